Source: an optimization exercise on an open RTL-to-GDS flow (aim: small area, a short achievable clock period and few clock cycles). Production flows keep margins and buffers that such runs may drop.
RTL that was checked went through simulation tests only; none was proved equivalent to the original.
Order is by start time. A run may have started before the one above it ended, and the first run may already hold edits.
The series may have gaps, and a smaller design here may also do less where the tests do not look.
No functional check of the RTL was part of run 1.

===== flow/design.v =====
module fix_mul(
	output reg overflow, 
	output reg [16-1:0] z, 
	input [16-1:0] a, b 
);
reg sign;
reg [16-1:0] abs_a, abs_b;
reg [2*16-1:0] abs_r_result;
always@(*) begin
	sign = a[16-1] ^ b[16-1];
	abs_a = a[16-1] ? ~a + 1 : a;
	abs_b = b[16-1] ? ~b + 1 : b;
	abs_r_result = abs_a[16-1:0] * abs_b[16-1:0];
	z = sign ? ~abs_r_result[16-1+10:10] + 1 : abs_r_result[16-1+10:10];
	if(abs_r_result[2*16-2:16-1+10] > 0) overflow = 1'b1;
	else overflow = 1'b0;
end
endmodule
module fix_div(
	output reg overflow, 
	output reg [16-1:0] z, 
	input [16-1:0] a, b 
);
reg sign;
reg [2*16-1:0] abs_a;
reg [16-1:0] abs_b;
reg [2*16-1:0] abs_r_result;
always@(*) begin
	sign = a[16-1] ^ b[16-1];
	abs_a[16-1:0] = 0;
	abs_a[16-1+10:10] = a[16-1] ? ~a + 1 : a;
	abs_a[2*16-1:16+10] = 0;
	abs_b = b[16-1] ? ~b + 1 : b;
	abs_r_result = abs_a[2*16-1:0] / {{16{1'b0}},abs_b[16-1:0]};
	z = sign ? ~abs_r_result[16-1:0] + 1 : abs_r_result[16-1:0];
	if(abs_r_result[2*16-2:16] > 0 || abs_b == 0) overflow = 1'b1;
	else overflow = 1'b0;
end
endmodule
module fix_add(
	output reg overflow, 
	output reg [16-1:0] z, 
	input [16-1:0] a, b 
);
reg [16:0] ext_a, ext_b, r_result;
always@(*) begin
	ext_a = {a[16-1],a};
	ext_b = {b[16-1],b};
	r_result = ext_a + ext_b;
	z = r_result[16-1:0];
	if(r_result[16] != r_result[16-1]) overflow = 1'b1;
	else overflow = 1'b0;
end
endmodule
module fix_mac(	 
	output overflow, 
	output [16-1:0] z, 
	input [16-1:0] a, b, c 
);
wire u_fix_mul_overflow;
wire [16-1:0] u_fix_mul_z;
fix_mul u_fix_mul(
	.overflow(u_fix_mul_overflow), 
	.z(u_fix_mul_z), 
	.a(a), .b(b) 
);
wire u_fix_add_overflow;
wire [16-1:0] u_fix_add_z;
fix_add u_fix_add(
	.overflow(u_fix_add_overflow), 
	.z(u_fix_add_z), 
	.a(u_fix_mul_z), .b(c) 
);
assign z = u_fix_add_z;
assign overflow = u_fix_mul_overflow | u_fix_add_overflow;
endmodule
module fix_sdc(	 
	output overflow, 
	output [16-1:0] z, 
	input [16-1:0] a, b, c 
);
wire [16-1:0] minus_b = ~b + 1;
wire u_fix_sub_overflow;
wire [16-1:0] u_fix_sub_z;
fix_add u_fix_sub(
	.overflow(u_fix_sub_overflow), 
	.z(u_fix_sub_z), 
	.a(a), .b(minus_b) 
);
wire u_fix_div_overflow;
wire [16-1:0] u_fix_div_z;
fix_div u_fix_div(
	.overflow(u_fix_div_overflow), 
	.z(u_fix_div_z), 
	.a(u_fix_sub_z), .b(c) 
);
assign z = u_fix_div_z;
assign overflow = u_fix_sub_overflow | u_fix_div_overflow;
endmodule
module fixu(
	output reg ack, 
	output reg overflow, 
	output reg [16-1:0] z, 
	input [16-1:0] a, b, c, 
	input fn, 
	input req, 
	input enable, 
	input rstn, clk 
);
reg [16-1:0] u_fix_mac_a, u_fix_mac_b, u_fix_mac_c;
wire [16-1:0] u_fix_mac_z;
wire u_fix_mac_overflow;
fix_mac u_fix_mac(
	.a(u_fix_mac_a), .b(u_fix_mac_b), .c(u_fix_mac_c), 
	.z(u_fix_mac_z), .overflow(u_fix_mac_overflow) 
);
reg [16-1:0] u_fix_sdc_a, u_fix_sdc_b, u_fix_sdc_c;
wire [16-1:0] u_fix_sdc_z;
wire u_fix_sdc_overflow;
fix_sdc u_fix_sdc(
	.a(u_fix_sdc_a), .b(u_fix_sdc_b), .c(u_fix_sdc_c), 
	.z(u_fix_sdc_z), .overflow(u_fix_sdc_overflow)
);
reg [1:0] req_d;
always@(negedge rstn or posedge clk) begin
	if(!rstn) req_d <= 2'b00;
	else if(enable) begin
		req_d[1] <= req_d[0];
		req_d[0] <= req;
	end
end
wire req_x = ^req_d;
reg [4:0] cnt;
always@(negedge rstn or posedge clk) begin
	if(!rstn) begin
		cnt <= 5'd0;
		ack <= 1'b0;
		z <= 0;
		overflow <= 1'b0;
	end
	else if(enable) begin
		if(cnt == 5'd0) begin
			if(req_x) begin
				case(fn)
					1'd0: begin
						cnt <= 5'd2;
						u_fix_mac_a <= a;
						u_fix_mac_b <= b;
						u_fix_mac_c <= c;
					end
					1'd1: begin
						cnt <= 5'd10;
						u_fix_sdc_a <= a;
						u_fix_sdc_b <= b;
						u_fix_sdc_c <= c;
					end
					default: begin
						u_fix_mac_a <= u_fix_mac_a;
						u_fix_mac_b <= u_fix_mac_b;
						u_fix_mac_c <= u_fix_mac_c;
						u_fix_sdc_a <= u_fix_sdc_a;
						u_fix_sdc_b <= u_fix_sdc_b;
						u_fix_sdc_c <= u_fix_sdc_c;
					end
				endcase
			end
		end
		else begin
			cnt <= cnt - 5'd1;
			if(cnt == 5'd1) begin
				ack <= ~ack;
				case(fn)
					1'd0: begin
						z <= u_fix_mac_z;
						overflow <= u_fix_mac_overflow;
					end
					1'd1: begin
						z <= u_fix_sdc_z;
						overflow <= u_fix_sdc_overflow;
					end
					default: begin
						z <= z;
						overflow <= overflow;
					end
				endcase
			end
		end
	end
end
endmodule
module fix_hpf_table(
	input sel_hpf_0p008, sel_hpf_0p002, sel_hpf_0p00025, 
	output [15:0] hpf_b1, hpf_b2, 
	output [15:0] hpf_a1, hpf_a2
);
assign hpf_b1 = sel_hpf_0p008 ? 16'd732		: sel_hpf_0p002 ? 16'd931	: sel_hpf_0p00025 ? 16'd1011	: 16'd1024;
assign hpf_b2 = sel_hpf_0p008 ? -16'd732	: sel_hpf_0p002 ? -16'd931	: sel_hpf_0p00025 ? -16'd1011	: 16'd1024;
assign hpf_a1 = sel_hpf_0p008 ? -16'd1024	: sel_hpf_0p002 ? -16'd1024	: sel_hpf_0p00025 ? -16'd1024	: 16'd1024;
assign hpf_a2 = sel_hpf_0p008 ? 16'd441		: sel_hpf_0p002 ? 16'd838	: sel_hpf_0p00025 ? 16'd998		: 16'd1024;
endmodule
module fix_lpf_table(
	input sel_lpf_0p1875, sel_lpf_0p325, sel_lpf_0p75, 
	output [15:0] lpf_b1, lpf_b2, lpf_b3, lpf_b4, lpf_b5, lpf_b6, 
	output [15:0] lpf_a1, lpf_a2, lpf_a3, lpf_a4, lpf_a5, lpf_a6
);
assign lpf_b1 = sel_lpf_0p1875 ? 16'd30		: sel_lpf_0p325 ? 16'd54	: sel_lpf_0p75 ? 16'd321	: 16'd1024;
assign lpf_b2 = sel_lpf_0p1875 ? -16'd55	: sel_lpf_0p325 ? -16'd3	: sel_lpf_0p75 ? 16'd1362	: 16'd1024;
assign lpf_b3 = sel_lpf_0p1875 ? 16'd33		: sel_lpf_0p325 ? 16'd56	: sel_lpf_0p75 ? 16'd2518	: 16'd1024;
assign lpf_b4 = sel_lpf_0p1875 ? 16'd33		: sel_lpf_0p325 ? 16'd56	: sel_lpf_0p75 ? 16'd2518	: 16'd1024;
assign lpf_b5 = sel_lpf_0p1875 ? -16'd55	: sel_lpf_0p325 ? -16'd3	: sel_lpf_0p75 ? 16'd1362	: 16'd1024;
assign lpf_b6 = sel_lpf_0p1875 ? 16'd30		: sel_lpf_0p325 ? 16'd54	: sel_lpf_0p75 ? 16'd321	: 16'd1024;
assign lpf_a1 = sel_lpf_0p1875 ? 16'd1024	: sel_lpf_0p325 ? 16'd1024	: sel_lpf_0p75 ? 16'd1024	: 16'd1024;
assign lpf_a2 = sel_lpf_0p1875 ? -16'd3507	: sel_lpf_0p325 ? -16'd2266	: sel_lpf_0p75 ? 16'd2270	: 16'd1024;
assign lpf_a3 = sel_lpf_0p1875 ? 16'd5000	: sel_lpf_0p325 ? 16'd2479	: sel_lpf_0p75 ? 16'd2647	: 16'd1024;
assign lpf_a4 = sel_lpf_0p1875 ? -16'd3656	: sel_lpf_0p325 ? -16'd1413	: sel_lpf_0p75 ? 16'd1729	: 16'd1024;
assign lpf_a5 = sel_lpf_0p1875 ? 16'd1366	: sel_lpf_0p325 ? 16'd444	: sel_lpf_0p75 ? 16'd631	: 16'd1024;
assign lpf_a6 = sel_lpf_0p1875 ? -16'd206	: sel_lpf_0p325 ? -16'd53	: sel_lpf_0p75 ? 16'd100	: 16'd1024;
endmodule
module fix_audio_ns(
	output reg ack, 
	output reg overflow, 
	output reg [16-1:0] tx_data, 
	input [16-1:0] rx_data, 
	input [16+16+16+4-1:0] conf, 
	input req, 
	input enable, 
	input rstn, clk 
);
reg [5:0] cst;
localparam
	st_error = (53^(53>>1)),
	st_done = (52^(52>>1)),
	st_vol = (51^(51>>1)), st_load_vol = (50^(50>>1)),
	st_vol_idle = (49^(49>>1)),
	st_kal_update_eec = (48^(48>>1)), st_kal_update_load_eec = (47^(47>>1)),
	st_kal_update_es = (46^(46>>1)), st_kal_update_load_es = (45^(45>>1)),
	st_kal_update_k = (44^(44>>1)),
	st_kal_update_k_load = (43^(43>>1)), st_kal_update_k_1 = (42^(42>>1)),
	st_kal_idle = (40^(40>>1)),
	st_lpf_y0 = (38^(38>>1)), st_lpf_a1 = (37^(37>>1)), 
	st_lpf_a6 = (36^(36>>1)), st_lpf_load_a6 = (35^(35>>1)), 
	st_lpf_a5 = (34^(34>>1)), st_lpf_load_a5 = (33^(33>>1)), 
	st_lpf_a4 = (32^(32>>1)), st_lpf_load_a4 = (31^(31>>1)), 
	st_lpf_a3 = (30^(30>>1)), st_lpf_load_a3 = (29^(29>>1)), 
	st_lpf_a2 = (28^(28>>1)), st_lpf_load_a2 = (27^(27>>1)), 
	st_lpf_b6 = (26^(26>>1)), st_lpf_load_b6 = (25^(25>>1)), 
	st_lpf_b5 = (24^(24>>1)), st_lpf_load_b5 = (23^(23>>1)), 
	st_lpf_b4 = (22^(22>>1)), st_lpf_load_b4 = (21^(21>>1)), 
	st_lpf_b3 = (20^(20>>1)), st_lpf_load_b3 = (19^(19>>1)), 
	st_lpf_b2 = (18^(18>>1)), st_lpf_load_b2 = (17^(17>>1)), 
	st_lpf_b1 = (16^(16>>1)), st_lpf_load_b1 = (15^(15>>1)), 
	st_lpf_shift = (14^(14>>1)),
	st_hpf_y0 = (13^(13>>1)),
	st_hpf_a1 = (12^(12>>1)), st_hpf_load_a1 = (11^(11>>1)), 
	st_hpf_a2 = (10^(10>>1)), st_hpf_load_a2 = (09^(09>>1)), 
	st_hpf_b2 = (08^(08>>1)), st_hpf_load_b2 = (07^(07>>1)), 
	st_hpf_b1 = (06^(06>>1)), st_hpf_load_b1 = (05^(05>>1)), 
	st_hpf_shift = (04^(04>>1)),
	st_in_vol = (03^(03>>1)), st_load_in_vol = (02^(02>>1)),
	st_in_vol_idle = (01^(01>>1)),
	st_idle = (00^(00>>1));
wire [1:0] sel_hpf = conf[1:0];
wire sel_hpf_0p008 = sel_hpf == 2'b11;
wire sel_hpf_0p002 = sel_hpf == 2'b10;
wire sel_hpf_0p00025 = sel_hpf == 2'b01;
wire disable_hpf = sel_hpf == 2'b00;
wire [15:0] hpf_b1, hpf_b2, hpf_a1, hpf_a2;
fix_hpf_table u_fix_hpf_table(
	sel_hpf_0p008, sel_hpf_0p002, sel_hpf_0p00025, 
	hpf_b1, hpf_b2, 
	hpf_a1, hpf_a2
);
wire [1:0] sel_lpf = conf[3:2];
wire sel_lpf_0p75 = sel_lpf == 2'b01;
wire sel_lpf_0p325 = sel_lpf == 2'b10;
wire sel_lpf_0p1875 = sel_lpf == 2'b11;
wire disable_lpf = sel_lpf == 2'b00;
wire [15:0] lpf_b1, lpf_b2, lpf_b3, lpf_b4, lpf_b5, lpf_b6;
wire [15:0] lpf_a1, lpf_a2, lpf_a3, lpf_a4, lpf_a5, lpf_a6;
fix_lpf_table u_fix_lpf_table(
	sel_lpf_0p1875, sel_lpf_0p325, sel_lpf_0p75, 
	lpf_b1, lpf_b2, lpf_b3, lpf_b4, lpf_b5, lpf_b6, 
	lpf_a1, lpf_a2, lpf_a3, lpf_a4, lpf_a5, lpf_a6
);
wire [16-1:0] kal_pnc = conf[16+4-1:4];
wire disable_kal = kal_pnc == {16{1'b0}};
wire [16-1:0] kal_mnc = 16'd1024;
wire [16-1:0] vol = conf[16+16+4-1:16+4];
wire disable_vol = vol == 16'd1024;
wire [16-1:0] in_vol = conf[16+16+16+4-1:16+16+4];
wire disable_in_vol = in_vol == 16'd1024;
wire u_fixu_ack;
wire u_fixu_overflow;
wire [16-1:0] u_fixu_z;
reg [16-1:0] u_fixu_a, u_fixu_b, u_fixu_c;
reg u_fixu_fn;
reg u_fixu_req;
fixu u_fixu(
	.ack(u_fixu_ack), 
	.overflow(u_fixu_overflow), 
	.z(u_fixu_z), 
	.a(u_fixu_a), .b(u_fixu_b), .c(u_fixu_c), 
	.fn(u_fixu_fn), 
	.req(u_fixu_req), 
	.enable(enable), 
	.rstn(rstn), .clk(clk) 
);
reg [1:0] req_d, u_fixu_ack_d;
always@(negedge rstn or posedge clk) begin
	if(!rstn) begin
		req_d <= 2'b00;
		u_fixu_ack_d <= 2'b00;
	end
	else if(enable) begin
		req_d[1] <= req_d[0];
		req_d[0] <= req;
		u_fixu_ack_d[1] <= u_fixu_ack_d[0];
		u_fixu_ack_d[0] <= u_fixu_ack;
	end
end
wire req_x = ^req_d;
wire u_fixu_ack_x = ^u_fixu_ack_d;
reg [16-1:0] data;
reg [16-1:0] hpf_x0, hpf_x1;
reg [16-1:0] hpf_y0, hpf_y1;
reg [16-1:0] lpf_x0, lpf_x1, lpf_x2, lpf_x3, lpf_x4, lpf_x5;
reg [16-1:0] lpf_y0, lpf_y1, lpf_y2, lpf_y3, lpf_y4, lpf_y5;
reg [15:0] kal_k, kal_es, kal_eec;
wire [15:0] kal_es_nst = kal_es;
wire [15:0] kal_eec_nst = kal_eec + kal_pnc;
always@(negedge rstn or posedge clk) begin
	if(!rstn) begin
		cst <= st_idle;
		data <= 0;
		u_fixu_fn <= 1'b0;
		u_fixu_req <= 1'b0;
		u_fixu_a <= 0;
		u_fixu_b <= 0;
		u_fixu_c <= 0;
		hpf_x0 <= 0; hpf_x1 <= 0;
		hpf_y0 <= 0; hpf_y1 <= 0;
		lpf_x0 <= 0; lpf_x1 <= 0; lpf_x2 <= 0; lpf_x3 <= 0; lpf_x4 <= 0; lpf_x5 <= 0;
		lpf_y0 <= 0; lpf_y1 <= 0; lpf_y2 <= 0; lpf_y3 <= 0; lpf_y4 <= 0; lpf_y5 <= 0;
		kal_k <= 0; kal_es <= 0; kal_eec <= 0;
		overflow <= 1'b0;
		ack <= 1'b0;
	end
	else if(enable) begin
		case(cst)
			st_idle: 
				if(req_x) begin
					cst <= st_in_vol_idle;
					data <= rx_data;
					overflow <= 1'b0;
				end
			st_in_vol_idle: begin
				if(disable_in_vol) cst <= st_hpf_shift;
				else cst <= st_load_in_vol;
			end
			st_load_in_vol: begin
				cst <= st_in_vol;
				u_fixu_fn <= 1'b0;
				u_fixu_req <= ~u_fixu_req;
				u_fixu_a <= data;
				u_fixu_b <= in_vol;
				u_fixu_c <= 0;
			end
			st_in_vol:
				if(u_fixu_ack_x) begin
					if(u_fixu_overflow) cst <= st_error;
					else begin
						cst <= st_hpf_shift;
						data <= u_fixu_z;
					end
				end
			st_hpf_shift: begin
				if(disable_hpf) cst <= st_lpf_shift;
				else cst <= st_hpf_load_b1;
				hpf_x0 <= data; hpf_x1 <= hpf_x0;
				hpf_y1 <= hpf_y0;
			end
			st_hpf_load_b1: begin
				cst <= st_hpf_b1;
				u_fixu_fn <= 1'b0;
				u_fixu_req <= ~u_fixu_req;
				u_fixu_a <= hpf_b1;
				u_fixu_b <= hpf_x0;
				u_fixu_c <= 0;
			end
			st_hpf_b1: 
				if(u_fixu_ack_x) begin
					if(u_fixu_overflow) cst <= st_error;
					else cst <= st_hpf_load_b2;
				end
			st_hpf_load_b2: begin
				cst <= st_hpf_b2;
				u_fixu_fn <= 1'b0;
				u_fixu_req <= ~u_fixu_req;
				u_fixu_a <= hpf_b2;
				u_fixu_b <= hpf_x1;
				u_fixu_c <= u_fixu_z;
			end
			st_hpf_b2: 
				if(u_fixu_ack_x) begin
					if(u_fixu_overflow) cst <= st_error;
					else begin
						cst <= st_hpf_load_a2;
						data <= u_fixu_z;
					end
				end
			st_hpf_load_a2: begin
				cst <= st_hpf_a2;
				u_fixu_fn <= 1'b0;
				u_fixu_req <= ~u_fixu_req;
				u_fixu_a <= hpf_a2;
				u_fixu_b <= hpf_y1;
				u_fixu_c <= 0;
			end
			st_hpf_a2: 
				if(u_fixu_ack_x) begin
					if(u_fixu_overflow) cst <= st_error;
					else cst <= st_hpf_load_a1;
				end
			st_hpf_load_a1: begin
				cst <= st_hpf_y0;
				u_fixu_fn <= 1'b1;
				u_fixu_req <= ~u_fixu_req;
				u_fixu_a <= data;
				u_fixu_b <= u_fixu_z;
				u_fixu_c <= hpf_a1;
			end
			st_hpf_y0: 
				if(u_fixu_ack_x) begin
					if(u_fixu_overflow) cst <= st_error;
					else begin
						cst <= st_lpf_shift;
						hpf_y0 <= u_fixu_z;
						data <= u_fixu_z;
					end
				end
			st_lpf_shift: begin
				if(disable_lpf) cst <= st_kal_idle;
				else cst <= st_lpf_load_b1;
				lpf_x0 <= data;
				lpf_x1 <= lpf_x0; lpf_x2 <= lpf_x1; lpf_x3 <= lpf_x2; lpf_x4 <= lpf_x3; lpf_x5 <= lpf_x4;
				lpf_y1 <= lpf_y0; lpf_y2 <= lpf_y1; lpf_y3 <= lpf_y2; lpf_y4 <= lpf_y3; lpf_y5 <= lpf_y4;
			end
			st_lpf_load_b1: begin
				cst <= st_lpf_b1;
				u_fixu_fn <= 1'b0;
				u_fixu_req <= ~u_fixu_req;
				u_fixu_a <= lpf_b1;
				u_fixu_b <= lpf_x0;
				u_fixu_c <= 0;
			end
			st_lpf_b1: 
				if(u_fixu_ack_x) begin
					if(u_fixu_overflow) cst <= st_error;
					else cst <= st_lpf_load_b2;
				end
			st_lpf_load_b2: begin
				cst <= st_lpf_b2;
				u_fixu_fn <= 1'b0;
				u_fixu_req <= ~u_fixu_req;
				u_fixu_a <= lpf_b2;
				u_fixu_b <= lpf_x1;
				u_fixu_c <= u_fixu_z;
			end
			st_lpf_b2: 
				if(u_fixu_ack_x) begin
					if(u_fixu_overflow) cst <= st_error;
					else cst <= st_lpf_load_b3;
				end
			st_lpf_load_b3: begin
				cst <= st_lpf_b3;
				u_fixu_fn <= 1'b0;
				u_fixu_req <= ~u_fixu_req;
				u_fixu_a <= lpf_b3;
				u_fixu_b <= lpf_x2;
				u_fixu_c <= u_fixu_z;
			end
			st_lpf_b3: 
				if(u_fixu_ack_x) begin
					if(u_fixu_overflow) cst <= st_error;
					else cst <= st_lpf_load_b4;
				end
			st_lpf_load_b4: begin
				cst <= st_lpf_b4;
				u_fixu_fn <= 1'b0;
				u_fixu_req <= ~u_fixu_req;
				u_fixu_a <= lpf_b4;
				u_fixu_b <= lpf_x3;
				u_fixu_c <= u_fixu_z;
			end
			st_lpf_b4: 
				if(u_fixu_ack_x) begin
					if(u_fixu_overflow) cst <= st_error;
					else cst <= st_lpf_load_b5;
				end
			st_lpf_load_b5: begin
				cst <= st_lpf_b5;
				u_fixu_fn <= 1'b0;
				u_fixu_req <= ~u_fixu_req;
				u_fixu_a <= lpf_b5;
				u_fixu_b <= lpf_x4;
				u_fixu_c <= u_fixu_z;
			end
			st_lpf_b5: 
				if(u_fixu_ack_x) begin
					if(u_fixu_overflow) cst <= st_error;
					else cst <= st_lpf_load_b6;
				end
			st_lpf_load_b6: begin
				cst <= st_lpf_b6;
				u_fixu_fn <= 1'b0;
				u_fixu_req <= ~u_fixu_req;
				u_fixu_a <= lpf_b6;
				u_fixu_b <= lpf_x5;
				u_fixu_c <= u_fixu_z;
			end
			st_lpf_b6: 
				if(u_fixu_ack_x) begin
					if(u_fixu_overflow) cst <= st_error;
					else begin
						cst <= st_lpf_load_a2;
						data <= u_fixu_z;
					end
				end
			st_lpf_load_a2: begin
				cst <= st_lpf_a2;
				u_fixu_fn <= 1'b0;
				u_fixu_req <= ~u_fixu_req;
				u_fixu_a <= lpf_a2;
				u_fixu_b <= lpf_y1;
				u_fixu_c <= 0;
			end
			st_lpf_a2: 
				if(u_fixu_ack_x) begin
					if(u_fixu_overflow) cst <= st_error;
					else cst <= st_lpf_load_a3;
				end
			st_lpf_load_a3: begin
				cst <= st_lpf_a3;
				u_fixu_fn <= 1'b0;
				u_fixu_req <= ~u_fixu_req;
				u_fixu_a <= lpf_a3;
				u_fixu_b <= lpf_y2;
				u_fixu_c <= u_fixu_z;
			end
			st_lpf_a3: 
				if(u_fixu_ack_x) begin
					if(u_fixu_overflow) cst <= st_error;
					else cst <= st_lpf_load_a4;
				end
			st_lpf_load_a4: begin
				cst <= st_lpf_a4;
				u_fixu_fn <= 1'b0;
				u_fixu_req <= ~u_fixu_req;
				u_fixu_a <= lpf_a4;
				u_fixu_b <= lpf_y3;
				u_fixu_c <= u_fixu_z;
			end
			st_lpf_a4: 
				if(u_fixu_ack_x) begin
					if(u_fixu_overflow) cst <= st_error;
					else cst <= st_lpf_load_a5;
				end
			st_lpf_load_a5: begin
				cst <= st_lpf_a5;
				u_fixu_fn <= 1'b0;
				u_fixu_req <= ~u_fixu_req;
				u_fixu_a <= lpf_a5;
				u_fixu_b <= lpf_y4;
				u_fixu_c <= u_fixu_z;
			end
			st_lpf_a5: 
				if(u_fixu_ack_x) begin
					if(u_fixu_overflow) cst <= st_error;
					else cst <= st_lpf_load_a6;
				end
			st_lpf_load_a6: begin
				cst <= st_lpf_a6;
				u_fixu_fn <= 1'b0;
				u_fixu_req <= ~u_fixu_req;
				u_fixu_a <= lpf_a6;
				u_fixu_b <= lpf_y5;
				u_fixu_c <= u_fixu_z;
			end
			st_lpf_a6: 
				if(u_fixu_ack_x) begin
					if(u_fixu_overflow) cst <= st_error;
					else cst <= st_lpf_a1;
				end
			st_lpf_a1: begin
				cst <= st_lpf_y0;
				u_fixu_fn <= 1'b1;
				u_fixu_req <= ~u_fixu_req;
				u_fixu_a <= data;
				u_fixu_b <= u_fixu_z;
				u_fixu_c <= lpf_a1;
			end
			st_lpf_y0: 
				if(u_fixu_ack_x) begin
					if(u_fixu_overflow) cst <= st_error;
					else begin
						cst <= st_kal_idle;
						lpf_y0 <= u_fixu_z;
						data <= u_fixu_z;
					end
				end
			st_kal_idle: begin
				if(disable_kal) cst <= st_vol_idle;
				else cst <= st_kal_update_k_1;
			end
			st_kal_update_k_1: begin
				cst <= st_kal_update_k_load;
				kal_k <= kal_eec_nst + kal_mnc;
			end
			st_kal_update_k_load: begin
				cst <= st_kal_update_k;
				u_fixu_fn <= 1'b1;
				u_fixu_req <= ~u_fixu_req;
				u_fixu_a <= kal_eec_nst;
				u_fixu_b <= 0;
				u_fixu_c <= kal_k;
			end
			st_kal_update_k: 
				if(u_fixu_ack_x) begin
					if(u_fixu_overflow) cst <= st_error;
					else begin
						cst <= st_kal_update_load_es;
						kal_k <= u_fixu_z;
					end
				end
			st_kal_update_load_es: begin
				cst <= st_kal_update_es;
				u_fixu_fn <= 1'b0;
				u_fixu_req <= ~u_fixu_req;
				u_fixu_a <= kal_k;
				u_fixu_b <= data + (~kal_es_nst + 1);
				u_fixu_c <= kal_es_nst;
			end
			st_kal_update_es: 
				if(u_fixu_ack_x) begin
					if(u_fixu_overflow) cst <= st_error;
					else begin
						cst <= st_kal_update_load_eec;
						kal_es <= u_fixu_z;
					end
				end
			st_kal_update_load_eec: begin
				cst <= st_kal_update_eec;
				u_fixu_fn <= 1'b0;
				u_fixu_req <= ~u_fixu_req;
				u_fixu_a <= ~kal_k + 1;
				u_fixu_b <= kal_eec_nst;
				u_fixu_c <= kal_eec_nst;
			end
			st_kal_update_eec: 
				if(u_fixu_ack_x) begin
					if(u_fixu_overflow) cst <= st_error;
					else begin
						cst <= st_vol_idle;
						kal_eec <= u_fixu_z;
						data <= kal_es;
					end
				end
			st_vol_idle: begin
				if(disable_vol) cst <= st_done;
				else cst <= st_load_vol;
			end
			st_load_vol: begin
				cst <= st_vol;
				u_fixu_fn <= 1'b0;
				u_fixu_req <= ~u_fixu_req;
				u_fixu_a <= data;
				u_fixu_b <= vol;
				u_fixu_c <= 0;
			end
			st_vol:
				if(u_fixu_ack_x) begin
					if(u_fixu_overflow) cst <= st_error;
					else begin
						cst <= st_done;
						data <= u_fixu_z;
					end
				end
			st_error: begin
				cst <= st_done;
				overflow <= 1'b1;
			end
			st_done: begin
				cst <= st_idle;
				tx_data <= data;
				ack <= ~ack;
			end
			default: cst <= st_idle;
		endcase
	end
end
endmodule

===== flow/run.sh =====
#!/bin/bash
# synth_recipe.tcl (not shown) runs the flow's synth.tcl, then flattens the netlist and writes it again
# the make line also repeats each setting of config.mk as NAME=value (left out here)
make -C /OpenROAD-flow-scripts/flow DESIGN_CONFIG=/design/flow/config.mk WORK_HOME=/design/flow/orfs CLKGATE_MAP_FILE= SYNTH_SCRIPT=/design/flow/synth_recipe.tcl finish

===== flow/config.mk =====
export PLATFORM = sky130hd
export DESIGN_NAME = fix_audio_ns
export DESIGN_NICKNAME = fix_audio_ns
export VERILOG_FILES = /design/flow/design.v
export SDC_FILE = /design/flow/constraint.sdc
export NUM_CORES = 4
export LEC_CHECK = 0
export CAP_MARGIN = 20
export CORE_MARGIN = 2
export CORE_UTILIZATION = 40
export SLEW_MARGIN = 20

===== flow/constraint.sdc =====
create_clock -name core_clock -period 90.0 [get_ports {clk}]
set_input_delay 18.0000 -clock core_clock [delete_from_list [all_inputs] [get_ports {clk}]]
set_output_delay 18.0000 -clock core_clock [all_outputs]
set_load 0.01 [all_outputs]

==> summary.txt, run 1 <==
ROUTE
--------------------------------------------------------------------------------
DRT met1 WL                                                         101,000 microns
Per-cell routed wire length                                         23.2 microns
Via density per instance                                                    6.10
Drt initial violations                                                     4,876
Drt drc                                                                        0
Vias                                                                      58,807
Routed met2 length                                                  101,000 microns
Uppermost metal layer occupied by signal nets                               met4
Detailed route wirelength on metal3                                 14,000 microns
Detailed-router iteration count before antenna repair                         10
Total Wirelength                                                    223,000 microns
Routed Antenna Nets                                                            0

CRITICAL PATH
--------------------------------------------------------------------------------
Critical Path Source Type                                                   flop
Worst path max stage delay                                               0.61 ns
Worst r2r path cells                                                         438
Worst Path Max Fanout                                                         33
Endpoint arrival time on the critical path                              85.05 ns
Cell at the slowest stage of the critical path                      sky130_fd_sc_hd__or4_4
Critical R2R Launch                                                 u_fixu.u_fix_sdc_c[9]
Worst flop-to-flop path endpoint                                    u_fixu.z[12]
Data required time at the worst endpoint                                90.55 ns
CP dominant cell by count                                           sky130_fd_sc_hd__a21o_1
Flop2flop setup slack                                                    5.50 ns
Worst Path Class, Setup                                             flop to flop
Kind of end point of the critical path                                      flop

FLOORPLAN
--------------------------------------------------------------------------------
Placeable Area                                                       0.154 sq mm
Initial core utilization                                                   0.402
X dimension of the die                                               397 microns
Vert. Die Dim                                                        397 microns
Placement Rows                                                               144
Top-level I/O count                                                           90
Area enclosed by the die boundary                                    0.158 sq mm

SYNTHESIS
--------------------------------------------------------------------------------
Dominant synthesized flop cell                                      sky130_fd_sc_hd__dfrtp_1
Number of synthesized register bits                                          519
Synthesis Warnings                                                             5
Number of flops mapped to enable cells by yosys                              112
Area share of the leading cell type in the synthesized netlist             0.165
Post-synthesis sequential area ratio                                       0.219
Combined area of all synthesized cells                              0.0618 sq mm
Synth area leaders                                                  sky130_fd_sc_hd__dfrtp_1 16%, sky130_fd_sc_hd__ha_1 11%, sky130_fd_sc_hd__mux2_2 6.7%
Post-Synthesis Cells                                                       7,380
Number of library cell types mapped by synthesis                             129
Library cell with the largest summed area after synthesis           sky130_fd_sc_hd__dfrtp_1
Share of async-settable or async-resettable flops after synthesis          0.784
Syn Area/Cell                                                         8.37 sq um

TIMING
--------------------------------------------------------------------------------
Final total negative setup slack                                            0 ns
Clock Skew                                                             0.0459 ns
Maximum achievable frequency                                          0.0118 GHz
Max Transition Viols Final                                                     0
# setup viols final                                                            0
Slew headroom                                                              0.141
Minimum clock period                                                    84.50 ns
Transition time at the pin with the least slew margin                    1.28 ns
Setup slack of the critical path after layout                            5.50 ns
Worst hold margin                                                       0.472 ns
Final cycle utilization of the critical path                               0.939
Final Hold Violating Endpoints                                                 0

HOLD PATH
--------------------------------------------------------------------------------
Instance count along the most critical hold path                               1
Hold Crit Start                                                       u_fixu_req
Worst hold path endpoint                                              u_fixu_req
Tightest Hold Check Type                                            flop to flop

CLOCK NETWORK
--------------------------------------------------------------------------------
Root buffer cell                                                    sky130_fd_sc_hd__clkbuf_16
Maximum count of clock buffers along a single path                             3
Number of buffers created by CTS                                              52
Clock Sinks                                                                  519
Skew-Pair Late Insertion Delay                                           0.65 ns
TritonCTS clock tree                                                       built
Clock Pin Slew Worst Setup and Hold Paths                                0.07 ns
Total number of H-tree levels                                                  2

PLACED DESIGN
--------------------------------------------------------------------------------
Gpl congestion                                                             0.953
Number of port buffers                                                        89
DP Area                                                             0.0663 sq mm
Hpwl dp                                                             170,000 microns
Pre-CTS setup slack                                                     -3.09 ns

GLOBAL ROUTE
--------------------------------------------------------------------------------
Via count of the first global-routing pass                                56,582
Largest net degree at the start of global routing                            184
Total global routing overflow                                                  0
Overall routing resource usage                                             0.274
Initial antenna violation count                                                1
First-pass GRT wire length                                          340,000 microns

CELLS AND AREA
--------------------------------------------------------------------------------
Layout net count                                                           8,391
Area growth syn-to-layout                                                  12.5%
# diodes                                                                       0
Count of filler cells inserted in the layout                              15,092
Fraction of layout instances using a drive strength above 1                0.144
Final standard cell area without fillers                            0.0695 sq mm

STATUS
--------------------------------------------------------------------------------
Status                                                  timing/DRC/antenna clean

RUN
--------------------------------------------------------------------------------
Max cap viols                                                                  0

==> layout by cell type, fill, tap and decap left out, types with 54 or more instances in the layout <==
cell type                         count
sky130_fd_sc_hd__and2_1              75
sky130_fd_sc_hd__a22oi_1             73
sky130_fd_sc_hd__a21o_1             177
sky130_fd_sc_hd__a31oi_1             83
sky130_fd_sc_hd__nand2b_1           118
sky130_fd_sc_hd__xor2_1             131
sky130_fd_sc_hd__nand3_1            134
sky130_fd_sc_hd__mux2i_1             54
sky130_fd_sc_hd__fa_1               197
sky130_fd_sc_hd__o31ai_1             94
sky130_fd_sc_hd__nor4_1              56
sky130_fd_sc_hd__nor2_1             653
sky130_fd_sc_hd__buf_4              323
sky130_fd_sc_hd__a21oi_1            467
sky130_fd_sc_hd__inv_1              443
sky130_fd_sc_hd__nor3_1             183
sky130_fd_sc_hd__xnor2_1            266
sky130_fd_sc_hd__or3_1               62
sky130_fd_sc_hd__clkdlybuf4s50_1     88
sky130_fd_sc_hd__ha_1               557
sky130_fd_sc_hd__nor2b_1             59
sky130_fd_sc_hd__edfxtp_1           112
sky130_fd_sc_hd__o21ai_0            332
sky130_fd_sc_hd__dfrtp_1            407
sky130_fd_sc_hd__nand4_1             83
sky130_fd_sc_hd__mux2_2             368
sky130_fd_sc_hd__a221oi_1            62
sky130_fd_sc_hd__nand2_1            647
sky130_fd_sc_hd__o21a_1             134
sky130_fd_sc_hd__o211ai_1            58
==> metal layers <==
layer / GRT usage / vias up
met4: 0.0815 / 0
met2: 0.442 / 2158
met5: 0 / -
li1: - / 27459
met1: 0.385 / 28798
met3: 0.0279 / 392
==> cells in the mapped netlist, types with 83 or more instances <==
master,instances
sky130_fd_sc_hd__nand4_1,83
sky130_fd_sc_hd__nand3_1,138
sky130_fd_sc_hd__nand2b_1,119
sky130_fd_sc_hd__clkbuf_1,231
sky130_fd_sc_hd__o31ai_1,97
sky130_fd_sc_hd__xnor2_1,272
sky130_fd_sc_hd__o21a_1,135
sky130_fd_sc_hd__mux2_2,368
sky130_fd_sc_hd__a31oi_1,83
sky130_fd_sc_hd__ha_1,563
sky130_fd_sc_hd__inv_1,443
sky130_fd_sc_hd__nor3_1,198
sky130_fd_sc_hd__a21oi_1,499
sky130_fd_sc_hd__nand2_1,655
sky130_fd_sc_hd__nor2_1,669
sky130_fd_sc_hd__a21o_1,178
sky130_fd_sc_hd__xor2_1,135
sky130_fd_sc_hd__fa_1,197
sky130_fd_sc_hd__o21ai_0,359
sky130_fd_sc_hd__dfrtp_1,407
sky130_fd_sc_hd__edfxtp_1,112
==> cell type report <==
class                           instances  area (sq um)  area share
Clock inverter                         17           201     0.00290
Timing Repair Buffer                  422          3490      0.0502
Tap cell                             2044          2560      0.0368
Clock buffer                           74          1470      0.0212
Sequential cell                       519         13500       0.195
Multi-Input combinational cell       6112         46500       0.669
Inverter                              452          1700      0.0244
==> cells by family (layout without fill, tap and decap cells) <==
group | after synthesis | in the layout | share of synthesized area
simple gates | 2375 | 2380 | 0.186
flops | 519 | 519 | 0.219
fa+ha+maj | 760 | 760 | 0.178
compound gates | 2128 | 2128 | 0.234
xor+xnor | 408 | 408 | 0.0580
buf+inv | 758 | 965 | 0.0471
other cells | 1 | 5 | 0.0000607
mux | 431 | 431 | 0.0776
==> timing repair <==
action                                  4_1_cts  5_1_grt
pin swaps                                     2       55
endpoints found under the setup margin       16       16
hold buffers                                  0        0
setup buffers                                 2       73
resized for setup                            28      194
gates cloned                                  1        5
==> per-stage QoR <==
stage               utilization  cells
detailed placement        0.431   9468
CTS                       0.443   9562
finish                    0.452   9640
global placement          0.431   9467
floorplan                     -   7384
global route              0.452   9640
==> worst max-delay path by stage <==
stage                           from            to  depth (start not counted)
2_1_floorplan  u_fixu.u_fix_sdc_c[0]  u_fixu.z[12]                        470
3_3_place_gp   u_fixu.u_fix_sdc_c[9]  u_fixu.z[10]                        429
3_5_place_dp   u_fixu.u_fix_sdc_c[9]  u_fixu.z[10]                        432
4_1_cts        u_fixu.u_fix_sdc_c[9]  u_fixu.z[12]                        436
5_1_grt        u_fixu.u_fix_sdc_c[0]  u_fixu.z[12]                        447
6_report       u_fixu.u_fix_sdc_c[9]  u_fixu.z[12]                        438
==> critical path, delay by kind of cell, from the launching register on <==
| kind | cells | cell delay [ns] |
|---|---|---|
| fa+ha+maj | 32 | 9.63 |
| simple gates | 136 | 25.77 |
| buf+inv | 28 | 4.72 |
| flops | 1 | 0.43 |
| compound gates | 233 | 41.39 |
| xor+xnor | 2 | 0.37 |
| mux | 7 | 1.97 |
Power of run 1 is left out: the tool's default activity adds up to more than one toggle a clock period on the data nets, which glitch-free logic cannot reach.
==> run 2, diff against run 1 <==
==> flow/design.v (replaced) <==
module fix_audio_ns(
	output reg ack,
	output reg overflow,
	output reg [15:0] tx_data,
	input [15:0] rx_data,
	input [51:0] conf,
	input req,
	input enable,
	input rstn, clk
);
reg req_r;
reg [15:0] rx_r;
reg [51:0] cf;
always @(negedge rstn or posedge clk)
	if (!rstn) req_r <= 1'b0;
	else req_r <= req;
always @(posedge clk) begin
	rx_r <= rx_data;
	cf <= conf;
end
wire [1:0] sel_hpf = cf[1:0];
wire [1:0] sel_lpf = cf[3:2];
wire [15:0] pnc = cf[19:4];
wire [15:0] vol = cf[35:20];
wire [15:0] in_vol = cf[51:36];
wire hpf_en = |sel_hpf;
wire lpf_en = |sel_lpf;
wire kal_en = |pnc;
wire vol_en = vol != 16'd1024;
wire iv_en = in_vol != 16'd1024;
localparam [4:0]
	S_IDLE = 5'd0,
	S_H1 = 5'd2, S_H2 = 5'd3, S_H3 = 5'd4,
	S_L1 = 5'd5, S_L2 = 5'd6, S_L3 = 5'd7, S_L4 = 5'd8, S_L5 = 5'd9, S_L6 = 5'd10,
	S_L7 = 5'd11, S_L8 = 5'd12, S_L9 = 5'd13, S_L10 = 5'd14, S_L11 = 5'd15,
	S_K2 = 5'd16, S_K1 = 5'd17, S_VOL = 5'd18;
reg [4:0] st;
wire go = (st == S_IDLE) & (req_r ^ ack);    
wire s_inv = go;
reg [15:0] data, acc;
reg [15:0] hx, hy;                  
reg [15:0] x1, x2, x3, x4, x5;      
reg [15:0] y1, y2, y3, y4, y5;      
reg [15:0] es, eec;                 
reg [2:0] cnt;                      
reg ovf;
reg hpend, lpend;
reg [15:0] dr, dq;                  
reg [2:0] dph;
reg [15:0] coef;
always @(*) begin
	coef = 16'd0;
	case (st)
	S_H1: case (sel_hpf) 2'b11: coef = 16'd732; 2'b10: coef = 16'd931; default: coef = 16'd1011; endcase
	S_H2: case (sel_hpf) 2'b11: coef = -16'd732; 2'b10: coef = -16'd931; default: coef = -16'd1011; endcase
	S_H3: case (sel_hpf) 2'b11: coef = 16'd441; 2'b10: coef = 16'd838; default: coef = 16'd998; endcase
	S_L1, S_L6: case (sel_lpf) 2'b11: coef = 16'd30; 2'b10: coef = 16'd54; default: coef = 16'd321; endcase
	S_L2, S_L5: case (sel_lpf) 2'b11: coef = -16'd55; 2'b10: coef = -16'd3; default: coef = 16'd1362; endcase
	S_L3, S_L4: case (sel_lpf) 2'b11: coef = 16'd33; 2'b10: coef = 16'd56; default: coef = 16'd2518; endcase
	S_L7: case (sel_lpf) 2'b11: coef = -16'd3507; 2'b10: coef = -16'd2266; default: coef = 16'd2270; endcase
	S_L8: case (sel_lpf) 2'b11: coef = 16'd5000; 2'b10: coef = 16'd2479; default: coef = 16'd2647; endcase
	S_L9: case (sel_lpf) 2'b11: coef = -16'd3656; 2'b10: coef = -16'd1413; default: coef = 16'd1729; endcase
	S_L10: case (sel_lpf) 2'b11: coef = 16'd1366; 2'b10: coef = 16'd444; default: coef = 16'd631; endcase
	S_L11: case (sel_lpf) 2'b11: coef = -16'd206; 2'b10: coef = -16'd53; default: coef = 16'd100; endcase
	default: coef = 16'd0;
	endcase
end
wire [15:0] eec_nst = eec + pnc;
wire [15:0] kk = eec_nst + 16'd1024;
wire [15:0] ae = eec_nst[15] ? ~eec_nst + 16'd1 : eec_nst;
wire [15:0] ad = kk[15] ? ~kk + 16'd1 : kk;
wire sgn_k = eec_nst[15] ^ kk[15];
wire dovf = (ad == 16'd0) | ({6'd0, ae} >= {ad, 6'd0});
function [31:0] div4(input [15:0] r_in, input [15:0] n_in, input [15:0] d);
	reg [15:0] r, n;
	reg [16:0] r17, t;
	integer i;
	begin
		r = r_in; n = n_in;
		for (i = 0; i < 4; i = i + 1) begin
			r17 = {r, n[15]};
			t = r17 - {1'b0, d};
			n = {n[14:0], ~t[16]};
			r = t[16] ? r17[15:0] : t[15:0];
		end
		div4 = {r, n};
	end
endfunction
wire [31:0] dstep = s_inv ? div4({6'd0, ae[15:6]}, {ae[5:0], 10'd0}, ad) : div4(dr, dq, ad);
wire [15:0] kq = dstep[15:0];
wire kready = dph == 3'd4;
reg [15:0] opa, opb, opc;
reg nega;
always @(*) begin
	opa = coef; opb = data; opc = 16'd0; nega = 1'b0;
	if (s_inv) begin opa = rx_r; opb = in_vol; end
	else case (st)
	S_H1: opb = data;
	S_H2: begin opb = (cnt != 3'd0) ? hx : 16'd0; opc = acc; end
	S_H3: opb = hy;
	S_L1: opb = data;
	S_L2: begin opb = (cnt >= 3'd1) ? x1 : 16'd0; opc = acc; end
	S_L3: begin opb = (cnt >= 3'd2) ? x2 : 16'd0; opc = acc; end
	S_L4: begin opb = (cnt >= 3'd3) ? x3 : 16'd0; opc = acc; end
	S_L5: begin opb = (cnt >= 3'd4) ? x4 : 16'd0; opc = acc; end
	S_L6: begin opb = (cnt >= 3'd5) ? x5 : 16'd0; opc = acc; end
	S_L7: opb = y1;
	S_L8: begin opb = (cnt >= 3'd1) ? y2 : 16'd0; opc = acc; end
	S_L9: begin opb = (cnt >= 3'd2) ? y3 : 16'd0; opc = acc; end
	S_L10: begin opb = (cnt >= 3'd3) ? y4 : 16'd0; opc = acc; end
	S_L11: begin opb = (cnt >= 3'd4) ? y5 : 16'd0; opc = acc; end
	S_K2: begin opa = dq; nega = 1'b1; opb = eec_nst; opc = eec_nst; end
	S_K1: begin opa = dq; opb = data - es; opc = es; end
	S_VOL: begin opa = vol; opb = data; end
	default: ;
	endcase
end
wire [15:0] ma = opa[15] ? ~opa + 16'd1 : opa;
wire [15:0] mb = opb[15] ? ~opb + 16'd1 : opb;
wire [31:0] prod = ma * mb;
wire msgn = opa[15] ^ opb[15] ^ (nega & (opa != 16'h8000));
wire movf = |prod[30:25];
wire [16:0] msum = {opc[15], opc} + ({1'b0, prod[25:10]} ^ {17{msgn}}) + {16'd0, msgn};
wire [15:0] z = msum[15:0];
wire mac_ovf = movf | (msum[16] ^ msum[15]);
wire [16:0] dsub = {data[15], data} - {z[15], z};
wire sovf = dsub[16] ^ dsub[15];
wire [15:0] yo = (st == S_H3) ? ~dsub[15:0] + 16'd1 : dsub[15:0];
wire [4:0] after_l = kal_en ? S_K2 : S_VOL;
wire [4:0] after_h = lpf_en ? S_L1 : after_l;
wire [4:0] after_i = hpf_en ? S_H1 : after_h;
always @(negedge rstn or posedge clk) begin
	if (!rstn) begin
		st <= S_IDLE;
		ack <= 1'b0;
		overflow <= 1'b0;
		ovf <= 1'b0;
		cnt <= 3'd0;
		hpend <= 1'b0;
		lpend <= 1'b0;
		dph <= 3'd0;
		hy <= 16'd0;
		y1 <= 16'd0;
		es <= 16'd0;
		eec <= 16'd0;
	end
	else if (enable) begin
		hpend <= s_inv;
		lpend <= s_inv & ~hpf_en | (st == S_H3);
		if (s_inv) dph <= 3'd1;
		else if (dph != 3'd4) dph <= dph + 3'd1;
		if (s_inv) begin
			st <= after_i;
			ovf <= iv_en & mac_ovf | kal_en & dovf;
		end
		else case (st)
		S_IDLE: ;
		S_H3: begin st <= after_h; ovf <= ovf | mac_ovf | sovf; hy <= yo; end
		S_L11: begin st <= after_l; ovf <= ovf | mac_ovf | sovf; y1 <= yo; end
		S_K2: if (kready) begin st <= S_K1; ovf <= ovf | mac_ovf; eec <= z; end
		S_K1: begin st <= S_VOL; ovf <= ovf | mac_ovf; es <= z; end
		S_VOL: begin
			st <= S_IDLE;
			ack <= ~ack;
			overflow <= ovf | vol_en & mac_ovf;
			if (cnt != 3'd5) cnt <= cnt + 3'd1;
		end
		default: begin st <= st + 5'd1; ovf <= ovf | mac_ovf; end
		endcase
	end
end
always @(posedge clk) begin
	if (enable) begin
		if (dph != 3'd4 || s_inv) begin
			dr <= dstep[31:16];
			dq <= (dph == 3'd3 && !s_inv) ? (sgn_k ? ~kq + 16'd1 : kq) : kq;
		end
		if (s_inv) data <= iv_en ? z : rx_r;
		case (st)
		S_H1, S_L1, S_L2, S_L3, S_L4, S_L5, S_L7, S_L8, S_L9, S_L10: acc <= z;
		S_H2, S_L6, S_K1: data <= z;
		S_H3, S_L11: data <= yo;
		S_VOL: tx_data <= vol_en ? z : data;
		default: ;
		endcase
		if ((st == S_H2) | hpend & ~hpf_en) hx <= data;
		if ((st == S_L6) | lpend & ~lpf_en) begin
			x1 <= data; x2 <= x1; x3 <= x2; x4 <= x3; x5 <= x4;
		end
		if ((st == S_L11) | lpend & ~lpf_en) begin
			y2 <= y1; y3 <= y2; y4 <= y3; y5 <= y4;
		end
	end
end
endmodule
==> summary.txt, run 2 <==
CRITICAL PATH
------------------------------------------------------------------------------------
Endpoint arrival time on the critical path                                  20.55 ns
Critical Path Source Type                                               primary input
Worst Path Max Fanout                                                             65
Data required time at the worst endpoint                                    90.20 ns
Kind of end point of the critical path                                          flop
Worst Path Class, Setup                                                 primary input to flop

GLOBAL ROUTE
------------------------------------------------------------------------------------
Overall routing resource usage                                                 0.260
Initial antenna violation count                                                    6
Total global routing overflow                                                      0
Via count of the first global-routing pass                                    31,193
Largest net degree at the start of global routing                                 66
First-pass GRT wire length                                              190,000 microns

ROUTE
------------------------------------------------------------------------------------
Detailed-router iteration count before antenna repair                              8
Total Wirelength                                                        125,000 microns
Routed Antenna Nets                                                                0
Via density per instance                                                        5.83
Per-cell routed wire length                                             22.9 microns
Drt drc                                                                            0
Vias                                                                          31,853
Drt initial violations                                                         3,284

CLOCK NETWORK
------------------------------------------------------------------------------------
Maximum count of clock buffers along a single path                                 3
Clock Pin Slew Worst Setup and Hold Paths                                    0.06 ns
Setup Fix Bufs, Post-CTS                                                           0
TritonCTS clock tree                                                           built
Skew-Pair Late Insertion Delay                                               0.60 ns
Post-cts gate resize count                                                         0
Root buffer cell                                                        sky130_fd_sc_hd__clkbuf_16
Number of buffers inserted for hold repair after clock tree synthesis              0
Total number of H-tree levels                                                      2
Number of buffers created by CTS                                                  43
Clock Sinks                                                                      389

SYNTHESIS
------------------------------------------------------------------------------------
Area share of the leading cell type in the synthesized netlist                 0.193
Post-Synthesis Cells                                                           4,106
Syn Area/Cell                                                             9.11 sq um
Dominant synthesized flop cell                                          sky130_fd_sc_hd__edfxtp_1
Most frequent cells after synthesis                                     408 x sky130_fd_sc_hd__nand2_1, 405 x sky130_fd_sc_hd__inv_1, 312 x sky130_fd_sc_hd__ha_1
Post-synthesis sequential area ratio                                           0.283
Number of synthesized register bits                                              389
Number of library cell types mapped by synthesis                                 107
Top-count cell post-synth                                               sky130_fd_sc_hd__nand2_1
Synthesis Warnings                                                                 1
Number of flops mapped to enable cells by yosys                                  240
Share of async-settable or async-resettable flops after synthesis              0.208
Combined area of all synthesized cells                                  0.0374 sq mm
Synth area leaders                                                      sky130_fd_sc_hd__edfxtp_1 19%, sky130_fd_sc_hd__fa_1 11%, sky130_fd_sc_hd__ha_1 10%
Library cell with the largest summed area after synthesis               sky130_fd_sc_hd__edfxtp_1

FLOORPLAN
------------------------------------------------------------------------------------
Area enclosed by the die boundary                                       0.0960 sq mm
Initial core utilization                                                       0.402
Placement Rows                                                                   112
Top-level I/O count                                                               90
Vert. Die Dim                                                            310 microns
Placeable Area                                                          0.0930 sq mm
X dimension of the die                                                   310 microns

TIMING
------------------------------------------------------------------------------------
Minimum clock period                                                        20.34 ns
Slew headroom                                                                  0.229
# setup viols final                                                                0
Transition time at the pin with the least slew margin                        1.15 ns
Final cycle utilization of the critical path                                   0.226
Unrepaired setup endpoints after global routing                                false
Final total negative setup slack                                                0 ns
Final Hold Violating Endpoints                                                     0
Max Transition Viols Final                                                         0
Maximum achievable frequency                                              0.0492 GHz
Clock Skew                                                                 0.0219 ns

STATUS
------------------------------------------------------------------------------------
Status                                                      timing/DRC/antenna clean

PLACED DESIGN
------------------------------------------------------------------------------------
Gpl congestion                                                                 0.987
Cell count after placement                                                     5,382
Hpwl dp                                                                 96,500 microns
Number of port buffers                                                            89

CELLS AND AREA
------------------------------------------------------------------------------------
Most common cell after layout, fill and taps aside                      sky130_fd_sc_hd__nand2_1
Number of standard cells in the final layout excluding fillers                 5,462
Area growth syn-to-layout                                                      11.1%
Fraction of layout instances using a drive strength above 1                   0.0739
Count of filler cells inserted in the layout                                   9,112
Most flop-heavy register                                                          cf
Layout net count                                                               4,761
Leading cell types in the layout, fill and taps excluded                407 x sky130_fd_sc_hd__nand2_1, 405 x sky130_fd_sc_hd__inv_1, 312 x sky130_fd_sc_hd__ha_1
Flip-flop count of the largest register, all copies and words added               52

HOLD PATH
------------------------------------------------------------------------------------
Tightest Hold Check Type                                                flop to flop

RUN
------------------------------------------------------------------------------------
Max cap viols                                                                      0

## run 2: changes by cell type after synthesis, moves of 107 or more
| cell | delta |
|---|---|
| sky130_fd_sc_hd__nor2_1 | -410 |
| sky130_fd_sc_hd__dfrtp_1 | -326 |
| sky130_fd_sc_hd__mux2_2 | -314 |
| sky130_fd_sc_hd__a21oi_1 | -291 |
| sky130_fd_sc_hd__ha_1 | -251 |
| sky130_fd_sc_hd__nand2_1 | -247 |
| sky130_fd_sc_hd__o21ai_0 | -144 |
| sky130_fd_sc_hd__edfxtp_1 | +128 |
| sky130_fd_sc_hd__a21o_1 | -124 |
| sky130_fd_sc_hd__nor3_1 | -120 |
| sky130_fd_sc_hd__o21a_1 | -107 |
## run 2: per-stage QoR
stage,setup slack (ns),hold WS [ns],util,cell area [sq um]
floorplan,67.69,0.417,-,37400
global placement,69.25,0.430,0.431,40100
detailed placement,69.14,0.433,0.431,40100
CTS,69.77,0.443,0.446,41500
global route,68.21,0.453,0.446,41500
finish,69.66,0.448,0.447,41500
## run 2: layout make-up
class | count | area, sq um | area share
clock buffer | 58 | 1220 | 0.0293
tap | 1254 | 1570 | 0.0378
clock inverter | 21 | 236 | 0.00569
multi-input combinational | 3140 | 24700 | 0.595
inverter | 405 | 1520 | 0.0366
sequential | 389 | 10600 | 0.255
antenna | 1 | 2.50 | 0.0000602
timing repair buffer | 194 | 1680 | 0.0404
## run 2: worst paths after layout
| check | from | end | slack (ns) | cells past startpoint |
|---|---|---|---|---|
| min in group asynchronous | rstn | y1[8] | 17.30 | 1 |
| worst max-delay path | enable | x2[11] | 69.66 | 4 |
| worst min-delay path | y2[11] | y3[11] | 0.45 | 0 |
| worst min register to register | y2[11] | y3[11] | 0.45 | 0 |
| worst max register to register | eec[9] | dq[14] | 70.06 | 75 |
| max in group asynchronous | rstn | eec[5] | 71.49 | 2 |
## run 2: cell families (layout without fill, tap and decap cells)
logic type / count (synthesis) / in the layout / share of synthesized area
simple gates: 1268 / 1268 / 0.169
other cells: 1 / 3 / 0.000100
fa+ha+maj: 517 / 517 / 0.214
buf+inv: 578 / 678 / 0.0600
mux: 136 / 136 / 0.0401
flops: 389 / 389 / 0.283
xor+xnor: 262 / 262 / 0.0623
compound gates: 955 / 955 / 0.171
## run 2: worst max-delay path: stages
cell and delay, ns:
sky130_fd_sc_hd__clkdlybuf4s50_1 0.81, sky130_fd_sc_hd__inv_1 0.36, sky130_fd_sc_hd__nor2_4 0.51, sky130_fd_sc_hd__buf_4 0.78
## run 2: layer usage
metal	wire, microns	track usage	up-vias
met5	32	0	-
met4	4950	0.0910	6
met3	10800	0.0433	247
met2	56200	0.417	1296
met1	53400	0.354	15566
li1	-	-	14738
Testbench counts for the RTL of run 2, summed over its fixed seeds: cycles 67,520.
Power of run 2 is left out for the same reason.
==> run 3, diff against run 2 <==
==> flow/design.v (replaced) <==
module fix_audio_ns(
	output reg ack,
	output reg overflow,
	output reg [15:0] tx_data,
	input [15:0] rx_data,
	input [51:0] conf,
	input req,
	input enable,
	input rstn, clk
);
reg req_r;
reg [15:0] rx_r;
reg [51:0] cf;
always @(negedge rstn or posedge clk)
	if (!rstn) req_r <= 1'b0;
	else req_r <= req;
always @(posedge clk) begin
	rx_r <= rx_data;
	cf <= conf;
end
wire [1:0] sel_hpf = cf[1:0];
wire [1:0] sel_lpf = cf[3:2];
wire [15:0] pnc = cf[19:4];
wire [15:0] vol = cf[35:20];
wire [15:0] in_vol = cf[51:36];
wire hen = |sel_hpf;
wire len = |sel_lpf;
wire ken = |pnc;
wire vol_en = vol != 16'd1024;
wire iv_en = in_vol != 16'd1024;
function [15:0] hcoef(input [1:0] i, input [1:0] s);
	case (i)
	2'd0: hcoef = s == 2'b11 ? 16'd732 : s == 2'b10 ? 16'd931 : 16'd1011;
	2'd1: hcoef = s == 2'b11 ? -16'd732 : s == 2'b10 ? -16'd931 : -16'd1011;
	default: hcoef = s == 2'b11 ? 16'd441 : s == 2'b10 ? 16'd838 : 16'd998;
	endcase
endfunction
function [15:0] lcoef(input [3:0] i, input [1:0] s);
	case (i)
	4'd0, 4'd5: lcoef = s == 2'b11 ? 16'd30 : s == 2'b10 ? 16'd54 : 16'd321;
	4'd1, 4'd4: lcoef = s == 2'b11 ? -16'd55 : s == 2'b10 ? -16'd3 : 16'd1362;
	4'd2, 4'd3: lcoef = s == 2'b11 ? 16'd33 : s == 2'b10 ? 16'd56 : 16'd2518;
	4'd6: lcoef = s == 2'b11 ? -16'd3507 : s == 2'b10 ? -16'd2266 : 16'd2270;
	4'd7: lcoef = s == 2'b11 ? 16'd5000 : s == 2'b10 ? 16'd2479 : 16'd2647;
	4'd8: lcoef = s == 2'b11 ? -16'd3656 : s == 2'b10 ? -16'd1413 : 16'd1729;
	4'd9: lcoef = s == 2'b11 ? 16'd1366 : s == 2'b10 ? 16'd444 : 16'd631;
	default: lcoef = s == 2'b11 ? -16'd206 : s == 2'b10 ? -16'd53 : 16'd100;
	endcase
endfunction
function [17:0] smul(input [15:0] a, input [15:0] b, input nega);
	reg [15:0] ma, mb;
	reg [31:0] p;
	begin
		ma = a[15] ? ~a + 16'd1 : a;
		mb = b[15] ? ~b + 16'd1 : b;
		p = ma * mb;
		smul = {|p[30:25], a[15] ^ b[15] ^ (nega & (a != 16'h8000)), p[25:10]};
	end
endfunction
function [16:0] sacc(input [15:0] c, input [17:0] m);
	reg [16:0] s;
	begin
		s = {c[15], c} + ({1'b0, m[15:0]} ^ {17{m[16]}}) + {16'd0, m[16]};
		sacc = {m[17] | (s[16] ^ s[15]), s[15:0]};
	end
endfunction
localparam [3:0]
	P_IDLE = 4'd0, P_H = 4'd1, P_LA1 = 4'd2, P_LA2 = 4'd3, P_LA3 = 4'd4,
	P_L1 = 4'd5, P_L2 = 4'd6, P_L3 = 4'd7, P_K = 4'd8, P_VOL = 4'd9;
reg [3:0] st;
wire go = (st == P_IDLE) & (req_r ^ ack);
reg [15:0] data, lacc, ha, la;
reg [15:0] hx, hy;                  
reg [15:0] x1, x2, x3, x4, x5;      
reg [15:0] y1, y2, y3, y4, y5;      
reg [15:0] es, eec;                 
reg [2:0] cnt;                      
reg ovf, k2done;
reg hpend, lpend;
reg [15:0] dr, dq;                  
reg [2:0] dph;
wire [15:0] hxv = cnt != 3'd0 ? hx : 16'd0;
wire [15:0] x1v = cnt >= 3'd1 ? x1 : 16'd0;
wire [15:0] x2v = cnt >= 3'd2 ? x2 : 16'd0;
wire [15:0] x3v = cnt >= 3'd3 ? x3 : 16'd0;
wire [15:0] x4v = cnt >= 3'd4 ? x4 : 16'd0;
wire [15:0] x5v = cnt >= 3'd5 ? x5 : 16'd0;
wire [15:0] y2v = cnt >= 3'd1 ? y2 : 16'd0;
wire [15:0] y3v = cnt >= 3'd2 ? y3 : 16'd0;
wire [15:0] y4v = cnt >= 3'd3 ? y4 : 16'd0;
wire [15:0] y5v = cnt >= 3'd4 ? y5 : 16'd0;
wire [15:0] eec_nst = eec + pnc;
wire [15:0] kk = eec_nst + 16'd1024;
wire [15:0] ae = eec_nst[15] ? ~eec_nst + 16'd1 : eec_nst;
wire [15:0] ad = kk[15] ? ~kk + 16'd1 : kk;
wire sgn_k = eec_nst[15] ^ kk[15];
wire dovf = (ad == 16'd0) | ({6'd0, ae} >= {ad, 6'd0});
function [31:0] div4(input [15:0] r_in, input [15:0] n_in, input [15:0] d);
	reg [15:0] r, n;
	reg [16:0] r17, t;
	integer i;
	begin
		r = r_in; n = n_in;
		for (i = 0; i < 4; i = i + 1) begin
			r17 = {r, n[15]};
			t = r17 - {1'b0, d};
			n = {n[14:0], ~t[16]};
			r = t[16] ? r17[15:0] : t[15:0];
		end
		div4 = {r, n};
	end
endfunction
wire [31:0] dstep = go ? div4({6'd0, ae[15:6]}, {ae[5:0], 10'd0}, ad) : div4(dr, dq, ad);
wire [15:0] kq = dstep[15:0];
wire kready = dph == 3'd4;
reg [15:0] a1, b1, c1, a2, b2, c2s;
reg n2, pair, u1, u2;
always @(*) begin
	a1 = 16'd0; b1 = data; c1 = 16'd0;
	a2 = 16'd0; b2 = 16'd0; c2s = 16'd0; n2 = 1'b0;
	pair = 1'b0; u1 = 1'b0; u2 = 1'b0;
	if (go) begin
		a1 = in_vol; b1 = rx_r; u1 = iv_en;
		a2 = hen ? hcoef(2'd2, sel_hpf) : lcoef(4'd6, sel_lpf);
		b2 = hen ? hy : y1;
		u2 = hen | len;
	end
	else case (st)
	P_H: begin
		a1 = hcoef(2'd0, sel_hpf); b1 = data;
		a2 = hcoef(2'd1, sel_hpf); b2 = hxv;
		pair = 1'b1; u1 = 1'b1; u2 = 1'b1;
	end
	P_LA1: begin
		a1 = hen ? lcoef(4'd6, sel_lpf) : lcoef(4'd7, sel_lpf);
		b1 = hen ? y1 : y2v;
		c1 = hen ? 16'd0 : la;
		a2 = hen ? lcoef(4'd7, sel_lpf) : lcoef(4'd8, sel_lpf);
		b2 = hen ? y2v : y3v;
		pair = 1'b1; u1 = 1'b1; u2 = 1'b1;
	end
	P_LA2: begin
		a1 = hen ? lcoef(4'd8, sel_lpf) : lcoef(4'd9, sel_lpf);
		b1 = hen ? y3v : y4v;
		c1 = la;
		a2 = hen ? lcoef(4'd9, sel_lpf) : lcoef(4'd10, sel_lpf);
		b2 = hen ? y4v : y5v;
		pair = 1'b1; u1 = 1'b1; u2 = 1'b1;
	end
	P_LA3: begin
		a1 = lcoef(4'd10, sel_lpf); b1 = y5v; c1 = la; u1 = 1'b1;
		a2 = dq; n2 = 1'b1; b2 = eec_nst; c2s = eec_nst; u2 = ken & kready;
	end
	P_L1: begin
		a1 = lcoef(4'd0, sel_lpf); b1 = data;
		a2 = lcoef(4'd1, sel_lpf); b2 = x1v;
		pair = 1'b1; u1 = 1'b1; u2 = 1'b1;
	end
	P_L2: begin
		a1 = lcoef(4'd2, sel_lpf); b1 = x2v; c1 = lacc;
		a2 = lcoef(4'd3, sel_lpf); b2 = x3v;
		pair = 1'b1; u1 = 1'b1; u2 = 1'b1;
	end
	P_L3: begin
		a1 = lcoef(4'd4, sel_lpf); b1 = x4v; c1 = lacc;
		a2 = lcoef(4'd5, sel_lpf); b2 = x5v;
		pair = 1'b1; u1 = 1'b1; u2 = 1'b1;
	end
	P_K: begin
		a1 = dq; b1 = data - es; c1 = es; u1 = kready;
		a2 = dq; n2 = 1'b1; b2 = eec_nst; c2s = eec_nst; u2 = kready & ~k2done;
	end
	P_VOL: begin
		a1 = vol; b1 = data; u1 = vol_en;
	end
	default: ;
	endcase
end
wire [17:0] m1 = smul(a1, b1, 1'b0);
wire [17:0] m2 = smul(a2, b2, n2);
wire [16:0] s1 = sacc(c1, m1);
wire [16:0] s2 = sacc(pair ? s1[15:0] : c2s, m2);
wire ovf1 = u1 & s1[16];
wire ovf2 = u2 & s2[16];
wire [15:0] sa = (st == P_H) ? ha : la;
wire [16:0] dsub = {s2[15], s2[15:0]} - {sa[15], sa};
wire sovf = dsub[16] ^ dsub[15];
wire [15:0] yo = (st == P_H) ? ~dsub[15:0] + 16'd1 : dsub[15:0];
wire [3:0] after_l = ken ? P_K : P_VOL;
wire [3:0] after_h = len ? P_LA1 : after_l;
wire [3:0] after_i = hen ? P_H : after_h;
always @(negedge rstn or posedge clk) begin
	if (!rstn) begin
		st <= P_IDLE;
		ack <= 1'b0;
		overflow <= 1'b0;
		ovf <= 1'b0;
		k2done <= 1'b0;
		cnt <= 3'd0;
		hpend <= 1'b0;
		lpend <= 1'b0;
		dph <= 3'd0;
		hy <= 16'd0;
		y1 <= 16'd0;
		es <= 16'd0;
		eec <= 16'd0;
	end
	else if (enable) begin
		hpend <= go;
		lpend <= go & ~hen | (st == P_H);
		if (go) dph <= 3'd1;
		else if (dph != 3'd4) dph <= dph + 3'd1;
		if (go) begin
			st <= after_i;
			ovf <= ovf1 | ovf2 | ken & dovf;
			k2done <= 1'b0;
		end
		else case (st)
		P_IDLE: ;
		P_H: begin st <= after_h; ovf <= ovf | ovf1 | ovf2 | sovf; hy <= yo; end
		P_LA2: begin st <= hen ? P_LA3 : P_L1; ovf <= ovf | ovf1 | ovf2; end
		P_LA3: begin
			st <= P_L1; ovf <= ovf | ovf1 | ovf2;
			if (u2) begin k2done <= 1'b1; eec <= s2[15:0]; end
		end
		P_L3: begin st <= after_l; ovf <= ovf | ovf1 | ovf2 | sovf; y1 <= yo; end
		P_K: if (kready) begin
			st <= P_VOL; ovf <= ovf | ovf1 | ovf2;
			es <= s1[15:0];
			if (u2) eec <= s2[15:0];
		end
		P_VOL: begin
			st <= P_IDLE;
			ack <= ~ack;
			overflow <= ovf | ovf1;
			if (cnt != 3'd5) cnt <= cnt + 3'd1;
		end
		default: begin st <= st + 4'd1; ovf <= ovf | ovf1 | ovf2; end
		endcase
	end
end
always @(posedge clk) begin
	if (enable) begin
		if (dph != 3'd4 || go) begin
			dr <= dstep[31:16];
			dq <= (dph == 3'd3 && !go) ? (sgn_k ? ~kq + 16'd1 : kq) : kq;
		end
		if (go) begin
			data <= iv_en ? s1[15:0] : rx_r;
			if (hen) ha <= s2[15:0];
			else la <= s2[15:0];
		end
		case (st)
		P_LA1, P_LA2: la <= s2[15:0];
		P_LA3: la <= s1[15:0];
		P_L1, P_L2: lacc <= s2[15:0];
		P_H, P_L3: data <= yo;
		P_K: if (kready) data <= s1[15:0];
		P_VOL: tx_data <= vol_en ? s1[15:0] : data;
		default: ;
		endcase
		if ((st == P_H) | hpend & ~hen) hx <= data;
		if ((st == P_L3) | lpend & ~len) begin
			x1 <= data; x2 <= x1; x3 <= x2; x4 <= x3; x5 <= x4;
			y2 <= y1; y3 <= y2; y4 <= y3; y5 <= y4;
		end
	end
end
endmodule
==> summary.txt, run 3 <==
SYNTHESIS
------------------------------------------------------------------------------------
Synth area leaders                                                      sky130_fd_sc_hd__edfxtp_1 17%, sky130_fd_sc_hd__fa_1 16%, sky130_fd_sc_hd__ha_1 11%
Number of flops mapped to enable cells by yosys                                  272
Post-Synthesis Cells                                                           5,543
Number of synthesized register bits                                              421
Top-count cell post-synth                                               sky130_fd_sc_hd__nand2_1
Combinational family with the most area after synthesis                  adder cells
Syn Area/Cell                                                             8.91 sq um
Combined area of all synthesized cells                                  0.0494 sq mm
Fraction of the mapped netlist area in compound gates                          0.165
Synth Area in XOR/XNOR                                                        0.0648
Dominant synthesized flop cell                                          sky130_fd_sc_hd__edfxtp_1
Number of library cell types mapped by synthesis                                 121
Most frequent cells after synthesis                                     647 x sky130_fd_sc_hd__nand2_1, 624 x sky130_fd_sc_hd__inv_1, 430 x sky130_fd_sc_hd__ha_1
Library cell with the largest summed area after synthesis               sky130_fd_sc_hd__edfxtp_1
Area share of the leading cell type in the synthesized netlist                 0.165
Post-synthesis sequential area ratio                                           0.234
Synthesis Warnings                                                                 1
Portion of netlist area occupied by mux cells                                 0.0339
Adder-cell area share of the yosys netlist                                     0.270
Share of async-settable or async-resettable flops after synthesis              0.192
Simple-gate area share of the yosys netlist                                    0.164

TIMING
------------------------------------------------------------------------------------
Maximum achievable frequency                                              0.0481 GHz
Final total negative setup slack                                                0 ns
Minimum clock period                                                        20.80 ns
Final Hold Violating Endpoints                                                     0
Transition time at the pin with the least slew margin                        1.20 ns
Slew headroom                                                                  0.186
Final cycle utilization of the critical path                                   0.231
Clock Skew                                                                 0.0957 ns
Setup slack of the critical path after layout                               69.20 ns
# setup viols final                                                                0
Unrepaired setup endpoints after global routing                                false
Max Transition Viols Final                                                         0

CELLS AND AREA
------------------------------------------------------------------------------------
Most common cell after layout, fill and taps aside                      sky130_fd_sc_hd__nand2_1
Total area of sequential cells                                          0.0116 sq mm
Number of standard cells in the final layout excluding fillers                 7,275
Fraction of layout instances using a drive strength above 1                   0.0806
Area growth syn-to-layout                                                      10.5%
Most flop-heavy register                                                          cf
Flip-flop count of the largest register, all copies and words added               52
Leading cell types in the layout, fill and taps excluded                646 x sky130_fd_sc_hd__nand2_1, 623 x sky130_fd_sc_hd__inv_1, 430 x sky130_fd_sc_hd__ha_1
Layout net count                                                               6,504
Multi-input logic area                                                  0.0347 sq mm
Count of filler cells inserted in the layout                                  11,875

CRITICAL PATH
------------------------------------------------------------------------------------
Cell at the slowest stage of the critical path                          sky130_fd_sc_hd__buf_4
Kind of end point of the critical path                                          flop
Endpoint arrival time on the critical path                                  21.04 ns
CP dominant cell by count                                               sky130_fd_sc_hd__buf_4
First element of the critical path                                            enable
Critical Path Source Type                                               primary input
Worst path max stage delay                                                   0.91 ns
Cell family with the largest share of critical-path delay               buffers and inverters
Data required time at the worst endpoint                                    90.24 ns
CP cell instances                                                       clkdlybuf4s50_1 -> buf_4 -> inv_1 -> a21oi_4 -> buf_4 -> buf_4
Worst Path Max Fanout                                                             77
Worst Path Class, Setup                                                 primary input to flop
Critical R2R Launch                                                           eec[0]
Worst path bufs/invs                                                               5

GLOBAL ROUTE
------------------------------------------------------------------------------------
First-pass GRT wire length                                              255,000 microns
Overall routing resource usage                                                 0.264
Largest net degree at the start of global routing                                 78
Via count of the first global-routing pass                                    41,043
Total global routing overflow                                                      0
Initial antenna violation count                                                    5

ROUTE
------------------------------------------------------------------------------------
Drt drc                                                                            0
Routed Antenna Nets                                                                0
Via density per instance                                                        5.80
Total Wirelength                                                        169,000 microns
Per-cell routed wire length                                             23.2 microns
Vias                                                                          42,176
Drt initial violations                                                         4,279
Detailed-router iteration count before antenna repair                              6

CLOCK NETWORK
------------------------------------------------------------------------------------
Skew-Pair Late Insertion Delay                                               0.70 ns
Number of buffers created by CTS                                                  51
Clock Sinks                                                                      421
Maximum count of clock buffers along a single path                                 3
Number of buffers inserted for hold repair after clock tree synthesis              0
Post-cts gate resize count                                                         0
Setup Fix Bufs, Post-CTS                                                           0
Root buffer cell                                                        sky130_fd_sc_hd__clkbuf_16
Total number of H-tree levels                                                      2
TritonCTS clock tree                                                           built
Clock Pin Slew Worst Setup and Hold Paths                                    0.06 ns

FLOORPLAN
------------------------------------------------------------------------------------
Placeable Area                                                           0.122 sq mm
Initial core utilization                                                       0.404
Placement Rows                                                                   128
Vert. Die Dim                                                            355 microns
Top-level I/O count                                                               90
Area enclosed by the die boundary                                        0.126 sq mm
X dimension of the die                                                   355 microns

RUN
------------------------------------------------------------------------------------
Max cap viols                                                                      0

PLACED DESIGN
------------------------------------------------------------------------------------
Gpl congestion                                                                 0.933
Cell count after placement                                                     7,177
Number of port buffers                                                            89
Hpwl dp                                                                 130,000 microns
Pre-CTS setup slack                                                         68.62 ns

HOLD PATH
------------------------------------------------------------------------------------
Tightest Hold Check Type                                                flop to flop
Hold Crit Start                                                                x4[5]

STATUS
------------------------------------------------------------------------------------
Status                                                      timing/DRC/antenna clean

==> run 3: area by class of cell <==
type | count | share of cell area
multi-input combinational | 4252 | 0.636
sequential | 421 | 0.212
inverter | 625 | 0.0430
timing repair buffer | 254 | 0.0390
tap | 1625 | 0.0373
clock buffer | 67 | 0.0269
clock inverter | 29 | 0.00649
antenna | 2 | 0.0000917
==> run 3: layer usage <==
| metal | vias up | GRT usage | share of wire |
|---|---|---|---|
| met4 | 8 | 0.0997 | 0.041 |
| met1 | 20785 | 0.356 | 0.41 |
| met5 | - | 0 | 0.00030 |
| met3 | 283 | 0.0571 | 0.096 |
| met2 | 1806 | 0.417 | 0.45 |
| li1 | 19294 | - | - |
==> run 3: metrics by stage <==
step,cell area (sq um),hold WS (ns),utilization
after floorplan,49400,0.417,-
after global placement,52700,0.424,0.431
after detailed placement,52700,0.427,0.431
after CTS,54500,0.432,0.446
after global routing,54600,0.449,0.447
final,54600,0.451,0.447
==> run 3: path summary, 6_finish.rpt <==
kind,to,slack [ns],depth (start not counted)
max,y4[1],69.20,6
min,x5[5],0.45,0
max reg2reg,dq[14],71.17,77
min reg2reg,x5[5],0.45,0
max in group asynchronous,ack,71.58,2
min in group asynchronous,eec[5],17.19,1
==> run 3: logic make-up (layout without fill, tap and decap cells) <==
| group | after synthesis | after routing |
|---|---|---|
| fa+ha+maj | 829 | 829 |
| other cells | 1 | 4 |
| flops | 421 | 421 |
| mux | 157 | 157 |
| compound gates | 1202 | 1202 |
| xor+xnor | 359 | 359 |
| buf+inv | 871 | 975 |
| simple gates | 1703 | 1703 |
Testbench counts for the RTL of run 3, summed over its fixed seeds: cycles 41,920.
Power of run 3 is left out for the same reason.
==> run 4, diff against run 3 <==
--- a/flow/design.v
+++ b/flow/design.v
@@ -1,3 +1,24 @@
+module umul16 (input [15:0] a, input [15:0] b, output [31:0] p);
+  localparam N = 16, M = 16;
+  wire [N*M-1:0] s, c;
+  genvar i, j;
+  generate for (i = 0; i < M; i = i + 1) begin : row
+    for (j = 0; j < N; j = j + 1) begin : col
+      wire x = a[j] & b[i];
+      if (i == 0) begin : r0
+        assign s[j] = x; assign c[j] = 1'b0;
+      end else begin : rn
+        wire y, z;
+        if (j == N-1) begin : top assign y = 1'b0; end else begin : nt assign y = s[(i-1)*N+j+1]; end
+        assign z = c[(i-1)*N+j];
+        assign s[i*N+j] = x ^ y ^ z;
+        assign c[i*N+j] = (x & y) | (x & z) | (y & z);
+      end
+    end
+    assign p[i] = s[i*N];
+  end endgenerate
+  assign p[31:16] = {1'b0, s[M*N-1:(M-1)*N+1]} + c[M*N-1:(M-1)*N];
+endmodule
 module fix_audio_ns(
 	output reg ack,
 	output reg overflow,
@@ -47,15 +68,11 @@
 	default: lcoef = s == 2'b11 ? -16'd206 : s == 2'b10 ? -16'd53 : 16'd100;
 	endcase
 endfunction
-function [17:0] smul(input [15:0] a, input [15:0] b, input nega);
-	reg [15:0] ma, mb;
-	reg [31:0] p;
-	begin
-		ma = a[15] ? ~a + 16'd1 : a;
-		mb = b[15] ? ~b + 16'd1 : b;
-		p = ma * mb;
-		smul = {|p[30:25], a[15] ^ b[15] ^ (nega & (a != 16'h8000)), p[25:10]};
-	end
+function [15:0] mag(input [15:0] a);
+	mag = a[15] ? ~a + 16'd1 : a;
+endfunction
+function [17:0] smul(input [31:0] p, input [15:0] a, input [15:0] b, input nega);
+	smul = {|p[30:25], a[15] ^ b[15] ^ (nega & (a != 16'h8000)), p[25:10]};
 endfunction
 function [16:0] sacc(input [15:0] c, input [17:0] m);
 	reg [16:0] s;
@@ -176,8 +193,11 @@
 	default: ;
 	endcase
 end
-wire [17:0] m1 = smul(a1, b1, 1'b0);
-wire [17:0] m2 = smul(a2, b2, n2);
+wire [31:0] p1, p2;
+umul16 u_mul1(.a(mag(a1)), .b(mag(b1)), .p(p1));
+umul16 u_mul2(.a(mag(a2)), .b(mag(b2)), .p(p2));
+wire [17:0] m1 = smul(p1, a1, b1, 1'b0);
+wire [17:0] m2 = smul(p2, a2, b2, n2);
 wire [16:0] s1 = sacc(c1, m1);
 wire [16:0] s2 = sacc(pair ? s1[15:0] : c2s, m2);
 wire ovf1 = u1 & s1[16];
==> summary.txt, run 4 <==
STATUS
------------------------------------------------------------------------------------
Status                                                      timing/DRC/antenna clean

CLOCK NETWORK
------------------------------------------------------------------------------------
Skew-Pair Late Insertion Delay                                               0.63 ns
Number of buffers inserted for hold repair after clock tree synthesis              0
Setup Fix Bufs, Post-CTS                                                           0
Clock Pin Slew Worst Setup and Hold Paths                                    0.06 ns
Number of buffers created by CTS                                                  48
Post-cts gate resize count                                                         0
Root buffer cell                                                        sky130_fd_sc_hd__clkbuf_16
Clock Sinks                                                                      421
Maximum count of clock buffers along a single path                                 3
TritonCTS clock tree                                                           built
Total number of H-tree levels                                                      2

TIMING
------------------------------------------------------------------------------------
Final total negative setup slack                                                0 ns
Maximum achievable frequency                                              0.0480 GHz
Minimum clock period                                                        20.85 ns
Final cycle utilization of the critical path                                   0.232
# setup viols final                                                                0
Clock Skew                                                                 0.0337 ns
Unrepaired setup endpoints after global routing                                false
Final Hold Violating Endpoints                                                     0
Transition time at the pin with the least slew margin                        1.21 ns
Max Transition Viols Final                                                         0
Worst hold margin                                                           0.453 ns
Slew headroom                                                                  0.169

GLOBAL ROUTE
------------------------------------------------------------------------------------
Total global routing overflow                                                      0
Overall routing resource usage                                                 0.256
Largest net degree at the start of global routing                                 77
Via count of the first global-routing pass                                    38,394
Initial antenna violation count                                                    4
First-pass GRT wire length                                              234,000 microns

CRITICAL PATH
------------------------------------------------------------------------------------
CP cell instances                                                       clkdlybuf4s50_1 -> buf_4 -> inv_1 -> a21oi_4 -> buf_4 -> buf_4
Worst path bufs/invs                                                               5
Critical Path Source Type                                               primary input
Data required time at the worst endpoint                                    90.24 ns
Kind of end point of the critical path                                          flop
Cell family with the largest share of critical-path delay               buffers and inverters
Worst path max stage delay                                                   0.87 ns
CP dominant cell by count                                               sky130_fd_sc_hd__buf_4
Worst Path Max Fanout                                                             76
Worst Path Class, Setup                                                 primary input to flop
Endpoint arrival time on the critical path                                  21.08 ns
Cell at the slowest stage of the critical path                          sky130_fd_sc_hd__buf_4

CELLS AND AREA
------------------------------------------------------------------------------------
Final standard cell area without fillers                                0.0512 sq mm
Count of filler cells inserted in the layout                                  11,094
Layout net count                                                               5,957
Most common cell after layout, fill and taps aside                      sky130_fd_sc_hd__nor2_1
Flip-flop count of the largest register, all copies and words added               52
Leading cell types in the layout, fill and taps excluded                729 x sky130_fd_sc_hd__nor2_1, 419 x sky130_fd_sc_hd__fa_1, 369 x sky130_fd_sc_hd__nand2_1
Area growth syn-to-layout                                                      10.3%
Fraction of layout instances using a drive strength above 1                   0.0811
Most flop-heavy register                                                          cf

HOLD PATH
------------------------------------------------------------------------------------
Tightest Hold Check Type                                                flop to flop

ROUTE
------------------------------------------------------------------------------------
Drt drc                                                                            0
Per-cell routed wire length                                             22.8 microns
Detailed-router iteration count before antenna repair                              8
Routed Antenna Nets                                                                0
Total Wirelength                                                        154,000 microns
Via density per instance                                                        5.91
Drt initial violations                                                         3,830
Vias                                                                          39,798

SYNTHESIS
------------------------------------------------------------------------------------
Dominant synthesized flop cell                                          sky130_fd_sc_hd__edfxtp_1
Post-synthesis sequential area ratio                                           0.249
Portion of netlist area occupied by mux cells                                 0.0313
Fraction of the mapped netlist area in compound gates                          0.177
Most frequent cells after synthesis                                     729 x sky130_fd_sc_hd__nor2_1, 419 x sky130_fd_sc_hd__fa_1, 370 x sky130_fd_sc_hd__nand2_1
Synthesis Warnings                                                                 1
Combined area of all synthesized cells                                  0.0464 sq mm
Number of library cell types mapped by synthesis                                 110
Number of flops mapped to enable cells by yosys                                  272
Area share of the leading cell type in the synthesized netlist                 0.181
Share of async-settable or async-resettable flops after synthesis              0.192
Combinational family with the most area after synthesis                  adder cells
Synth area leaders                                                      sky130_fd_sc_hd__fa_1 18%, sky130_fd_sc_hd__edfxtp_1 18%, sky130_fd_sc_hd__ha_1 7.8%
Top-count cell post-synth                                               sky130_fd_sc_hd__nor2_1
Synth Area in XOR/XNOR                                                        0.0613
Syn Area/Cell                                                             9.06 sq um
Number of synthesized register bits                                              421
Simple-gate area share of the yosys netlist                                    0.174
Post-Synthesis Cells                                                           5,122
Library cell with the largest summed area after synthesis               sky130_fd_sc_hd__fa_1
Adder-cell area share of the yosys netlist                                     0.261

FLOORPLAN
------------------------------------------------------------------------------------
X dimension of the die                                                   345 microns
Placeable Area                                                           0.115 sq mm
Vert. Die Dim                                                            345 microns
Placement Rows                                                                   124
Area enclosed by the die boundary                                        0.119 sq mm
Initial core utilization                                                       0.405
Top-level I/O count                                                               90

PLACED DESIGN
------------------------------------------------------------------------------------
Gpl congestion                                                                  1.01
Hpwl dp                                                                 120,000 microns
Number of port buffers                                                            89
DP Area                                                                 0.0495 sq mm

RUN
------------------------------------------------------------------------------------
Max cap viols                                                                      0

[run 4: kinds of logic after synthesis]
kind of cell	Yosys count
other cells	1
flops	421
buf+inv	558
compound gates	1239
xor+xnor	318
mux	134
fa+ha+maj	716
simple gates	1735
[run 4: worst paths after layout]
kind	cells past startpoint	slack [ns]	from	end
max	6	69.15	enable	x1[15]
min	0	0.45	x3[12]	x4[12]
max reg2reg	63	69.29	st[0]	data[15]
min reg2reg	0	0.45	x3[12]	x4[12]
max in group asynchronous	2	71.51	rstn	y1[8]
min in group asynchronous	1	17.24	rstn	dph[2]
[run 4: worst register-to-register path: cells and delay by family (launching register included)]
kind	cells	cell delay [ns]
compound gates	19	5.70
xor+xnor	5	1.34
fa+ha+maj	22	9.33
buf+inv	8	1.19
flops	1	0.43
simple gates	9	2.41
[run 4: stage by stage]
stage | setup slack (ns) | instances | util
after floorplan | 64.02 | 5123 | -
after global placement | 68.64 | 6639 | 0.432
after detailed placement | 68.58 | 6639 | 0.432
after CTS | 69.25 | 6729 | 0.446
after global routing | 68.36 | 6729 | 0.446
final | 69.15 | 6732 | 0.446
[run 4: metal layers]
layer,vias up,GRT usage,part of all wire
met4,2,0.0998,0.044
met1,19757,0.358,0.44
met3,289,0.0411,0.080
met5,-,0,0.000085
li1,18222,-,-
met2,1528,0.398,0.44
[run 4: layout make-up]
class,count,area (sq um),area share
timing repair buffer,262,2190,0.0427
inverter,300,1130,0.0220
antenna,3,7.51,0.000147
clock inverter,21,249,0.00486
clock buffer,69,1370,0.0267
sequential,421,11600,0.226
tap,1512,1890,0.0370
multi-input combinational,4144,32800,0.641
Testbench counts for the RTL of run 4, summed over its fixed seeds: cycles 41,920.
Power of run 4 is left out for the same reason.
==> run 5, diff against run 4 <==
--- a/flow/config.mk
+++ b/flow/config.mk
@@ -5,7 +5,7 @@
 export SDC_FILE = /design/flow/constraint.sdc
 export NUM_CORES = 4
 export LEC_CHECK = 0
-export CAP_MARGIN = 20
+export CAP_MARGIN = 40
 export CORE_MARGIN = 2
 export CORE_UTILIZATION = 40
-export SLEW_MARGIN = 20
+export SLEW_MARGIN = 60
==> summary.txt, run 5 <==
STATUS
------------------------------------------------------------------------------------
Status                                                      timing/DRC/antenna clean

TIMING
------------------------------------------------------------------------------------
Maximum achievable frequency                                              0.0494 GHz
Worst hold margin                                                           0.447 ns
Final cycle utilization of the critical path                                   0.225
Unrepaired setup endpoints after global routing                                false
Minimum clock period                                                        20.25 ns
Max Transition Viols Final                                                         0
# setup viols final                                                                0
Clock Skew                                                                 0.0432 ns
Setup slack of the critical path after layout                               69.75 ns
Final total negative setup slack                                                0 ns
Transition time at the pin with the least slew margin                       0.644 ns
Slew headroom                                                                  0.571
Final Hold Violating Endpoints                                                     0

HOLD PATH
------------------------------------------------------------------------------------
Tightest Hold Check Type                                                flop to flop
Instance count along the most critical hold path                                   0
Hold Crit Start                                                               x1[12]
Worst hold path endpoint                                                      x2[12]

CRITICAL PATH
------------------------------------------------------------------------------------
Worst r2r path cells                                                              65
Worst flop-to-flop path endpoint                                            data[15]
Critical R2R Launch                                                            cf[0]
Critical Path Source Type                                               primary input
Worst Path Max Fanout                                                             69
Worst Path Class, Setup                                                 primary input to flop
Flop2flop setup slack                                                       70.49 ns
Kind of end point of the critical path                                          flop
Endpoint arrival time on the critical path                                  20.55 ns
Data required time at the worst endpoint                                    90.30 ns

FLOORPLAN
------------------------------------------------------------------------------------
Area enclosed by the die boundary                                        0.119 sq mm
Top-level I/O count                                                               90
Placement Rows                                                                   124
Vert. Die Dim                                                            345 microns
X dimension of the die                                                   345 microns
Placeable Area                                                           0.115 sq mm
Initial core utilization                                                       0.405

ROUTE
------------------------------------------------------------------------------------
Routed Antenna Nets                                                                0
Via density per instance                                                        5.89
Per-cell routed wire length                                             22.9 microns
Drt drc                                                                            0
Total Wirelength                                                        154,000 microns
Detailed-router iteration count before antenna repair                              8
Vias                                                                          39,749
Drt initial violations                                                         3,845

CLOCK NETWORK
------------------------------------------------------------------------------------
Number of buffers created by CTS                                                  49
Root buffer cell                                                        sky130_fd_sc_hd__clkbuf_16
Clock Sinks                                                                      421
Total number of H-tree levels                                                      2
Number of buffers inserted for hold repair after clock tree synthesis              0
Skew-Pair Late Insertion Delay                                               0.65 ns
Clock Pin Slew Worst Setup and Hold Paths                                    0.07 ns
Maximum count of clock buffers along a single path                                 3
Setup Fix Bufs, Post-CTS                                                           0
Post-cts gate resize count                                                         0
TritonCTS clock tree                                                           built

SYNTHESIS
------------------------------------------------------------------------------------
Syn Area/Cell                                                             9.06 sq um
Top-count cell post-synth                                               sky130_fd_sc_hd__nor2_1
Number of synthesized register bits                                              421
Synth area leaders                                                      sky130_fd_sc_hd__fa_1 18%, sky130_fd_sc_hd__edfxtp_1 18%, sky130_fd_sc_hd__ha_1 7.8%
Synthesis Warnings                                                                 1
Library cell with the largest summed area after synthesis               sky130_fd_sc_hd__fa_1
Combined area of all synthesized cells                                  0.0464 sq mm
Share of async-settable or async-resettable flops after synthesis              0.192
Dominant synthesized flop cell                                          sky130_fd_sc_hd__edfxtp_1
Post-synthesis sequential area ratio                                           0.249
Area share of the leading cell type in the synthesized netlist                 0.181
Post-Synthesis Cells                                                           5,122
Number of library cell types mapped by synthesis                                 110
Number of flops mapped to enable cells by yosys                                  272
Most frequent cells after synthesis                                     729 x sky130_fd_sc_hd__nor2_1, 419 x sky130_fd_sc_hd__fa_1, 370 x sky130_fd_sc_hd__nand2_1

PLACED DESIGN
------------------------------------------------------------------------------------
Hpwl dp                                                                 121,000 microns
Gpl congestion                                                                  1.01
Pre-CTS setup slack                                                         69.18 ns
Cell count after placement                                                     6,651
Number of port buffers                                                            89

GLOBAL ROUTE
------------------------------------------------------------------------------------
Initial antenna violation count                                                    2
Via count of the first global-routing pass                                    38,527
Total global routing overflow                                                      0
Overall routing resource usage                                                 0.258
Largest net degree at the start of global routing                                 77
First-pass GRT wire length                                              234,000 microns

CELLS AND AREA
------------------------------------------------------------------------------------
Most common cell after layout, fill and taps aside                      sky130_fd_sc_hd__nor2_1
Area growth syn-to-layout                                                      12.2%
Most flop-heavy register                                                          cf
Layout net count                                                               5,977
Leading cell types in the layout, fill and taps excluded                725 x sky130_fd_sc_hd__nor2_1, 419 x sky130_fd_sc_hd__fa_1, 368 x sky130_fd_sc_hd__nand2_1
Count of filler cells inserted in the layout                                  11,135
Number of standard cells in the final layout excluding fillers                 6,752
Fraction of layout instances using a drive strength above 1                    0.100
Flip-flop count of the largest register, all copies and words added               52

RUN
------------------------------------------------------------------------------------
Max cap viols                                                                      0

==> run 5: cells by family (layout without fill, tap and decap cells) <==
family	count (synthesis)	after routing	synth area share
other	1	4	0.0000808
XOR/XNOR	318	318	0.0613
AND/OR/NAND/NOR	1735	1735	0.174
adder cells (fa/ha/maj)	716	716	0.261
buffers and inverters	558	673	0.0463
AO/OA/AOI/OAI	1239	1239	0.177
flip-flops	421	421	0.249
multiplexers	134	134	0.0313
==> run 5: stage by stage <==
stage | util | cell area, sq um
global route | 0.454 | 52000
detailed placement | 0.437 | 50100
floorplan | - | 46400
CTS | 0.452 | 51800
global placement | 0.432 | 49500
finish | 0.454 | 52000
==> run 5: critical path, cell delays in order <==
cell	delay, ns
sky130_fd_sc_hd__clkdlybuf4s50_1	0.46
sky130_fd_sc_hd__buf_4	0.43
sky130_fd_sc_hd__inv_1	0.28
sky130_fd_sc_hd__a21oi_4	0.21
sky130_fd_sc_hd__buf_8	0.43
sky130_fd_sc_hd__buf_8	0.29
sky130_fd_sc_hd__buf_16	0.30
==> run 5: worst max path at each step <==
| stage | start | end | depth (start not counted) | slack (ns) |
|---|---|---|---|---|
| 2_1_floorplan | enable | x1[0] | 3 | 64.02 |
| 3_3_place_gp | enable | x3[15] | 6 | 68.64 |
| 3_5_place_dp | enable | x1[15] | 6 | 69.18 |
| 4_1_cts | enable | x1[15] | 6 | 69.84 |
| 5_1_grt | enable | x1[15] | 7 | 69.65 |
| 6_report | enable | x1[15] | 7 | 69.75 |
==> run 5: layout make-up <==
class                           instances  area, sq um  share of cell area
Multi-Input combinational cell       4144        33300               0.641
Antenna cell                            2         5.00           0.0000962
Clock buffer                           69         1490              0.0286
Tap cell                             1512         1890              0.0364
Timing Repair Buffer                  281         2420              0.0465
Inverter                              300         1130              0.0216
Sequential cell                       421        11600               0.222
Clock inverter                         23          205             0.00394
==> run 5: per-layer routing <==
metal | global-route usage | part of all wire
met4 | 0.111 | 0.049
met3 | 0.0464 | 0.082
met1 | 0.357 | 0.43
met2 | 0.396 | 0.44
met5 | 0 | 0.000084
Power of run 5 is left out for the same reason.
==> run 6, diff against run 5 <==
==> flow/design.v (replaced) <==
module umul16 (input [15:0] a, input [15:0] b, output [31:0] p);
  localparam N = 16, M = 16;
  wire [N*M-1:0] s, c;
  genvar i, j;
  generate for (i = 0; i < M; i = i + 1) begin : row
    for (j = 0; j < N; j = j + 1) begin : col
      wire x = a[j] & b[i];
      if (i == 0) begin : r0
        assign s[j] = x; assign c[j] = 1'b0;
      end else begin : rn
        wire y, z;
        if (j == N-1) begin : top assign y = 1'b0; end else begin : nt assign y = s[(i-1)*N+j+1]; end
        assign z = c[(i-1)*N+j];
        assign s[i*N+j] = x ^ y ^ z;
        assign c[i*N+j] = (x & y) | (x & z) | (y & z);
      end
    end
    assign p[i] = s[i*N];
  end endgenerate
  assign p[31:16] = {1'b0, s[M*N-1:(M-1)*N+1]} + c[M*N-1:(M-1)*N];
endmodule
module fix_audio_ns(
	output reg ack,
	output reg overflow,
	output reg [15:0] tx_data,
	input [15:0] rx_data,
	input [51:0] conf,
	input req,
	input enable,
	input rstn, clk
);
reg [15:0] rx_r;
reg [51:0] cf;
always @(posedge clk) begin
	rx_r <= rx_data;
	cf <= conf;
end
wire [1:0] sel_hpf = cf[1:0];
wire [1:0] sel_lpf = cf[3:2];
wire [15:0] pnc = cf[19:4];
wire [15:0] vol = cf[35:20];
wire [15:0] in_vol = cf[51:36];
wire hen = |sel_hpf;
wire len = |sel_lpf;
wire ken = |pnc;
wire vol_en = vol != 16'd1024;
wire iv_en = in_vol != 16'd1024;
function [15:0] hcoef(input [1:0] i, input [1:0] s);
	case (i)
	2'd0: hcoef = s == 2'b11 ? 16'd732 : s == 2'b10 ? 16'd931 : 16'd1011;
	2'd1: hcoef = s == 2'b11 ? -16'd732 : s == 2'b10 ? -16'd931 : -16'd1011;
	default: hcoef = s == 2'b11 ? 16'd441 : s == 2'b10 ? 16'd838 : 16'd998;
	endcase
endfunction
function [15:0] lbcoef(input [2:0] i, input [1:0] s);
	case (i)
	3'd0, 3'd5: lbcoef = s == 2'b11 ? 16'd30 : s == 2'b10 ? 16'd54 : 16'd321;
	3'd1, 3'd4: lbcoef = s == 2'b11 ? -16'd55 : s == 2'b10 ? -16'd3 : 16'd1362;
	default: lbcoef = s == 2'b11 ? 16'd33 : s == 2'b10 ? 16'd56 : 16'd2518;
	endcase
endfunction
function [15:0] lacoef(input [2:0] i, input [1:0] s);
	case (i)
	3'd0: lacoef = s == 2'b11 ? -16'd3507 : s == 2'b10 ? -16'd2266 : 16'd2270;
	3'd1: lacoef = s == 2'b11 ? 16'd5000 : s == 2'b10 ? 16'd2479 : 16'd2647;
	3'd2: lacoef = s == 2'b11 ? -16'd3656 : s == 2'b10 ? -16'd1413 : 16'd1729;
	3'd3: lacoef = s == 2'b11 ? 16'd1366 : s == 2'b10 ? 16'd444 : 16'd631;
	default: lacoef = s == 2'b11 ? -16'd206 : s == 2'b10 ? -16'd53 : 16'd100;
	endcase
endfunction
function [15:0] mag(input [15:0] a);
	mag = a[15] ? ~a + 16'd1 : a;
endfunction
function [17:0] smul(input [31:0] p, input [15:0] a, input [15:0] b, input nega);
	smul = {|p[30:25], a[15] ^ b[15] ^ (nega & (a != 16'h8000)), p[25:10]};
endfunction
function [16:0] sacc(input [15:0] c, input [17:0] m);
	reg [16:0] s;
	begin
		s = {c[15], c} + ({1'b0, m[15:0]} ^ {17{m[16]}}) + {16'd0, m[16]};
		sacc = {m[17] | (s[16] ^ s[15]), s[15:0]};
	end
endfunction
localparam [2:0]
	P_IDLE = 3'd0, P_H = 3'd1, P_X = 3'd2, P_L1 = 3'd3, P_L2 = 3'd4, P_L3 = 3'd5,
	P_K = 3'd6, P_VOL = 3'd7;
reg [2:0] st;
reg go;                             
reg tg;                             
reg [15:0] data, lacc;
reg [15:0] hx, hy;                  
reg [15:0] x1, x2, x3, x4, x5;      
reg [15:0] y1, y2, y3, y4, y5;      
reg [15:0] es, eec;                 
reg [2:0] nsh;                      
reg ovf;
reg hpend, lpend;
reg [15:0] ha, la;
reg ha_v, ha_o, la_o;
reg [1:0] ha_sel, la_sel;
reg [2:0] ps;                       
reg [15:0] dused, dr, dq;
reg [2:0] dph;
wire [15:0] hxv = nsh != 3'd0 ? hx : 16'd0;
wire [15:0] x1v = nsh >= 3'd1 ? x1 : 16'd0;
wire [15:0] x2v = nsh >= 3'd2 ? x2 : 16'd0;
wire [15:0] x3v = nsh >= 3'd3 ? x3 : 16'd0;
wire [15:0] x4v = nsh >= 3'd4 ? x4 : 16'd0;
wire [15:0] x5v = nsh >= 3'd5 ? x5 : 16'd0;
wire [15:0] y2v = nsh >= 3'd1 ? y2 : 16'd0;
wire [15:0] y3v = nsh >= 3'd2 ? y3 : 16'd0;
wire [15:0] y4v = nsh >= 3'd3 ? y4 : 16'd0;
wire [15:0] y5v = nsh >= 3'd4 ? y5 : 16'd0;
function [15:0] ysel(input [2:0] i, input [15:0] v1, v2, v3, v4, v5);
	case (i)
	3'd0: ysel = v1;
	3'd1: ysel = v2;
	3'd2: ysel = v3;
	3'd3: ysel = v4;
	default: ysel = v5;
	endcase
endfunction
wire [15:0] eec_nst = eec + pnc;
wire [15:0] kk = dused + 16'd1024;
wire [15:0] ae = mag(dused);
wire [15:0] ad = mag(kk);
wire sgn_k = dused[15] ^ kk[15];
wire dovf = (ad == 16'd0) | ({6'd0, ae} >= {ad, 6'd0});
function [31:0] div4(input [15:0] r_in, input [15:0] n_in, input [15:0] d);
	reg [15:0] r, n;
	reg [16:0] r17, t;
	integer i;
	begin
		r = r_in; n = n_in;
		for (i = 0; i < 4; i = i + 1) begin
			r17 = {r, n[15]};
			t = r17 - {1'b0, d};
			n = {n[14:0], ~t[16]};
			r = t[16] ? r17[15:0] : t[15:0];
		end
		div4 = {r, n};
	end
endfunction
wire [31:0] dstep = dph == 3'd0 ? div4({6'd0, ae[15:6]}, {ae[5:0], 10'd0}, ad) : div4(dr, dq, ad);
wire [15:0] kq = dstep[15:0];
wire kready = (dph == 3'd4) & (dused == eec_nst);
wire idle_free = (st == P_IDLE) & ~go;
wire m1free = idle_free | (st == P_X);
wire m2free = m1free | go | (st == P_VOL);
wire ha_ok = ha_v & (ha_sel == sel_hpf);
wire [2:0] ps_e = la_sel == sel_lpf ? ps : 3'd0;
wire do_ha = m2free & hen & ~ha_ok;
wire do_la1 = m1free & len & (ps_e != 3'd5);
wire [2:0] i2 = do_la1 ? ps_e + 3'd1 : ps_e;
wire do_la2 = m2free & ~do_ha & len & (i2 != 3'd5);
wire k_go = (st == P_K) & kready;
reg [15:0] a1, b1, c1, a2, b2, c2s;
reg pair, u1;
always @(*) begin
	a1 = 16'd0; b1 = data; c1 = 16'd0; u1 = 1'b0;
	a2 = 16'd0; b2 = 16'd0; c2s = 16'd0;
	pair = 1'b0;
	case (st)
	P_H: begin
		a1 = hcoef(2'd0, sel_hpf); b1 = data;
		a2 = hcoef(2'd1, sel_hpf); b2 = hxv;
		pair = 1'b1; u1 = 1'b1;
	end
	P_L1: begin
		a1 = lbcoef(3'd0, sel_lpf); b1 = data;
		a2 = lbcoef(3'd1, sel_lpf); b2 = x1v;
		pair = 1'b1; u1 = 1'b1;
	end
	P_L2: begin
		a1 = lbcoef(3'd2, sel_lpf); b1 = x2v; c1 = lacc;
		a2 = lbcoef(3'd3, sel_lpf); b2 = x3v;
		pair = 1'b1; u1 = 1'b1;
	end
	P_L3: begin
		a1 = lbcoef(3'd4, sel_lpf); b1 = x4v; c1 = lacc;
		a2 = lbcoef(3'd5, sel_lpf); b2 = x5v;
		pair = 1'b1; u1 = 1'b1;
	end
	P_K: begin
		a1 = dq; b1 = data - es; c1 = es; u1 = kready;
		a2 = dq; b2 = eec_nst; c2s = eec_nst;
	end
	P_VOL: begin
		a1 = vol; b1 = data; u1 = vol_en;
	end
	default: ;
	endcase
	if (go) begin
		a1 = in_vol; b1 = rx_r; u1 = iv_en;
	end
	if (do_la1) begin
		a1 = lacoef(ps_e, sel_lpf); b1 = ysel(ps_e, y1, y2v, y3v, y4v, y5v);
		c1 = ps_e == 3'd0 ? 16'd0 : la;
	end
	if (do_ha) begin
		a2 = hcoef(2'd2, sel_hpf); b2 = hy; c2s = 16'd0;
	end
	if (do_la2) begin
		a2 = lacoef(i2, sel_lpf); b2 = ysel(i2, y1, y2v, y3v, y4v, y5v);
		pair = do_la1;
		c2s = ps_e == 3'd0 ? 16'd0 : la;
	end
end
wire [31:0] p1, p2;
umul16 u_mul1(.a(mag(a1)), .b(mag(b1)), .p(p1));
umul16 u_mul2(.a(mag(a2)), .b(mag(b2)), .p(p2));
wire [17:0] m1 = smul(p1, a1, b1, 1'b0);
wire [17:0] m2 = smul(p2, a2, b2, st == P_K);
wire [16:0] s1 = sacc(c1, m1);
wire [16:0] s2 = sacc(pair ? s1[15:0] : c2s, m2);
wire ovf1 = u1 & s1[16];
wire ovf12 = ovf1 | s2[16];
wire [15:0] sa = (st == P_H) ? ha : la;
wire [16:0] dsub = {s2[15], s2[15:0]} - {sa[15], sa};
wire sovf = dsub[16] ^ dsub[15];
wire [15:0] yo = (st == P_H) ? ~dsub[15:0] + 16'd1 : dsub[15:0];
wire shift_now = (st == P_L3) | lpend & ~len;
wire ha_ok_n = (ha_ok | do_ha) & (st != P_H);
wire [2:0] ps_n = ps_e + {2'd0, do_la1} + {2'd0, do_la2};
wire [2:0] after_l = ken ? P_K : P_VOL;
wire [2:0] after_h = len ? (ps_n == 3'd5 ? P_L1 : P_X) : after_l;
wire [2:0] after_i = hen ? (ha_ok_n ? P_H : P_X) : after_h;
reg [2:0] st_n;
reg ack_n;
always @(*) begin
	st_n = st; ack_n = ack;
	if (enable) begin
		if (go) st_n = after_i;
		else case (st)
		P_H: st_n = after_h;
		P_X: if (tg ? ps_n == 3'd5 : ha_ok_n) st_n = tg ? P_L1 : P_H;
		P_L1: st_n = P_L2;
		P_L2: st_n = P_L3;
		P_L3: st_n = after_l;
		P_K: if (kready) st_n = P_VOL;
		P_VOL: begin st_n = P_IDLE; ack_n = ~ack; end
		default: ;
		endcase
	end
end
always @(negedge rstn or posedge clk) begin
	if (!rstn) begin
		st <= P_IDLE;
		go <= 1'b0;
		ack <= 1'b0;
		overflow <= 1'b0;
		tg <= 1'b0;
		ovf <= 1'b0;
		nsh <= 3'd0;
		hpend <= 1'b0;
		lpend <= 1'b0;
		ha_v <= 1'b0;
		ps <= 3'd0;
		dph <= 3'd5;
		hy <= 16'd0;
		y1 <= 16'd0;
		es <= 16'd0;
		eec <= 16'd0;
	end
	else begin
		st <= st_n;
		ack <= ack_n;
		go <= (st_n == P_IDLE) & (req ^ ack_n);
		if (enable) begin
			hpend <= go;
			lpend <= go & ~hen | (st == P_H);
			if (go) begin
				tg <= ~hen;
				ovf <= ovf1;
			end
			case (st)
			P_H: begin
				tg <= 1'b1;
				ovf <= ovf | ovf12 | sovf | ha_o;
				hy <= yo;
			end
			P_L1, P_L2: ovf <= ovf | ovf12;
			P_L3: begin ovf <= ovf | ovf12 | sovf | la_o; y1 <= yo; end
			P_K: if (kready) begin
				ovf <= ovf | ovf12 | dovf;
				es <= s1[15:0];
				eec <= s2[15:0];
			end
			P_VOL: begin
				overflow <= ovf | ovf1;
			end
			default: ;
			endcase
			if (shift_now & nsh != 3'd5) nsh <= nsh + 3'd1;
			ha_v <= ha_ok_n;
			ps <= shift_now ? 3'd0 : ps_n;
			if (k_go | dph == 3'd5 | dused != eec_nst) dph <= 3'd0;
			else if (dph != 3'd4) dph <= dph + 3'd1;
		end
	end
end
always @(posedge clk) begin
	if (enable) begin
		if (k_go) dused <= s2[15:0] + pnc;
		else if (dph == 3'd5 | dused != eec_nst) dused <= eec_nst;
		else if (dph != 3'd4) begin
			dr <= dstep[31:16];
			dq <= dph == 3'd3 ? (sgn_k ? ~kq + 16'd1 : kq) : kq;
		end
		if (do_ha) begin
			ha <= s2[15:0]; ha_o <= s2[16]; ha_sel <= sel_hpf;
		end
		if (do_la1 | do_la2) begin
			la <= do_la2 ? s2[15:0] : s1[15:0];
			la_o <= (ps_e != 3'd0 & la_o) | do_la1 & s1[16] | do_la2 & s2[16];
			la_sel <= sel_lpf;
		end
		if (go) data <= iv_en ? s1[15:0] : rx_r;
		case (st)
		P_L1, P_L2: lacc <= s2[15:0];
		P_H, P_L3: data <= yo;
		P_K: if (kready) data <= s1[15:0];
		P_VOL: tx_data <= vol_en ? s1[15:0] : data;
		default: ;
		endcase
		if ((st == P_H) | hpend & ~hen) hx <= data;
		if (shift_now) begin
			x1 <= data; x2 <= x1; x3 <= x2; x4 <= x3; x5 <= x4;
			y2 <= y1; y3 <= y2; y4 <= y3; y5 <= y4;
		end
	end
end
endmodule
--- a/flow/config.mk
+++ b/flow/config.mk
@@ -5,7 +5,7 @@
 export SDC_FILE = /design/flow/constraint.sdc
 export NUM_CORES = 4
 export LEC_CHECK = 0
-export CAP_MARGIN = 40
+export CAP_MARGIN = 20
 export CORE_MARGIN = 2
 export CORE_UTILIZATION = 40
-export SLEW_MARGIN = 60
+export SLEW_MARGIN = 20
==> summary.txt, run 6 <==
ROUTE
------------------------------------------------------------------------------------
Drt initial violations                                                         4,288
Total Wirelength                                                        159,000 microns
Per-cell routed wire length                                             23.2 microns
Detailed-router iteration count before antenna repair                              9
Via density per instance                                                        5.87
Routed Antenna Nets                                                                0
Drt drc                                                                            0
Vias                                                                          40,123

TIMING
------------------------------------------------------------------------------------
Transition time at the pin with the least slew margin                        1.08 ns
Clock Skew                                                                 0.0501 ns
Final cycle utilization of the critical path                                   0.223
Maximum achievable frequency                                              0.0499 GHz
# setup viols final                                                                0
Max Transition Viols Final                                                         0
Minimum clock period                                                        20.03 ns
Final total negative setup slack                                                0 ns
Final Hold Violating Endpoints                                                     0
Unrepaired setup endpoints after global routing                                false
Slew headroom                                                                  0.275

CELLS AND AREA
------------------------------------------------------------------------------------
Layout net count                                                               6,051
Most common cell after layout, fill and taps aside                      sky130_fd_sc_hd__nor2_1
Leading cell types in the layout, fill and taps excluded                652 x sky130_fd_sc_hd__nor2_1, 425 x sky130_fd_sc_hd__nand2_1, 421 x sky130_fd_sc_hd__fa_1
Area growth syn-to-layout                                                      10.5%
Fraction of layout instances using a drive strength above 1                   0.0802
Most flop-heavy register                                                          cf
Flip-flop count of the largest register, all copies and words added               52

CRITICAL PATH
------------------------------------------------------------------------------------
Cell at the slowest stage of the critical path                          sky130_fd_sc_hd__buf_4
Worst path max stage delay                                                   0.78 ns
Worst path bufs/invs                                                               4
CP cell instances                                                       buf_2 -> buf_4 -> nand2_1 -> inv_6 -> buf_4
Cell family with the largest share of critical-path delay               buffers and inverters
Endpoint arrival time on the critical path                                  20.29 ns
Worst Path Max Fanout                                                             81
Worst Path Class, Setup                                                 primary input to flop
Kind of end point of the critical path                                          flop
Critical Path Source Type                                               primary input
CP dominant cell by count                                               sky130_fd_sc_hd__buf_4
Data required time at the worst endpoint                                    90.26 ns

FLOORPLAN
------------------------------------------------------------------------------------
X dimension of the die                                                   350 microns
Top-level I/O count                                                               90
Placeable Area                                                           0.118 sq mm
Vert. Die Dim                                                            350 microns
Placement Rows                                                                   126
Area enclosed by the die boundary                                        0.122 sq mm
Initial core utilization                                                       0.404

SYNTHESIS
------------------------------------------------------------------------------------
Syn Area/Cell                                                             9.17 sq um
Number of library cell types mapped by synthesis                                 115
Synthesis Warnings                                                                 1
Top-count cell post-synth                                               sky130_fd_sc_hd__nor2_1
Post-Synthesis Cells                                                           5,209
Number of synthesized register bits                                              446
Post-synthesis sequential area ratio                                           0.257
Area share of the leading cell type in the synthesized netlist                 0.185
Share of async-settable or async-resettable flops after synthesis              0.188
Number of flops mapped to enable cells by yosys                                  294
Most frequent cells after synthesis                                     655 x sky130_fd_sc_hd__nor2_1, 425 x sky130_fd_sc_hd__nand2_1, 421 x sky130_fd_sc_hd__fa_1
Combined area of all synthesized cells                                  0.0477 sq mm
Synth area leaders                                                      sky130_fd_sc_hd__edfxtp_1 18%, sky130_fd_sc_hd__fa_1 18%, sky130_fd_sc_hd__ha_1 7.9%
Library cell with the largest summed area after synthesis               sky130_fd_sc_hd__edfxtp_1
Dominant synthesized flop cell                                          sky130_fd_sc_hd__edfxtp_1

PLACED DESIGN
------------------------------------------------------------------------------------
Hpwl dp                                                                 125,000 microns
Gpl congestion                                                                  1.01
Number of port buffers                                                            89

CLOCK NETWORK
------------------------------------------------------------------------------------
Maximum count of clock buffers along a single path                                 3
Root buffer cell                                                        sky130_fd_sc_hd__clkbuf_16
Skew-Pair Late Insertion Delay                                               0.67 ns
Clock Pin Slew Worst Setup and Hold Paths                                    0.06 ns
Post-cts gate resize count                                                         0
Clock Sinks                                                                      446
Total number of H-tree levels                                                      2
Number of buffers created by CTS                                                  53
TritonCTS clock tree                                                           built
Number of buffers inserted for hold repair after clock tree synthesis              0
Setup Fix Bufs, Post-CTS                                                           0

GLOBAL ROUTE
------------------------------------------------------------------------------------
Largest net degree at the start of global routing                                 82
Total global routing overflow                                                      0
Overall routing resource usage                                                 0.256
Via count of the first global-routing pass                                    38,346
First-pass GRT wire length                                              239,000 microns
Initial antenna violation count                                                    4

HOLD PATH
------------------------------------------------------------------------------------
Tightest Hold Check Type                                                flop to flop

RUN
------------------------------------------------------------------------------------
Max cap viols                                                                      0

STATUS
------------------------------------------------------------------------------------
Status                                                      timing/DRC/antenna clean

==> run 6: cell families (layout without fill, tap and decap cells) <==
kind of cell	count (synthesis)	count (layout)	synth area share
AND/OR/NAND/NOR	1623	1623	0.156
adder cells (fa/ha/maj)	738	738	0.259
XOR/XNOR	360	360	0.0680
AO/OA/AOI/OAI	1303	1303	0.179
buffers and inverters	593	683	0.0481
other	1	4	0.0000785
flip-flops	446	446	0.257
multiplexers	145	145	0.0326
==> run 6: final cells by class <==
type                       count  area [sq um]
fill                       11562         65500
multi-input combinational   4171         33300
sequential                   446         12300
timing repair buffer         253          2130
tap                         1536          1920
clock buffer                  69          1450
inverter                     331          1250
clock inverter                30           390
antenna                        2          5.00
==> run 6: final timing paths <==
check	start	to	slack [ns]	cells past startpoint
max in group asynchronous	rstn	st[0]	71.42	2
min reg2reg	x4[15]	x5[15]	0.43	0
max reg2reg	cf[2]	ovf	70.09	61
min in group asynchronous	rstn	es[4]	17.27	1
min	x4[15]	x5[15]	0.43	0
max	enable	y3[4]	69.97	5
==> run 6: through the flow <==
| stage | setup slack, ns | utilization | cells | instance area, sq um | hold WS (ns) |
|---|---|---|---|---|---|
| 3_5_place_dp | 69.41 | 0.430 | 6736 | 50900 | 0.435 |
| 5_1_grt | 68.92 | 0.446 | 6836 | 52800 | 0.419 |
| 3_3_place_gp | 69.43 | 0.430 | 6736 | 50900 | 0.431 |
| 2_1_floorplan | 68.12 | - | 5210 | 47800 | 0.403 |
| 6_report | 69.97 | 0.446 | 6838 | 52800 | 0.428 |
| 4_1_cts | 70.07 | 0.446 | 6835 | 52700 | 0.411 |
==> run 6: per-layer routing <==
| metal | vias to the layer above | part of all wire | routed length, microns | track usage |
|---|---|---|---|---|
| met5 | - | 0.00015 | 23 | 0 |
| met4 | 4 | 0.043 | 6880 | 0.101 |
| met3 | 321 | 0.089 | 14200 | 0.0534 |
| met1 | 19683 | 0.42 | 66400 | 0.342 |
| met2 | 1652 | 0.45 | 71000 | 0.408 |
| li1 | 18463 | - | - | - |
Testbench counts for the RTL of run 6, summed over its fixed seeds: cycles 34,560.
Power of run 6 is left out for the same reason.
==> run 7, diff against run 6 <==
--- a/flow/config.mk
+++ b/flow/config.mk
@@ -5,7 +5,7 @@
 export SDC_FILE = /design/flow/constraint.sdc
 export NUM_CORES = 4
 export LEC_CHECK = 0
-export CAP_MARGIN = 20
+export CAP_MARGIN = 40
 export CORE_MARGIN = 2
 export CORE_UTILIZATION = 40
-export SLEW_MARGIN = 20
+export SLEW_MARGIN = 60
==> summary.txt, run 7 <==
TIMING
------------------------------------------------------------------------------------
Final Hold Violating Endpoints                                                     0
Clock Skew                                                                 0.0308 ns
Maximum achievable frequency                                              0.0506 GHz
Slew headroom                                                                  0.529
Final total negative setup slack                                                0 ns
Transition time at the pin with the least slew margin                       0.704 ns
Worst hold margin                                                           0.440 ns
Final cycle utilization of the critical path                                   0.220
Minimum clock period                                                        19.76 ns
Max Transition Viols Final                                                         0
# setup viols final                                                                0
Unrepaired setup endpoints after global routing                                false

CELLS AND AREA
------------------------------------------------------------------------------------
Layout net count                                                               6,078
Area growth syn-to-layout                                                      12.5%
Leading cell types in the layout, fill and taps excluded                650 x sky130_fd_sc_hd__nor2_1, 421 x sky130_fd_sc_hd__nand2_1, 420 x sky130_fd_sc_hd__fa_1
Most common cell after layout, fill and taps aside                      sky130_fd_sc_hd__nor2_1
Count of filler cells inserted in the layout                                  11,465
Flip-flop count of the largest register, all copies and words added               52
Fraction of layout instances using a drive strength above 1                    0.102
Most flop-heavy register                                                          cf

SYNTHESIS
------------------------------------------------------------------------------------
Top-count cell post-synth                                               sky130_fd_sc_hd__nor2_1
Dominant synthesized flop cell                                          sky130_fd_sc_hd__edfxtp_1
Area share of the leading cell type in the synthesized netlist                 0.185
Number of synthesized register bits                                              446
Number of library cell types mapped by synthesis                                 115
Synth area leaders                                                      sky130_fd_sc_hd__edfxtp_1 18%, sky130_fd_sc_hd__fa_1 18%, sky130_fd_sc_hd__ha_1 7.9%
Share of async-settable or async-resettable flops after synthesis              0.188
Library cell with the largest summed area after synthesis               sky130_fd_sc_hd__edfxtp_1
Syn Area/Cell                                                             9.17 sq um
Post-Synthesis Cells                                                           5,209
Combined area of all synthesized cells                                  0.0477 sq mm
Number of flops mapped to enable cells by yosys                                  294
Post-synthesis sequential area ratio                                           0.257
Synthesis Warnings                                                                 1
Most frequent cells after synthesis                                     655 x sky130_fd_sc_hd__nor2_1, 425 x sky130_fd_sc_hd__nand2_1, 421 x sky130_fd_sc_hd__fa_1

ROUTE
------------------------------------------------------------------------------------
Total Wirelength                                                        159,000 microns
Per-cell routed wire length                                             23.2 microns
Routed Antenna Nets                                                                0
Detailed-router iteration count before antenna repair                              7
Drt initial violations                                                         4,280
Drt drc                                                                            0
Vias                                                                          40,452
Via density per instance                                                        5.89

FLOORPLAN
------------------------------------------------------------------------------------
Initial core utilization                                                       0.404
Placement Rows                                                                   126
Area enclosed by the die boundary                                        0.122 sq mm
Placeable Area                                                           0.118 sq mm
Vert. Die Dim                                                            350 microns
Top-level I/O count                                                               90
X dimension of the die                                                   350 microns

CRITICAL PATH
------------------------------------------------------------------------------------
Cell family with the largest share of critical-path delay               buffers and inverters
Worst path max stage delay                                                   0.60 ns
Cell at the slowest stage of the critical path                          sky130_fd_sc_hd__clkdlybuf4s50_1
Data required time at the worst endpoint                                    72.00 ns
Kind of end point of the critical path                                  primary output
Endpoint arrival time on the critical path                                   1.76 ns
CP cell instances                                                       clkdlybuf4s50_1
Worst Path Max Fanout                                                              1
Worst path bufs/invs                                                               1
Worst Path Class, Setup                                                 flop to primary output
Critical Path Source Type                                                       flop

CLOCK NETWORK
------------------------------------------------------------------------------------
Maximum count of clock buffers along a single path                                 3
Post-cts gate resize count                                                         0
TritonCTS clock tree                                                           built
Root buffer cell                                                        sky130_fd_sc_hd__clkbuf_16
Total number of H-tree levels                                                      2
Skew-Pair Late Insertion Delay                                               0.67 ns
Setup Fix Bufs, Post-CTS                                                           0
Number of buffers created by CTS                                                  56
Clock Sinks                                                                      446
Clock Pin Slew Worst Setup and Hold Paths                                    0.06 ns
Number of buffers inserted for hold repair after clock tree synthesis              0

GLOBAL ROUTE
------------------------------------------------------------------------------------
Largest net degree at the start of global routing                                 82
Initial antenna violation count                                                    4
Total global routing overflow                                                      0
Via count of the first global-routing pass                                    38,785
Overall routing resource usage                                                 0.259
First-pass GRT wire length                                              241,000 microns

PLACED DESIGN
------------------------------------------------------------------------------------
Number of port buffers                                                            89
Gpl congestion                                                                  1.01
Hpwl dp                                                                 125,000 microns

HOLD PATH
------------------------------------------------------------------------------------
Tightest Hold Check Type                                                flop to flop

RUN
------------------------------------------------------------------------------------
Max cap viols                                                                      0

STATUS
------------------------------------------------------------------------------------
Status                                                      timing/DRC/antenna clean

run 7: cell counts after synthesis:
No cell type changed its count.
run 7: cells by family after synthesis:
| group | after synthesis | share of synthesized area |
|---|---|---|
| simple gates | 1623 | 0.156 |
| flops | 446 | 0.257 |
| mux | 145 | 0.0326 |
| other cells | 1 | 0.0000785 |
| buf+inv | 593 | 0.0481 |
| compound gates | 1303 | 0.179 |
| fa+ha+maj | 738 | 0.259 |
| xor+xnor | 360 | 0.0680 |
run 7: final timing paths:
check	slack, ns	cells after the start	start	endpoint
min reg2reg	0.44	0	x2[8]	x3[8]
min	0.44	0	x2[8]	x3[8]
min in group asynchronous	17.26	1	rstn	eec[6]
max reg2reg	70.98	61	cf[3]	ovf
max in group asynchronous	71.82	3	rstn	dph[0]
max	70.24	1	tx_data[14]	tx_data[14]
run 7: layout make-up:
type / instances / area, sq um / share of cell area
inverters: 331 / 1260 / 0.0235
clock buffers: 74 / 1590 / 0.0297
well taps: 1536 / 1920 / 0.0358
clock inverters: 32 / 342 / 0.00636
flip-flops and latches: 446 / 12300 / 0.229
repair buffers: 277 / 2340 / 0.0436
diodes: 1 / 2.50 / 0.0000466
multi-input cells: 4171 / 33900 / 0.632
run 7: through the flow:
step / cells / area (sq um) / util / setup WS, ns
after CTS: 6859 / 53500 / 0.453 / 70.25
after global routing: 6867 / 53700 / 0.454 / 69.88
after floorplan: 5210 / 47800 / - / 68.12
after detailed placement: 6753 / 51600 / 0.436 / 69.70
final: 6868 / 53700 / 0.454 / 70.24
after global placement: 6736 / 50900 / 0.430 / 69.43
run 7: metal layers:
| layer | wire length, microns | up-vias | GRT usage |
|---|---|---|---|
| li1 | - | 18526 | - |
| met1 | 66100 | 19859 | 0.346 |
| met2 | 71100 | 1752 | 0.408 |
| met3 | 14400 | 315 | 0.0533 |
| met4 | 7400 | 0 | 0.107 |
| met5 | 0 | - | 0 |
Power of run 7 is left out for the same reason.
==> run 8, diff against run 7 <==
--- a/flow/design.v
+++ b/flow/design.v
@@ -29,12 +29,9 @@
 	input enable,
 	input rstn, clk
 );
-reg [15:0] rx_r;
 reg [51:0] cf;
-always @(posedge clk) begin
-	rx_r <= rx_data;
+always @(posedge clk)
 	cf <= conf;
-end
 wire [1:0] sel_hpf = cf[1:0];
 wire [1:0] sel_lpf = cf[3:2];
 wire [15:0] pnc = cf[19:4];
@@ -87,7 +84,7 @@
 reg [2:0] st;
 reg go;                             
 reg tg;                             
-reg [15:0] data, lacc;
+reg [15:0] data;
 reg [15:0] hx, hy;                  
 reg [15:0] x1, x2, x3, x4, x5;      
 reg [15:0] y1, y2, y3, y4, y5;      
@@ -149,7 +146,7 @@
 wire m2free = m1free | go | (st == P_VOL);
 wire ha_ok = ha_v & (ha_sel == sel_hpf);
 wire [2:0] ps_e = la_sel == sel_lpf ? ps : 3'd0;
-wire do_ha = m2free & hen & ~ha_ok;
+wire do_ha = m2free & hen & ~ha_ok & ~((st == P_X) & tg);
 wire do_la1 = m1free & len & (ps_e != 3'd5);
 wire [2:0] i2 = do_la1 ? ps_e + 3'd1 : ps_e;
 wire do_la2 = m2free & ~do_ha & len & (i2 != 3'd5);
@@ -172,12 +169,12 @@
 		pair = 1'b1; u1 = 1'b1;
 	end
 	P_L2: begin
-		a1 = lbcoef(3'd2, sel_lpf); b1 = x2v; c1 = lacc;
+		a1 = lbcoef(3'd2, sel_lpf); b1 = x2v; c1 = ha;
 		a2 = lbcoef(3'd3, sel_lpf); b2 = x3v;
 		pair = 1'b1; u1 = 1'b1;
 	end
 	P_L3: begin
-		a1 = lbcoef(3'd4, sel_lpf); b1 = x4v; c1 = lacc;
+		a1 = lbcoef(3'd4, sel_lpf); b1 = x4v; c1 = ha;
 		a2 = lbcoef(3'd5, sel_lpf); b2 = x5v;
 		pair = 1'b1; u1 = 1'b1;
 	end
@@ -191,7 +188,7 @@
 	default: ;
 	endcase
 	if (go) begin
-		a1 = in_vol; b1 = rx_r; u1 = iv_en;
+		a1 = in_vol; b1 = data; u1 = iv_en;
 	end
 	if (do_la1) begin
 		a1 = lacoef(ps_e, sel_lpf); b1 = ysel(ps_e, y1, y2v, y3v, y4v, y5v);
@@ -300,6 +297,7 @@
 	end
 end
 always @(posedge clk) begin
+	if ((st == P_IDLE) & ~(go & enable)) data <= rx_data;
 	if (enable) begin
 		if (k_go) dused <= s2[15:0] + pnc;
 		else if (dph == 3'd5 | dused != eec_nst) dused <= eec_nst;
@@ -315,9 +313,9 @@
 			la_o <= (ps_e != 3'd0 & la_o) | do_la1 & s1[16] | do_la2 & s2[16];
 			la_sel <= sel_lpf;
 		end
-		if (go) data <= iv_en ? s1[15:0] : rx_r;
+		if (go & iv_en) data <= s1[15:0];
 		case (st)
-		P_L1, P_L2: lacc <= s2[15:0];
+		P_L1, P_L2: ha <= s2[15:0];
 		P_H, P_L3: data <= yo;
 		P_K: if (kready) data <= s1[15:0];
 		P_VOL: tx_data <= vol_en ? s1[15:0] : data;
--- a/flow/config.mk
+++ b/flow/config.mk
@@ -5,7 +5,7 @@
 export SDC_FILE = /design/flow/constraint.sdc
 export NUM_CORES = 4
 export LEC_CHECK = 0
-export CAP_MARGIN = 40
+export CAP_MARGIN = 20
 export CORE_MARGIN = 2
 export CORE_UTILIZATION = 40
-export SLEW_MARGIN = 60
+export SLEW_MARGIN = 20
==> summary.txt, run 8 <==
ROUTE
------------------------------------------------------------------------------------
Vias                                                                          40,459
Total Wirelength                                                        158,000 microns
Uppermost metal layer occupied by signal nets                                   met5
DRT met1 WL                                                             64,600 microns
Routed Antenna Nets                                                                0
Per-cell routed wire length                                             22.9 microns
Drt drc                                                                            0
Via density per instance                                                        5.89
Detailed route wirelength on metal3                                     13,900 microns
Detailed-router iteration count before antenna repair                             10
Drt initial violations                                                         4,209
Routed met2 length                                                      70,500 microns

TIMING
------------------------------------------------------------------------------------
Minimum clock period                                                        20.09 ns
Unrepaired setup endpoints after global routing                                false
Clock Skew                                                                 0.0508 ns
Max Transition Viols Final                                                         0
Final Hold Violating Endpoints                                                     0
Maximum achievable frequency                                              0.0498 GHz
Slew headroom                                                                  0.161
Final total negative setup slack                                                0 ns
Transition time at the pin with the least slew margin                        1.25 ns
Final cycle utilization of the critical path                                   0.223
Setup slack of the critical path after layout                               69.91 ns
# setup viols final                                                                0

SYNTHESIS
------------------------------------------------------------------------------------
Combined area of all synthesized cells                                  0.0467 sq mm
Post-Synthesis Cells                                                           5,251
Area share of the leading cell type in the synthesized netlist                 0.180
Synthesis Warnings                                                                 1
Most frequent cells after synthesis                                     725 x sky130_fd_sc_hd__nor2_1, 436 x sky130_fd_sc_hd__nand2_1, 421 x sky130_fd_sc_hd__fa_1
Number of synthesized register bits                                              414
Post-synthesis sequential area ratio                                           0.243
Synth area leaders                                                      sky130_fd_sc_hd__fa_1 18%, sky130_fd_sc_hd__edfxtp_1 17%, sky130_fd_sc_hd__ha_1 8.1%
Number of library cell types mapped by synthesis                                 115
Top-count cell post-synth                                               sky130_fd_sc_hd__nor2_1
Library cell with the largest summed area after synthesis               sky130_fd_sc_hd__fa_1
Dominant synthesized flop cell                                          sky130_fd_sc_hd__edfxtp_1
Number of flops mapped to enable cells by yosys                                  262
Share of async-settable or async-resettable flops after synthesis              0.203
Syn Area/Cell                                                             8.90 sq um

CLOCK NETWORK
------------------------------------------------------------------------------------
Total number of H-tree levels                                                      2
TritonCTS clock tree                                                           built
Post-cts gate resize count                                                         0
Setup Fix Bufs, Post-CTS                                                           0
Clock Sinks                                                                      414
Number of buffers created by CTS                                                  50
Skew-Pair Late Insertion Delay                                               0.67 ns
Maximum count of clock buffers along a single path                                 3
Root buffer cell                                                        sky130_fd_sc_hd__clkbuf_16
Number of buffers inserted for hold repair after clock tree synthesis              0
Clock Pin Slew Worst Setup and Hold Paths                                    0.07 ns

GLOBAL ROUTE
------------------------------------------------------------------------------------
Largest net degree at the start of global routing                                 88
First-pass GRT wire length                                              241,000 microns
Total global routing overflow                                                      0
Via count of the first global-routing pass                                    39,438
Overall routing resource usage                                                 0.260
Initial antenna violation count                                                    6

CRITICAL PATH
------------------------------------------------------------------------------------
Data required time at the worst endpoint                                    90.26 ns
Worst path max stage delay                                                   0.94 ns
CP dominant cell by count                                               sky130_fd_sc_hd__buf_4
Cell at the slowest stage of the critical path                          sky130_fd_sc_hd__buf_4
Cell family with the largest share of critical-path delay               buffers and inverters
CP cell instances                                                       buf_2 -> buf_4 -> nand2_1 -> inv_6 -> buf_4
Worst Path Class, Setup                                                 primary input to flop
Worst path bufs/invs                                                               4
Endpoint arrival time on the critical path                                  20.35 ns
Worst Path Max Fanout                                                             87
Critical Path Source Type                                               primary input
Kind of end point of the critical path                                          flop

FLOORPLAN
------------------------------------------------------------------------------------
X dimension of the die                                                   346 microns
Initial core utilization                                                       0.403
Vert. Die Dim                                                            346 microns
Placement Rows                                                                   125
Area enclosed by the die boundary                                        0.120 sq mm
Placeable Area                                                           0.116 sq mm
Top-level I/O count                                                               90

PLACED DESIGN
------------------------------------------------------------------------------------
Number of port buffers                                                            89
Hpwl dp                                                                 123,000 microns
Pre-CTS setup slack                                                         69.34 ns
Gpl congestion                                                                 0.974

CELLS AND AREA
------------------------------------------------------------------------------------
Layout net count                                                               6,097
Area growth syn-to-layout                                                      10.5%
Most flop-heavy register                                                          cf
Flip-flop count of the largest register, all copies and words added               52
Fraction of layout instances using a drive strength above 1                   0.0790
Most common cell after layout, fill and taps aside                      sky130_fd_sc_hd__nor2_1
Leading cell types in the layout, fill and taps excluded                722 x sky130_fd_sc_hd__nor2_1, 436 x sky130_fd_sc_hd__nand2_1, 421 x sky130_fd_sc_hd__fa_1

STATUS
------------------------------------------------------------------------------------
Status                                                      timing/DRC/antenna clean

RUN
------------------------------------------------------------------------------------
Max cap viols                                                                      0

HOLD PATH
------------------------------------------------------------------------------------
Tightest Hold Check Type                                                flop to flop

==> run 8: worst reg2reg max path: cells and delay by family (launching register included) <==
kind,cells,cell delay (ns)
buffers and inverters,6,1.28
adder cells (fa/ha/maj),21,9.69
flip-flops,1,0.31
AO/OA/AOI/OAI,11,2.15
XOR/XNOR,5,1.78
AND/OR/NAND/NOR,17,4.07
==> run 8: final cells by class <==
cell class / instances / area [sq um]
fillers: 11385 / 64400
multi-input cells: 4210 / 33200
flip-flops and latches: 414 / 11300
repair buffers: 259 / 2160
well taps: 1524 / 1910
clock buffers: 72 / 1470
inverters: 367 / 1380
clock inverters: 22 / 221
diodes: 3 / 7.51
==> run 8: per-stage QoR <==
step / instances / instance area, sq um / hold WS [ns] / util
5_1_grt: 6868 / 51600 / 0.457 / 0.445
6_report: 6871 / 51700 / 0.449 / 0.445
2_1_floorplan: 5252 / 46700 / 0.422 / -
3_5_place_dp: 6773 / 49900 / 0.435 / 0.430
4_1_cts: 6867 / 51600 / 0.446 / 0.445
3_3_place_gp: 6773 / 49900 / 0.429 / 0.430
==> run 8: path summary, 6_finish.rpt <==
check,from,end,slack (ns),cells after the start
worst max-delay path,enable,x5[5],69.91,5
worst max register to register,cf[3],data[15],70.53,60
min in group asynchronous,rstn,dph[1],17.25,1
worst min-delay path,x2[3],x3[3],0.45,0
worst min register to register,x2[3],x3[3],0.45,0
max in group asynchronous,rstn,es[8],71.44,2
==> run 8: cell families (layout without fill, tap and decap cells) <==
kind of cell,count (synthesis),after routing,synth area share
other,1,5,0.0000803
buffers and inverters,628,720,0.0516
adders and majority gates,741,741,0.265
and+or+nand+nor,1652,1652,0.158
xor gates and xnor gates,357,357,0.0676
AOI/OAI and AO/OA,1322,1322,0.184
muxes,136,136,0.0309
DFF,414,414,0.243
==> run 8: metal layers <==
metal | up-vias | GRT usage
li1 | 18502 | -
met1 | 19942 | 0.342
met2 | 1661 | 0.413
met3 | 348 | 0.0508
met4 | 6 | 0.121
met5 | - | 0
Testbench counts for the RTL of run 8, summed over its fixed seeds: cycles 34,560.
Power of run 8 is left out for the same reason.
==> run 9, diff against run 8 <==
--- a/flow/config.mk
+++ b/flow/config.mk
@@ -5,7 +5,7 @@
 export SDC_FILE = /design/flow/constraint.sdc
 export NUM_CORES = 4
 export LEC_CHECK = 0
-export CAP_MARGIN = 20
+export CAP_MARGIN = 40
 export CORE_MARGIN = 2
 export CORE_UTILIZATION = 40
-export SLEW_MARGIN = 20
+export SLEW_MARGIN = 60
==> summary.txt, run 9 <==
RUN
------------------------------------------------------------------------------------
Max cap viols                                                                      0

ROUTE
------------------------------------------------------------------------------------
Drt drc                                                                            0
Detailed-router iteration count before antenna repair                             11
Drt initial violations                                                         4,435
Vias                                                                          40,641
Routed Antenna Nets                                                                0
Per-cell routed wire length                                             23.0 microns
Total Wirelength                                                        158,000 microns
Via density per instance                                                        5.90

FLOORPLAN
------------------------------------------------------------------------------------
Placement Rows                                                                   125
Top-level I/O count                                                               90
X dimension of the die                                                   346 microns
Placeable Area                                                           0.116 sq mm
Vert. Die Dim                                                            346 microns
Initial core utilization                                                       0.403
Area enclosed by the die boundary                                        0.120 sq mm

SYNTHESIS
------------------------------------------------------------------------------------
Synthesis Warnings                                                                 1
Area share of the leading cell type in the synthesized netlist                 0.180
Combined area of all synthesized cells                                  0.0467 sq mm
Post-Synthesis Cells                                                           5,251
Adder-cell area share of the yosys netlist                                     0.265
Number of flops mapped to enable cells by yosys                                  262
Simple-gate area share of the yosys netlist                                    0.158
Library cell with the largest summed area after synthesis               sky130_fd_sc_hd__fa_1
Portion of netlist area occupied by mux cells                                 0.0309
Synth Area in XOR/XNOR                                                        0.0676
Number of synthesized register bits                                              414
Share of async-settable or async-resettable flops after synthesis              0.203
Post-synthesis sequential area ratio                                           0.243
Fraction of the mapped netlist area in compound gates                          0.184
Syn Area/Cell                                                             8.90 sq um
Combinational family with the most area after synthesis                  adder cells
Synth area leaders                                                      sky130_fd_sc_hd__fa_1 18%, sky130_fd_sc_hd__edfxtp_1 17%, sky130_fd_sc_hd__ha_1 8.1%
Dominant synthesized flop cell                                          sky130_fd_sc_hd__edfxtp_1
Number of library cell types mapped by synthesis                                 115
Most frequent cells after synthesis                                     725 x sky130_fd_sc_hd__nor2_1, 436 x sky130_fd_sc_hd__nand2_1, 421 x sky130_fd_sc_hd__fa_1
Top-count cell post-synth                                               sky130_fd_sc_hd__nor2_1

CRITICAL PATH
------------------------------------------------------------------------------------
Worst Path Class, Setup                                                 flop to primary output
Cell at the slowest stage of the critical path                          sky130_fd_sc_hd__clkdlybuf4s50_1
Data required time at the worst endpoint                                    72.00 ns
Critical Path Source Type                                                       flop
Endpoint arrival time on the critical path                                   1.80 ns
CP cell instances                                                       clkdlybuf4s50_1
Kind of end point of the critical path                                  primary output
Worst path bufs/invs                                                               1
Worst Path Max Fanout                                                              1
Worst path max stage delay                                                   0.63 ns
Cell family with the largest share of critical-path delay               buffers and inverters

CLOCK NETWORK
------------------------------------------------------------------------------------
Number of buffers created by CTS                                                  50
Clock Sinks                                                                      414
Maximum count of clock buffers along a single path                                 3
Root buffer cell                                                        sky130_fd_sc_hd__clkbuf_16
Setup Fix Bufs, Post-CTS                                                           0
Skew-Pair Late Insertion Delay                                               0.64 ns
Total number of H-tree levels                                                      2
Post-cts gate resize count                                                         0
Clock Pin Slew Worst Setup and Hold Paths                                    0.06 ns
TritonCTS clock tree                                                           built
Number of buffers inserted for hold repair after clock tree synthesis              0

GLOBAL ROUTE
------------------------------------------------------------------------------------
Via count of the first global-routing pass                                    39,560
Largest net degree at the start of global routing                                 63
Initial antenna violation count                                                    5
Total global routing overflow                                                      0
First-pass GRT wire length                                              242,000 microns
Overall routing resource usage                                                 0.261

TIMING
------------------------------------------------------------------------------------
Slew headroom                                                                  0.584
Transition time at the pin with the least slew margin                       0.620 ns
Final total negative setup slack                                                0 ns
Clock Skew                                                                 0.0356 ns
Final cycle utilization of the critical path                                   0.220
Setup slack of the critical path after layout                               70.20 ns
# setup viols final                                                                0
Unrepaired setup endpoints after global routing                                false
Final Hold Violating Endpoints                                                     0
Minimum clock period                                                        19.80 ns
Max Transition Viols Final                                                         0
Maximum achievable frequency                                              0.0505 GHz

CELLS AND AREA
------------------------------------------------------------------------------------
Most flop-heavy register                                                          cf
Multi-input logic area                                                  0.0337 sq mm
Layout net count                                                               6,116
Area growth syn-to-layout                                                      12.2%
Leading cell types in the layout, fill and taps excluded                714 x sky130_fd_sc_hd__nor2_1, 432 x sky130_fd_sc_hd__nand2_1, 420 x sky130_fd_sc_hd__fa_1
Flip-flop count of the largest register, all copies and words added               52
Total area of sequential cells                                          0.0113 sq mm
Fraction of layout instances using a drive strength above 1                   0.0974
Most common cell after layout, fill and taps aside                      sky130_fd_sc_hd__nor2_1
Count of filler cells inserted in the layout                                  11,363

PLACED DESIGN
------------------------------------------------------------------------------------
Hpwl dp                                                                 124,000 microns
Pre-CTS setup slack                                                         69.67 ns
Number of port buffers                                                            89
Gpl congestion                                                                 0.974

STATUS
------------------------------------------------------------------------------------
Status                                                      timing/DRC/antenna clean

HOLD PATH
------------------------------------------------------------------------------------
Tightest Hold Check Type                                                flop to flop

[run 9: cell counts after synthesis]
Identical to the previous run, type by type.
[run 9: worst paths after layout]
kind	from	slack, ns	cells after the start	end
worst min register to register	x3[13]	0.44	0	x4[13]
worst max register to register	cf[3]	71.25	62	data[15]
worst min-delay path	x3[13]	0.44	0	x4[13]
max in group asynchronous	rstn	71.84	3	hy[7]
worst max-delay path	tx_data[1]	70.20	1	tx_data[1]
min in group asynchronous	rstn	17.28	1	dph[1]
[run 9: logic make-up (layout without fill, tap and decap cells)]
kind of cell,after synthesis,after routing
simple gates,1652,1652
compound gates,1322,1322
fa+ha+maj,741,741
buf+inv,628,736
flops,414,414
xor+xnor,357,357
mux,136,136
other cells,1,3
[run 9: final cells by class]
cell class                 count  area share
antenna                        1   0.0000477
clock buffer                  61      0.0258
clock inverter                30     0.00673
inverter                     367      0.0264
multi-input combinational   4210       0.644
sequential                   414       0.216
tap                         1524      0.0364
timing repair buffer         278      0.0448
[run 9: metrics by stage]
step	hold slack (ns)	utilization	instances	instance area, sq um
6_report	0.437	0.452	6885	52400
5_1_grt	0.460	0.452	6884	52400
4_1_cts	0.433	0.450	6881	52200
3_5_place_dp	0.435	0.435	6790	50500
3_3_place_gp	0.429	0.430	6773	49900
2_1_floorplan	0.422	-	5252	46700
[run 9: routing by layer]
| metal | track usage | routed length, microns | share of wire |
|---|---|---|---|
| met1 | 0.350 | 65500 | 0.41 |
| met2 | 0.418 | 71200 | 0.45 |
| met3 | 0.0439 | 13700 | 0.087 |
| met4 | 0.109 | 7830 | 0.049 |
| met5 | 0 | 24 | 0.00015 |
Power of run 9 is left out for the same reason.
==> run 10, diff against run 9 <==
--- a/flow/config.mk
+++ b/flow/config.mk
@@ -7,5 +7,5 @@
 export LEC_CHECK = 0
 export CAP_MARGIN = 40
 export CORE_MARGIN = 2
-export CORE_UTILIZATION = 40
+export CORE_UTILIZATION = 65
 export SLEW_MARGIN = 60
==> summary.txt, run 10 <==
TIMING
------------------------------------------------------------------------------------
Final total negative setup slack                                                0 ns
Final cycle utilization of the critical path                                   0.219
Unrepaired setup endpoints after global routing                                false
Transition time at the pin with the least slew margin                       0.670 ns
Minimum clock period                                                        19.74 ns
Max Transition Viols Final                                                         0
Clock Skew                                                                 0.0575 ns
# setup viols final                                                                0
Slew headroom                                                                  0.549
Final Hold Violating Endpoints                                                     0
Maximum achievable frequency                                              0.0507 GHz
Worst hold margin                                                           0.444 ns

CELLS AND AREA
------------------------------------------------------------------------------------
Area growth syn-to-layout                                                      10.4%
Most flop-heavy register                                                          cf
Fraction of layout instances using a drive strength above 1                   0.0946
Count of filler cells inserted in the layout                                   5,568
Flip-flop count of the largest register, all copies and words added               52
Layout net count                                                               6,117
Leading cell types in the layout, fill and taps excluded                715 x sky130_fd_sc_hd__nor2_1, 432 x sky130_fd_sc_hd__nand2_1, 421 x sky130_fd_sc_hd__fa_1
Final design utilization                                                       0.723
Number of standard cells in the final layout excluding fillers                 6,314
Most common cell after layout, fill and taps aside                      sky130_fd_sc_hd__nor2_1

SYNTHESIS
------------------------------------------------------------------------------------
Number of synthesized register bits                                              414
Simple-gate area share of the yosys netlist                                    0.158
Synthesis Warnings                                                                 1
Number of library cell types mapped by synthesis                                 115
Fraction of the mapped netlist area in compound gates                          0.184
Area share of the leading cell type in the synthesized netlist                 0.180
Combinational family with the most area after synthesis                  adder cells
Post-Synthesis Cells                                                           5,251
Post-synthesis sequential area ratio                                           0.243
Syn Area/Cell                                                             8.90 sq um
Dominant synthesized flop cell                                          sky130_fd_sc_hd__edfxtp_1
Synth Area in XOR/XNOR                                                        0.0676
Top-count cell post-synth                                               sky130_fd_sc_hd__nor2_1
Portion of netlist area occupied by mux cells                                 0.0309
Library cell with the largest summed area after synthesis               sky130_fd_sc_hd__fa_1
Most frequent cells after synthesis                                     725 x sky130_fd_sc_hd__nor2_1, 436 x sky130_fd_sc_hd__nand2_1, 421 x sky130_fd_sc_hd__fa_1
Adder-cell area share of the yosys netlist                                     0.265
Number of flops mapped to enable cells by yosys                                  262
Synth area leaders                                                      sky130_fd_sc_hd__fa_1 18%, sky130_fd_sc_hd__edfxtp_1 17%, sky130_fd_sc_hd__ha_1 8.1%
Share of async-settable or async-resettable flops after synthesis              0.203
Combined area of all synthesized cells                                  0.0467 sq mm

CRITICAL PATH
------------------------------------------------------------------------------------
Worst r2r path cells                                                              59
Flop2flop setup slack                                                       71.23 ns
Critical Path Source Type                                               primary input
Endpoint arrival time on the critical path                                  20.01 ns
Cell family with the largest share of critical-path delay               buffers and inverters
Data required time at the worst endpoint                                    90.27 ns
Worst path max stage delay                                                   0.46 ns
Kind of end point of the critical path                                          flop
Cell at the slowest stage of the critical path                          sky130_fd_sc_hd__buf_4
CP cell instances                                                       buf_2 -> buf_4 -> nand2_1 -> inv_8 -> buf_8 -> buf_16
Worst flop-to-flop path endpoint                                            data[15]
Worst Path Max Fanout                                                             71
Critical R2R Launch                                                            st[1]
Worst Path Class, Setup                                                 primary input to flop
Worst path bufs/invs                                                               5

STATUS
------------------------------------------------------------------------------------
Status                                                      timing/DRC/antenna clean

CLOCK NETWORK
------------------------------------------------------------------------------------
Skew-Pair Late Insertion Delay                                               0.65 ns
TritonCTS clock tree                                                           built
Root buffer cell                                                        sky130_fd_sc_hd__clkbuf_16
Setup Fix Bufs, Post-CTS                                                           0
Clock Sinks                                                                      414
Post-cts gate resize count                                                         0
Clock Pin Slew Worst Setup and Hold Paths                                    0.06 ns
Total number of H-tree levels                                                      2
Number of buffers created by CTS                                                  49
Maximum count of clock buffers along a single path                                 3
Number of buffers inserted for hold repair after clock tree synthesis              0

GLOBAL ROUTE
------------------------------------------------------------------------------------
Via count of the first global-routing pass                                    40,225
Overall routing resource usage                                                 0.427
First-pass GRT wire length                                              240,000 microns
Largest net degree at the start of global routing                                 75
Initial antenna violation count                                                    5
Total global routing overflow                                                      0

PLACED DESIGN
------------------------------------------------------------------------------------
Gpl congestion                                                                  1.02
Number of port buffers                                                            89
Hpwl dp                                                                 121,000 microns
Cell count after placement                                                     6,214

ROUTE
------------------------------------------------------------------------------------
Uppermost metal layer occupied by signal nets                                   met5
Routed met2 length                                                      69,400 microns
Total Wirelength                                                        157,000 microns
Routed Antenna Nets                                                                0
Detailed-router iteration count before antenna repair                             11
Via density per instance                                                        6.64
Detailed route wirelength on metal3                                     18,600 microns
Drt drc                                                                            0
Vias                                                                          41,942
DRT met1 WL                                                             57,600 microns
Per-cell routed wire length                                             24.9 microns
Drt initial violations                                                         5,572

FLOORPLAN
------------------------------------------------------------------------------------
X dimension of the die                                                   272 microns
Initial core utilization                                                       0.655
Area enclosed by the die boundary                                       0.0740 sq mm
Top-level I/O count                                                               90
Placement Rows                                                                    98
Vert. Die Dim                                                            272 microns
Placeable Area                                                          0.0714 sq mm

HOLD PATH
------------------------------------------------------------------------------------
Worst hold path endpoint                                                       x3[6]
Hold Crit Start                                                                x2[6]
Instance count along the most critical hold path                                   0
Tightest Hold Check Type                                                flop to flop

RUN
------------------------------------------------------------------------------------
Max cap viols                                                                      0

-- run 10: cell counts after synthesis --
Identical to the previous run, type by type.
-- run 10: cell type report --
class,instances,area (sq um),area share
multi-input cells,4210,33600,0.652
flip-flops and latches,414,11300,0.220
repair buffers,280,2340,0.0454
inverters,367,1390,0.0269
clock buffers,55,1260,0.0244
well taps,950,1190,0.0230
clock inverters,35,429,0.00832
diodes,3,7.51,0.000145
-- run 10: stage by stage --
step,area (sq um),setup slack (ns)
floorplan,46700,68.08
global placement,49200,69.40
detailed placement,49700,69.75
CTS,51400,70.34
global route,51600,70.13
finish,51600,70.26
-- run 10: kinds of logic (layout without fill, tap and decap cells) --
kind of cell             count (synthesis)  count (layout)
XOR/XNOR                               357             357
AND/OR/NAND/NOR                       1652            1652
AO/OA/AOI/OAI                         1322            1322
other                                    1               5
multiplexers                           136             136
buffers and inverters                  628             737
adder cells (fa/ha/maj)                741             741
flip-flops                             414             414
-- run 10: worst reg2reg max path, delay by kind of cell, from the launching register on --
family	cells	cell delay, ns
and+or+nand+nor	10	2.30
adders and majority gates	21	9.01
xor gates and xnor gates	4	1.05
DFF	1	0.78
AOI/OAI and AO/OA	16	3.49
buffers and inverters	8	2.00
-- run 10: routing by layer --
layer | vias to the layer above | GRT usage
met2 | 2593 | 0.655
met4 | 4 | 0.263
met1 | 20242 | 0.557
met5 | - | 0
li1 | 18541 | -
met3 | 562 | 0.0928
-- run 10: worst max-delay path by stage --
| stage | start | to | slack, ns | cells after the start |
|---|---|---|---|---|
| after floorplan | enable | x1[0] | 68.08 | 4 |
| after global placement | enable | x3[10] | 69.40 | 5 |
| after detailed placement | enable | x5[8] | 69.75 | 5 |
| after CTS | tx_data[15] | tx_data[15] | 70.34 | 1 |
| after global routing | enable | data[4] | 70.13 | 11 |
| final | enable | x5[8] | 70.26 | 6 |
Power of run 10 is left out for the same reason.
==> run 11, diff against run 10 <==
--- a/flow/design.v
+++ b/flow/design.v
@@ -97,7 +97,8 @@
 reg [1:0] ha_sel, la_sel;
 reg [2:0] ps;                       
 reg [15:0] dused, dr, dq;
-reg [2:0] dph;
+reg [2:0] dph;                      
+reg dlong;                          
 wire [15:0] hxv = nsh != 3'd0 ? hx : 16'd0;
 wire [15:0] x1v = nsh >= 3'd1 ? x1 : 16'd0;
 wire [15:0] x2v = nsh >= 3'd2 ? x2 : 16'd0;
@@ -138,8 +139,12 @@
 		div4 = {r, n};
 	end
 endfunction
-wire [31:0] dstep = dph == 3'd0 ? div4({6'd0, ae[15:6]}, {ae[5:0], 10'd0}, ad) : div4(dr, dq, ad);
+wire [15:0] dr0 = dph != 3'd0 ? dr : dlong ? {6'd0, ae[15:6]} : {2'd0, ae[15:2]};
+wire [15:0] dq0 = dph != 3'd0 ? dq : dlong ? {ae[5:0], 10'd0} : {ae[1:0], 14'd0};
+wire [31:0] dstep = div4(dr0, dq0, ad);
 wire [15:0] kq = dstep[15:0];
+wire dshort_bad = ~dlong & ({2'd0, ae[15:2]} >= ad);
+wire dlast = dlong ? dph == 3'd3 : dph == 3'd2;
 wire kready = (dph == 3'd4) & (dused == eec_nst);
 wire idle_free = (st == P_IDLE) & ~go;
 wire m1free = idle_free | (st == P_X);
@@ -254,6 +259,7 @@
 		ha_v <= 1'b0;
 		ps <= 3'd0;
 		dph <= 3'd5;
+		dlong <= 1'b0;
 		hy <= 16'd0;
 		y1 <= 16'd0;
 		es <= 16'd0;
@@ -291,7 +297,11 @@
 			if (shift_now & nsh != 3'd5) nsh <= nsh + 3'd1;
 			ha_v <= ha_ok_n;
 			ps <= shift_now ? 3'd0 : ps_n;
-			if (k_go | dph == 3'd5 | dused != eec_nst) dph <= 3'd0;
+			if (k_go | dph == 3'd5 | dused != eec_nst) begin
+				dph <= 3'd0; dlong <= 1'b0;
+			end
+			else if (dph == 3'd0 & dshort_bad) dlong <= 1'b1;
+			else if (dlast) dph <= 3'd4;
 			else if (dph != 3'd4) dph <= dph + 3'd1;
 		end
 	end
@@ -301,9 +311,9 @@
 	if (enable) begin
 		if (k_go) dused <= s2[15:0] + pnc;
 		else if (dph == 3'd5 | dused != eec_nst) dused <= eec_nst;
-		else if (dph != 3'd4) begin
+		else if (dph != 3'd4 & ~(dph == 3'd0 & dshort_bad)) begin
 			dr <= dstep[31:16];
-			dq <= dph == 3'd3 ? (sgn_k ? ~kq + 16'd1 : kq) : kq;
+			dq <= dlast ? (sgn_k ? ~kq + 16'd1 : kq) : kq;
 		end
 		if (do_ha) begin
 			ha <= s2[15:0]; ha_o <= s2[16]; ha_sel <= sel_hpf;
==> flow/config.mk (replaced) <==
export PLATFORM = sky130hd
export DESIGN_NAME = fix_audio_ns
export DESIGN_NICKNAME = fix_audio_ns
export VERILOG_FILES = /design/flow/design.v
export SDC_FILE = /design/flow/constraint.sdc
export NUM_CORES = 4
export LEC_CHECK = 0
export CAP_MARGIN = 20
export CORE_MARGIN = 2
export CORE_UTILIZATION = 40
export SLEW_MARGIN = 20
==> summary.txt, run 11 <==
CELLS AND AREA
------------------------------------------------------------------------------------
Area growth syn-to-layout                                                      10.9%
Most common cell after layout, fill and taps aside                      sky130_fd_sc_hd__nor2_1
Layout net count                                                               5,721
Fraction of layout instances using a drive strength above 1                   0.0771
# diodes                                                                           0
Total area of sequential cells                                          0.0114 sq mm
Leading cell types in the layout, fill and taps excluded                645 x sky130_fd_sc_hd__nor2_1, 417 x sky130_fd_sc_hd__fa_1, 348 x sky130_fd_sc_hd__nand2_1
Final design utilization                                                       0.448
Count of filler cells inserted in the layout                                  10,859
Multi-input logic area                                                  0.0314 sq mm
Flip-flop count of the largest register, all copies and words added               52
Most flop-heavy register                                                          cf

TIMING
------------------------------------------------------------------------------------
Slew headroom                                                                  0.183
Transition time at the pin with the least slew margin                        1.22 ns
Final cycle utilization of the critical path                                   0.227
Clock Skew                                                                 0.0451 ns
Final total negative setup slack                                                0 ns
Minimum clock period                                                        20.41 ns
Final Hold Violating Endpoints                                                     0
Unrepaired setup endpoints after global routing                                false
Maximum achievable frequency                                              0.0490 GHz
# setup viols final                                                                0
Max Transition Viols Final                                                         0

FLOORPLAN
------------------------------------------------------------------------------------
Initial core utilization                                                       0.404
Top-level I/O count                                                               90
Placeable Area                                                           0.111 sq mm
Placement Rows                                                                   122
X dimension of the die                                                   339 microns
Vert. Die Dim                                                            339 microns
Area enclosed by the die boundary                                        0.115 sq mm

HOLD PATH
------------------------------------------------------------------------------------
Instance count along the most critical hold path                                   0
Tightest Hold Check Type                                                flop to flop

CRITICAL PATH
------------------------------------------------------------------------------------
Worst path max stage delay                                                   0.85 ns
Worst Path Class, Setup                                                 primary input to flop
CP cell instances                                                       clkdlybuf4s50_1 -> buf_4 -> nand2b_1 -> inv_6 -> buf_4
Critical Path Source Type                                               primary input
CP dominant cell by count                                               sky130_fd_sc_hd__buf_4
Data required time at the worst endpoint                                    90.27 ns
Endpoint arrival time on the critical path                                  20.68 ns
Worst r2r path cells                                                              58
Kind of end point of the critical path                                          flop
Cell at the slowest stage of the critical path                          sky130_fd_sc_hd__buf_4
Worst Path Max Fanout                                                             77

ROUTE
------------------------------------------------------------------------------------
Per-cell routed wire length                                             24.1 microns
Routed Antenna Nets                                                                0
Detailed-router iteration count before antenna repair                              9
Vias                                                                          38,976
Drt drc                                                                            0
Via density per instance                                                        5.99
Total Wirelength                                                        157,000 microns
Drt initial violations                                                         4,471

CLOCK NETWORK
------------------------------------------------------------------------------------
Number of buffers created by CTS                                                  51
Root buffer cell                                                        sky130_fd_sc_hd__clkbuf_16
Post-cts gate resize count                                                         0
Total number of H-tree levels                                                      2
TritonCTS clock tree                                                           built
Setup Fix Bufs, Post-CTS                                                           0
Clock Pin Slew Worst Setup and Hold Paths                                    0.06 ns
Skew-Pair Late Insertion Delay                                               0.66 ns
Maximum count of clock buffers along a single path                                 3
Number of buffers inserted for hold repair after clock tree synthesis              0
Clock Sinks                                                                      415

PLACED DESIGN
------------------------------------------------------------------------------------
Number of port buffers                                                            89
Gpl congestion                                                                  1.01
Hpwl dp                                                                 123,000 microns

SYNTHESIS
------------------------------------------------------------------------------------
Area share of the leading cell type in the synthesized netlist                 0.186
Synthesis Warnings                                                                 1
Share of async-settable or async-resettable flops after synthesis              0.205
Combined area of all synthesized cells                                  0.0449 sq mm
Synth area leaders                                                      sky130_fd_sc_hd__fa_1 19%, sky130_fd_sc_hd__edfxtp_1 18%, sky130_fd_sc_hd__ha_1 7.1%
Top-count cell post-synth                                               sky130_fd_sc_hd__nor2_1
Dominant synthesized flop cell                                          sky130_fd_sc_hd__edfxtp_1
Number of synthesized register bits                                              415
Library cell with the largest summed area after synthesis               sky130_fd_sc_hd__fa_1
Most frequent cells after synthesis                                     645 x sky130_fd_sc_hd__nor2_1, 417 x sky130_fd_sc_hd__fa_1, 348 x sky130_fd_sc_hd__nand2_1
Number of flops mapped to enable cells by yosys                                  262
Post-synthesis sequential area ratio                                           0.253
Post-Synthesis Cells                                                           4,931
Number of library cell types mapped by synthesis                                 102
Syn Area/Cell                                                             9.10 sq um

RUN
------------------------------------------------------------------------------------
Max cap viols                                                                      0

GLOBAL ROUTE
------------------------------------------------------------------------------------
Via count of the first global-routing pass                                    37,668
Overall routing resource usage                                                 0.270
First-pass GRT wire length                                              239,000 microns
Initial antenna violation count                                                    4
Largest net degree at the start of global routing                                 78
Total global routing overflow                                                      0

STATUS
------------------------------------------------------------------------------------
Status                                                      timing/DRC/antenna clean

## run 11: area by class of cell
| class | instances | share of cell area |
|---|---|---|
| multi-input combinational | 3921 | 0.631 |
| sequential | 415 | 0.228 |
| timing repair buffer | 248 | 0.0418 |
| tap | 1488 | 0.0374 |
| clock buffer | 67 | 0.0288 |
| inverter | 340 | 0.0258 |
| clock inverter | 29 | 0.00629 |
## run 11: cells by family after synthesis
logic type / synth area share
buf+inv: 0.0502
mux: 0.0279
simple gates: 0.162
compound gates: 0.185
fa+ha+maj: 0.260
xor+xnor: 0.0614
flops: 0.253
## run 11: per-stage QoR
stage | hold WS (ns) | setup slack [ns] | std cells | area [sq um]
finish | 0.448 | 69.59 | 6508 | 49700
CTS | 0.450 | 69.67 | 6507 | 49700
floorplan | 0.406 | 68.33 | 4931 | 44900
global placement | 0.430 | 69.06 | 6411 | 47900
detailed placement | 0.435 | 68.98 | 6411 | 48000
global route | 0.455 | 68.87 | 6508 | 49700
## run 11: worst max-delay path: cells and delay by family
kind	cells	cell delay (ns)
buffers and inverters	4	2.29
and+or+nand+nor	1	0.28
## run 11: worst paths after layout
kind	endpoint	slack, ns	start
max	x3[9]	69.59	enable
min	x5[11]	0.45	x4[11]
max reg2reg	ovf	69.83	cf[3]
min reg2reg	x5[11]	0.45	x4[11]
max in group asynchronous	st[0]	71.44	rstn
min in group asynchronous	eec[14]	17.39	rstn
## run 11: routing by layer
| layer | vias up | GRT usage | share of wire |
|---|---|---|---|
| met1 | 19414 | 0.371 | 0.42 |
| met4 | 0 | 0.107 | 0.045 |
| met3 | 280 | 0.0409 | 0.084 |
| li1 | 17591 | - | - |
| met2 | 1691 | 0.426 | 0.45 |
| met5 | - | 0 | 0 |
Testbench counts for the RTL of run 11, summed over its fixed seeds: cycles 33,600.
Power of run 11 is left out for the same reason.
==> run 12, diff against run 11 <==
--- a/flow/config.mk
+++ b/flow/config.mk
@@ -5,7 +5,7 @@
 export SDC_FILE = /design/flow/constraint.sdc
 export NUM_CORES = 4
 export LEC_CHECK = 0
-export CAP_MARGIN = 20
+export CAP_MARGIN = 40
 export CORE_MARGIN = 2
 export CORE_UTILIZATION = 40
-export SLEW_MARGIN = 20
+export SLEW_MARGIN = 60
==> summary.txt, run 12 <==
PLACED DESIGN
------------------------------------------------------------------------------------
Gpl congestion                                                                  1.01
Pre-CTS setup slack                                                         69.44 ns
Cell count after placement                                                     6,436
Hpwl dp                                                                 124,000 microns
Number of port buffers                                                            89

CRITICAL PATH
------------------------------------------------------------------------------------
Worst Path Class, Setup                                                 primary input to flop
Critical Path Source Type                                               primary input
Endpoint arrival time on the critical path                                  20.28 ns
Flop2flop setup slack                                                       70.36 ns
Worst Path Max Fanout                                                             68
Kind of end point of the critical path                                          flop
Data required time at the worst endpoint                                    90.35 ns

SYNTHESIS
------------------------------------------------------------------------------------
Library cell with the largest summed area after synthesis               sky130_fd_sc_hd__fa_1
Post-synthesis sequential area ratio                                           0.253
Combined area of all synthesized cells                                  0.0449 sq mm
Top-count cell post-synth                                               sky130_fd_sc_hd__nor2_1
Synth area leaders                                                      sky130_fd_sc_hd__fa_1 19%, sky130_fd_sc_hd__edfxtp_1 18%, sky130_fd_sc_hd__ha_1 7.1%
Area share of the leading cell type in the synthesized netlist                 0.186
Most frequent cells after synthesis                                     645 x sky130_fd_sc_hd__nor2_1, 417 x sky130_fd_sc_hd__fa_1, 348 x sky130_fd_sc_hd__nand2_1
Post-Synthesis Cells                                                           4,931
Number of flops mapped to enable cells by yosys                                  262
Number of synthesized register bits                                              415
Number of library cell types mapped by synthesis                                 102
Syn Area/Cell                                                             9.10 sq um
Share of async-settable or async-resettable flops after synthesis              0.205
Synthesis Warnings                                                                 1
Dominant synthesized flop cell                                          sky130_fd_sc_hd__edfxtp_1

FLOORPLAN
------------------------------------------------------------------------------------
Placement Rows                                                                   122
X dimension of the die                                                   339 microns
Placeable Area                                                           0.111 sq mm
Area enclosed by the die boundary                                        0.115 sq mm
Vert. Die Dim                                                            339 microns
Initial core utilization                                                       0.404
Top-level I/O count                                                               90

TIMING
------------------------------------------------------------------------------------
Final total negative setup slack                                                0 ns
Final cycle utilization of the critical path                                   0.221
Final Hold Violating Endpoints                                                     0
Maximum achievable frequency                                              0.0502 GHz
Clock Skew                                                                 0.0648 ns
Minimum clock period                                                        19.93 ns
# setup viols final                                                                0
Unrepaired setup endpoints after global routing                                false
Setup slack of the critical path after layout                               70.07 ns
Transition time at the pin with the least slew margin                       0.632 ns
Max Transition Viols Final                                                         0
Slew headroom                                                                  0.578

CELLS AND AREA
------------------------------------------------------------------------------------
Most flop-heavy register                                                          cf
Layout net count                                                               5,752
Leading cell types in the layout, fill and taps excluded                642 x sky130_fd_sc_hd__nor2_1, 417 x sky130_fd_sc_hd__fa_1, 345 x sky130_fd_sc_hd__nand2_1
Most common cell after layout, fill and taps aside                      sky130_fd_sc_hd__nor2_1
# diodes                                                                           0
Area growth syn-to-layout                                                      13.2%
Flip-flop count of the largest register, all copies and words added               52
Fraction of layout instances using a drive strength above 1                    0.101
Count of filler cells inserted in the layout                                  10,682
Number of standard cells in the final layout excluding fillers                 6,539

ROUTE
------------------------------------------------------------------------------------
Drt drc                                                                            0
Total Wirelength                                                        157,000 microns
Drt initial violations                                                         4,536
Via density per instance                                                        5.97
Per-cell routed wire length                                             24.0 microns
Routed Antenna Nets                                                                0
Vias                                                                          39,016
Detailed-router iteration count before antenna repair                              9

CLOCK NETWORK
------------------------------------------------------------------------------------
Skew-Pair Late Insertion Delay                                               0.68 ns
Post-cts gate resize count                                                         0
Clock Sinks                                                                      415
Number of buffers inserted for hold repair after clock tree synthesis              0
Total number of H-tree levels                                                      2
Clock Pin Slew Worst Setup and Hold Paths                                    0.06 ns
TritonCTS clock tree                                                           built
Maximum count of clock buffers along a single path                                 3
Setup Fix Bufs, Post-CTS                                                           0
Root buffer cell                                                        sky130_fd_sc_hd__clkbuf_16
Number of buffers created by CTS                                                  51

RUN
------------------------------------------------------------------------------------
Max cap viols                                                                      0

GLOBAL ROUTE
------------------------------------------------------------------------------------
Total global routing overflow                                                      0
Via count of the first global-routing pass                                    38,201
Initial antenna violation count                                                    2
Overall routing resource usage                                                 0.271
Largest net degree at the start of global routing                                 78
First-pass GRT wire length                                              241,000 microns

STATUS
------------------------------------------------------------------------------------
Status                                                      timing/DRC/antenna clean

HOLD PATH
------------------------------------------------------------------------------------
Tightest Hold Check Type                                                flop to flop

run 12: cell counts after synthesis:
Identical to the previous run, type by type.
run 12: worst paths after layout:
kind,from,end,cells past startpoint
worst min register to register,x1[0],x2[0],0
max in group asynchronous,rstn,dph[2],2
min in group asynchronous,rstn,eec[12],1
worst max register to register,cf[2],ovf,62
worst max-delay path,enable,x2[9],6
worst min-delay path,x1[0],x2[0],0
run 12: critical path, cell delays in order:
cell and delay, ns:
sky130_fd_sc_hd__clkdlybuf4s50_1 0.46, sky130_fd_sc_hd__buf_4 0.44, sky130_fd_sc_hd__nand2b_1 0.29, sky130_fd_sc_hd__inv_8 0.45, sky130_fd_sc_hd__buf_8 0.29, sky130_fd_sc_hd__buf_16 0.29
run 12: through the flow:
stage / cell area (sq um) / utilization / hold WS [ns]
after floorplan: 44900 / - / 0.406
after global placement: 47900 / 0.432 / 0.430
after detailed placement: 48700 / 0.439 / 0.436
after CTS: 50600 / 0.456 / 0.449
after global routing: 50800 / 0.458 / 0.457
final: 50800 / 0.458 / 0.448
run 12: area by class of cell:
cell class / count / area [sq um] / share of cell area
clock buffer: 61 / 1380 / 0.0272
clock inverter: 35 / 457 / 0.00899
timing repair buffer: 279 / 2340 / 0.0461
multi-input combinational: 3921 / 32100 / 0.632
sequential: 415 / 11400 / 0.224
tap: 1488 / 1860 / 0.0366
inverter: 340 / 1280 / 0.0253
run 12: cells by family (layout without fill, tap and decap cells):
group	count (synthesis)	count (layout)	synth area share
AOI/OAI and AO/OA	1246	1246	0.185
xor gates and xnor gates	308	308	0.0614
adders and majority gates	685	685	0.260
buffers and inverters	595	715	0.0502
DFF	415	415	0.253
muxes	118	118	0.0279
and+or+nand+nor	1564	1564	0.162
run 12: metal layers:
metal / track usage / part of all wire / vias up
li1: - / - / 17640
met1: 0.367 / 0.42 / 19483
met2: 0.431 / 0.45 / 1613
met3: 0.0484 / 0.084 / 280
met4: 0.107 / 0.046 / 0
met5: 0 / 0 / -
Power of run 12 is left out for the same reason.
==> run 13, diff against run 12 <==
==> flow/flow/run.sh (new file) <==
#!/bin/bash
# The standard layout (standard.sh), except that the library's delay cells
# (clkdlybuf*, dlygate*, dlymetal*) are not used, so the port buffers that
# the flow inserts are plain buffers. Everything else is the standard flow's config.mk.
set -e
cp standard.sh standard.sh.txt
cat >> config.mk <<'EOT'
export DONT_USE_CELLS += sky130_fd_sc_hd__clkdlybuf4s15_1 sky130_fd_sc_hd__clkdlybuf4s15_2 sky130_fd_sc_hd__clkdlybuf4s18_1 sky130_fd_sc_hd__clkdlybuf4s18_2 sky130_fd_sc_hd__clkdlybuf4s25_1 sky130_fd_sc_hd__clkdlybuf4s25_2 sky130_fd_sc_hd__clkdlybuf4s50_1 sky130_fd_sc_hd__clkdlybuf4s50_2 sky130_fd_sc_hd__dlygate4sd1_1 sky130_fd_sc_hd__dlygate4sd2_1 sky130_fd_sc_hd__dlygate4sd3_1 sky130_fd_sc_hd__dlymetal6s2s_1 sky130_fd_sc_hd__dlymetal6s4s_1 sky130_fd_sc_hd__dlymetal6s6s_1
EOT
bash standard.sh > standard.log 2>&1
==> flow/standard.sh (new file) <==
#!/bin/bash
# synth_recipe.tcl (not shown) runs the flow's synth.tcl, then flattens the netlist and writes it again
# the make line also repeats each setting of config.mk as NAME=value (left out here)
make -C /OpenROAD-flow-scripts/flow DESIGN_CONFIG=/design/flow/config.mk WORK_HOME=/design/flow/orfs CLKGATE_MAP_FILE= SYNTH_SCRIPT=/design/flow/synth_recipe.tcl "${@:-finish}"
--- a/flow/config.mk
+++ b/flow/config.mk
@@ -9,3 +9,4 @@
 export CORE_MARGIN = 2
 export CORE_UTILIZATION = 40
 export SLEW_MARGIN = 60
+export DONT_USE_CELLS += sky130_fd_sc_hd__clkdlybuf4s15_1 sky130_fd_sc_hd__clkdlybuf4s15_2 sky130_fd_sc_hd__clkdlybuf4s18_1 sky130_fd_sc_hd__clkdlybuf4s18_2 sky130_fd_sc_hd__clkdlybuf4s25_1 sky130_fd_sc_hd__clkdlybuf4s25_2 sky130_fd_sc_hd__clkdlybuf4s50_1 sky130_fd_sc_hd__clkdlybuf4s50_2 sky130_fd_sc_hd__dlygate4sd1_1 sky130_fd_sc_hd__dlygate4sd2_1 sky130_fd_sc_hd__dlygate4sd3_1 sky130_fd_sc_hd__dlymetal6s2s_1 sky130_fd_sc_hd__dlymetal6s4s_1 sky130_fd_sc_hd__dlymetal6s6s_1
removed: flow/run.sh
==> summary.txt, run 13 <==
ROUTE
------------------------------------------------------------------------------------
Via density per instance                                                        5.97
Routed Antenna Nets                                                                0
Per-cell routed wire length                                             24.2 microns
Vias                                                                          39,086
Drt initial violations                                                         4,388
Total Wirelength                                                        158,000 microns
Detailed-router iteration count before antenna repair                              9
Drt drc                                                                            0

GLOBAL ROUTE
------------------------------------------------------------------------------------
Most used routing layer                                                         met2
Total global routing overflow                                                      0
First-pass GRT wire length                                              239,000 microns
Grt met1 use                                                                   0.374
Met2 track demand over resource in global routing                              0.419
Met3 track demand over resource                                               0.0540
Initial antenna violation count                                                    5
Largest net degree at the start of global routing                                106
Via count of the first global-routing pass                                    37,733
Overall routing resource usage                                                 0.271

CRITICAL PATH
------------------------------------------------------------------------------------
Critical Path Source Type                                               primary input
Worst r2r path cells                                                              60
First element of the critical path                                            enable
Critical R2R Launch                                                            cf[2]
Data required time at the worst endpoint                                    90.26 ns
Critical path endpoint                                                        dr[15]
Kind of end point of the critical path                                          flop
Worst flop-to-flop path endpoint                                                 ovf
Worst Path Max Fanout                                                             20
Flop2flop setup slack                                                       70.15 ns
Endpoint arrival time on the critical path                                  20.27 ns
Worst Path Class, Setup                                                 primary input to flop

TIMING
------------------------------------------------------------------------------------
Final total negative setup slack                                                0 ns
Clock Skew                                                                 0.0639 ns
Maximum achievable frequency                                              0.0500 GHz
Minimum clock period                                                        20.01 ns
# setup viols final                                                                0
Final cycle utilization of the critical path                                   0.222
Final Hold Violating Endpoints                                                     0
Max Transition Viols Final                                                         0
Slew headroom                                                                  0.585
Worst hold margin                                                           0.448 ns
Unrepaired setup endpoints after global routing                                false
Transition time at the pin with the least slew margin                       0.606 ns
Setup slack of the critical path after layout                               69.99 ns

CLOCK NETWORK
------------------------------------------------------------------------------------
Maximum count of clock buffers along a single path                                 3
Number of buffers created by CTS                                                  50
Setup Fix Bufs, Post-CTS                                                           0
Clock Sinks                                                                      415
Clock Pin Slew Worst Setup and Hold Paths                                    0.06 ns
Post-cts gate resize count                                                         0
Root buffer cell                                                        sky130_fd_sc_hd__clkbuf_16
Number of buffers inserted for hold repair after clock tree synthesis              0
Skew-Pair Late Insertion Delay                                               0.68 ns
Total number of H-tree levels                                                      2
TritonCTS clock tree                                                           built

CELLS AND AREA
------------------------------------------------------------------------------------
Final standard cell area without fillers                                0.0496 sq mm
Total area of sequential cells                                          0.0114 sq mm
Layout net count                                                               5,758
Area growth syn-to-layout                                                      10.5%
Count of filler cells inserted in the layout                                  10,817
Flip-flop count of the largest register, all copies and words added               52
Multi-input logic area                                                  0.0320 sq mm
Fraction of layout instances using a drive strength above 1                   0.0876
Most common cell after layout, fill and taps aside                      sky130_fd_sc_hd__nor2_1
Most flop-heavy register                                                          cf
Leading cell types in the layout, fill and taps excluded                642 x sky130_fd_sc_hd__nor2_1, 416 x sky130_fd_sc_hd__fa_1, 346 x sky130_fd_sc_hd__nand2_1

PLACED DESIGN
------------------------------------------------------------------------------------
Hpwl dp                                                                 126,000 microns
Number of port buffers                                                            89
DP Area                                                                 0.0477 sq mm
Pre-CTS setup slack                                                         69.42 ns
Gpl congestion                                                                 0.976

SYNTHESIS
------------------------------------------------------------------------------------
Post-Synthesis Cells                                                           4,931
Post-synthesis sequential area ratio                                           0.253
Dominant synthesized flop cell                                          sky130_fd_sc_hd__edfxtp_1
Number of synthesized register bits                                              415
Top-count cell post-synth                                               sky130_fd_sc_hd__nor2_1
Area share of the leading cell type in the synthesized netlist                 0.186
Combined area of all synthesized cells                                  0.0449 sq mm
Synthesis Warnings                                                                 1
Synth area leaders                                                      sky130_fd_sc_hd__fa_1 19%, sky130_fd_sc_hd__edfxtp_1 18%, sky130_fd_sc_hd__ha_1 7.1%
Most frequent cells after synthesis                                     645 x sky130_fd_sc_hd__nor2_1, 417 x sky130_fd_sc_hd__fa_1, 348 x sky130_fd_sc_hd__nand2_1
Number of flops mapped to enable cells by yosys                                  262
Number of library cell types mapped by synthesis                                 109
Library cell with the largest summed area after synthesis               sky130_fd_sc_hd__fa_1
Share of async-settable or async-resettable flops after synthesis              0.205
Syn Area/Cell                                                             9.11 sq um

FLOORPLAN
------------------------------------------------------------------------------------
Top-level I/O count                                                               90
Placeable Area                                                           0.111 sq mm
X dimension of the die                                                   339 microns
Vert. Die Dim                                                            339 microns
Placement Rows                                                                   122
Initial core utilization                                                       0.405
Area enclosed by the die boundary                                        0.115 sq mm

RUN
------------------------------------------------------------------------------------
Max cap viols                                                                      0

HOLD PATH
------------------------------------------------------------------------------------
Hold Crit Start                                                                x3[4]
Tightest Hold Check Type                                                flop to flop

STATUS
------------------------------------------------------------------------------------
Status                                                      timing/DRC/antenna clean

## run 13: cell types whose count changed in the layout (fill, tap and decap cells not counted), sizes merged
cell,before,now
nand4bb,2,1
diode,0,3
clkinvlp,11,3
clkinv,19,20
clkbuf,65,75
or4bb,0,1
dlymetal6s2s,1,0
buf,186,277
inv,338,340
clkdlybuf4s50,88,0
bufinv,7,4
## run 13: layout make-up
class	instances	share of cell area
antenna	3	0.000151
clock buffer	66	0.0285
clock inverter	27	0.00615
inverter	340	0.0261
multi-input combinational	3921	0.645
sequential	415	0.229
tap	1488	0.0375
timing repair buffer	286	0.0273
## run 13: layer usage
layer  part of all wire  vias up
li1                   -    17670
met1               0.42    19352
met2               0.44     1773
met3              0.096      285
met4              0.044        6
met5            0.00025        -
## run 13: worst min-delay path by stage
stage / to / depth (start not counted) / slack [ns]
global route: x4[4] / 0 / 0.45
floorplan: ha_sel[0] / 0 / 0.41
detailed placement: x2[1] / 0 / 0.44
global placement: x2[12] / 0 / 0.43
CTS: x4[4] / 0 / 0.45
finish: x4[4] / 0 / 0.45
## run 13: worst max-delay path, stage by stage
cell and delay (ns):
sky130_fd_sc_hd__buf_2 0.30, sky130_fd_sc_hd__buf_2 0.50, sky130_fd_sc_hd__nand3_1 0.13, sky130_fd_sc_hd__a31oi_1 0.37, sky130_fd_sc_hd__and2_2 0.44, sky130_fd_sc_hd__buf_2 0.49
## run 13: logic make-up (layout without fill, tap and decap cells)
logic type,Yosys count,after routing,synth area share
compound gates,1246,1246,0.185
xor+xnor,308,308,0.0616
fa+ha+maj,685,685,0.260
buf+inv,595,719,0.0502
flops,415,415,0.253
mux,118,118,0.0278
other cells,0,3,0
simple gates,1564,1564,0.163
## run 13: stage by stage
step,std cells,util
6_report,6546,0.447
5_1_grt,6543,0.447
4_1_cts,6536,0.445
3_5_place_dp,6443,0.430
3_3_place_gp,6426,0.423
2_1_floorplan,4931,-
Power of run 13 is left out for the same reason.
==> run 14, diff against run 13 <==
--- a/flow/design.v
+++ b/flow/design.v
@@ -149,8 +149,8 @@
 wire idle_free = (st == P_IDLE) & ~go;
 wire m1free = idle_free | (st == P_X);
 wire m2free = m1free | go | (st == P_VOL);
-wire ha_ok = ha_v & (ha_sel == sel_hpf);
-wire [2:0] ps_e = la_sel == sel_lpf ? ps : 3'd0;
+reg ha_ok;                          
+reg [2:0] ps_e;                     
 wire do_ha = m2free & hen & ~ha_ok & ~((st == P_X) & tg);
 wire do_la1 = m1free & len & (ps_e != 3'd5);
 wire [2:0] i2 = do_la1 ? ps_e + 3'd1 : ps_e;
@@ -258,6 +258,8 @@
 		lpend <= 1'b0;
 		ha_v <= 1'b0;
 		ps <= 3'd0;
+		ha_ok <= 1'b0;
+		ps_e <= 3'd0;
 		dph <= 3'd5;
 		dlong <= 1'b0;
 		hy <= 16'd0;
@@ -269,6 +271,9 @@
 		st <= st_n;
 		ack <= ack_n;
 		go <= (st_n == P_IDLE) & (req ^ ack_n);
+		ha_ok <= (enable ? ha_ok_n : ha_v) & ((enable & do_ha ? sel_hpf : ha_sel) == conf[1:0]);
+		ps_e <= (enable & (do_la1 | do_la2) ? sel_lpf : la_sel) == conf[3:2] ?
+			(enable ? (shift_now ? 3'd0 : ps_n) : ps) : 3'd0;
 		if (enable) begin
 			hpend <= go;
 			lpend <= go & ~hen | (st == P_H);
==> flow/run.sh (new file) <==
#!/bin/bash
# synth_recipe.tcl (not shown) runs the flow's synth.tcl, then flattens the netlist and writes it again
# the make line also repeats each setting of config.mk as NAME=value (left out here)
make -C /OpenROAD-flow-scripts/flow DESIGN_CONFIG=/design/flow/config.mk WORK_HOME=/design/flow/orfs CLKGATE_MAP_FILE= SYNTH_SCRIPT=/design/flow/synth_recipe.tcl finish
==> flow/config.mk (replaced) <==
export PLATFORM = sky130hd
export DESIGN_NAME = fix_audio_ns
export DESIGN_NICKNAME = fix_audio_ns
export VERILOG_FILES = /design/flow/design.v
export SDC_FILE = /design/flow/constraint.sdc
export NUM_CORES = 4
export LEC_CHECK = 0
export CAP_MARGIN = 40
export CORE_MARGIN = 2
export CORE_UTILIZATION = 40
export SLEW_MARGIN = 60
removed: flow/flow/run.sh
removed: flow/standard.sh
==> summary.txt, run 14 <==
CRITICAL PATH
------------------------------------------------------------------------------------
Worst flop-to-flop path endpoint                                                 ovf
Critical Path Source Type                                                       flop
Worst Path Class, Setup                                                 flop to primary output
Worst Path Max Fanout                                                              1
Kind of end point of the critical path                                  primary output
Worst r2r path cells                                                              62
Data required time at the worst endpoint                                    72.00 ns
Cell at the slowest stage of the critical path                          sky130_fd_sc_hd__clkdlybuf4s50_1
CP cell instances                                                       clkdlybuf4s50_1
Cell family with the largest share of critical-path delay               buffers and inverters
Critical R2R Launch                                                            cf[3]
Endpoint arrival time on the critical path                                   1.77 ns
Worst path bufs/invs                                                               1
Worst path max stage delay                                                   0.60 ns
Flop2flop setup slack                                                       71.11 ns

STATUS
------------------------------------------------------------------------------------
Status                                                      timing/DRC/antenna clean

HOLD PATH
------------------------------------------------------------------------------------
Tightest Hold Check Type                                                flop to flop
Worst hold path endpoint                                                       x2[1]
Instance count along the most critical hold path                                   0
Hold Crit Start                                                                x1[1]

SYNTHESIS
------------------------------------------------------------------------------------
Dominant synthesized flop cell                                          sky130_fd_sc_hd__edfxtp_1
Combinational family with the most area after synthesis                  adder cells
Synth area leaders                                                      sky130_fd_sc_hd__fa_1 19%, sky130_fd_sc_hd__edfxtp_1 18%, sky130_fd_sc_hd__ha_1 7.1%
Number of flops mapped to enable cells by yosys                                  262
Library cell with the largest summed area after synthesis               sky130_fd_sc_hd__fa_1
Combined area of all synthesized cells                                  0.0449 sq mm
Number of synthesized register bits                                              419
Post-Synthesis Cells                                                           4,934
Number of library cell types mapped by synthesis                                 119
Area share of the leading cell type in the synthesized netlist                 0.186
Syn Area/Cell                                                             9.09 sq um
Synthesis Warnings                                                                 1
Synth Area in XOR/XNOR                                                        0.0624
Top-count cell post-synth                                               sky130_fd_sc_hd__nor2_1
Most frequent cells after synthesis                                     625 x sky130_fd_sc_hd__nor2_1, 434 x sky130_fd_sc_hd__nand2_1, 417 x sky130_fd_sc_hd__fa_1
Portion of netlist area occupied by mux cells                                 0.0329
Share of async-settable or async-resettable flops after synthesis              0.212
Adder-cell area share of the yosys netlist                                     0.260
Fraction of the mapped netlist area in compound gates                          0.176
Post-synthesis sequential area ratio                                           0.255
Simple-gate area share of the yosys netlist                                    0.162

TIMING
------------------------------------------------------------------------------------
Transition time at the pin with the least slew margin                       0.634 ns
Minimum clock period                                                        19.77 ns
Clock Skew                                                                 0.0424 ns
Maximum achievable frequency                                              0.0506 GHz
Slew headroom                                                                  0.573
Final Hold Violating Endpoints                                                     0
Final total negative setup slack                                                0 ns
Setup slack of the critical path after layout                               70.23 ns
Unrepaired setup endpoints after global routing                                false
# setup viols final                                                                0
Max Transition Viols Final                                                         0
Final cycle utilization of the critical path                                   0.220

CLOCK NETWORK
------------------------------------------------------------------------------------
Maximum count of clock buffers along a single path                                 3
Clock Pin Slew Worst Setup and Hold Paths                                    0.06 ns
Number of buffers inserted for hold repair after clock tree synthesis              0
Skew-Pair Late Insertion Delay                                               0.66 ns
TritonCTS clock tree                                                           built
Total number of H-tree levels                                                      2
Post-cts gate resize count                                                         0
Clock Sinks                                                                      419
Number of buffers created by CTS                                                  51
Setup Fix Bufs, Post-CTS                                                           0
Root buffer cell                                                        sky130_fd_sc_hd__clkbuf_16

PLACED DESIGN
------------------------------------------------------------------------------------
Pre-CTS setup slack                                                         69.67 ns
Gpl congestion                                                                 0.986
Number of port buffers                                                            89
Hpwl dp                                                                 121,000 microns

ROUTE
------------------------------------------------------------------------------------
Vias                                                                          38,421
Drt drc                                                                            0
Total Wirelength                                                        155,000 microns
Per-cell routed wire length                                             23.7 microns
Routed Antenna Nets                                                                0
Detailed-router iteration count before antenna repair                              6
Via density per instance                                                        5.88
Drt initial violations                                                         4,369

CELLS AND AREA
------------------------------------------------------------------------------------
Area growth syn-to-layout                                                      12.2%
Multi-input logic area                                                  0.0317 sq mm
Fraction of layout instances using a drive strength above 1                   0.0975
Count of filler cells inserted in the layout                                  10,800
Most flop-heavy register                                                          cf
Total area of sequential cells                                          0.0115 sq mm
Most common cell after layout, fill and taps aside                      sky130_fd_sc_hd__nor2_1
Leading cell types in the layout, fill and taps excluded                620 x sky130_fd_sc_hd__nor2_1, 430 x sky130_fd_sc_hd__nand2_1, 417 x sky130_fd_sc_hd__fa_1
Final design utilization                                                       0.454
Layout net count                                                               5,746
Flip-flop count of the largest register, all copies and words added               52
# diodes                                                                           0

FLOORPLAN
------------------------------------------------------------------------------------
X dimension of the die                                                   339 microns
Top-level I/O count                                                               90
Area enclosed by the die boundary                                        0.115 sq mm
Placement Rows                                                                   122
Vert. Die Dim                                                            339 microns
Initial core utilization                                                       0.404
Placeable Area                                                           0.111 sq mm

GLOBAL ROUTE
------------------------------------------------------------------------------------
Total global routing overflow                                                      0
Via count of the first global-routing pass                                    36,931
First-pass GRT wire length                                              237,000 microns
Largest net degree at the start of global routing                                 62
Initial antenna violation count                                                    2
Overall routing resource usage                                                 0.268

RUN
------------------------------------------------------------------------------------
Max cap viols                                                                      0

-- run 14: logic make-up after synthesis --
logic type | Yosys count
simple gates | 1588
compound gates | 1203
fa+ha+maj | 685
buf+inv | 584
flops | 419
xor+xnor | 317
mux | 138
-- run 14: area by class of cell --
class,count,share of cell area
Multi-Input combinational cell,3931,0.630
Sequential cell,419,0.228
Timing Repair Buffer,275,0.0471
Tap cell,1488,0.0370
Clock buffer,70,0.0290
Inverter,324,0.0243
Clock inverter,25,0.00487
-- run 14: worst max-delay path by stage --
stage,from,endpoint,slack [ns],cells past startpoint
detailed placement,enable,x1[12],69.67,6
CTS,tx_data[1],tx_data[1],70.25,1
finish,tx_data[0],tx_data[0],70.23,1
global placement,enable,x1[12],69.40,5
floorplan,enable,x1[0],68.32,3
global route,enable,data[8],70.12,13
-- run 14: per-layer routing --
| layer | part of all wire | up-vias | global-route usage |
|---|---|---|---|
| met5 | 0 | - | 0 |
| met2 | 0.44 | 1661 | 0.406 |
| li1 | - | 17436 | - |
| met4 | 0.039 | 0 | 0.0982 |
| met3 | 0.087 | 263 | 0.0506 |
| met1 | 0.43 | 19061 | 0.380 |
-- run 14: stage by stage --
stage,cell area (sq um),cells,hold WS [ns]
6_report,50400,6532,0.443
5_1_grt,50400,6532,0.441
4_1_cts,50200,6527,0.429
3_5_place_dp,48500,6432,0.433
3_3_place_gp,47800,6407,0.428
2_1_floorplan,44900,4934,0.422
Testbench counts for the RTL of run 14, summed over its fixed seeds: cycles 33,600.
Power of run 14 is left out for the same reason.
==> run 15, diff against run 14 <==
==> flow/flow/run.sh (new file) <==
#!/bin/bash
# The standard layout (standard.sh), with one change after synthesis: the
# library's delay cells (clkdlybuf*, dlygate*, dlymetal*) are not used, so the
# buffers the flow puts on the ports are plain buffers. Synthesis runs first,
# unchanged; the rest reads the same config.mk with those cells added to
# DONT_USE_CELLS.
set -euo pipefail
bash standard.sh synth > standard_synth.log 2>&1
cat >> config.mk <<'EOT'
export DONT_USE_CELLS += sky130_fd_sc_hd__clkdlybuf4s15_1 sky130_fd_sc_hd__clkdlybuf4s15_2 sky130_fd_sc_hd__clkdlybuf4s18_1 sky130_fd_sc_hd__clkdlybuf4s18_2 sky130_fd_sc_hd__clkdlybuf4s25_1 sky130_fd_sc_hd__clkdlybuf4s25_2 sky130_fd_sc_hd__clkdlybuf4s50_1 sky130_fd_sc_hd__clkdlybuf4s50_2 sky130_fd_sc_hd__dlygate4sd1_1 sky130_fd_sc_hd__dlygate4sd2_1 sky130_fd_sc_hd__dlygate4sd3_1 sky130_fd_sc_hd__dlymetal6s2s_1 sky130_fd_sc_hd__dlymetal6s4s_1 sky130_fd_sc_hd__dlymetal6s6s_1
EOT
bash standard.sh > standard.log 2>&1
==> flow/standard.sh (new file) <==
#!/bin/bash
# synth_recipe.tcl (not shown) runs the flow's synth.tcl, then flattens the netlist and writes it again
# the make line also repeats each setting of config.mk as NAME=value (left out here)
make -C /OpenROAD-flow-scripts/flow DESIGN_CONFIG=/design/flow/config.mk WORK_HOME=/design/flow/orfs CLKGATE_MAP_FILE= SYNTH_SCRIPT=/design/flow/synth_recipe.tcl "${@:-finish}"
--- a/flow/config.mk
+++ b/flow/config.mk
@@ -9,3 +9,4 @@
 export CORE_MARGIN = 2
 export CORE_UTILIZATION = 40
 export SLEW_MARGIN = 60
+export DONT_USE_CELLS += sky130_fd_sc_hd__clkdlybuf4s15_1 sky130_fd_sc_hd__clkdlybuf4s15_2 sky130_fd_sc_hd__clkdlybuf4s18_1 sky130_fd_sc_hd__clkdlybuf4s18_2 sky130_fd_sc_hd__clkdlybuf4s25_1 sky130_fd_sc_hd__clkdlybuf4s25_2 sky130_fd_sc_hd__clkdlybuf4s50_1 sky130_fd_sc_hd__clkdlybuf4s50_2 sky130_fd_sc_hd__dlygate4sd1_1 sky130_fd_sc_hd__dlygate4sd2_1 sky130_fd_sc_hd__dlygate4sd3_1 sky130_fd_sc_hd__dlymetal6s2s_1 sky130_fd_sc_hd__dlymetal6s4s_1 sky130_fd_sc_hd__dlymetal6s6s_1
removed: flow/run.sh
==> summary.txt, run 15 <==
GLOBAL ROUTE
------------------------------------------------------------------------------------
First-pass GRT wire length                                              239,000 microns
Via count of the first global-routing pass                                    37,210
Total global routing overflow                                                      0
Largest net degree at the start of global routing                                 97
Overall routing resource usage                                                 0.270
Initial antenna violation count                                                    3

CELLS AND AREA
------------------------------------------------------------------------------------
Area growth syn-to-layout                                                      10.3%
Fraction of layout instances using a drive strength above 1                   0.0925
Count of filler cells inserted in the layout                                  10,781
Most common cell after layout, fill and taps aside                      sky130_fd_sc_hd__nor2_1
Leading cell types in the layout, fill and taps excluded                618 x sky130_fd_sc_hd__nor2_1, 430 x sky130_fd_sc_hd__nand2_1, 417 x sky130_fd_sc_hd__fa_1
Flip-flop count of the largest register, all copies and words added               52
Total area of sequential cells                                          0.0115 sq mm
Most flop-heavy register                                                          cf
Final standard cell area without fillers                                0.0495 sq mm
Layout net count                                                               5,739
Multi-input logic area                                                  0.0318 sq mm

SYNTHESIS
------------------------------------------------------------------------------------
Syn Area/Cell                                                             9.09 sq um
Number of synthesized register bits                                              419
Post-synthesis sequential area ratio                                           0.255
Share of async-settable or async-resettable flops after synthesis              0.212
Number of flops mapped to enable cells by yosys                                  262
Combined area of all synthesized cells                                  0.0449 sq mm
Synthesis Warnings                                                                 1
Top-count cell post-synth                                               sky130_fd_sc_hd__nor2_1
Library cell with the largest summed area after synthesis               sky130_fd_sc_hd__fa_1
Synth area leaders                                                      sky130_fd_sc_hd__fa_1 19%, sky130_fd_sc_hd__edfxtp_1 18%, sky130_fd_sc_hd__ha_1 7.1%
Dominant synthesized flop cell                                          sky130_fd_sc_hd__edfxtp_1
Most frequent cells after synthesis                                     625 x sky130_fd_sc_hd__nor2_1, 434 x sky130_fd_sc_hd__nand2_1, 417 x sky130_fd_sc_hd__fa_1
Number of library cell types mapped by synthesis                                 119
Area share of the leading cell type in the synthesized netlist                 0.186
Post-Synthesis Cells                                                           4,934

CRITICAL PATH
------------------------------------------------------------------------------------
Critical R2R Launch                                                          ps_e[1]
Data required time at the worst endpoint                                    90.51 ns
Flop2flop setup slack                                                       70.79 ns
Worst Path Class, Setup                                                 primary input to flop
Critical Path Source Type                                               primary input
Kind of end point of the critical path                                          flop
Worst flop-to-flop path endpoint                                                 ovf
Worst Path Max Fanout                                                             29
Endpoint arrival time on the critical path                                  20.29 ns
Worst r2r path cells                                                              63

CLOCK NETWORK
------------------------------------------------------------------------------------
Root buffer cell                                                        sky130_fd_sc_hd__clkbuf_16
Post-cts gate resize count                                                         0
Setup Fix Bufs, Post-CTS                                                           0
Maximum count of clock buffers along a single path                                 3
TritonCTS clock tree                                                           built
Skew-Pair Late Insertion Delay                                               0.66 ns
Clock Sinks                                                                      419
Total number of H-tree levels                                                      2
Clock Pin Slew Worst Setup and Hold Paths                                    0.07 ns
Number of buffers created by CTS                                                  51
Number of buffers inserted for hold repair after clock tree synthesis              0

ROUTE
------------------------------------------------------------------------------------
Routed Antenna Nets                                                                0
Via density per instance                                                        5.94
Drt initial violations                                                         4,525
Vias                                                                          38,809
Total Wirelength                                                        156,000 microns
Per-cell routed wire length                                             23.9 microns
Drt drc                                                                            0
Detailed-router iteration count before antenna repair                              7

TIMING
------------------------------------------------------------------------------------
Slew headroom                                                                  0.563
Setup slack of the critical path after layout                               70.22 ns
Final total negative setup slack                                                0 ns
# setup viols final                                                                0
Minimum clock period                                                        19.78 ns
Final Hold Violating Endpoints                                                     0
Clock Skew                                                                 0.0409 ns
Unrepaired setup endpoints after global routing                                false
Maximum achievable frequency                                              0.0506 GHz
Max Transition Viols Final                                                         0
Worst hold margin                                                           0.424 ns
Final cycle utilization of the critical path                                   0.220
Transition time at the pin with the least slew margin                       0.648 ns

PLACED DESIGN
------------------------------------------------------------------------------------
Pre-CTS setup slack                                                         69.54 ns
DP Area                                                                 0.0475 sq mm
Gpl congestion                                                                 0.997
Number of port buffers                                                            89
Hpwl dp                                                                 123,000 microns

STATUS
------------------------------------------------------------------------------------
Status                                                      timing/DRC/antenna clean

HOLD PATH
------------------------------------------------------------------------------------
Tightest Hold Check Type                                                flop to flop
Instance count along the most critical hold path                                   0
Hold Crit Start                                                                x2[1]
Worst hold path endpoint                                                       x3[1]

FLOORPLAN
------------------------------------------------------------------------------------
X dimension of the die                                                   339 microns
Vert. Die Dim                                                            339 microns
Top-level I/O count                                                               90
Placement Rows                                                                   122
Area enclosed by the die boundary                                        0.115 sq mm
Initial core utilization                                                       0.404
Placeable Area                                                           0.111 sq mm

RUN
------------------------------------------------------------------------------------
Max cap viols                                                                      0

-- run 15: final cells by class --
cell class	instances	share of cell area
clock inverters	25	0.00470
diodes	4	0.000202
repair buffers	268	0.0276
multi-input cells	3931	0.643
clock buffers	70	0.0304
flip-flops and latches	419	0.232
well taps	1488	0.0376
inverters	324	0.0249
-- run 15: cells by family (layout without fill, tap and decap cells) --
family,count (synthesis),in the layout,share of synthesized area
buffers and inverters,584,687,0.0508
AOI/OAI and AO/OA,1203,1203,0.176
muxes,138,138,0.0329
and+or+nand+nor,1588,1588,0.162
DFF,419,419,0.255
xor gates and xnor gates,317,317,0.0624
adders and majority gates,685,685,0.260
other,0,4,0
-- run 15: stage by stage --
step                cells  utilization
floorplan            4934            -
global placement     6405        0.421
detailed placement   6427        0.428
CTS                  6522        0.444
global route         6525        0.446
finish               6529        0.446
-- run 15: worst max-delay path by stage --
stage	startpoint	endpoint	slack (ns)	cells past startpoint
6_report	enable	data[10]	70.22	9
3_3_place_gp	enable	y5[1]	69.10	4
3_5_place_dp	enable	data[10]	69.54	9
2_1_floorplan	enable	x1[0]	68.32	3
5_1_grt	ps_e[0]	ovf	69.84	63
4_1_cts	enable	data[10]	70.21	9
-- run 15: metal layers --
metal	share of wire	GRT usage
met1	0.44	0.391
met4	0.038	0.0945
met5	0.000083	0
met3	0.088	0.0410
met2	0.44	0.408
-- run 15: critical path, cell delays in order --
cell,delay [ns]
sky130_fd_sc_hd__clkbuf_4,0.29
sky130_fd_sc_hd__nand2_1,0.21
sky130_fd_sc_hd__nor3b_4,0.47
sky130_fd_sc_hd__buf_2,0.46
sky130_fd_sc_hd__mux2i_1,0.29
sky130_fd_sc_hd__o221ai_1,0.13
sky130_fd_sc_hd__a21oi_1,0.19
sky130_fd_sc_hd__a21o_1,0.14
sky130_fd_sc_hd__a22oi_1,0.07
Power of run 15 is left out for the same reason.
==> run 16, diff against run 15 <==
--- a/flow/design.v
+++ b/flow/design.v
@@ -82,7 +82,9 @@
 	P_IDLE = 3'd0, P_H = 3'd1, P_X = 3'd2, P_L1 = 3'd3, P_L2 = 3'd4, P_L3 = 3'd5,
 	P_K = 3'd6, P_VOL = 3'd7;
 reg [2:0] st;
-reg go;                             
+reg gor;                            
+reg enp;                            
+wire go = gor & enp;
 reg tg;                             
 reg [15:0] data;
 reg [15:0] hx, hy;                  
@@ -221,7 +223,8 @@
 wire [16:0] dsub = {s2[15], s2[15:0]} - {sa[15], sa};
 wire sovf = dsub[16] ^ dsub[15];
 wire [15:0] yo = (st == P_H) ? ~dsub[15:0] + 16'd1 : dsub[15:0];
-wire shift_now = (st == P_L3) | lpend & ~len;
+reg shr;                            
+wire shift_now = shr;
 wire ha_ok_n = (ha_ok | do_ha) & (st != P_H);
 wire [2:0] ps_n = ps_e + {2'd0, do_la1} + {2'd0, do_la2};
 wire [2:0] after_l = ken ? P_K : P_VOL;
@@ -248,7 +251,9 @@
 always @(negedge rstn or posedge clk) begin
 	if (!rstn) begin
 		st <= P_IDLE;
-		go <= 1'b0;
+		gor <= 1'b0;
+		enp <= 1'b0;
+		shr <= 1'b0;
 		ack <= 1'b0;
 		overflow <= 1'b0;
 		tg <= 1'b0;
@@ -270,7 +275,9 @@
 	else begin
 		st <= st_n;
 		ack <= ack_n;
-		go <= (st_n == P_IDLE) & (req ^ ack_n);
+		gor <= (st_n == P_IDLE) & (req ^ ack_n);
+		enp <= enable;
+		shr <= (st_n == P_L3) | (enable ? go & ~hen | (st == P_H) : lpend) & ~|conf[3:2];
 		ha_ok <= (enable ? ha_ok_n : ha_v) & ((enable & do_ha ? sel_hpf : ha_sel) == conf[1:0]);
 		ps_e <= (enable & (do_la1 | do_la2) ? sel_lpf : la_sel) == conf[3:2] ?
 			(enable ? (shift_now ? 3'd0 : ps_n) : ps) : 3'd0;
@@ -312,7 +319,6 @@
 	end
 end
 always @(posedge clk) begin
-	if ((st == P_IDLE) & ~(go & enable)) data <= rx_data;
 	if (enable) begin
 		if (k_go) dused <= s2[15:0] + pnc;
 		else if (dph == 3'd5 | dused != eec_nst) dused <= eec_nst;
@@ -328,6 +334,7 @@
 			la_o <= (ps_e != 3'd0 & la_o) | do_la1 & s1[16] | do_la2 & s2[16];
 			la_sel <= sel_lpf;
 		end
+		if ((st == P_IDLE) & ~go) data <= rx_data;
 		if (go & iv_en) data <= s1[15:0];
 		case (st)
 		P_L1, P_L2: ha <= s2[15:0];
==> summary.txt, run 16 <==
PLACED DESIGN
------------------------------------------------------------------------------------
Number of port buffers                                                            89
Gpl congestion                                                                 0.968
Hpwl dp                                                                 125,000 microns

CELLS AND AREA
------------------------------------------------------------------------------------
Layout net count                                                               5,782
Total area of sequential cells                                          0.0117 sq mm
Leading cell types in the layout, fill and taps excluded                673 x sky130_fd_sc_hd__nor2_1, 417 x sky130_fd_sc_hd__fa_1, 415 x sky130_fd_sc_hd__nand2_1
Multi-input logic area                                                  0.0321 sq mm
Flip-flop count of the largest register, all copies and words added               52
Count of filler cells inserted in the layout                                  10,946
Area growth syn-to-layout                                                      10.7%
Fraction of layout instances using a drive strength above 1                   0.0963
# diodes                                                                           0
Most flop-heavy register                                                          cf
Most common cell after layout, fill and taps aside                      sky130_fd_sc_hd__nor2_1

CRITICAL PATH
------------------------------------------------------------------------------------
Worst r2r path cells                                                              60
Critical Path Source Type                                               primary input
Data required time at the worst endpoint                                    90.32 ns
Kind of end point of the critical path                                          flop
Worst flop-to-flop path endpoint                                            data[14]
Flop2flop setup slack                                                       70.49 ns
Worst Path Max Fanout                                                             21
Worst Path Class, Setup                                                 primary input to flop
Critical R2R Launch                                                          ps_e[1]
Endpoint arrival time on the critical path                                  20.21 ns

TIMING
------------------------------------------------------------------------------------
Unrepaired setup endpoints after global routing                                false
Clock Skew                                                                 0.0637 ns
Maximum achievable frequency                                              0.0503 GHz
Minimum clock period                                                        19.89 ns
Final Hold Violating Endpoints                                                     0
Final total negative setup slack                                                0 ns
Slew headroom                                                                  0.547
Max Transition Viols Final                                                         0
Transition time at the pin with the least slew margin                       0.672 ns
Final cycle utilization of the critical path                                   0.221
# setup viols final                                                                0

SYNTHESIS
------------------------------------------------------------------------------------
Post-Synthesis Cells                                                           4,978
Combined area of all synthesized cells                                  0.0451 sq mm
Synthesis Warnings                                                                 1
Number of library cell types mapped by synthesis                                 100
Number of flops mapped to enable cells by yosys                                  278
Number of synthesized register bits                                              421
Most frequent cells after synthesis                                     682 x sky130_fd_sc_hd__nor2_1, 421 x sky130_fd_sc_hd__nand2_1, 417 x sky130_fd_sc_hd__fa_1
Synth area leaders                                                      sky130_fd_sc_hd__edfxtp_1 19%, sky130_fd_sc_hd__fa_1 19%, sky130_fd_sc_hd__ha_1 7.1%
Top-count cell post-synth                                               sky130_fd_sc_hd__nor2_1
Syn Area/Cell                                                             9.06 sq um
Post-synthesis sequential area ratio                                           0.259
Share of async-settable or async-resettable flops after synthesis              0.216
Library cell with the largest summed area after synthesis               sky130_fd_sc_hd__edfxtp_1
Dominant synthesized flop cell                                          sky130_fd_sc_hd__edfxtp_1
Area share of the leading cell type in the synthesized netlist                 0.185

HOLD PATH
------------------------------------------------------------------------------------
Tightest Hold Check Type                                                flop to flop
Instance count along the most critical hold path                                   0
Hold Crit Start                                                                x4[8]
Worst hold path endpoint                                                       x5[8]

CLOCK NETWORK
------------------------------------------------------------------------------------
Maximum count of clock buffers along a single path                                 3
Total number of H-tree levels                                                      2
TritonCTS clock tree                                                           built
Root buffer cell                                                        sky130_fd_sc_hd__clkbuf_16
Setup Fix Bufs, Post-CTS                                                           0
Clock Pin Slew Worst Setup and Hold Paths                                    0.06 ns
Clock Sinks                                                                      421
Post-cts gate resize count                                                         0
Number of buffers created by CTS                                                  47
Number of buffers inserted for hold repair after clock tree synthesis              0
Skew-Pair Late Insertion Delay                                               0.68 ns

ROUTE
------------------------------------------------------------------------------------
Per-cell routed wire length                                             24.2 microns
Total Wirelength                                                        159,000 microns
Via density per instance                                                        5.97
Drt drc                                                                            0
Drt initial violations                                                         4,586
Routed Antenna Nets                                                                0
Vias                                                                          39,252
Detailed-router iteration count before antenna repair                              6

GLOBAL ROUTE
------------------------------------------------------------------------------------
Total global routing overflow                                                      0
Largest net degree at the start of global routing                                 95
First-pass GRT wire length                                              244,000 microns
Overall routing resource usage                                                 0.275
Initial antenna violation count                                                    3
Via count of the first global-routing pass                                    38,227

FLOORPLAN
------------------------------------------------------------------------------------
Top-level I/O count                                                               90
Initial core utilization                                                       0.402
Placeable Area                                                           0.112 sq mm
Placement Rows                                                                   123
Area enclosed by the die boundary                                        0.115 sq mm
X dimension of the die                                                   340 microns
Vert. Die Dim                                                            340 microns

RUN
------------------------------------------------------------------------------------
Max cap viols                                                                      0

STATUS
------------------------------------------------------------------------------------
Status                                                      timing/DRC/antenna clean

[run 16: worst max path at each step]
stage | startpoint | endpoint | cells past startpoint
floorplan | enable | x1[0] | 4
global placement | enable | x1[6] | 4
detailed placement | enable | hx[11] | 5
CTS | enable | hx[10] | 5
global route | ps_e[1] | data[14] | 62
finish | enable | hx[9] | 5
[run 16: worst max-delay path, stage by stage]
cell and delay (ns):
sky130_fd_sc_hd__clkbuf_2 0.42, sky130_fd_sc_hd__clkbuf_4 0.50, sky130_fd_sc_hd__clkinv_1 0.54, sky130_fd_sc_hd__nor2_1 0.26
sky130_fd_sc_hd__buf_2 0.44
[run 16: logic make-up (layout without fill, tap and decap cells)]
| kind of cell | after synthesis | after routing | share of synthesized area |
|---|---|---|---|
| flip-flops | 421 | 421 | 0.259 |
| multiplexers | 139 | 139 | 0.0329 |
| buffers and inverters | 581 | 679 | 0.0495 |
| adder cells (fa/ha/maj) | 685 | 685 | 0.259 |
| XOR/XNOR | 331 | 331 | 0.0645 |
| AO/OA/AOI/OAI | 1176 | 1176 | 0.170 |
| AND/OR/NAND/NOR | 1645 | 1645 | 0.165 |
[run 16: area by class of cell]
class | instances | area share
multi-input combinational | 3976 | 0.644
sequential | 421 | 0.234
tap | 1500 | 0.0376
timing repair buffer | 277 | 0.0280
clock buffer | 64 | 0.0271
inverter | 314 | 0.0240
clock inverter | 24 | 0.00547
[run 16: metrics by stage]
stage | util | area (sq um) | cells | hold slack, ns | setup WS [ns]
floorplan | - | 45100 | 4978 | 0.403 | 68.02
global placement | 0.420 | 47100 | 6463 | 0.429 | 69.15
detailed placement | 0.428 | 48000 | 6483 | 0.434 | 69.55
CTS | 0.443 | 49700 | 6571 | 0.449 | 70.25
global route | 0.445 | 49900 | 6576 | 0.456 | 69.54
finish | 0.445 | 49900 | 6576 | 0.447 | 70.11
[run 16: routing by layer]
layer  global-route usage  share of wire  vias up
li1                     -              -    17579
met1                0.388           0.43    19577
met2                0.417           0.44     1755
met3               0.0451          0.082      337
met4                0.119          0.052        4
met5                    0        0.00015        -
Testbench counts for the RTL of run 16, summed over its fixed seeds: cycles 33,600.
Power of run 16 is left out for the same reason.
==> run 17, diff against run 16 <==
--- a/flow/design.v
+++ b/flow/design.v
@@ -111,14 +111,12 @@
 wire [15:0] y3v = nsh >= 3'd2 ? y3 : 16'd0;
 wire [15:0] y4v = nsh >= 3'd3 ? y4 : 16'd0;
 wire [15:0] y5v = nsh >= 3'd4 ? y5 : 16'd0;
-function [15:0] ysel(input [2:0] i, input [15:0] v1, v2, v3, v4, v5);
-	case (i)
-	3'd0: ysel = v1;
-	3'd1: ysel = v2;
-	3'd2: ysel = v3;
-	3'd3: ysel = v4;
-	default: ysel = v5;
-	endcase
+function [15:0] ysel(input [4:0] i, input [15:0] v1, v2, v3, v4, v5);
+	ysel = v1 & {16{i[0]}} | v2 & {16{i[1]}} | v3 & {16{i[2]}} | v4 & {16{i[3]}} | v5 & {16{i[4]}};
+endfunction
+function [15:0] lacoef1(input [4:0] i, input [1:0] s);
+	lacoef1 = lacoef(3'd0, s) & {16{i[0]}} | lacoef(3'd1, s) & {16{i[1]}} | lacoef(3'd2, s) & {16{i[2]}}
+		| lacoef(3'd3, s) & {16{i[3]}} | lacoef(3'd4, s) & {16{i[4]}};
 endfunction
 wire [15:0] eec_nst = eec + pnc;
 wire [15:0] kk = dused + 16'd1024;
@@ -153,10 +151,11 @@
 wire m2free = m1free | go | (st == P_VOL);
 reg ha_ok;                          
 reg [2:0] ps_e;                     
+reg [5:0] pso;                      
 wire do_ha = m2free & hen & ~ha_ok & ~((st == P_X) & tg);
-wire do_la1 = m1free & len & (ps_e != 3'd5);
-wire [2:0] i2 = do_la1 ? ps_e + 3'd1 : ps_e;
-wire do_la2 = m2free & ~do_ha & len & (i2 != 3'd5);
+wire do_la1 = m1free & len & ~pso[5];
+wire [5:0] i2o = do_la1 ? {pso[4:0], 1'b0} : pso;
+wire do_la2 = m2free & ~do_ha & len & ~i2o[5];
 wire k_go = (st == P_K) & kready;
 reg [15:0] a1, b1, c1, a2, b2, c2s;
 reg pair, u1;
@@ -198,16 +197,16 @@
 		a1 = in_vol; b1 = data; u1 = iv_en;
 	end
 	if (do_la1) begin
-		a1 = lacoef(ps_e, sel_lpf); b1 = ysel(ps_e, y1, y2v, y3v, y4v, y5v);
-		c1 = ps_e == 3'd0 ? 16'd0 : la;
+		a1 = lacoef1(pso[4:0], sel_lpf); b1 = ysel(pso[4:0], y1, y2v, y3v, y4v, y5v);
+		c1 = pso[0] ? 16'd0 : la;
 	end
 	if (do_ha) begin
 		a2 = hcoef(2'd2, sel_hpf); b2 = hy; c2s = 16'd0;
 	end
 	if (do_la2) begin
-		a2 = lacoef(i2, sel_lpf); b2 = ysel(i2, y1, y2v, y3v, y4v, y5v);
+		a2 = lacoef1(i2o[4:0], sel_lpf); b2 = ysel(i2o[4:0], y1, y2v, y3v, y4v, y5v);
 		pair = do_la1;
-		c2s = ps_e == 3'd0 ? 16'd0 : la;
+		c2s = pso[0] ? 16'd0 : la;
 	end
 end
 wire [31:0] p1, p2;
@@ -227,6 +226,8 @@
 wire shift_now = shr;
 wire ha_ok_n = (ha_ok | do_ha) & (st != P_H);
 wire [2:0] ps_n = ps_e + {2'd0, do_la1} + {2'd0, do_la2};
+wire [2:0] ps_nx = (enable & (do_la1 | do_la2) ? sel_lpf : la_sel) == conf[3:2] ?
+	(enable ? (shift_now ? 3'd0 : ps_n) : ps) : 3'd0;
 wire [2:0] after_l = ken ? P_K : P_VOL;
 wire [2:0] after_h = len ? (ps_n == 3'd5 ? P_L1 : P_X) : after_l;
 wire [2:0] after_i = hen ? (ha_ok_n ? P_H : P_X) : after_h;
@@ -265,6 +266,7 @@
 		ps <= 3'd0;
 		ha_ok <= 1'b0;
 		ps_e <= 3'd0;
+		pso <= 6'd1;
 		dph <= 3'd5;
 		dlong <= 1'b0;
 		hy <= 16'd0;
@@ -279,8 +281,8 @@
 		enp <= enable;
 		shr <= (st_n == P_L3) | (enable ? go & ~hen | (st == P_H) : lpend) & ~|conf[3:2];
 		ha_ok <= (enable ? ha_ok_n : ha_v) & ((enable & do_ha ? sel_hpf : ha_sel) == conf[1:0]);
-		ps_e <= (enable & (do_la1 | do_la2) ? sel_lpf : la_sel) == conf[3:2] ?
-			(enable ? (shift_now ? 3'd0 : ps_n) : ps) : 3'd0;
+		ps_e <= ps_nx;
+		pso <= 6'd1 << ps_nx;
 		if (enable) begin
 			hpend <= go;
 			lpend <= go & ~hen | (st == P_H);
@@ -331,7 +333,7 @@
 		end
 		if (do_la1 | do_la2) begin
 			la <= do_la2 ? s2[15:0] : s1[15:0];
-			la_o <= (ps_e != 3'd0 & la_o) | do_la1 & s1[16] | do_la2 & s2[16];
+			la_o <= (~pso[0] & la_o) | do_la1 & s1[16] | do_la2 & s2[16];
 			la_sel <= sel_lpf;
 		end
 		if ((st == P_IDLE) & ~go) data <= rx_data;
==> summary.txt, run 17 <==
STATUS
------------------------------------------------------------------------------------
Status                                                      timing/DRC/antenna clean

CELLS AND AREA
------------------------------------------------------------------------------------
# diodes                                                                           0
Most common cell after layout, fill and taps aside                      sky130_fd_sc_hd__nor2_1
Final standard cell area without fillers                                0.0497 sq mm
Count of filler cells inserted in the layout                                  10,992
Most flop-heavy register                                                          cf
Leading cell types in the layout, fill and taps excluded                674 x sky130_fd_sc_hd__nor2_1, 417 x sky130_fd_sc_hd__fa_1, 398 x sky130_fd_sc_hd__nand2_1
Flip-flop count of the largest register, all copies and words added               52
Fraction of layout instances using a drive strength above 1                   0.0975
Layout net count                                                               5,716
Multi-input logic area                                                  0.0318 sq mm
Area growth syn-to-layout                                                      9.81%
Total area of sequential cells                                          0.0118 sq mm

ROUTE
------------------------------------------------------------------------------------
Via density per instance                                                        5.94
Detailed-router iteration count before antenna repair                              8
DRT met1 WL                                                             69,100 microns
Detailed route wirelength on metal3                                     13,300 microns
Vias                                                                          38,687
Drt drc                                                                            0
Drt initial violations                                                         4,534
Uppermost metal layer occupied by signal nets                                   met5
Total Wirelength                                                        157,000 microns
Routed Antenna Nets                                                                0
Routed met2 length                                                      68,800 microns
Per-cell routed wire length                                             24.1 microns

SYNTHESIS
------------------------------------------------------------------------------------
Post-synthesis sequential area ratio                                           0.261
Share of async-settable or async-resettable flops after synthesis              0.227
Number of flops mapped to enable cells by yosys                                  278
Most frequent cells after synthesis                                     679 x sky130_fd_sc_hd__nor2_1, 417 x sky130_fd_sc_hd__fa_1, 402 x sky130_fd_sc_hd__nand2_1
Combined area of all synthesized cells                                  0.0453 sq mm
Post-Synthesis Cells                                                           4,901
Synth area leaders                                                      sky130_fd_sc_hd__edfxtp_1 18%, sky130_fd_sc_hd__fa_1 18%, sky130_fd_sc_hd__ha_1 6.9%
Number of library cell types mapped by synthesis                                 118
Library cell with the largest summed area after synthesis               sky130_fd_sc_hd__edfxtp_1
Top-count cell post-synth                                               sky130_fd_sc_hd__nor2_1
Syn Area/Cell                                                             9.24 sq um
Synthesis Warnings                                                                 1
Number of synthesized register bits                                              427
Dominant synthesized flop cell                                          sky130_fd_sc_hd__edfxtp_1
Area share of the leading cell type in the synthesized netlist                 0.184

PLACED DESIGN
------------------------------------------------------------------------------------
DP Area                                                                 0.0479 sq mm
Number of port buffers                                                            89
Hpwl dp                                                                 126,000 microns
Gpl congestion                                                                 0.994

CLOCK NETWORK
------------------------------------------------------------------------------------
Post-cts gate resize count                                                         0
Number of buffers inserted for hold repair after clock tree synthesis              0
Root buffer cell                                                        sky130_fd_sc_hd__clkbuf_16
Skew-Pair Late Insertion Delay                                               0.65 ns
Setup Fix Bufs, Post-CTS                                                           0
Clock Pin Slew Worst Setup and Hold Paths                                    0.06 ns
Total number of H-tree levels                                                      2
TritonCTS clock tree                                                           built
Number of buffers created by CTS                                                  47
Clock Sinks                                                                      427
Maximum count of clock buffers along a single path                                 3

TIMING
------------------------------------------------------------------------------------
Maximum achievable frequency                                              0.0499 GHz
Final Hold Violating Endpoints                                                     0
Transition time at the pin with the least slew margin                       0.656 ns
Clock Skew                                                                 0.0588 ns
Slew headroom                                                                  0.561
Final total negative setup slack                                                0 ns
Max Transition Viols Final                                                         0
# setup viols final                                                                0
Final cycle utilization of the critical path                                   0.223
Minimum clock period                                                        20.03 ns
Unrepaired setup endpoints after global routing                                false
Worst hold margin                                                           0.450 ns

CRITICAL PATH
------------------------------------------------------------------------------------
Critical Path Source Type                                               primary input
Worst Path Max Fanout                                                             26
Data required time at the worst endpoint                                    90.54 ns
Worst Path Class, Setup                                                 primary input to flop
Cell at the slowest stage of the critical path                          sky130_fd_sc_hd__buf_4
CP cell instances                                                       clkbuf_2 -> buf_4 -> inv_1 -> nor3_4 -> mux2i_1 -> xor2_1 -> nand2_1 -> nor2_1 -> nand2_1 -> nor2_1
Endpoint arrival time on the critical path                                  20.57 ns
Worst path bufs/invs                                                               3
Worst path max stage delay                                                   0.47 ns
Kind of end point of the critical path                                          flop
Cell family with the largest share of critical-path delay               buffers and inverters

GLOBAL ROUTE
------------------------------------------------------------------------------------
Largest net degree at the start of global routing                                 99
First-pass GRT wire length                                              241,000 microns
Overall routing resource usage                                                 0.271
Initial antenna violation count                                                    5
Via count of the first global-routing pass                                    37,762
Total global routing overflow                                                      0

FLOORPLAN
------------------------------------------------------------------------------------
Initial core utilization                                                       0.403
Vert. Die Dim                                                            340 microns
X dimension of the die                                                   340 microns
Area enclosed by the die boundary                                        0.116 sq mm
Top-level I/O count                                                               90
Placeable Area                                                           0.112 sq mm
Placement Rows                                                                   123

HOLD PATH
------------------------------------------------------------------------------------
Tightest Hold Check Type                                                flop to flop

RUN
------------------------------------------------------------------------------------
Max cap viols                                                                      0

[run 17: cell types whose count changed after synthesis, sizes merged, moves of 14 or more]
| cell | change |
|---|---|
| a22oi | -14 |
| a31oi | -22 |
| xnor2 | -41 |
| inv | +18 |
| a222oi | +42 |
| a21oi | -23 |
| clkbuf | -14 |
| o21ai | -29 |
| nand2 | -18 |
| or3 | +14 |
[run 17: cells by family after synthesis]
kind of cell / synth area share
muxes: 0.0377
and+or+nand+nor: 0.167
buffers and inverters: 0.0511
AOI/OAI and AO/OA: 0.170
xor gates and xnor gates: 0.0572
DFF: 0.261
adders and majority gates: 0.256
[run 17: metrics by stage]
step	util	worst slack (ns)	std cells
finish	0.443	69.97	6515
global route	0.443	69.84	6515
CTS	0.441	69.97	6509
detailed placement	0.426	69.32	6421
global placement	0.420	68.67	6401
floorplan	-	68.01	4901
[run 17: area by class of cell]
class / instances / share of cell area
Timing Repair Buffer: 278 / 0.0270
Tap cell: 1500 / 0.0378
Clock inverter: 21 / 0.00513
Multi-Input combinational cell: 3889 / 0.639
Inverter: 333 / 0.0255
Clock buffer: 67 / 0.0277
Sequential cell: 427 / 0.238
[run 17: final timing paths]
kind	from	to	slack, ns	depth (start not counted)
max	enable	pso[3]	69.97	10
min	x1[2]	x2[2]	0.45	0
max reg2reg	st[2]	data[15]	71.15	60
min reg2reg	x1[2]	x2[2]	0.45	0
max in group asynchronous	rstn	es[5]	71.81	3
min in group asynchronous	rstn	pso[1]	17.24	1
[run 17: metal layers]
layer,track usage,up-vias
met3,0.0397,261
met2,0.412,1743
li1,-,17422
met1,0.395,19259
met5,0,-
met4,0.0909,2
Testbench counts for the RTL of run 17, summed over its fixed seeds: cycles 33,600.
Power of run 17 is left out for the same reason.

==> port drivers added, routing unchanged <==
No port has a modelled driver above. Below, the same layouts with a new extraction and two added sets of constraints.
Step 1: set_driving_cell puts a clkbuf_16 on clk and a buf_2 on each other input, an assumption about the parent block.
Step 2 moves the port delays by t, midway between the first and last clock arrival at a register: inputs arrive t later, outputs are due t later. That takes back most of the time a late clock gives input paths.
Slacks: no drivers / after step 1 / after step 2; pairs: no drivers / after step 1.
run	t, ns	setup WS [ns]	worst register clock-pin slew, ns	worst slew at a driven data input, ns	pins driven straight from the clock port
run 1	0.700	5.499 / 5.499 / 5.499	0.08 / 0.08	0.05	1
run 2	0.641	69.657 / 69.616 / 68.974	0.07 / 0.07	0.09	1
run 3	0.723	69.197 / 69.241 / 68.518	0.07 / 0.07	0.04	1
run 4	0.692	69.153 / 69.203 / 68.512	0.07 / 0.07	0.07	1
run 5	0.700	69.750 / 69.801 / 69.101	0.07 / 0.07	0.07	1
run 6	0.716	69.971 / 70.018 / 69.302	0.07 / 0.07	0.06	1
run 7	0.728	70.239 / 70.164 / 69.705	0.07 / 0.07	0.05	1
run 8	0.724	69.911 / 69.960 / 69.237	0.07 / 0.07	0.19	1
run 9	0.699	70.201 / 70.127 / 69.607	0.07 / 0.07	0.20	1
run 10	0.692	70.259 / 70.228 / 69.611	0.08 / 0.08	0.12	1
run 11	0.701	69.590 / 69.628 / 68.928	0.07 / 0.07	0.06	1
run 12	0.711	70.069 / 70.108 / 69.398	0.08 / 0.08	0.07	1
run 13	0.717	69.988 / 70.040 / 69.323	0.07 / 0.07	0.06	1
run 14	0.707	70.229 / 70.158 / 69.625	0.07 / 0.07	0.13	1
run 15	0.710	70.219 / 70.223 / 69.513	0.07 / 0.07	0.14	1
run 16	0.709	70.108 / 70.131 / 69.422	0.07 / 0.07	0.08	1
run 17	0.683	69.973 / 69.962 / 69.278	0.07 / 0.07	0.10	1
After both steps setup and hold are still met in every run listed. For run 15, which loses most, drivers alone change the setup slack by +0.004 ns; drivers and shift together by -0.706 ns.
